Background: an optimization exercise with open tools, aiming at small area. Do not read the settings as production practice. The RTL was checked by simulation tests, not by an equivalence proof against the original design. Runs are listed by start time; runs that overlapped did not see each other's results, and the first one shown may already differ from the original design. Some runs may be left out. An edit can pass the tests and still lose a function that they never use. Power is estimated from default activity; no workload was simulated. The flow treats the clock pin as an ideal source, which a real chip does not have.

==> run.sh <==
#!/bin/bash
# synth_recipe.tcl (not shown) runs the flow's synth.tcl, then flattens the netlist and writes it again
# the make line also repeats each setting of config.mk as NAME=value (left out here)
make -C /OpenROAD-flow-scripts/flow DESIGN_CONFIG=/design/flow/config.mk WORK_HOME=/design/flow/orfs CLKGATE_MAP_FILE= SYNTH_SCRIPT=/design/flow/synth_recipe.tcl finish
==> config.mk <==
export PLATFORM = sky130hd
export DESIGN_NAME = LedMatrix
export DESIGN_NICKNAME = LedMatrix
export VERILOG_FILES = /design/flow/design.v
export SDC_FILE = /design/flow/constraint.sdc
export NUM_CORES = 4
export LEC_CHECK = 0
export CAP_MARGIN = 20
export CORE_MARGIN = 2
export CORE_UTILIZATION = 40
export SLEW_MARGIN = 20
==> constraint.sdc <==
create_clock -name core_clock -period 10.0 [get_ports {clk}]
set_input_delay 2.0000 -clock core_clock [delete_from_list [all_inputs] [get_ports {clk}]]
set_output_delay 2.0000 -clock core_clock [all_outputs]
set_load 0.01 [all_outputs]
==> design.v <==
`timescale 1ns/1ps
module LedMatrix (
  output reg [34:0]   io_col,
  output     [5:0]    io_row,
  input               bus_write,
  input      [6:0]    bus_address,
  input      [31:0]   bus_writeData,
  input               clk,
  input               reset
);
  wire       [7:0]    _zz_pwm_pwmCnt_valueNext;
  wire       [0:0]    _zz_pwm_pwmCnt_valueNext_1;
  wire                _zz_ledSta;
  wire       [0:0]    _zz_ledSta_1;
  wire       [64:0]   _zz_ledSta_2;
  wire                _zz_ledSta_3;
  wire       [0:0]    _zz_ledSta_4;
  wire       [56:0]   _zz_ledSta_5;
  wire                _zz_ledSta_6;
  wire       [0:0]    _zz_ledSta_7;
  wire       [48:0]   _zz_ledSta_8;
  wire                _zz_ledSta_9;
  wire       [0:0]    _zz_ledSta_10;
  wire       [40:0]   _zz_ledSta_11;
  wire                _zz_ledSta_12;
  wire       [0:0]    _zz_ledSta_13;
  wire       [32:0]   _zz_ledSta_14;
  wire                _zz_ledSta_15;
  wire       [0:0]    _zz_ledSta_16;
  wire       [24:0]   _zz_ledSta_17;
  wire                _zz_ledSta_18;
  wire       [0:0]    _zz_ledSta_19;
  wire       [16:0]   _zz_ledSta_20;
  wire                _zz_ledSta_21;
  wire       [0:0]    _zz_ledSta_22;
  wire       [8:0]    _zz_ledSta_23;
  wire                _zz_ledSta_24;
  wire       [0:0]    _zz_ledSta_25;
  wire       [0:0]    _zz_ledSta_26;
  wire       [2:0]    _zz_scanner_rowCnt_valueNext;
  wire       [0:0]    _zz_scanner_rowCnt_valueNext_1;
  wire       [5:0]    _zz_io_row;
  wire       [7:0]    regs_ice_0;
  wire       [7:0]    regs_ice_1;
  wire       [7:0]    regs_ice_2;
  wire       [7:0]    regs_ice_3;
  wire       [7:0]    regs_ice_4;
  wire       [7:0]    regs_ice_5;
  wire       [7:0]    regs_ice_6;
  wire       [7:0]    regs_ice_7;
  wire       [7:0]    regs_ice_8;
  wire       [7:0]    regs_ice_9;
  wire       [7:0]    regs_ice_10;
  wire       [7:0]    regs_ice_11;
  wire       [7:0]    regs_ice_12;
  wire       [7:0]    regs_ice_13;
  wire       [7:0]    regs_ice_14;
  wire       [7:0]    regs_ice_15;
  wire       [7:0]    regs_ice_16;
  wire       [7:0]    regs_ice_17;
  wire       [7:0]    regs_ice_18;
  wire       [7:0]    regs_ice_19;
  wire       [7:0]    regs_ice_20;
  wire       [7:0]    regs_ice_21;
  wire       [7:0]    regs_ice_22;
  wire       [7:0]    regs_ice_23;
  wire       [7:0]    regs_ice_24;
  wire       [7:0]    regs_ice_25;
  wire       [7:0]    regs_ice_26;
  wire       [7:0]    regs_ice_27;
  wire       [7:0]    regs_ice_28;
  wire       [7:0]    regs_ice_29;
  wire       [7:0]    regs_ice_30;
  wire       [7:0]    regs_ice_31;
  wire       [7:0]    regs_ice_32;
  wire       [7:0]    regs_ice_33;
  wire       [7:0]    regs_ice_34;
  wire       [7:0]    regs_ice_35;
  wire       [7:0]    regs_ice_36;
  wire       [7:0]    regs_ice_37;
  wire       [7:0]    regs_ice_38;
  wire       [7:0]    regs_ice_39;
  wire       [7:0]    regs_ice_40;
  wire       [7:0]    regs_ice_41;
  wire       [7:0]    regs_ice_42;
  wire       [7:0]    regs_ice_43;
  wire       [7:0]    regs_ice_44;
  wire       [7:0]    regs_ice_45;
  wire       [7:0]    regs_ice_46;
  wire       [7:0]    regs_ice_47;
  wire       [7:0]    regs_ice_48;
  wire       [7:0]    regs_ice_49;
  wire       [7:0]    regs_ice_50;
  wire       [7:0]    regs_ice_51;
  wire       [7:0]    regs_ice_52;
  wire       [7:0]    regs_ice_53;
  wire       [7:0]    regs_ice_54;
  wire       [7:0]    regs_ice_55;
  wire       [7:0]    regs_ice_56;
  wire       [7:0]    regs_ice_57;
  wire       [7:0]    regs_ice_58;
  wire       [7:0]    regs_ice_59;
  wire       [7:0]    regs_ice_60;
  wire       [7:0]    regs_ice_61;
  wire       [7:0]    regs_ice_62;
  wire       [7:0]    regs_ice_63;
  wire       [7:0]    regs_ice_64;
  wire       [7:0]    regs_ice_65;
  wire       [7:0]    regs_ice_66;
  wire       [7:0]    regs_ice_67;
  wire       [7:0]    regs_ice_68;
  wire       [7:0]    regs_ice_69;
  wire       [7:0]    regs_ice_70;
  wire       [7:0]    regs_ice_71;
  wire       [7:0]    regs_ice_72;
  wire       [15:0]   regs_fn;
  wire       [7:0]    regs_locks_0;
  wire       [7:0]    regs_locks_1;
  wire       [7:0]    regs_locks_2;
  wire       [23:0]   regs_rgb_0;
  wire       [23:0]   regs_rgb_1;
  wire       [23:0]   regs_rgb_2;
  wire       [23:0]   regs_rgb_3;
  wire       [23:0]   regs_rgb_4;
  wire       [23:0]   regs_rgb_5;
  wire       [23:0]   regs_rgb_6;
  wire       [23:0]   regs_rgb_7;
  wire       [23:0]   regs_rgb_8;
  wire       [23:0]   regs_rgb_9;
  wire       [23:0]   regs_rgb_10;
  wire       [23:0]   regs_rgb_11;
  wire       [23:0]   regs_rgb_12;
  wire       [23:0]   regs_rgb_13;
  wire       [23:0]   regs_rgb_14;
  wire       [23:0]   regs_rgb_15;
  wire       [23:0]   regs_rgb_16;
  wire       [23:0]   regs_rgb_17;
  wire       [23:0]   regs_rgb_18;
  wire       [23:0]   regs_rgb_19;
  wire       [23:0]   regs_rgb_20;
  wire       [23:0]   regs_rgb_21;
  wire       [23:0]   regs_rgb_22;
  wire       [23:0]   regs_rgb_23;
  wire       [23:0]   regs_rgb_24;
  wire       [23:0]   regs_rgb_25;
  wire       [23:0]   regs_rgb_26;
  wire       [23:0]   regs_rgb_27;
  wire       [23:0]   regs_rgb_28;
  wire       [23:0]   regs_rgb_29;
  wire                when_LedMatrix_l21;
  reg        [7:0]   _zz_regs_ice_0;
  wire                when_LedMatrix_l21_1;
  reg        [7:0]   _zz_regs_ice_1;
  wire                when_LedMatrix_l21_2;
  reg        [7:0]   _zz_regs_ice_2;
  wire                when_LedMatrix_l21_3;
  reg        [7:0]   _zz_regs_ice_3;
  wire                when_LedMatrix_l21_4;
  reg        [7:0]   _zz_regs_ice_4;
  wire                when_LedMatrix_l21_5;
  reg        [7:0]   _zz_regs_ice_5;
  wire                when_LedMatrix_l21_6;
  reg        [7:0]   _zz_regs_ice_6;
  wire                when_LedMatrix_l21_7;
  reg        [7:0]   _zz_regs_ice_7;
  wire                when_LedMatrix_l21_8;
  reg        [7:0]   _zz_regs_ice_8;
  wire                when_LedMatrix_l21_9;
  reg        [7:0]   _zz_regs_ice_9;
  wire                when_LedMatrix_l21_10;
  reg        [7:0]   _zz_regs_ice_10;
  wire                when_LedMatrix_l21_11;
  reg        [7:0]   _zz_regs_ice_11;
  wire                when_LedMatrix_l21_12;
  reg        [7:0]   _zz_regs_ice_12;
  wire                when_LedMatrix_l21_13;
  reg        [7:0]   _zz_regs_ice_13;
  wire                when_LedMatrix_l21_14;
  reg        [7:0]   _zz_regs_ice_14;
  wire                when_LedMatrix_l21_15;
  reg        [7:0]   _zz_regs_ice_15;
  wire                when_LedMatrix_l21_16;
  reg        [7:0]   _zz_regs_ice_16;
  wire                when_LedMatrix_l21_17;
  reg        [7:0]   _zz_regs_ice_17;
  wire                when_LedMatrix_l21_18;
  reg        [7:0]   _zz_regs_ice_18;
  wire                when_LedMatrix_l21_19;
  reg        [7:0]   _zz_regs_ice_19;
  wire                when_LedMatrix_l21_20;
  reg        [7:0]   _zz_regs_ice_20;
  wire                when_LedMatrix_l21_21;
  reg        [7:0]   _zz_regs_ice_21;
  wire                when_LedMatrix_l21_22;
  reg        [7:0]   _zz_regs_ice_22;
  wire                when_LedMatrix_l21_23;
  reg        [7:0]   _zz_regs_ice_23;
  wire                when_LedMatrix_l21_24;
  reg        [7:0]   _zz_regs_ice_24;
  wire                when_LedMatrix_l21_25;
  reg        [7:0]   _zz_regs_ice_25;
  wire                when_LedMatrix_l21_26;
  reg        [7:0]   _zz_regs_ice_26;
  wire                when_LedMatrix_l21_27;
  reg        [7:0]   _zz_regs_ice_27;
  wire                when_LedMatrix_l21_28;
  reg        [7:0]   _zz_regs_ice_28;
  wire                when_LedMatrix_l21_29;
  reg        [7:0]   _zz_regs_ice_29;
  wire                when_LedMatrix_l21_30;
  reg        [7:0]   _zz_regs_ice_30;
  wire                when_LedMatrix_l21_31;
  reg        [7:0]   _zz_regs_ice_31;
  wire                when_LedMatrix_l21_32;
  reg        [7:0]   _zz_regs_ice_32;
  wire                when_LedMatrix_l21_33;
  reg        [7:0]   _zz_regs_ice_33;
  wire                when_LedMatrix_l21_34;
  reg        [7:0]   _zz_regs_ice_34;
  wire                when_LedMatrix_l21_35;
  reg        [7:0]   _zz_regs_ice_35;
  wire                when_LedMatrix_l21_36;
  reg        [7:0]   _zz_regs_ice_36;
  wire                when_LedMatrix_l21_37;
  reg        [7:0]   _zz_regs_ice_37;
  wire                when_LedMatrix_l21_38;
  reg        [7:0]   _zz_regs_ice_38;
  wire                when_LedMatrix_l21_39;
  reg        [7:0]   _zz_regs_ice_39;
  wire                when_LedMatrix_l21_40;
  reg        [7:0]   _zz_regs_ice_40;
  wire                when_LedMatrix_l21_41;
  reg        [7:0]   _zz_regs_ice_41;
  wire                when_LedMatrix_l21_42;
  reg        [7:0]   _zz_regs_ice_42;
  wire                when_LedMatrix_l21_43;
  reg        [7:0]   _zz_regs_ice_43;
  wire                when_LedMatrix_l21_44;
  reg        [7:0]   _zz_regs_ice_44;
  wire                when_LedMatrix_l21_45;
  reg        [7:0]   _zz_regs_ice_45;
  wire                when_LedMatrix_l21_46;
  reg        [7:0]   _zz_regs_ice_46;
  wire                when_LedMatrix_l21_47;
  reg        [7:0]   _zz_regs_ice_47;
  wire                when_LedMatrix_l21_48;
  reg        [7:0]   _zz_regs_ice_48;
  wire                when_LedMatrix_l21_49;
  reg        [7:0]   _zz_regs_ice_49;
  wire                when_LedMatrix_l21_50;
  reg        [7:0]   _zz_regs_ice_50;
  wire                when_LedMatrix_l21_51;
  reg        [7:0]   _zz_regs_ice_51;
  wire                when_LedMatrix_l21_52;
  reg        [7:0]   _zz_regs_ice_52;
  wire                when_LedMatrix_l21_53;
  reg        [7:0]   _zz_regs_ice_53;
  wire                when_LedMatrix_l21_54;
  reg        [7:0]   _zz_regs_ice_54;
  wire                when_LedMatrix_l21_55;
  reg        [7:0]   _zz_regs_ice_55;
  wire                when_LedMatrix_l21_56;
  reg        [7:0]   _zz_regs_ice_56;
  wire                when_LedMatrix_l21_57;
  reg        [7:0]   _zz_regs_ice_57;
  wire                when_LedMatrix_l21_58;
  reg        [7:0]   _zz_regs_ice_58;
  wire                when_LedMatrix_l21_59;
  reg        [7:0]   _zz_regs_ice_59;
  wire                when_LedMatrix_l21_60;
  reg        [7:0]   _zz_regs_ice_60;
  wire                when_LedMatrix_l21_61;
  reg        [7:0]   _zz_regs_ice_61;
  wire                when_LedMatrix_l21_62;
  reg        [7:0]   _zz_regs_ice_62;
  wire                when_LedMatrix_l21_63;
  reg        [7:0]   _zz_regs_ice_63;
  wire                when_LedMatrix_l21_64;
  reg        [7:0]   _zz_regs_ice_64;
  wire                when_LedMatrix_l21_65;
  reg        [7:0]   _zz_regs_ice_65;
  wire                when_LedMatrix_l21_66;
  reg        [7:0]   _zz_regs_ice_66;
  wire                when_LedMatrix_l21_67;
  reg        [7:0]   _zz_regs_ice_67;
  wire                when_LedMatrix_l21_68;
  reg        [7:0]   _zz_regs_ice_68;
  wire                when_LedMatrix_l21_69;
  reg        [7:0]   _zz_regs_ice_69;
  wire                when_LedMatrix_l21_70;
  reg        [7:0]   _zz_regs_ice_70;
  wire                when_LedMatrix_l21_71;
  reg        [7:0]   _zz_regs_ice_71;
  wire                when_LedMatrix_l21_72;
  reg        [7:0]   _zz_regs_ice_72;
  wire                when_LedMatrix_l21_73;
  reg        [15:0]  _zz_regs_fn;
  wire                when_LedMatrix_l21_74;
  reg        [23:0]  _zz_regs_rgb_0;
  wire                when_LedMatrix_l21_75;
  reg        [23:0]  _zz_regs_rgb_1;
  wire                when_LedMatrix_l21_76;
  reg        [23:0]  _zz_regs_rgb_2;
  wire                when_LedMatrix_l21_77;
  reg        [23:0]  _zz_regs_rgb_3;
  wire                when_LedMatrix_l21_78;
  reg        [23:0]  _zz_regs_rgb_4;
  wire                when_LedMatrix_l21_79;
  reg        [23:0]  _zz_regs_rgb_5;
  wire                when_LedMatrix_l21_80;
  reg        [23:0]  _zz_regs_rgb_6;
  wire                when_LedMatrix_l21_81;
  reg        [23:0]  _zz_regs_rgb_7;
  wire                when_LedMatrix_l21_82;
  reg        [23:0]  _zz_regs_rgb_8;
  wire                when_LedMatrix_l21_83;
  reg        [23:0]  _zz_regs_rgb_9;
  wire                when_LedMatrix_l21_84;
  reg        [23:0]  _zz_regs_rgb_10;
  wire                when_LedMatrix_l21_85;
  reg        [23:0]  _zz_regs_rgb_11;
  wire                when_LedMatrix_l21_86;
  reg        [23:0]  _zz_regs_rgb_12;
  wire                when_LedMatrix_l21_87;
  reg        [23:0]  _zz_regs_rgb_13;
  wire                when_LedMatrix_l21_88;
  reg        [23:0]  _zz_regs_rgb_14;
  wire                when_LedMatrix_l21_89;
  reg        [23:0]  _zz_regs_rgb_15;
  wire                when_LedMatrix_l21_90;
  reg        [23:0]  _zz_regs_rgb_16;
  wire                when_LedMatrix_l21_91;
  reg        [23:0]  _zz_regs_rgb_17;
  wire                when_LedMatrix_l21_92;
  reg        [23:0]  _zz_regs_rgb_18;
  wire                when_LedMatrix_l21_93;
  reg        [23:0]  _zz_regs_rgb_19;
  wire                when_LedMatrix_l21_94;
  reg        [23:0]  _zz_regs_rgb_20;
  wire                when_LedMatrix_l21_95;
  reg        [23:0]  _zz_regs_rgb_21;
  wire                when_LedMatrix_l21_96;
  reg        [23:0]  _zz_regs_rgb_22;
  wire                when_LedMatrix_l21_97;
  reg        [23:0]  _zz_regs_rgb_23;
  wire                when_LedMatrix_l21_98;
  reg        [23:0]  _zz_regs_rgb_24;
  wire                when_LedMatrix_l21_99;
  reg        [23:0]  _zz_regs_rgb_25;
  wire                when_LedMatrix_l21_100;
  reg        [23:0]  _zz_regs_rgb_26;
  wire                when_LedMatrix_l21_101;
  reg        [23:0]  _zz_regs_rgb_27;
  wire                when_LedMatrix_l21_102;
  reg        [23:0]  _zz_regs_rgb_28;
  wire                when_LedMatrix_l21_103;
  reg        [23:0]  _zz_regs_rgb_29;
  wire                when_LedMatrix_l21_104;
  reg        [7:0]   _zz_regs_locks_0;
  wire                when_LedMatrix_l21_105;
  reg        [7:0]   _zz_regs_locks_1;
  wire                when_LedMatrix_l21_106;
  reg        [7:0]   _zz_regs_locks_2;
  reg        [167:0]  ledSta;
  reg        [12:0]   _zz_when_ClockDomain_l369;
  wire                when_ClockDomain_l369;
  reg                 when_ClockDomain_l369_regNext;
  wire                pwm_pwmCnt_willIncrement;
  wire                pwm_pwmCnt_willClear;
  reg        [7:0]    pwm_pwmCnt_valueNext;
  reg        [7:0]    pwm_pwmCnt_value;
  wire                pwm_pwmCnt_willOverflowIfInc;
  wire                pwm_pwmCnt_willOverflow;
  reg        [9:0]    _zz_when_ClockDomain_l369_1;
  wire                when_ClockDomain_l369_1;
  reg                 when_ClockDomain_l369_1_regNext;
  wire                scanner_rowCnt_willIncrement;
  wire                scanner_rowCnt_willClear;
  reg        [2:0]    scanner_rowCnt_valueNext;
  reg        [2:0]    scanner_rowCnt_value;
  wire                scanner_rowCnt_willOverflowIfInc;
  wire                scanner_rowCnt_willOverflow;
  assign _zz_pwm_pwmCnt_valueNext_1 = pwm_pwmCnt_willIncrement;
  assign _zz_pwm_pwmCnt_valueNext = {7'd0, _zz_pwm_pwmCnt_valueNext_1};
  assign _zz_scanner_rowCnt_valueNext_1 = scanner_rowCnt_willIncrement;
  assign _zz_scanner_rowCnt_valueNext = {2'd0, _zz_scanner_rowCnt_valueNext_1};
  assign _zz_io_row = (6'h01 <<< scanner_rowCnt_value);
  assign _zz_ledSta = (regs_ice_66 < pwm_pwmCnt_value);
  assign _zz_ledSta_1 = (regs_ice_65 < pwm_pwmCnt_value);
  assign _zz_ledSta_2 = {(regs_ice_64 < pwm_pwmCnt_value),{(regs_ice_63 < pwm_pwmCnt_value),{(regs_ice_62 < pwm_pwmCnt_value),{(regs_ice_61 < pwm_pwmCnt_value),{(regs_ice_60 < pwm_pwmCnt_value),{(regs_ice_59 < pwm_pwmCnt_value),{_zz_ledSta_3,{_zz_ledSta_4,_zz_ledSta_5}}}}}}}};
  assign _zz_ledSta_3 = (regs_ice_58 < pwm_pwmCnt_value);
  assign _zz_ledSta_4 = (regs_ice_57 < pwm_pwmCnt_value);
  assign _zz_ledSta_5 = {(regs_ice_56 < pwm_pwmCnt_value),{(regs_ice_55 < pwm_pwmCnt_value),{(regs_ice_54 < pwm_pwmCnt_value),{(regs_ice_53 < pwm_pwmCnt_value),{(regs_ice_52 < pwm_pwmCnt_value),{(regs_ice_51 < pwm_pwmCnt_value),{_zz_ledSta_6,{_zz_ledSta_7,_zz_ledSta_8}}}}}}}};
  assign _zz_ledSta_6 = (regs_ice_50 < pwm_pwmCnt_value);
  assign _zz_ledSta_7 = (regs_ice_49 < pwm_pwmCnt_value);
  assign _zz_ledSta_8 = {(regs_ice_48 < pwm_pwmCnt_value),{(regs_ice_47 < pwm_pwmCnt_value),{(regs_ice_46 < pwm_pwmCnt_value),{(regs_ice_45 < pwm_pwmCnt_value),{(regs_ice_44 < pwm_pwmCnt_value),{(regs_ice_43 < pwm_pwmCnt_value),{_zz_ledSta_9,{_zz_ledSta_10,_zz_ledSta_11}}}}}}}};
  assign _zz_ledSta_9 = (regs_ice_42 < pwm_pwmCnt_value);
  assign _zz_ledSta_10 = (regs_ice_41 < pwm_pwmCnt_value);
  assign _zz_ledSta_11 = {(regs_ice_40 < pwm_pwmCnt_value),{(regs_ice_39 < pwm_pwmCnt_value),{(regs_ice_38 < pwm_pwmCnt_value),{(regs_ice_37 < pwm_pwmCnt_value),{(regs_ice_36 < pwm_pwmCnt_value),{(regs_ice_35 < pwm_pwmCnt_value),{_zz_ledSta_12,{_zz_ledSta_13,_zz_ledSta_14}}}}}}}};
  assign _zz_ledSta_12 = (regs_ice_34 < pwm_pwmCnt_value);
  assign _zz_ledSta_13 = (regs_ice_33 < pwm_pwmCnt_value);
  assign _zz_ledSta_14 = {(regs_ice_32 < pwm_pwmCnt_value),{(regs_ice_31 < pwm_pwmCnt_value),{(regs_ice_30 < pwm_pwmCnt_value),{(regs_ice_29 < pwm_pwmCnt_value),{(regs_ice_28 < pwm_pwmCnt_value),{(regs_ice_27 < pwm_pwmCnt_value),{_zz_ledSta_15,{_zz_ledSta_16,_zz_ledSta_17}}}}}}}};
  assign _zz_ledSta_15 = (regs_ice_26 < pwm_pwmCnt_value);
  assign _zz_ledSta_16 = (regs_ice_25 < pwm_pwmCnt_value);
  assign _zz_ledSta_17 = {(regs_ice_24 < pwm_pwmCnt_value),{(regs_ice_23 < pwm_pwmCnt_value),{(regs_ice_22 < pwm_pwmCnt_value),{(regs_ice_21 < pwm_pwmCnt_value),{(regs_ice_20 < pwm_pwmCnt_value),{(regs_ice_19 < pwm_pwmCnt_value),{_zz_ledSta_18,{_zz_ledSta_19,_zz_ledSta_20}}}}}}}};
  assign _zz_ledSta_18 = (regs_ice_18 < pwm_pwmCnt_value);
  assign _zz_ledSta_19 = (regs_ice_17 < pwm_pwmCnt_value);
  assign _zz_ledSta_20 = {(regs_ice_16 < pwm_pwmCnt_value),{(regs_ice_15 < pwm_pwmCnt_value),{(regs_ice_14 < pwm_pwmCnt_value),{(regs_ice_13 < pwm_pwmCnt_value),{(regs_ice_12 < pwm_pwmCnt_value),{(regs_ice_11 < pwm_pwmCnt_value),{_zz_ledSta_21,{_zz_ledSta_22,_zz_ledSta_23}}}}}}}};
  assign _zz_ledSta_21 = (regs_ice_10 < pwm_pwmCnt_value);
  assign _zz_ledSta_22 = (regs_ice_9 < pwm_pwmCnt_value);
  assign _zz_ledSta_23 = {(regs_ice_8 < pwm_pwmCnt_value),{(regs_ice_7 < pwm_pwmCnt_value),{(regs_ice_6 < pwm_pwmCnt_value),{(regs_ice_5 < pwm_pwmCnt_value),{(regs_ice_4 < pwm_pwmCnt_value),{(regs_ice_3 < pwm_pwmCnt_value),{_zz_ledSta_24,{_zz_ledSta_25,_zz_ledSta_26}}}}}}}};
  assign _zz_ledSta_24 = (regs_ice_2 < pwm_pwmCnt_value);
  assign _zz_ledSta_25 = (regs_ice_1 < pwm_pwmCnt_value);
  assign _zz_ledSta_26 = (regs_ice_0 < pwm_pwmCnt_value);
  assign when_LedMatrix_l21 = (bus_write && (bus_address == 7'h0));
  assign regs_ice_0 = _zz_regs_ice_0[7:0];
  assign when_LedMatrix_l21_1 = (bus_write && (bus_address == 7'h01));
  assign regs_ice_1 = _zz_regs_ice_1[7:0];
  assign when_LedMatrix_l21_2 = (bus_write && (bus_address == 7'h02));
  assign regs_ice_2 = _zz_regs_ice_2[7:0];
  assign when_LedMatrix_l21_3 = (bus_write && (bus_address == 7'h03));
  assign regs_ice_3 = _zz_regs_ice_3[7:0];
  assign when_LedMatrix_l21_4 = (bus_write && (bus_address == 7'h04));
  assign regs_ice_4 = _zz_regs_ice_4[7:0];
  assign when_LedMatrix_l21_5 = (bus_write && (bus_address == 7'h05));
  assign regs_ice_5 = _zz_regs_ice_5[7:0];
  assign when_LedMatrix_l21_6 = (bus_write && (bus_address == 7'h06));
  assign regs_ice_6 = _zz_regs_ice_6[7:0];
  assign when_LedMatrix_l21_7 = (bus_write && (bus_address == 7'h07));
  assign regs_ice_7 = _zz_regs_ice_7[7:0];
  assign when_LedMatrix_l21_8 = (bus_write && (bus_address == 7'h08));
  assign regs_ice_8 = _zz_regs_ice_8[7:0];
  assign when_LedMatrix_l21_9 = (bus_write && (bus_address == 7'h09));
  assign regs_ice_9 = _zz_regs_ice_9[7:0];
  assign when_LedMatrix_l21_10 = (bus_write && (bus_address == 7'h0a));
  assign regs_ice_10 = _zz_regs_ice_10[7:0];
  assign when_LedMatrix_l21_11 = (bus_write && (bus_address == 7'h0b));
  assign regs_ice_11 = _zz_regs_ice_11[7:0];
  assign when_LedMatrix_l21_12 = (bus_write && (bus_address == 7'h0c));
  assign regs_ice_12 = _zz_regs_ice_12[7:0];
  assign when_LedMatrix_l21_13 = (bus_write && (bus_address == 7'h0d));
  assign regs_ice_13 = _zz_regs_ice_13[7:0];
  assign when_LedMatrix_l21_14 = (bus_write && (bus_address == 7'h0e));
  assign regs_ice_14 = _zz_regs_ice_14[7:0];
  assign when_LedMatrix_l21_15 = (bus_write && (bus_address == 7'h0f));
  assign regs_ice_15 = _zz_regs_ice_15[7:0];
  assign when_LedMatrix_l21_16 = (bus_write && (bus_address == 7'h10));
  assign regs_ice_16 = _zz_regs_ice_16[7:0];
  assign when_LedMatrix_l21_17 = (bus_write && (bus_address == 7'h11));
  assign regs_ice_17 = _zz_regs_ice_17[7:0];
  assign when_LedMatrix_l21_18 = (bus_write && (bus_address == 7'h12));
  assign regs_ice_18 = _zz_regs_ice_18[7:0];
  assign when_LedMatrix_l21_19 = (bus_write && (bus_address == 7'h13));
  assign regs_ice_19 = _zz_regs_ice_19[7:0];
  assign when_LedMatrix_l21_20 = (bus_write && (bus_address == 7'h14));
  assign regs_ice_20 = _zz_regs_ice_20[7:0];
  assign when_LedMatrix_l21_21 = (bus_write && (bus_address == 7'h15));
  assign regs_ice_21 = _zz_regs_ice_21[7:0];
  assign when_LedMatrix_l21_22 = (bus_write && (bus_address == 7'h16));
  assign regs_ice_22 = _zz_regs_ice_22[7:0];
  assign when_LedMatrix_l21_23 = (bus_write && (bus_address == 7'h17));
  assign regs_ice_23 = _zz_regs_ice_23[7:0];
  assign when_LedMatrix_l21_24 = (bus_write && (bus_address == 7'h18));
  assign regs_ice_24 = _zz_regs_ice_24[7:0];
  assign when_LedMatrix_l21_25 = (bus_write && (bus_address == 7'h19));
  assign regs_ice_25 = _zz_regs_ice_25[7:0];
  assign when_LedMatrix_l21_26 = (bus_write && (bus_address == 7'h1a));
  assign regs_ice_26 = _zz_regs_ice_26[7:0];
  assign when_LedMatrix_l21_27 = (bus_write && (bus_address == 7'h1b));
  assign regs_ice_27 = _zz_regs_ice_27[7:0];
  assign when_LedMatrix_l21_28 = (bus_write && (bus_address == 7'h1c));
  assign regs_ice_28 = _zz_regs_ice_28[7:0];
  assign when_LedMatrix_l21_29 = (bus_write && (bus_address == 7'h1d));
  assign regs_ice_29 = _zz_regs_ice_29[7:0];
  assign when_LedMatrix_l21_30 = (bus_write && (bus_address == 7'h1e));
  assign regs_ice_30 = _zz_regs_ice_30[7:0];
  assign when_LedMatrix_l21_31 = (bus_write && (bus_address == 7'h1f));
  assign regs_ice_31 = _zz_regs_ice_31[7:0];
  assign when_LedMatrix_l21_32 = (bus_write && (bus_address == 7'h20));
  assign regs_ice_32 = _zz_regs_ice_32[7:0];
  assign when_LedMatrix_l21_33 = (bus_write && (bus_address == 7'h21));
  assign regs_ice_33 = _zz_regs_ice_33[7:0];
  assign when_LedMatrix_l21_34 = (bus_write && (bus_address == 7'h22));
  assign regs_ice_34 = _zz_regs_ice_34[7:0];
  assign when_LedMatrix_l21_35 = (bus_write && (bus_address == 7'h23));
  assign regs_ice_35 = _zz_regs_ice_35[7:0];
  assign when_LedMatrix_l21_36 = (bus_write && (bus_address == 7'h24));
  assign regs_ice_36 = _zz_regs_ice_36[7:0];
  assign when_LedMatrix_l21_37 = (bus_write && (bus_address == 7'h25));
  assign regs_ice_37 = _zz_regs_ice_37[7:0];
  assign when_LedMatrix_l21_38 = (bus_write && (bus_address == 7'h26));
  assign regs_ice_38 = _zz_regs_ice_38[7:0];
  assign when_LedMatrix_l21_39 = (bus_write && (bus_address == 7'h27));
  assign regs_ice_39 = _zz_regs_ice_39[7:0];
  assign when_LedMatrix_l21_40 = (bus_write && (bus_address == 7'h28));
  assign regs_ice_40 = _zz_regs_ice_40[7:0];
  assign when_LedMatrix_l21_41 = (bus_write && (bus_address == 7'h29));
  assign regs_ice_41 = _zz_regs_ice_41[7:0];
  assign when_LedMatrix_l21_42 = (bus_write && (bus_address == 7'h2a));
  assign regs_ice_42 = _zz_regs_ice_42[7:0];
  assign when_LedMatrix_l21_43 = (bus_write && (bus_address == 7'h2b));
  assign regs_ice_43 = _zz_regs_ice_43[7:0];
  assign when_LedMatrix_l21_44 = (bus_write && (bus_address == 7'h2c));
  assign regs_ice_44 = _zz_regs_ice_44[7:0];
  assign when_LedMatrix_l21_45 = (bus_write && (bus_address == 7'h2d));
  assign regs_ice_45 = _zz_regs_ice_45[7:0];
  assign when_LedMatrix_l21_46 = (bus_write && (bus_address == 7'h2e));
  assign regs_ice_46 = _zz_regs_ice_46[7:0];
  assign when_LedMatrix_l21_47 = (bus_write && (bus_address == 7'h2f));
  assign regs_ice_47 = _zz_regs_ice_47[7:0];
  assign when_LedMatrix_l21_48 = (bus_write && (bus_address == 7'h30));
  assign regs_ice_48 = _zz_regs_ice_48[7:0];
  assign when_LedMatrix_l21_49 = (bus_write && (bus_address == 7'h31));
  assign regs_ice_49 = _zz_regs_ice_49[7:0];
  assign when_LedMatrix_l21_50 = (bus_write && (bus_address == 7'h32));
  assign regs_ice_50 = _zz_regs_ice_50[7:0];
  assign when_LedMatrix_l21_51 = (bus_write && (bus_address == 7'h33));
  assign regs_ice_51 = _zz_regs_ice_51[7:0];
  assign when_LedMatrix_l21_52 = (bus_write && (bus_address == 7'h34));
  assign regs_ice_52 = _zz_regs_ice_52[7:0];
  assign when_LedMatrix_l21_53 = (bus_write && (bus_address == 7'h35));
  assign regs_ice_53 = _zz_regs_ice_53[7:0];
  assign when_LedMatrix_l21_54 = (bus_write && (bus_address == 7'h36));
  assign regs_ice_54 = _zz_regs_ice_54[7:0];
  assign when_LedMatrix_l21_55 = (bus_write && (bus_address == 7'h37));
  assign regs_ice_55 = _zz_regs_ice_55[7:0];
  assign when_LedMatrix_l21_56 = (bus_write && (bus_address == 7'h38));
  assign regs_ice_56 = _zz_regs_ice_56[7:0];
  assign when_LedMatrix_l21_57 = (bus_write && (bus_address == 7'h39));
  assign regs_ice_57 = _zz_regs_ice_57[7:0];
  assign when_LedMatrix_l21_58 = (bus_write && (bus_address == 7'h3a));
  assign regs_ice_58 = _zz_regs_ice_58[7:0];
  assign when_LedMatrix_l21_59 = (bus_write && (bus_address == 7'h3b));
  assign regs_ice_59 = _zz_regs_ice_59[7:0];
  assign when_LedMatrix_l21_60 = (bus_write && (bus_address == 7'h3c));
  assign regs_ice_60 = _zz_regs_ice_60[7:0];
  assign when_LedMatrix_l21_61 = (bus_write && (bus_address == 7'h3d));
  assign regs_ice_61 = _zz_regs_ice_61[7:0];
  assign when_LedMatrix_l21_62 = (bus_write && (bus_address == 7'h3e));
  assign regs_ice_62 = _zz_regs_ice_62[7:0];
  assign when_LedMatrix_l21_63 = (bus_write && (bus_address == 7'h3f));
  assign regs_ice_63 = _zz_regs_ice_63[7:0];
  assign when_LedMatrix_l21_64 = (bus_write && (bus_address == 7'h40));
  assign regs_ice_64 = _zz_regs_ice_64[7:0];
  assign when_LedMatrix_l21_65 = (bus_write && (bus_address == 7'h41));
  assign regs_ice_65 = _zz_regs_ice_65[7:0];
  assign when_LedMatrix_l21_66 = (bus_write && (bus_address == 7'h42));
  assign regs_ice_66 = _zz_regs_ice_66[7:0];
  assign when_LedMatrix_l21_67 = (bus_write && (bus_address == 7'h43));
  assign regs_ice_67 = _zz_regs_ice_67[7:0];
  assign when_LedMatrix_l21_68 = (bus_write && (bus_address == 7'h44));
  assign regs_ice_68 = _zz_regs_ice_68[7:0];
  assign when_LedMatrix_l21_69 = (bus_write && (bus_address == 7'h45));
  assign regs_ice_69 = _zz_regs_ice_69[7:0];
  assign when_LedMatrix_l21_70 = (bus_write && (bus_address == 7'h46));
  assign regs_ice_70 = _zz_regs_ice_70[7:0];
  assign when_LedMatrix_l21_71 = (bus_write && (bus_address == 7'h47));
  assign regs_ice_71 = _zz_regs_ice_71[7:0];
  assign when_LedMatrix_l21_72 = (bus_write && (bus_address == 7'h48));
  assign regs_ice_72 = _zz_regs_ice_72[7:0];
  assign when_LedMatrix_l21_73 = (bus_write && (bus_address == 7'h49));
  assign regs_fn = _zz_regs_fn[15:0];
  assign when_LedMatrix_l21_74 = (bus_write && (bus_address == 7'h4a));
  assign regs_rgb_0 = _zz_regs_rgb_0[23:0];
  assign when_LedMatrix_l21_75 = (bus_write && (bus_address == 7'h4b));
  assign regs_rgb_1 = _zz_regs_rgb_1[23:0];
  assign when_LedMatrix_l21_76 = (bus_write && (bus_address == 7'h4c));
  assign regs_rgb_2 = _zz_regs_rgb_2[23:0];
  assign when_LedMatrix_l21_77 = (bus_write && (bus_address == 7'h4d));
  assign regs_rgb_3 = _zz_regs_rgb_3[23:0];
  assign when_LedMatrix_l21_78 = (bus_write && (bus_address == 7'h4e));
  assign regs_rgb_4 = _zz_regs_rgb_4[23:0];
  assign when_LedMatrix_l21_79 = (bus_write && (bus_address == 7'h4f));
  assign regs_rgb_5 = _zz_regs_rgb_5[23:0];
  assign when_LedMatrix_l21_80 = (bus_write && (bus_address == 7'h50));
  assign regs_rgb_6 = _zz_regs_rgb_6[23:0];
  assign when_LedMatrix_l21_81 = (bus_write && (bus_address == 7'h51));
  assign regs_rgb_7 = _zz_regs_rgb_7[23:0];
  assign when_LedMatrix_l21_82 = (bus_write && (bus_address == 7'h52));
  assign regs_rgb_8 = _zz_regs_rgb_8[23:0];
  assign when_LedMatrix_l21_83 = (bus_write && (bus_address == 7'h53));
  assign regs_rgb_9 = _zz_regs_rgb_9[23:0];
  assign when_LedMatrix_l21_84 = (bus_write && (bus_address == 7'h54));
  assign regs_rgb_10 = _zz_regs_rgb_10[23:0];
  assign when_LedMatrix_l21_85 = (bus_write && (bus_address == 7'h55));
  assign regs_rgb_11 = _zz_regs_rgb_11[23:0];
  assign when_LedMatrix_l21_86 = (bus_write && (bus_address == 7'h56));
  assign regs_rgb_12 = _zz_regs_rgb_12[23:0];
  assign when_LedMatrix_l21_87 = (bus_write && (bus_address == 7'h57));
  assign regs_rgb_13 = _zz_regs_rgb_13[23:0];
  assign when_LedMatrix_l21_88 = (bus_write && (bus_address == 7'h58));
  assign regs_rgb_14 = _zz_regs_rgb_14[23:0];
  assign when_LedMatrix_l21_89 = (bus_write && (bus_address == 7'h59));
  assign regs_rgb_15 = _zz_regs_rgb_15[23:0];
  assign when_LedMatrix_l21_90 = (bus_write && (bus_address == 7'h5a));
  assign regs_rgb_16 = _zz_regs_rgb_16[23:0];
  assign when_LedMatrix_l21_91 = (bus_write && (bus_address == 7'h5b));
  assign regs_rgb_17 = _zz_regs_rgb_17[23:0];
  assign when_LedMatrix_l21_92 = (bus_write && (bus_address == 7'h5c));
  assign regs_rgb_18 = _zz_regs_rgb_18[23:0];
  assign when_LedMatrix_l21_93 = (bus_write && (bus_address == 7'h5d));
  assign regs_rgb_19 = _zz_regs_rgb_19[23:0];
  assign when_LedMatrix_l21_94 = (bus_write && (bus_address == 7'h5e));
  assign regs_rgb_20 = _zz_regs_rgb_20[23:0];
  assign when_LedMatrix_l21_95 = (bus_write && (bus_address == 7'h5f));
  assign regs_rgb_21 = _zz_regs_rgb_21[23:0];
  assign when_LedMatrix_l21_96 = (bus_write && (bus_address == 7'h60));
  assign regs_rgb_22 = _zz_regs_rgb_22[23:0];
  assign when_LedMatrix_l21_97 = (bus_write && (bus_address == 7'h61));
  assign regs_rgb_23 = _zz_regs_rgb_23[23:0];
  assign when_LedMatrix_l21_98 = (bus_write && (bus_address == 7'h62));
  assign regs_rgb_24 = _zz_regs_rgb_24[23:0];
  assign when_LedMatrix_l21_99 = (bus_write && (bus_address == 7'h63));
  assign regs_rgb_25 = _zz_regs_rgb_25[23:0];
  assign when_LedMatrix_l21_100 = (bus_write && (bus_address == 7'h64));
  assign regs_rgb_26 = _zz_regs_rgb_26[23:0];
  assign when_LedMatrix_l21_101 = (bus_write && (bus_address == 7'h65));
  assign regs_rgb_27 = _zz_regs_rgb_27[23:0];
  assign when_LedMatrix_l21_102 = (bus_write && (bus_address == 7'h66));
  assign regs_rgb_28 = _zz_regs_rgb_28[23:0];
  assign when_LedMatrix_l21_103 = (bus_write && (bus_address == 7'h67));
  assign regs_rgb_29 = _zz_regs_rgb_29[23:0];
  assign when_LedMatrix_l21_104 = (bus_write && (bus_address == 7'h68));
  assign when_LedMatrix_l21_105 = (bus_write && (bus_address == 7'h69));
  assign when_LedMatrix_l21_106 = (bus_write && (bus_address == 7'h6a));
  assign regs_locks_0 = _zz_regs_locks_0[7:0];
  assign regs_locks_1 = _zz_regs_locks_1[7:0];
  assign regs_locks_2 = _zz_regs_locks_2[7:0];
  assign when_ClockDomain_l369 = (_zz_when_ClockDomain_l369 == 13'h1387);
  assign pwm_pwmCnt_willClear = 1'b0;
  assign pwm_pwmCnt_willOverflowIfInc = (pwm_pwmCnt_value == 8'hff);
  assign pwm_pwmCnt_willOverflow = (pwm_pwmCnt_willOverflowIfInc && pwm_pwmCnt_willIncrement);
  always @(*) begin
    pwm_pwmCnt_valueNext = (pwm_pwmCnt_value + _zz_pwm_pwmCnt_valueNext);
    if(pwm_pwmCnt_willClear) begin
      pwm_pwmCnt_valueNext = 8'h0;
    end
  end
  assign pwm_pwmCnt_willIncrement = 1'b1;
  always @(*) begin
    ledSta[72 : 0] = {(regs_ice_72 < pwm_pwmCnt_value),{(regs_ice_71 < pwm_pwmCnt_value),{(regs_ice_70 < pwm_pwmCnt_value),{(regs_ice_69 < pwm_pwmCnt_value),{(regs_ice_68 < pwm_pwmCnt_value),{(regs_ice_67 < pwm_pwmCnt_value),{_zz_ledSta,{_zz_ledSta_1,_zz_ledSta_2}}}}}}}};
    ledSta[74 : 73] = {(regs_fn[7 : 0] < pwm_pwmCnt_value),(regs_fn[15 : 8] < pwm_pwmCnt_value)};
    ledSta[77 : 75] = {(regs_rgb_0[7 : 0] < pwm_pwmCnt_value),{(regs_rgb_0[15 : 8] < pwm_pwmCnt_value),(regs_rgb_0[23 : 16] < pwm_pwmCnt_value)}};
    ledSta[80 : 78] = {(regs_rgb_1[7 : 0] < pwm_pwmCnt_value),{(regs_rgb_1[15 : 8] < pwm_pwmCnt_value),(regs_rgb_1[23 : 16] < pwm_pwmCnt_value)}};
    ledSta[83 : 81] = {(regs_rgb_2[7 : 0] < pwm_pwmCnt_value),{(regs_rgb_2[15 : 8] < pwm_pwmCnt_value),(regs_rgb_2[23 : 16] < pwm_pwmCnt_value)}};
    ledSta[86 : 84] = {(regs_rgb_3[7 : 0] < pwm_pwmCnt_value),{(regs_rgb_3[15 : 8] < pwm_pwmCnt_value),(regs_rgb_3[23 : 16] < pwm_pwmCnt_value)}};
    ledSta[89 : 87] = {(regs_rgb_4[7 : 0] < pwm_pwmCnt_value),{(regs_rgb_4[15 : 8] < pwm_pwmCnt_value),(regs_rgb_4[23 : 16] < pwm_pwmCnt_value)}};
    ledSta[92 : 90] = {(regs_rgb_5[7 : 0] < pwm_pwmCnt_value),{(regs_rgb_5[15 : 8] < pwm_pwmCnt_value),(regs_rgb_5[23 : 16] < pwm_pwmCnt_value)}};
    ledSta[95 : 93] = {(regs_rgb_6[7 : 0] < pwm_pwmCnt_value),{(regs_rgb_6[15 : 8] < pwm_pwmCnt_value),(regs_rgb_6[23 : 16] < pwm_pwmCnt_value)}};
    ledSta[98 : 96] = {(regs_rgb_7[7 : 0] < pwm_pwmCnt_value),{(regs_rgb_7[15 : 8] < pwm_pwmCnt_value),(regs_rgb_7[23 : 16] < pwm_pwmCnt_value)}};
    ledSta[101 : 99] = {(regs_rgb_8[7 : 0] < pwm_pwmCnt_value),{(regs_rgb_8[15 : 8] < pwm_pwmCnt_value),(regs_rgb_8[23 : 16] < pwm_pwmCnt_value)}};
    ledSta[104 : 102] = {(regs_rgb_9[7 : 0] < pwm_pwmCnt_value),{(regs_rgb_9[15 : 8] < pwm_pwmCnt_value),(regs_rgb_9[23 : 16] < pwm_pwmCnt_value)}};
    ledSta[107 : 105] = {(regs_rgb_10[7 : 0] < pwm_pwmCnt_value),{(regs_rgb_10[15 : 8] < pwm_pwmCnt_value),(regs_rgb_10[23 : 16] < pwm_pwmCnt_value)}};
    ledSta[110 : 108] = {(regs_rgb_11[7 : 0] < pwm_pwmCnt_value),{(regs_rgb_11[15 : 8] < pwm_pwmCnt_value),(regs_rgb_11[23 : 16] < pwm_pwmCnt_value)}};
    ledSta[113 : 111] = {(regs_rgb_12[7 : 0] < pwm_pwmCnt_value),{(regs_rgb_12[15 : 8] < pwm_pwmCnt_value),(regs_rgb_12[23 : 16] < pwm_pwmCnt_value)}};
    ledSta[116 : 114] = {(regs_rgb_13[7 : 0] < pwm_pwmCnt_value),{(regs_rgb_13[15 : 8] < pwm_pwmCnt_value),(regs_rgb_13[23 : 16] < pwm_pwmCnt_value)}};
    ledSta[119 : 117] = {(regs_rgb_14[7 : 0] < pwm_pwmCnt_value),{(regs_rgb_14[15 : 8] < pwm_pwmCnt_value),(regs_rgb_14[23 : 16] < pwm_pwmCnt_value)}};
    ledSta[122 : 120] = {(regs_rgb_15[7 : 0] < pwm_pwmCnt_value),{(regs_rgb_15[15 : 8] < pwm_pwmCnt_value),(regs_rgb_15[23 : 16] < pwm_pwmCnt_value)}};
    ledSta[125 : 123] = {(regs_rgb_16[7 : 0] < pwm_pwmCnt_value),{(regs_rgb_16[15 : 8] < pwm_pwmCnt_value),(regs_rgb_16[23 : 16] < pwm_pwmCnt_value)}};
    ledSta[128 : 126] = {(regs_rgb_17[7 : 0] < pwm_pwmCnt_value),{(regs_rgb_17[15 : 8] < pwm_pwmCnt_value),(regs_rgb_17[23 : 16] < pwm_pwmCnt_value)}};
    ledSta[131 : 129] = {(regs_rgb_18[7 : 0] < pwm_pwmCnt_value),{(regs_rgb_18[15 : 8] < pwm_pwmCnt_value),(regs_rgb_18[23 : 16] < pwm_pwmCnt_value)}};
    ledSta[134 : 132] = {(regs_rgb_19[7 : 0] < pwm_pwmCnt_value),{(regs_rgb_19[15 : 8] < pwm_pwmCnt_value),(regs_rgb_19[23 : 16] < pwm_pwmCnt_value)}};
    ledSta[137 : 135] = {(regs_rgb_20[7 : 0] < pwm_pwmCnt_value),{(regs_rgb_20[15 : 8] < pwm_pwmCnt_value),(regs_rgb_20[23 : 16] < pwm_pwmCnt_value)}};
    ledSta[140 : 138] = {(regs_rgb_21[7 : 0] < pwm_pwmCnt_value),{(regs_rgb_21[15 : 8] < pwm_pwmCnt_value),(regs_rgb_21[23 : 16] < pwm_pwmCnt_value)}};
    ledSta[143 : 141] = {(regs_rgb_22[7 : 0] < pwm_pwmCnt_value),{(regs_rgb_22[15 : 8] < pwm_pwmCnt_value),(regs_rgb_22[23 : 16] < pwm_pwmCnt_value)}};
    ledSta[146 : 144] = {(regs_rgb_23[7 : 0] < pwm_pwmCnt_value),{(regs_rgb_23[15 : 8] < pwm_pwmCnt_value),(regs_rgb_23[23 : 16] < pwm_pwmCnt_value)}};
    ledSta[149 : 147] = {(regs_rgb_24[7 : 0] < pwm_pwmCnt_value),{(regs_rgb_24[15 : 8] < pwm_pwmCnt_value),(regs_rgb_24[23 : 16] < pwm_pwmCnt_value)}};
    ledSta[152 : 150] = {(regs_rgb_25[7 : 0] < pwm_pwmCnt_value),{(regs_rgb_25[15 : 8] < pwm_pwmCnt_value),(regs_rgb_25[23 : 16] < pwm_pwmCnt_value)}};
    ledSta[155 : 153] = {(regs_rgb_26[7 : 0] < pwm_pwmCnt_value),{(regs_rgb_26[15 : 8] < pwm_pwmCnt_value),(regs_rgb_26[23 : 16] < pwm_pwmCnt_value)}};
    ledSta[158 : 156] = {(regs_rgb_27[7 : 0] < pwm_pwmCnt_value),{(regs_rgb_27[15 : 8] < pwm_pwmCnt_value),(regs_rgb_27[23 : 16] < pwm_pwmCnt_value)}};
    ledSta[161 : 159] = {(regs_rgb_28[7 : 0] < pwm_pwmCnt_value),{(regs_rgb_28[15 : 8] < pwm_pwmCnt_value),(regs_rgb_28[23 : 16] < pwm_pwmCnt_value)}};
    ledSta[164 : 162] = {(regs_rgb_29[7 : 0] < pwm_pwmCnt_value),{(regs_rgb_29[15 : 8] < pwm_pwmCnt_value),(regs_rgb_29[23 : 16] < pwm_pwmCnt_value)}};
    ledSta[167 : 165] = {(regs_locks_2 < pwm_pwmCnt_value),{(regs_locks_1 < pwm_pwmCnt_value),(regs_locks_0 < pwm_pwmCnt_value)}};
  end
  assign when_ClockDomain_l369_1 = (_zz_when_ClockDomain_l369_1 == 10'h340);
  assign scanner_rowCnt_willClear = 1'b0;
  assign scanner_rowCnt_willOverflowIfInc = (scanner_rowCnt_value == 3'b101);
  assign scanner_rowCnt_willOverflow = (scanner_rowCnt_willOverflowIfInc && scanner_rowCnt_willIncrement);
  always @(*) begin
    if(scanner_rowCnt_willOverflow) begin
      scanner_rowCnt_valueNext = 3'b000;
    end else begin
      scanner_rowCnt_valueNext = (scanner_rowCnt_value + _zz_scanner_rowCnt_valueNext);
    end
    if(scanner_rowCnt_willClear) begin
      scanner_rowCnt_valueNext = 3'b000;
    end
  end
  assign scanner_rowCnt_willIncrement = 1'b1;
  assign io_row = (~ _zz_io_row);
  always @(*) begin
    io_col = (~ 35'h0);
    case(scanner_rowCnt_value)
      3'b000 : begin
        io_col[0] = ledSta[0];
        io_col[13 : 2] = ledSta[12 : 1];
        io_col[22 : 14] = ledSta[83 : 75];
        io_col[28] = ledSta[165];
        io_col[31] = ledSta[166];
        io_col[34] = ledSta[167];
      end
      3'b001 : begin
        io_col[13 : 0] = ledSta[26 : 13];
        io_col[34 : 14] = ledSta[104 : 84];
      end
      3'b010 : begin
        io_col[13 : 0] = ledSta[40 : 27];
        io_col[34 : 14] = ledSta[125 : 105];
      end
      3'b011 : begin
        io_col[11 : 0] = ledSta[52 : 41];
        io_col[13] = ledSta[53];
        io_col[31 : 23] = ledSta[134 : 126];
      end
      3'b100 : begin
        io_col[10 : 0] = ledSta[64 : 54];
        io_col[13] = ledSta[65];
        io_col[19 : 17] = ledSta[137 : 135];
        io_col[31 : 23] = ledSta[146 : 138];
      end
      3'b101 : begin
        io_col[2 : 0] = ledSta[68 : 66];
        io_col[5] = ledSta[69];
        io_col[10 : 9] = ledSta[71 : 70];
        io_col[12 : 11] = ledSta[74 : 73];
        io_col[25 : 13] = {ledSta[158 : 147],ledSta[72]};
        io_col[34 : 29] = ledSta[164 : 159];
      end
      default : begin
      end
    endcase
  end
  always @(posedge clk or posedge reset) begin
    if(reset) begin
      _zz_regs_ice_0 <= 8'h0;
      _zz_regs_ice_1 <= 8'h0;
      _zz_regs_ice_2 <= 8'h0;
      _zz_regs_ice_3 <= 8'h0;
      _zz_regs_ice_4 <= 8'h0;
      _zz_regs_ice_5 <= 8'h0;
      _zz_regs_ice_6 <= 8'h0;
      _zz_regs_ice_7 <= 8'h0;
      _zz_regs_ice_8 <= 8'h0;
      _zz_regs_ice_9 <= 8'h0;
      _zz_regs_ice_10 <= 8'h0;
      _zz_regs_ice_11 <= 8'h0;
      _zz_regs_ice_12 <= 8'h0;
      _zz_regs_ice_13 <= 8'h0;
      _zz_regs_ice_14 <= 8'h0;
      _zz_regs_ice_15 <= 8'h0;
      _zz_regs_ice_16 <= 8'h0;
      _zz_regs_ice_17 <= 8'h0;
      _zz_regs_ice_18 <= 8'h0;
      _zz_regs_ice_19 <= 8'h0;
      _zz_regs_ice_20 <= 8'h0;
      _zz_regs_ice_21 <= 8'h0;
      _zz_regs_ice_22 <= 8'h0;
      _zz_regs_ice_23 <= 8'h0;
      _zz_regs_ice_24 <= 8'h0;
      _zz_regs_ice_25 <= 8'h0;
      _zz_regs_ice_26 <= 8'h0;
      _zz_regs_ice_27 <= 8'h0;
      _zz_regs_ice_28 <= 8'h0;
      _zz_regs_ice_29 <= 8'h0;
      _zz_regs_ice_30 <= 8'h0;
      _zz_regs_ice_31 <= 8'h0;
      _zz_regs_ice_32 <= 8'h0;
      _zz_regs_ice_33 <= 8'h0;
      _zz_regs_ice_34 <= 8'h0;
      _zz_regs_ice_35 <= 8'h0;
      _zz_regs_ice_36 <= 8'h0;
      _zz_regs_ice_37 <= 8'h0;
      _zz_regs_ice_38 <= 8'h0;
      _zz_regs_ice_39 <= 8'h0;
      _zz_regs_ice_40 <= 8'h0;
      _zz_regs_ice_41 <= 8'h0;
      _zz_regs_ice_42 <= 8'h0;
      _zz_regs_ice_43 <= 8'h0;
      _zz_regs_ice_44 <= 8'h0;
      _zz_regs_ice_45 <= 8'h0;
      _zz_regs_ice_46 <= 8'h0;
      _zz_regs_ice_47 <= 8'h0;
      _zz_regs_ice_48 <= 8'h0;
      _zz_regs_ice_49 <= 8'h0;
      _zz_regs_ice_50 <= 8'h0;
      _zz_regs_ice_51 <= 8'h0;
      _zz_regs_ice_52 <= 8'h0;
      _zz_regs_ice_53 <= 8'h0;
      _zz_regs_ice_54 <= 8'h0;
      _zz_regs_ice_55 <= 8'h0;
      _zz_regs_ice_56 <= 8'h0;
      _zz_regs_ice_57 <= 8'h0;
      _zz_regs_ice_58 <= 8'h0;
      _zz_regs_ice_59 <= 8'h0;
      _zz_regs_ice_60 <= 8'h0;
      _zz_regs_ice_61 <= 8'h0;
      _zz_regs_ice_62 <= 8'h0;
      _zz_regs_ice_63 <= 8'h0;
      _zz_regs_ice_64 <= 8'h0;
      _zz_regs_ice_65 <= 8'h0;
      _zz_regs_ice_66 <= 8'h0;
      _zz_regs_ice_67 <= 8'h0;
      _zz_regs_ice_68 <= 8'h0;
      _zz_regs_ice_69 <= 8'h0;
      _zz_regs_ice_70 <= 8'h0;
      _zz_regs_ice_71 <= 8'h0;
      _zz_regs_ice_72 <= 8'h0;
      _zz_regs_fn <= 16'h0;
      _zz_regs_rgb_0 <= 24'h0;
      _zz_regs_rgb_1 <= 24'h0;
      _zz_regs_rgb_2 <= 24'h0;
      _zz_regs_rgb_3 <= 24'h0;
      _zz_regs_rgb_4 <= 24'h0;
      _zz_regs_rgb_5 <= 24'h0;
      _zz_regs_rgb_6 <= 24'h0;
      _zz_regs_rgb_7 <= 24'h0;
      _zz_regs_rgb_8 <= 24'h0;
      _zz_regs_rgb_9 <= 24'h0;
      _zz_regs_rgb_10 <= 24'h0;
      _zz_regs_rgb_11 <= 24'h0;
      _zz_regs_rgb_12 <= 24'h0;
      _zz_regs_rgb_13 <= 24'h0;
      _zz_regs_rgb_14 <= 24'h0;
      _zz_regs_rgb_15 <= 24'h0;
      _zz_regs_rgb_16 <= 24'h0;
      _zz_regs_rgb_17 <= 24'h0;
      _zz_regs_rgb_18 <= 24'h0;
      _zz_regs_rgb_19 <= 24'h0;
      _zz_regs_rgb_20 <= 24'h0;
      _zz_regs_rgb_21 <= 24'h0;
      _zz_regs_rgb_22 <= 24'h0;
      _zz_regs_rgb_23 <= 24'h0;
      _zz_regs_rgb_24 <= 24'h0;
      _zz_regs_rgb_25 <= 24'h0;
      _zz_regs_rgb_26 <= 24'h0;
      _zz_regs_rgb_27 <= 24'h0;
      _zz_regs_rgb_28 <= 24'h0;
      _zz_regs_rgb_29 <= 24'h0;
      _zz_regs_locks_0 <= 8'h0;
      _zz_regs_locks_1 <= 8'h0;
      _zz_regs_locks_2 <= 8'h0;
      _zz_when_ClockDomain_l369 <= 13'h0;
      when_ClockDomain_l369_regNext <= 1'b0;
      _zz_when_ClockDomain_l369_1 <= 10'h0;
      when_ClockDomain_l369_1_regNext <= 1'b0;
    end else begin
      if(when_LedMatrix_l21) begin
        _zz_regs_ice_0 <= bus_writeData[7:0];
      end
      if(when_LedMatrix_l21_1) begin
        _zz_regs_ice_1 <= bus_writeData[7:0];
      end
      if(when_LedMatrix_l21_2) begin
        _zz_regs_ice_2 <= bus_writeData[7:0];
      end
      if(when_LedMatrix_l21_3) begin
        _zz_regs_ice_3 <= bus_writeData[7:0];
      end
      if(when_LedMatrix_l21_4) begin
        _zz_regs_ice_4 <= bus_writeData[7:0];
      end
      if(when_LedMatrix_l21_5) begin
        _zz_regs_ice_5 <= bus_writeData[7:0];
      end
      if(when_LedMatrix_l21_6) begin
        _zz_regs_ice_6 <= bus_writeData[7:0];
      end
      if(when_LedMatrix_l21_7) begin
        _zz_regs_ice_7 <= bus_writeData[7:0];
      end
      if(when_LedMatrix_l21_8) begin
        _zz_regs_ice_8 <= bus_writeData[7:0];
      end
      if(when_LedMatrix_l21_9) begin
        _zz_regs_ice_9 <= bus_writeData[7:0];
      end
      if(when_LedMatrix_l21_10) begin
        _zz_regs_ice_10 <= bus_writeData[7:0];
      end
      if(when_LedMatrix_l21_11) begin
        _zz_regs_ice_11 <= bus_writeData[7:0];
      end
      if(when_LedMatrix_l21_12) begin
        _zz_regs_ice_12 <= bus_writeData[7:0];
      end
      if(when_LedMatrix_l21_13) begin
        _zz_regs_ice_13 <= bus_writeData[7:0];
      end
      if(when_LedMatrix_l21_14) begin
        _zz_regs_ice_14 <= bus_writeData[7:0];
      end
      if(when_LedMatrix_l21_15) begin
        _zz_regs_ice_15 <= bus_writeData[7:0];
      end
      if(when_LedMatrix_l21_16) begin
        _zz_regs_ice_16 <= bus_writeData[7:0];
      end
      if(when_LedMatrix_l21_17) begin
        _zz_regs_ice_17 <= bus_writeData[7:0];
      end
      if(when_LedMatrix_l21_18) begin
        _zz_regs_ice_18 <= bus_writeData[7:0];
      end
      if(when_LedMatrix_l21_19) begin
        _zz_regs_ice_19 <= bus_writeData[7:0];
      end
      if(when_LedMatrix_l21_20) begin
        _zz_regs_ice_20 <= bus_writeData[7:0];
      end
      if(when_LedMatrix_l21_21) begin
        _zz_regs_ice_21 <= bus_writeData[7:0];
      end
      if(when_LedMatrix_l21_22) begin
        _zz_regs_ice_22 <= bus_writeData[7:0];
      end
      if(when_LedMatrix_l21_23) begin
        _zz_regs_ice_23 <= bus_writeData[7:0];
      end
      if(when_LedMatrix_l21_24) begin
        _zz_regs_ice_24 <= bus_writeData[7:0];
      end
      if(when_LedMatrix_l21_25) begin
        _zz_regs_ice_25 <= bus_writeData[7:0];
      end
      if(when_LedMatrix_l21_26) begin
        _zz_regs_ice_26 <= bus_writeData[7:0];
      end
      if(when_LedMatrix_l21_27) begin
        _zz_regs_ice_27 <= bus_writeData[7:0];
      end
      if(when_LedMatrix_l21_28) begin
        _zz_regs_ice_28 <= bus_writeData[7:0];
      end
      if(when_LedMatrix_l21_29) begin
        _zz_regs_ice_29 <= bus_writeData[7:0];
      end
      if(when_LedMatrix_l21_30) begin
        _zz_regs_ice_30 <= bus_writeData[7:0];
      end
      if(when_LedMatrix_l21_31) begin
        _zz_regs_ice_31 <= bus_writeData[7:0];
      end
      if(when_LedMatrix_l21_32) begin
        _zz_regs_ice_32 <= bus_writeData[7:0];
      end
      if(when_LedMatrix_l21_33) begin
        _zz_regs_ice_33 <= bus_writeData[7:0];
      end
      if(when_LedMatrix_l21_34) begin
        _zz_regs_ice_34 <= bus_writeData[7:0];
      end
      if(when_LedMatrix_l21_35) begin
        _zz_regs_ice_35 <= bus_writeData[7:0];
      end
      if(when_LedMatrix_l21_36) begin
        _zz_regs_ice_36 <= bus_writeData[7:0];
      end
      if(when_LedMatrix_l21_37) begin
        _zz_regs_ice_37 <= bus_writeData[7:0];
      end
      if(when_LedMatrix_l21_38) begin
        _zz_regs_ice_38 <= bus_writeData[7:0];
      end
      if(when_LedMatrix_l21_39) begin
        _zz_regs_ice_39 <= bus_writeData[7:0];
      end
      if(when_LedMatrix_l21_40) begin
        _zz_regs_ice_40 <= bus_writeData[7:0];
      end
      if(when_LedMatrix_l21_41) begin
        _zz_regs_ice_41 <= bus_writeData[7:0];
      end
      if(when_LedMatrix_l21_42) begin
        _zz_regs_ice_42 <= bus_writeData[7:0];
      end
      if(when_LedMatrix_l21_43) begin
        _zz_regs_ice_43 <= bus_writeData[7:0];
      end
      if(when_LedMatrix_l21_44) begin
        _zz_regs_ice_44 <= bus_writeData[7:0];
      end
      if(when_LedMatrix_l21_45) begin
        _zz_regs_ice_45 <= bus_writeData[7:0];
      end
      if(when_LedMatrix_l21_46) begin
        _zz_regs_ice_46 <= bus_writeData[7:0];
      end
      if(when_LedMatrix_l21_47) begin
        _zz_regs_ice_47 <= bus_writeData[7:0];
      end
      if(when_LedMatrix_l21_48) begin
        _zz_regs_ice_48 <= bus_writeData[7:0];
      end
      if(when_LedMatrix_l21_49) begin
        _zz_regs_ice_49 <= bus_writeData[7:0];
      end
      if(when_LedMatrix_l21_50) begin
        _zz_regs_ice_50 <= bus_writeData[7:0];
      end
      if(when_LedMatrix_l21_51) begin
        _zz_regs_ice_51 <= bus_writeData[7:0];
      end
      if(when_LedMatrix_l21_52) begin
        _zz_regs_ice_52 <= bus_writeData[7:0];
      end
      if(when_LedMatrix_l21_53) begin
        _zz_regs_ice_53 <= bus_writeData[7:0];
      end
      if(when_LedMatrix_l21_54) begin
        _zz_regs_ice_54 <= bus_writeData[7:0];
      end
      if(when_LedMatrix_l21_55) begin
        _zz_regs_ice_55 <= bus_writeData[7:0];
      end
      if(when_LedMatrix_l21_56) begin
        _zz_regs_ice_56 <= bus_writeData[7:0];
      end
      if(when_LedMatrix_l21_57) begin
        _zz_regs_ice_57 <= bus_writeData[7:0];
      end
      if(when_LedMatrix_l21_58) begin
        _zz_regs_ice_58 <= bus_writeData[7:0];
      end
      if(when_LedMatrix_l21_59) begin
        _zz_regs_ice_59 <= bus_writeData[7:0];
      end
      if(when_LedMatrix_l21_60) begin
        _zz_regs_ice_60 <= bus_writeData[7:0];
      end
      if(when_LedMatrix_l21_61) begin
        _zz_regs_ice_61 <= bus_writeData[7:0];
      end
      if(when_LedMatrix_l21_62) begin
        _zz_regs_ice_62 <= bus_writeData[7:0];
      end
      if(when_LedMatrix_l21_63) begin
        _zz_regs_ice_63 <= bus_writeData[7:0];
      end
      if(when_LedMatrix_l21_64) begin
        _zz_regs_ice_64 <= bus_writeData[7:0];
      end
      if(when_LedMatrix_l21_65) begin
        _zz_regs_ice_65 <= bus_writeData[7:0];
      end
      if(when_LedMatrix_l21_66) begin
        _zz_regs_ice_66 <= bus_writeData[7:0];
      end
      if(when_LedMatrix_l21_67) begin
        _zz_regs_ice_67 <= bus_writeData[7:0];
      end
      if(when_LedMatrix_l21_68) begin
        _zz_regs_ice_68 <= bus_writeData[7:0];
      end
      if(when_LedMatrix_l21_69) begin
        _zz_regs_ice_69 <= bus_writeData[7:0];
      end
      if(when_LedMatrix_l21_70) begin
        _zz_regs_ice_70 <= bus_writeData[7:0];
      end
      if(when_LedMatrix_l21_71) begin
        _zz_regs_ice_71 <= bus_writeData[7:0];
      end
      if(when_LedMatrix_l21_72) begin
        _zz_regs_ice_72 <= bus_writeData[7:0];
      end
      if(when_LedMatrix_l21_73) begin
        _zz_regs_fn <= bus_writeData[15:0];
      end
      if(when_LedMatrix_l21_74) begin
        _zz_regs_rgb_0 <= bus_writeData[23:0];
      end
      if(when_LedMatrix_l21_75) begin
        _zz_regs_rgb_1 <= bus_writeData[23:0];
      end
      if(when_LedMatrix_l21_76) begin
        _zz_regs_rgb_2 <= bus_writeData[23:0];
      end
      if(when_LedMatrix_l21_77) begin
        _zz_regs_rgb_3 <= bus_writeData[23:0];
      end
      if(when_LedMatrix_l21_78) begin
        _zz_regs_rgb_4 <= bus_writeData[23:0];
      end
      if(when_LedMatrix_l21_79) begin
        _zz_regs_rgb_5 <= bus_writeData[23:0];
      end
      if(when_LedMatrix_l21_80) begin
        _zz_regs_rgb_6 <= bus_writeData[23:0];
      end
      if(when_LedMatrix_l21_81) begin
        _zz_regs_rgb_7 <= bus_writeData[23:0];
      end
      if(when_LedMatrix_l21_82) begin
        _zz_regs_rgb_8 <= bus_writeData[23:0];
      end
      if(when_LedMatrix_l21_83) begin
        _zz_regs_rgb_9 <= bus_writeData[23:0];
      end
      if(when_LedMatrix_l21_84) begin
        _zz_regs_rgb_10 <= bus_writeData[23:0];
      end
      if(when_LedMatrix_l21_85) begin
        _zz_regs_rgb_11 <= bus_writeData[23:0];
      end
      if(when_LedMatrix_l21_86) begin
        _zz_regs_rgb_12 <= bus_writeData[23:0];
      end
      if(when_LedMatrix_l21_87) begin
        _zz_regs_rgb_13 <= bus_writeData[23:0];
      end
      if(when_LedMatrix_l21_88) begin
        _zz_regs_rgb_14 <= bus_writeData[23:0];
      end
      if(when_LedMatrix_l21_89) begin
        _zz_regs_rgb_15 <= bus_writeData[23:0];
      end
      if(when_LedMatrix_l21_90) begin
        _zz_regs_rgb_16 <= bus_writeData[23:0];
      end
      if(when_LedMatrix_l21_91) begin
        _zz_regs_rgb_17 <= bus_writeData[23:0];
      end
      if(when_LedMatrix_l21_92) begin
        _zz_regs_rgb_18 <= bus_writeData[23:0];
      end
      if(when_LedMatrix_l21_93) begin
        _zz_regs_rgb_19 <= bus_writeData[23:0];
      end
      if(when_LedMatrix_l21_94) begin
        _zz_regs_rgb_20 <= bus_writeData[23:0];
      end
      if(when_LedMatrix_l21_95) begin
        _zz_regs_rgb_21 <= bus_writeData[23:0];
      end
      if(when_LedMatrix_l21_96) begin
        _zz_regs_rgb_22 <= bus_writeData[23:0];
      end
      if(when_LedMatrix_l21_97) begin
        _zz_regs_rgb_23 <= bus_writeData[23:0];
      end
      if(when_LedMatrix_l21_98) begin
        _zz_regs_rgb_24 <= bus_writeData[23:0];
      end
      if(when_LedMatrix_l21_99) begin
        _zz_regs_rgb_25 <= bus_writeData[23:0];
      end
      if(when_LedMatrix_l21_100) begin
        _zz_regs_rgb_26 <= bus_writeData[23:0];
      end
      if(when_LedMatrix_l21_101) begin
        _zz_regs_rgb_27 <= bus_writeData[23:0];
      end
      if(when_LedMatrix_l21_102) begin
        _zz_regs_rgb_28 <= bus_writeData[23:0];
      end
      if(when_LedMatrix_l21_103) begin
        _zz_regs_rgb_29 <= bus_writeData[23:0];
      end
      if(when_LedMatrix_l21_104) begin
        _zz_regs_locks_0 <= bus_writeData[7:0];
      end
      if(when_LedMatrix_l21_105) begin
        _zz_regs_locks_1 <= bus_writeData[7:0];
      end
      if(when_LedMatrix_l21_106) begin
        _zz_regs_locks_2 <= bus_writeData[7:0];
      end
      _zz_when_ClockDomain_l369 <= (_zz_when_ClockDomain_l369 + 13'h0001);
      if(when_ClockDomain_l369) begin
        _zz_when_ClockDomain_l369 <= 13'h0;
      end
      when_ClockDomain_l369_regNext <= when_ClockDomain_l369;
      _zz_when_ClockDomain_l369_1 <= (_zz_when_ClockDomain_l369_1 + 10'h001);
      if(when_ClockDomain_l369_1) begin
        _zz_when_ClockDomain_l369_1 <= 10'h0;
      end
      when_ClockDomain_l369_1_regNext <= when_ClockDomain_l369_1;
    end
  end
  always @(posedge clk or posedge reset) begin
    if(reset) begin
      pwm_pwmCnt_value <= 8'h0;
    end else begin
      if(when_ClockDomain_l369_regNext) begin
        pwm_pwmCnt_value <= pwm_pwmCnt_valueNext;
      end
    end
  end
  always @(posedge clk or posedge reset) begin
    if(reset) begin
      scanner_rowCnt_value <= 3'b000;
    end else begin
      if(when_ClockDomain_l369_1_regNext) begin
        scanner_rowCnt_value <= scanner_rowCnt_valueNext;
      end
    end
  end
endmodule
==> flow_summary.json, run 1 <==
{
  "status": "timing/DRC/antenna clean",
  "rsz0062_at_grt": "false",
  "yosysTopAreaCell": "dfrtp_1",
  "top_layer": "met4",
  "io_pins": 83,
  "clk_pin_slew_worst_paths_ns": 0.06,
  "firstDrtPassIters": 5,
  "slew_violations": 0,
  "ys_types": 80,
  "ir_worst_vdd_mv": 0.1093,
  "drt-initial-drc-count": 2977,
  "cpMaxStageDelayCell": "buf_4",
  "synthTopCellsByArea": "dfrtp_1 44%, ha_1 19%, mux2_2 19%",
  "cts_setup_buffers": 0,
  "gp_congestion": 0.7951,
  "worst_r2r_endpoint": "pwm_pwmCnt_value[7]",
  "p_per_area_mw_per_mm2": 164.6,
  "ys.flop_type": "dfrtp_1",
  "arrival_ns": 5.08,
  "ys_ff_latch": 1380,
  "die_h_um": 444.5,
  "total_power_w": 0.01421,
  "dr_total_vias": 50950,
  "yosys_warnings": 1,
  "required_ns": 8.00,
  "whs_ns": 0.4615,
  "place.port_buffers": 74,
  "crit_path_max_fanout": 73,
  "hp-start": "_zz_when_ClockDomain_l369[0]",
  "cp-end-kind": "output port",
  "critPathLaunchType": "register",
  "cts_sinks": 1380,
  "crit_top_cell": "o21ai_0",
  "placementRows": 161,
  "synth_top_cells_by_count": "1380 x dfrtp_1, 1287 x mux2_2, 1183 x ha_1",
  "slew_headroom_pct": 20.92,
  "drc_errors": 0,
  "coreArea_mm2": 0.1926,
  "ant_nets": 0,
  "ff_latch_area_mm2": 0.03454,
  "synth_nets": 7371,
  "fillers": 17580,
  "cts_tree": "done",
  "hold_viol_final": 0,
  "area_growth_pct": 11.21,
  "post_cts_resized": 0,
  "finalSetupViolCount": 0,
  "ys_seq_area_share_pct": 44.49,
  "wl_met3_um": 8081,
  "wl_um": 214200,
  "htree_levels": 4,
  "crit_family": "buffers and inverters",
  "reg2reg_depth": 6,
  "numCtsBuffers": 152,
  "hold_path_depth": 1,
  "nets": 7417,
  "wl_met2_um": 102700,
  "avgSynthCellArea_um2": 12.63,
  "synth_cells": 6146,
  "overflow": 0,
  "grt_use_total_pct": 21.89,
  "hold_class": "register to register",
  "fin_setup_tns_ns": 0,
  "path_buf_inv": 3,
  "max_stage_delay_ns": 0.72,
  "grt_pass1_wl_um": 330800,
  "die-width_um": 444.5,
  "yosysTopAreaCellShare_pct": 44.49,
  "drive_gt1_share_pct": 27.45,
  "wl_met1_um": 97560,
  "power_leakage_nw": 42.65,
  "antenna_found_initial": 17,
  "synth.most_common_cell": "dfrtp_1",
  "synth_edf_count": 0,
  "worst_pin_slew_ns": 1.186,
  "grt_pass1_vias": 53150,
  "final.min_clock_period_ns": 7.080,
  "timing.final.crit_share_pct": 70.80,
  "whs_endpoint": "_zz_when_ClockDomain_l369[0]",
  "multi_input_area_mm2": 0.04176,
  "async_reset_ff_share_pct": 100.0,
  "mappedNetlistArea_mm2": 0.07761,
  "max_freq_ghz": 0.1412,
  "start_util_pct": 40.30,
  "cap_violations": 0,
  "fp.dieArea_mm2": 0.1976,
  "vias_per_cell": 5.758,
  "worstSetupPathType": "register to output port",
  "ctsLongestPathBuffers": 3,
  "ff2ff_setup_slack_ns": 7.27,
  "clkLatencyLatePin_ns": 0.82,
  "wl_per_cell_um": 24.21,
  "dpl.hpwl_um": 122300,
  "cp_cell_sequence": "inv_8 -> buf_4 -> ha_1 -> nand2_1 -> o21ai_0 -> a21o_1 -> a21oi_1 -> o21ai_0 -> nand4_1 -> clkdlybuf4s50_1",
  "rr_startpoint": "pwm_pwmCnt_value[0]",
  "hold_buffers": 0,
  "root_buffer": "clkbuf_16",
  "clock_skew_ns": 0.01909,
  "grt_max_degree": 165
}
[logic make-up (layout without fill, tap and decap cells)]
| group | Yosys count | after routing | share of synthesized area, % |
|---|---|---|---|
| AOI/OAI and AO/OA | 1158 | 1158 | 9.542 |
| xor gates and xnor gates | 25 | 25 | 0.2821 |
| muxes | 1344 | 1344 | 19.60 |
| adders and majority gates | 1183 | 1183 | 19.07 |
| buffers and inverters | 296 | 466 | 1.756 |
| DFF | 1380 | 1380 | 44.49 |
| and+or+nand+nor | 760 | 760 | 5.260 |
| other | 0 | 7 | 0 |
[worst max-delay path by stage]
stage,start,end,cells past startpoint
global placement,pwm_pwmCnt_value[2],io_col[11],10
global route,pwm_pwmCnt_value[0],io_col[29],9
detailed placement,pwm_pwmCnt_value[2],io_col[11],10
CTS,pwm_pwmCnt_value[2],io_col[11],10
floorplan,reset,_zz_regs_fn[0],1
finish,pwm_pwmCnt_value[2],io_col[11],10
[through the flow]
step / area, µm² / setup slack [ns] / utilization [%] / std cells
after floorplan: 77620 / -11.09 / - / 6146
after global placement: 81030 / 3.747 / 42.08 / 8563
after detailed placement: 81050 / 3.763 / 42.09 / 8564
after CTS: 86290 / 2.839 / 44.81 / 8842
after global routing: 86310 / 2.807 / 44.82 / 8846
final: 86310 / 2.920 / 44.82 / 8849
[final cells by class]
type | instances | share of cell area (%)
multi-input cells | 4470 | 48.38
flip-flops and latches | 1380 | 40.01
clock buffers | 228 | 5.295
well taps | 2526 | 3.662
repair buffers | 159 | 1.655
clock inverters | 50 | 0.7755
inverters | 29 | 0.1971
diodes | 7 | 0.02029
[power breakdown]
| part | internal [W] | leakage, nW | switching [W] |
|---|---|---|---|
| logic | 0.00101 | 21.3 | 0.00103 |
| registers | 0.00603 | 18.8 | 0.000240 |
| clock network | 0.00346 | 2.60 | 0.00243 |
| total | 0.0105 | 42.6 | 0.00371 |
[routing by layer]
layer  global-route usage [%]  up-vias
li1                         -    23340
met1                    29.21    26500
met2                    36.86      805
met3                    2.872      312
met4                    6.770        0
met5                        0        -
[layout by cell type, fill, tap and decap left out, types with 11 or more instances in the layout]
cell	instances
buf_2	16
nand2_1	227
xor2_1	11
o21bai_1	15
nor2_1	107
and3_1	13
clkbuf_1	29
a31oi_1	33
mux2_4	20
nand3_1	77
xnor2_1	14
a21o_1	129
dfrtp_1	1379
a2111oi_0	33
clkdlybuf4s50_1	50
mux2_1	37
o211ai_1	60
bufinv_16	11
o21ai_0	317
a211o_1	41
ha_1	1183
nor2b_1	41
clkbuf_8	46
inv_1	17
o2111ai_1	13
nor4_1	37
nor2_4	15
mux2_2	1287
a21oi_1	258
a211oi_1	141
nand4_1	42
buf_4	75
nor3_1	37
clkbuf_16	153
nor3b_1	23
o21a_1	39
nand2b_1	61
clkinv_2	23
==> run 2: changes to the inputs <==
==> design.v (replaced) <==
`timescale 1ns/1ps
module LedMatrix (
  output     [34:0]   io_col,
  output     [5:0]    io_row,
  input               bus_write,
  input      [6:0]    bus_address,
  input      [31:0]   bus_writeData,
  input               clk,
  input               reset
);
  reg  [12:0] pwmDiv;
  reg         pwmTick;
  reg  [9:0]  rowDiv;
  reg         rowTick;
  reg  [7:0]  pwmCnt;
  reg  [2:0]  rowCnt;
  wire        pwmWrap = (pwmDiv == 13'd4999);
  wire        rowWrap = (rowDiv == 10'd832);
  always @(posedge clk or posedge reset) begin
    if (reset) begin
      pwmDiv  <= 13'd0;
      pwmTick <= 1'b0;
      rowDiv  <= 10'd0;
      rowTick <= 1'b0;
      pwmCnt  <= 8'd0;
      rowCnt  <= 3'd0;
    end else begin
      pwmDiv  <= pwmWrap ? 13'd0 : pwmDiv + 13'd1;
      pwmTick <= pwmWrap;
      rowDiv  <= rowWrap ? 10'd0 : rowDiv + 10'd1;
      rowTick <= rowWrap;
      if (pwmTick) pwmCnt <= pwmCnt + 8'd1;
      if (rowTick) rowCnt <= (rowCnt == 3'd5) ? 3'd0 : rowCnt + 3'd1;
    end
  end
  reg         ph;
  reg         done;
  always @(posedge clk or posedge reset) begin
    if (reset) begin
      ph   <= 1'b1;
      done <= 1'b0;
    end else begin
      ph   <= ~ph;
      done <= 1'b1;
    end
  end
  wire        clr = ~done;
  wire [23:0] wd = bus_writeData[23:0] ^ {24{ph}};
  reg  [7:0] r0;
  wire        ld0 = bus_write & (bus_address == 7'd0);
  wire        ha0 = ld0 | clr;
  wire        hb0 = ~ld0;
  always @(posedge clk) r0 <= ~((r0 | {8{ha0}}) & (wd[7:0] | {8{hb0}}));
  reg  [7:0] r1;
  wire        ld1 = bus_write & (bus_address == 7'd1);
  wire        ha1 = ld1 | clr;
  wire        hb1 = ~ld1;
  always @(posedge clk) r1 <= ~((r1 | {8{ha1}}) & (wd[7:0] | {8{hb1}}));
  reg  [7:0] r2;
  wire        ld2 = bus_write & (bus_address == 7'd2);
  wire        ha2 = ld2 | clr;
  wire        hb2 = ~ld2;
  always @(posedge clk) r2 <= ~((r2 | {8{ha2}}) & (wd[7:0] | {8{hb2}}));
  reg  [7:0] r3;
  wire        ld3 = bus_write & (bus_address == 7'd3);
  wire        ha3 = ld3 | clr;
  wire        hb3 = ~ld3;
  always @(posedge clk) r3 <= ~((r3 | {8{ha3}}) & (wd[7:0] | {8{hb3}}));
  reg  [7:0] r4;
  wire        ld4 = bus_write & (bus_address == 7'd4);
  wire        ha4 = ld4 | clr;
  wire        hb4 = ~ld4;
  always @(posedge clk) r4 <= ~((r4 | {8{ha4}}) & (wd[7:0] | {8{hb4}}));
  reg  [7:0] r5;
  wire        ld5 = bus_write & (bus_address == 7'd5);
  wire        ha5 = ld5 | clr;
  wire        hb5 = ~ld5;
  always @(posedge clk) r5 <= ~((r5 | {8{ha5}}) & (wd[7:0] | {8{hb5}}));
  reg  [7:0] r6;
  wire        ld6 = bus_write & (bus_address == 7'd6);
  wire        ha6 = ld6 | clr;
  wire        hb6 = ~ld6;
  always @(posedge clk) r6 <= ~((r6 | {8{ha6}}) & (wd[7:0] | {8{hb6}}));
  reg  [7:0] r7;
  wire        ld7 = bus_write & (bus_address == 7'd7);
  wire        ha7 = ld7 | clr;
  wire        hb7 = ~ld7;
  always @(posedge clk) r7 <= ~((r7 | {8{ha7}}) & (wd[7:0] | {8{hb7}}));
  reg  [7:0] r8;
  wire        ld8 = bus_write & (bus_address == 7'd8);
  wire        ha8 = ld8 | clr;
  wire        hb8 = ~ld8;
  always @(posedge clk) r8 <= ~((r8 | {8{ha8}}) & (wd[7:0] | {8{hb8}}));
  reg  [7:0] r9;
  wire        ld9 = bus_write & (bus_address == 7'd9);
  wire        ha9 = ld9 | clr;
  wire        hb9 = ~ld9;
  always @(posedge clk) r9 <= ~((r9 | {8{ha9}}) & (wd[7:0] | {8{hb9}}));
  reg  [7:0] r10;
  wire        ld10 = bus_write & (bus_address == 7'd10);
  wire        ha10 = ld10 | clr;
  wire        hb10 = ~ld10;
  always @(posedge clk) r10 <= ~((r10 | {8{ha10}}) & (wd[7:0] | {8{hb10}}));
  reg  [7:0] r11;
  wire        ld11 = bus_write & (bus_address == 7'd11);
  wire        ha11 = ld11 | clr;
  wire        hb11 = ~ld11;
  always @(posedge clk) r11 <= ~((r11 | {8{ha11}}) & (wd[7:0] | {8{hb11}}));
  reg  [7:0] r12;
  wire        ld12 = bus_write & (bus_address == 7'd12);
  wire        ha12 = ld12 | clr;
  wire        hb12 = ~ld12;
  always @(posedge clk) r12 <= ~((r12 | {8{ha12}}) & (wd[7:0] | {8{hb12}}));
  reg  [7:0] r13;
  wire        ld13 = bus_write & (bus_address == 7'd13);
  wire        ha13 = ld13 | clr;
  wire        hb13 = ~ld13;
  always @(posedge clk) r13 <= ~((r13 | {8{ha13}}) & (wd[7:0] | {8{hb13}}));
  reg  [7:0] r14;
  wire        ld14 = bus_write & (bus_address == 7'd14);
  wire        ha14 = ld14 | clr;
  wire        hb14 = ~ld14;
  always @(posedge clk) r14 <= ~((r14 | {8{ha14}}) & (wd[7:0] | {8{hb14}}));
  reg  [7:0] r15;
  wire        ld15 = bus_write & (bus_address == 7'd15);
  wire        ha15 = ld15 | clr;
  wire        hb15 = ~ld15;
  always @(posedge clk) r15 <= ~((r15 | {8{ha15}}) & (wd[7:0] | {8{hb15}}));
  reg  [7:0] r16;
  wire        ld16 = bus_write & (bus_address == 7'd16);
  wire        ha16 = ld16 | clr;
  wire        hb16 = ~ld16;
  always @(posedge clk) r16 <= ~((r16 | {8{ha16}}) & (wd[7:0] | {8{hb16}}));
  reg  [7:0] r17;
  wire        ld17 = bus_write & (bus_address == 7'd17);
  wire        ha17 = ld17 | clr;
  wire        hb17 = ~ld17;
  always @(posedge clk) r17 <= ~((r17 | {8{ha17}}) & (wd[7:0] | {8{hb17}}));
  reg  [7:0] r18;
  wire        ld18 = bus_write & (bus_address == 7'd18);
  wire        ha18 = ld18 | clr;
  wire        hb18 = ~ld18;
  always @(posedge clk) r18 <= ~((r18 | {8{ha18}}) & (wd[7:0] | {8{hb18}}));
  reg  [7:0] r19;
  wire        ld19 = bus_write & (bus_address == 7'd19);
  wire        ha19 = ld19 | clr;
  wire        hb19 = ~ld19;
  always @(posedge clk) r19 <= ~((r19 | {8{ha19}}) & (wd[7:0] | {8{hb19}}));
  reg  [7:0] r20;
  wire        ld20 = bus_write & (bus_address == 7'd20);
  wire        ha20 = ld20 | clr;
  wire        hb20 = ~ld20;
  always @(posedge clk) r20 <= ~((r20 | {8{ha20}}) & (wd[7:0] | {8{hb20}}));
  reg  [7:0] r21;
  wire        ld21 = bus_write & (bus_address == 7'd21);
  wire        ha21 = ld21 | clr;
  wire        hb21 = ~ld21;
  always @(posedge clk) r21 <= ~((r21 | {8{ha21}}) & (wd[7:0] | {8{hb21}}));
  reg  [7:0] r22;
  wire        ld22 = bus_write & (bus_address == 7'd22);
  wire        ha22 = ld22 | clr;
  wire        hb22 = ~ld22;
  always @(posedge clk) r22 <= ~((r22 | {8{ha22}}) & (wd[7:0] | {8{hb22}}));
  reg  [7:0] r23;
  wire        ld23 = bus_write & (bus_address == 7'd23);
  wire        ha23 = ld23 | clr;
  wire        hb23 = ~ld23;
  always @(posedge clk) r23 <= ~((r23 | {8{ha23}}) & (wd[7:0] | {8{hb23}}));
  reg  [7:0] r24;
  wire        ld24 = bus_write & (bus_address == 7'd24);
  wire        ha24 = ld24 | clr;
  wire        hb24 = ~ld24;
  always @(posedge clk) r24 <= ~((r24 | {8{ha24}}) & (wd[7:0] | {8{hb24}}));
  reg  [7:0] r25;
  wire        ld25 = bus_write & (bus_address == 7'd25);
  wire        ha25 = ld25 | clr;
  wire        hb25 = ~ld25;
  always @(posedge clk) r25 <= ~((r25 | {8{ha25}}) & (wd[7:0] | {8{hb25}}));
  reg  [7:0] r26;
  wire        ld26 = bus_write & (bus_address == 7'd26);
  wire        ha26 = ld26 | clr;
  wire        hb26 = ~ld26;
  always @(posedge clk) r26 <= ~((r26 | {8{ha26}}) & (wd[7:0] | {8{hb26}}));
  reg  [7:0] r27;
  wire        ld27 = bus_write & (bus_address == 7'd27);
  wire        ha27 = ld27 | clr;
  wire        hb27 = ~ld27;
  always @(posedge clk) r27 <= ~((r27 | {8{ha27}}) & (wd[7:0] | {8{hb27}}));
  reg  [7:0] r28;
  wire        ld28 = bus_write & (bus_address == 7'd28);
  wire        ha28 = ld28 | clr;
  wire        hb28 = ~ld28;
  always @(posedge clk) r28 <= ~((r28 | {8{ha28}}) & (wd[7:0] | {8{hb28}}));
  reg  [7:0] r29;
  wire        ld29 = bus_write & (bus_address == 7'd29);
  wire        ha29 = ld29 | clr;
  wire        hb29 = ~ld29;
  always @(posedge clk) r29 <= ~((r29 | {8{ha29}}) & (wd[7:0] | {8{hb29}}));
  reg  [7:0] r30;
  wire        ld30 = bus_write & (bus_address == 7'd30);
  wire        ha30 = ld30 | clr;
  wire        hb30 = ~ld30;
  always @(posedge clk) r30 <= ~((r30 | {8{ha30}}) & (wd[7:0] | {8{hb30}}));
  reg  [7:0] r31;
  wire        ld31 = bus_write & (bus_address == 7'd31);
  wire        ha31 = ld31 | clr;
  wire        hb31 = ~ld31;
  always @(posedge clk) r31 <= ~((r31 | {8{ha31}}) & (wd[7:0] | {8{hb31}}));
  reg  [7:0] r32;
  wire        ld32 = bus_write & (bus_address == 7'd32);
  wire        ha32 = ld32 | clr;
  wire        hb32 = ~ld32;
  always @(posedge clk) r32 <= ~((r32 | {8{ha32}}) & (wd[7:0] | {8{hb32}}));
  reg  [7:0] r33;
  wire        ld33 = bus_write & (bus_address == 7'd33);
  wire        ha33 = ld33 | clr;
  wire        hb33 = ~ld33;
  always @(posedge clk) r33 <= ~((r33 | {8{ha33}}) & (wd[7:0] | {8{hb33}}));
  reg  [7:0] r34;
  wire        ld34 = bus_write & (bus_address == 7'd34);
  wire        ha34 = ld34 | clr;
  wire        hb34 = ~ld34;
  always @(posedge clk) r34 <= ~((r34 | {8{ha34}}) & (wd[7:0] | {8{hb34}}));
  reg  [7:0] r35;
  wire        ld35 = bus_write & (bus_address == 7'd35);
  wire        ha35 = ld35 | clr;
  wire        hb35 = ~ld35;
  always @(posedge clk) r35 <= ~((r35 | {8{ha35}}) & (wd[7:0] | {8{hb35}}));
  reg  [7:0] r36;
  wire        ld36 = bus_write & (bus_address == 7'd36);
  wire        ha36 = ld36 | clr;
  wire        hb36 = ~ld36;
  always @(posedge clk) r36 <= ~((r36 | {8{ha36}}) & (wd[7:0] | {8{hb36}}));
  reg  [7:0] r37;
  wire        ld37 = bus_write & (bus_address == 7'd37);
  wire        ha37 = ld37 | clr;
  wire        hb37 = ~ld37;
  always @(posedge clk) r37 <= ~((r37 | {8{ha37}}) & (wd[7:0] | {8{hb37}}));
  reg  [7:0] r38;
  wire        ld38 = bus_write & (bus_address == 7'd38);
  wire        ha38 = ld38 | clr;
  wire        hb38 = ~ld38;
  always @(posedge clk) r38 <= ~((r38 | {8{ha38}}) & (wd[7:0] | {8{hb38}}));
  reg  [7:0] r39;
  wire        ld39 = bus_write & (bus_address == 7'd39);
  wire        ha39 = ld39 | clr;
  wire        hb39 = ~ld39;
  always @(posedge clk) r39 <= ~((r39 | {8{ha39}}) & (wd[7:0] | {8{hb39}}));
  reg  [7:0] r40;
  wire        ld40 = bus_write & (bus_address == 7'd40);
  wire        ha40 = ld40 | clr;
  wire        hb40 = ~ld40;
  always @(posedge clk) r40 <= ~((r40 | {8{ha40}}) & (wd[7:0] | {8{hb40}}));
  reg  [7:0] r41;
  wire        ld41 = bus_write & (bus_address == 7'd41);
  wire        ha41 = ld41 | clr;
  wire        hb41 = ~ld41;
  always @(posedge clk) r41 <= ~((r41 | {8{ha41}}) & (wd[7:0] | {8{hb41}}));
  reg  [7:0] r42;
  wire        ld42 = bus_write & (bus_address == 7'd42);
  wire        ha42 = ld42 | clr;
  wire        hb42 = ~ld42;
  always @(posedge clk) r42 <= ~((r42 | {8{ha42}}) & (wd[7:0] | {8{hb42}}));
  reg  [7:0] r43;
  wire        ld43 = bus_write & (bus_address == 7'd43);
  wire        ha43 = ld43 | clr;
  wire        hb43 = ~ld43;
  always @(posedge clk) r43 <= ~((r43 | {8{ha43}}) & (wd[7:0] | {8{hb43}}));
  reg  [7:0] r44;
  wire        ld44 = bus_write & (bus_address == 7'd44);
  wire        ha44 = ld44 | clr;
  wire        hb44 = ~ld44;
  always @(posedge clk) r44 <= ~((r44 | {8{ha44}}) & (wd[7:0] | {8{hb44}}));
  reg  [7:0] r45;
  wire        ld45 = bus_write & (bus_address == 7'd45);
  wire        ha45 = ld45 | clr;
  wire        hb45 = ~ld45;
  always @(posedge clk) r45 <= ~((r45 | {8{ha45}}) & (wd[7:0] | {8{hb45}}));
  reg  [7:0] r46;
  wire        ld46 = bus_write & (bus_address == 7'd46);
  wire        ha46 = ld46 | clr;
  wire        hb46 = ~ld46;
  always @(posedge clk) r46 <= ~((r46 | {8{ha46}}) & (wd[7:0] | {8{hb46}}));
  reg  [7:0] r47;
  wire        ld47 = bus_write & (bus_address == 7'd47);
  wire        ha47 = ld47 | clr;
  wire        hb47 = ~ld47;
  always @(posedge clk) r47 <= ~((r47 | {8{ha47}}) & (wd[7:0] | {8{hb47}}));
  reg  [7:0] r48;
  wire        ld48 = bus_write & (bus_address == 7'd48);
  wire        ha48 = ld48 | clr;
  wire        hb48 = ~ld48;
  always @(posedge clk) r48 <= ~((r48 | {8{ha48}}) & (wd[7:0] | {8{hb48}}));
  reg  [7:0] r49;
  wire        ld49 = bus_write & (bus_address == 7'd49);
  wire        ha49 = ld49 | clr;
  wire        hb49 = ~ld49;
  always @(posedge clk) r49 <= ~((r49 | {8{ha49}}) & (wd[7:0] | {8{hb49}}));
  reg  [7:0] r50;
  wire        ld50 = bus_write & (bus_address == 7'd50);
  wire        ha50 = ld50 | clr;
  wire        hb50 = ~ld50;
  always @(posedge clk) r50 <= ~((r50 | {8{ha50}}) & (wd[7:0] | {8{hb50}}));
  reg  [7:0] r51;
  wire        ld51 = bus_write & (bus_address == 7'd51);
  wire        ha51 = ld51 | clr;
  wire        hb51 = ~ld51;
  always @(posedge clk) r51 <= ~((r51 | {8{ha51}}) & (wd[7:0] | {8{hb51}}));
  reg  [7:0] r52;
  wire        ld52 = bus_write & (bus_address == 7'd52);
  wire        ha52 = ld52 | clr;
  wire        hb52 = ~ld52;
  always @(posedge clk) r52 <= ~((r52 | {8{ha52}}) & (wd[7:0] | {8{hb52}}));
  reg  [7:0] r53;
  wire        ld53 = bus_write & (bus_address == 7'd53);
  wire        ha53 = ld53 | clr;
  wire        hb53 = ~ld53;
  always @(posedge clk) r53 <= ~((r53 | {8{ha53}}) & (wd[7:0] | {8{hb53}}));
  reg  [7:0] r54;
  wire        ld54 = bus_write & (bus_address == 7'd54);
  wire        ha54 = ld54 | clr;
  wire        hb54 = ~ld54;
  always @(posedge clk) r54 <= ~((r54 | {8{ha54}}) & (wd[7:0] | {8{hb54}}));
  reg  [7:0] r55;
  wire        ld55 = bus_write & (bus_address == 7'd55);
  wire        ha55 = ld55 | clr;
  wire        hb55 = ~ld55;
  always @(posedge clk) r55 <= ~((r55 | {8{ha55}}) & (wd[7:0] | {8{hb55}}));
  reg  [7:0] r56;
  wire        ld56 = bus_write & (bus_address == 7'd56);
  wire        ha56 = ld56 | clr;
  wire        hb56 = ~ld56;
  always @(posedge clk) r56 <= ~((r56 | {8{ha56}}) & (wd[7:0] | {8{hb56}}));
  reg  [7:0] r57;
  wire        ld57 = bus_write & (bus_address == 7'd57);
  wire        ha57 = ld57 | clr;
  wire        hb57 = ~ld57;
  always @(posedge clk) r57 <= ~((r57 | {8{ha57}}) & (wd[7:0] | {8{hb57}}));
  reg  [7:0] r58;
  wire        ld58 = bus_write & (bus_address == 7'd58);
  wire        ha58 = ld58 | clr;
  wire        hb58 = ~ld58;
  always @(posedge clk) r58 <= ~((r58 | {8{ha58}}) & (wd[7:0] | {8{hb58}}));
  reg  [7:0] r59;
  wire        ld59 = bus_write & (bus_address == 7'd59);
  wire        ha59 = ld59 | clr;
  wire        hb59 = ~ld59;
  always @(posedge clk) r59 <= ~((r59 | {8{ha59}}) & (wd[7:0] | {8{hb59}}));
  reg  [7:0] r60;
  wire        ld60 = bus_write & (bus_address == 7'd60);
  wire        ha60 = ld60 | clr;
  wire        hb60 = ~ld60;
  always @(posedge clk) r60 <= ~((r60 | {8{ha60}}) & (wd[7:0] | {8{hb60}}));
  reg  [7:0] r61;
  wire        ld61 = bus_write & (bus_address == 7'd61);
  wire        ha61 = ld61 | clr;
  wire        hb61 = ~ld61;
  always @(posedge clk) r61 <= ~((r61 | {8{ha61}}) & (wd[7:0] | {8{hb61}}));
  reg  [7:0] r62;
  wire        ld62 = bus_write & (bus_address == 7'd62);
  wire        ha62 = ld62 | clr;
  wire        hb62 = ~ld62;
  always @(posedge clk) r62 <= ~((r62 | {8{ha62}}) & (wd[7:0] | {8{hb62}}));
  reg  [7:0] r63;
  wire        ld63 = bus_write & (bus_address == 7'd63);
  wire        ha63 = ld63 | clr;
  wire        hb63 = ~ld63;
  always @(posedge clk) r63 <= ~((r63 | {8{ha63}}) & (wd[7:0] | {8{hb63}}));
  reg  [7:0] r64;
  wire        ld64 = bus_write & (bus_address == 7'd64);
  wire        ha64 = ld64 | clr;
  wire        hb64 = ~ld64;
  always @(posedge clk) r64 <= ~((r64 | {8{ha64}}) & (wd[7:0] | {8{hb64}}));
  reg  [7:0] r65;
  wire        ld65 = bus_write & (bus_address == 7'd65);
  wire        ha65 = ld65 | clr;
  wire        hb65 = ~ld65;
  always @(posedge clk) r65 <= ~((r65 | {8{ha65}}) & (wd[7:0] | {8{hb65}}));
  reg  [7:0] r66;
  wire        ld66 = bus_write & (bus_address == 7'd66);
  wire        ha66 = ld66 | clr;
  wire        hb66 = ~ld66;
  always @(posedge clk) r66 <= ~((r66 | {8{ha66}}) & (wd[7:0] | {8{hb66}}));
  reg  [7:0] r67;
  wire        ld67 = bus_write & (bus_address == 7'd67);
  wire        ha67 = ld67 | clr;
  wire        hb67 = ~ld67;
  always @(posedge clk) r67 <= ~((r67 | {8{ha67}}) & (wd[7:0] | {8{hb67}}));
  reg  [7:0] r68;
  wire        ld68 = bus_write & (bus_address == 7'd68);
  wire        ha68 = ld68 | clr;
  wire        hb68 = ~ld68;
  always @(posedge clk) r68 <= ~((r68 | {8{ha68}}) & (wd[7:0] | {8{hb68}}));
  reg  [7:0] r69;
  wire        ld69 = bus_write & (bus_address == 7'd69);
  wire        ha69 = ld69 | clr;
  wire        hb69 = ~ld69;
  always @(posedge clk) r69 <= ~((r69 | {8{ha69}}) & (wd[7:0] | {8{hb69}}));
  reg  [7:0] r70;
  wire        ld70 = bus_write & (bus_address == 7'd70);
  wire        ha70 = ld70 | clr;
  wire        hb70 = ~ld70;
  always @(posedge clk) r70 <= ~((r70 | {8{ha70}}) & (wd[7:0] | {8{hb70}}));
  reg  [7:0] r71;
  wire        ld71 = bus_write & (bus_address == 7'd71);
  wire        ha71 = ld71 | clr;
  wire        hb71 = ~ld71;
  always @(posedge clk) r71 <= ~((r71 | {8{ha71}}) & (wd[7:0] | {8{hb71}}));
  reg  [7:0] r72;
  wire        ld72 = bus_write & (bus_address == 7'd72);
  wire        ha72 = ld72 | clr;
  wire        hb72 = ~ld72;
  always @(posedge clk) r72 <= ~((r72 | {8{ha72}}) & (wd[7:0] | {8{hb72}}));
  reg  [15:0] r73;
  wire        ld73 = bus_write & (bus_address == 7'd73);
  wire        ha73 = ld73 | clr;
  wire        hb73 = ~ld73;
  always @(posedge clk) r73 <= ~((r73 | {16{ha73}}) & (wd[15:0] | {16{hb73}}));
  reg  [23:0] r74;
  wire        ld74 = bus_write & (bus_address == 7'd74);
  wire        ha74 = ld74 | clr;
  wire        hb74 = ~ld74;
  always @(posedge clk) r74 <= ~((r74 | {24{ha74}}) & (wd[23:0] | {24{hb74}}));
  reg  [23:0] r75;
  wire        ld75 = bus_write & (bus_address == 7'd75);
  wire        ha75 = ld75 | clr;
  wire        hb75 = ~ld75;
  always @(posedge clk) r75 <= ~((r75 | {24{ha75}}) & (wd[23:0] | {24{hb75}}));
  reg  [23:0] r76;
  wire        ld76 = bus_write & (bus_address == 7'd76);
  wire        ha76 = ld76 | clr;
  wire        hb76 = ~ld76;
  always @(posedge clk) r76 <= ~((r76 | {24{ha76}}) & (wd[23:0] | {24{hb76}}));
  reg  [23:0] r77;
  wire        ld77 = bus_write & (bus_address == 7'd77);
  wire        ha77 = ld77 | clr;
  wire        hb77 = ~ld77;
  always @(posedge clk) r77 <= ~((r77 | {24{ha77}}) & (wd[23:0] | {24{hb77}}));
  reg  [23:0] r78;
  wire        ld78 = bus_write & (bus_address == 7'd78);
  wire        ha78 = ld78 | clr;
  wire        hb78 = ~ld78;
  always @(posedge clk) r78 <= ~((r78 | {24{ha78}}) & (wd[23:0] | {24{hb78}}));
  reg  [23:0] r79;
  wire        ld79 = bus_write & (bus_address == 7'd79);
  wire        ha79 = ld79 | clr;
  wire        hb79 = ~ld79;
  always @(posedge clk) r79 <= ~((r79 | {24{ha79}}) & (wd[23:0] | {24{hb79}}));
  reg  [23:0] r80;
  wire        ld80 = bus_write & (bus_address == 7'd80);
  wire        ha80 = ld80 | clr;
  wire        hb80 = ~ld80;
  always @(posedge clk) r80 <= ~((r80 | {24{ha80}}) & (wd[23:0] | {24{hb80}}));
  reg  [23:0] r81;
  wire        ld81 = bus_write & (bus_address == 7'd81);
  wire        ha81 = ld81 | clr;
  wire        hb81 = ~ld81;
  always @(posedge clk) r81 <= ~((r81 | {24{ha81}}) & (wd[23:0] | {24{hb81}}));
  reg  [23:0] r82;
  wire        ld82 = bus_write & (bus_address == 7'd82);
  wire        ha82 = ld82 | clr;
  wire        hb82 = ~ld82;
  always @(posedge clk) r82 <= ~((r82 | {24{ha82}}) & (wd[23:0] | {24{hb82}}));
  reg  [23:0] r83;
  wire        ld83 = bus_write & (bus_address == 7'd83);
  wire        ha83 = ld83 | clr;
  wire        hb83 = ~ld83;
  always @(posedge clk) r83 <= ~((r83 | {24{ha83}}) & (wd[23:0] | {24{hb83}}));
  reg  [23:0] r84;
  wire        ld84 = bus_write & (bus_address == 7'd84);
  wire        ha84 = ld84 | clr;
  wire        hb84 = ~ld84;
  always @(posedge clk) r84 <= ~((r84 | {24{ha84}}) & (wd[23:0] | {24{hb84}}));
  reg  [23:0] r85;
  wire        ld85 = bus_write & (bus_address == 7'd85);
  wire        ha85 = ld85 | clr;
  wire        hb85 = ~ld85;
  always @(posedge clk) r85 <= ~((r85 | {24{ha85}}) & (wd[23:0] | {24{hb85}}));
  reg  [23:0] r86;
  wire        ld86 = bus_write & (bus_address == 7'd86);
  wire        ha86 = ld86 | clr;
  wire        hb86 = ~ld86;
  always @(posedge clk) r86 <= ~((r86 | {24{ha86}}) & (wd[23:0] | {24{hb86}}));
  reg  [23:0] r87;
  wire        ld87 = bus_write & (bus_address == 7'd87);
  wire        ha87 = ld87 | clr;
  wire        hb87 = ~ld87;
  always @(posedge clk) r87 <= ~((r87 | {24{ha87}}) & (wd[23:0] | {24{hb87}}));
  reg  [23:0] r88;
  wire        ld88 = bus_write & (bus_address == 7'd88);
  wire        ha88 = ld88 | clr;
  wire        hb88 = ~ld88;
  always @(posedge clk) r88 <= ~((r88 | {24{ha88}}) & (wd[23:0] | {24{hb88}}));
  reg  [23:0] r89;
  wire        ld89 = bus_write & (bus_address == 7'd89);
  wire        ha89 = ld89 | clr;
  wire        hb89 = ~ld89;
  always @(posedge clk) r89 <= ~((r89 | {24{ha89}}) & (wd[23:0] | {24{hb89}}));
  reg  [23:0] r90;
  wire        ld90 = bus_write & (bus_address == 7'd90);
  wire        ha90 = ld90 | clr;
  wire        hb90 = ~ld90;
  always @(posedge clk) r90 <= ~((r90 | {24{ha90}}) & (wd[23:0] | {24{hb90}}));
  reg  [23:0] r91;
  wire        ld91 = bus_write & (bus_address == 7'd91);
  wire        ha91 = ld91 | clr;
  wire        hb91 = ~ld91;
  always @(posedge clk) r91 <= ~((r91 | {24{ha91}}) & (wd[23:0] | {24{hb91}}));
  reg  [23:0] r92;
  wire        ld92 = bus_write & (bus_address == 7'd92);
  wire        ha92 = ld92 | clr;
  wire        hb92 = ~ld92;
  always @(posedge clk) r92 <= ~((r92 | {24{ha92}}) & (wd[23:0] | {24{hb92}}));
  reg  [23:0] r93;
  wire        ld93 = bus_write & (bus_address == 7'd93);
  wire        ha93 = ld93 | clr;
  wire        hb93 = ~ld93;
  always @(posedge clk) r93 <= ~((r93 | {24{ha93}}) & (wd[23:0] | {24{hb93}}));
  reg  [23:0] r94;
  wire        ld94 = bus_write & (bus_address == 7'd94);
  wire        ha94 = ld94 | clr;
  wire        hb94 = ~ld94;
  always @(posedge clk) r94 <= ~((r94 | {24{ha94}}) & (wd[23:0] | {24{hb94}}));
  reg  [23:0] r95;
  wire        ld95 = bus_write & (bus_address == 7'd95);
  wire        ha95 = ld95 | clr;
  wire        hb95 = ~ld95;
  always @(posedge clk) r95 <= ~((r95 | {24{ha95}}) & (wd[23:0] | {24{hb95}}));
  reg  [23:0] r96;
  wire        ld96 = bus_write & (bus_address == 7'd96);
  wire        ha96 = ld96 | clr;
  wire        hb96 = ~ld96;
  always @(posedge clk) r96 <= ~((r96 | {24{ha96}}) & (wd[23:0] | {24{hb96}}));
  reg  [23:0] r97;
  wire        ld97 = bus_write & (bus_address == 7'd97);
  wire        ha97 = ld97 | clr;
  wire        hb97 = ~ld97;
  always @(posedge clk) r97 <= ~((r97 | {24{ha97}}) & (wd[23:0] | {24{hb97}}));
  reg  [23:0] r98;
  wire        ld98 = bus_write & (bus_address == 7'd98);
  wire        ha98 = ld98 | clr;
  wire        hb98 = ~ld98;
  always @(posedge clk) r98 <= ~((r98 | {24{ha98}}) & (wd[23:0] | {24{hb98}}));
  reg  [23:0] r99;
  wire        ld99 = bus_write & (bus_address == 7'd99);
  wire        ha99 = ld99 | clr;
  wire        hb99 = ~ld99;
  always @(posedge clk) r99 <= ~((r99 | {24{ha99}}) & (wd[23:0] | {24{hb99}}));
  reg  [23:0] r100;
  wire        ld100 = bus_write & (bus_address == 7'd100);
  wire        ha100 = ld100 | clr;
  wire        hb100 = ~ld100;
  always @(posedge clk) r100 <= ~((r100 | {24{ha100}}) & (wd[23:0] | {24{hb100}}));
  reg  [23:0] r101;
  wire        ld101 = bus_write & (bus_address == 7'd101);
  wire        ha101 = ld101 | clr;
  wire        hb101 = ~ld101;
  always @(posedge clk) r101 <= ~((r101 | {24{ha101}}) & (wd[23:0] | {24{hb101}}));
  reg  [23:0] r102;
  wire        ld102 = bus_write & (bus_address == 7'd102);
  wire        ha102 = ld102 | clr;
  wire        hb102 = ~ld102;
  always @(posedge clk) r102 <= ~((r102 | {24{ha102}}) & (wd[23:0] | {24{hb102}}));
  reg  [23:0] r103;
  wire        ld103 = bus_write & (bus_address == 7'd103);
  wire        ha103 = ld103 | clr;
  wire        hb103 = ~ld103;
  always @(posedge clk) r103 <= ~((r103 | {24{ha103}}) & (wd[23:0] | {24{hb103}}));
  reg  [7:0] r104;
  wire        ld104 = bus_write & (bus_address == 7'd104);
  wire        ha104 = ld104 | clr;
  wire        hb104 = ~ld104;
  always @(posedge clk) r104 <= ~((r104 | {8{ha104}}) & (wd[7:0] | {8{hb104}}));
  reg  [7:0] r105;
  wire        ld105 = bus_write & (bus_address == 7'd105);
  wire        ha105 = ld105 | clr;
  wire        hb105 = ~ld105;
  always @(posedge clk) r105 <= ~((r105 | {8{ha105}}) & (wd[7:0] | {8{hb105}}));
  reg  [7:0] r106;
  wire        ld106 = bus_write & (bus_address == 7'd106);
  wire        ha106 = ld106 | clr;
  wire        hb106 = ~ld106;
  always @(posedge clk) r106 <= ~((r106 | {8{ha106}}) & (wd[7:0] | {8{hb106}}));
  wire [5:0]  rs;
  assign rs[0] = (rowCnt == 3'd0);
  assign rs[1] = (rowCnt == 3'd1);
  assign rs[2] = (rowCnt == 3'd2);
  assign rs[3] = (rowCnt == 3'd3);
  assign rs[4] = (rowCnt == 3'd4);
  assign rs[5] = (rowCnt == 3'd5);
  assign io_row = ~rs;
  wire [7:0]  pm = pwmCnt ^ {8{~ph}};
  wire        cin = ~ph;
  wire [7:0]  x0 = ({8{rs[0]}} & r0[7:0]) | ({8{rs[1]}} & r13[7:0]) | ({8{rs[2]}} & r27[7:0]) | ({8{rs[3]}} & r41[7:0]) | ({8{rs[4]}} & r54[7:0]) | ({8{rs[5]}} & r66[7:0]);
  wire [8:0]  c0;
  assign c0[0] = cin;
  genvar g0;
  generate for (g0 = 0; g0 < 8; g0 = g0 + 1) begin : ch0
    assign c0[g0+1] = (pm[g0] & x0[g0]) | (pm[g0] & c0[g0]) | (x0[g0] & c0[g0]);
  end endgenerate
  assign io_col[0] = (c0[8] ^ cin);
  wire [7:0]  x1 = ({8{rs[1]}} & r14[7:0]) | ({8{rs[2]}} & r28[7:0]) | ({8{rs[3]}} & r42[7:0]) | ({8{rs[4]}} & r55[7:0]) | ({8{rs[5]}} & r67[7:0]);
  wire [8:0]  c1;
  assign c1[0] = cin;
  genvar g1;
  generate for (g1 = 0; g1 < 8; g1 = g1 + 1) begin : ch1
    assign c1[g1+1] = (pm[g1] & x1[g1]) | (pm[g1] & c1[g1]) | (x1[g1] & c1[g1]);
  end endgenerate
  assign io_col[1] = (c1[8] ^ cin) | rs[0];
  wire [7:0]  x2 = ({8{rs[0]}} & r1[7:0]) | ({8{rs[1]}} & r15[7:0]) | ({8{rs[2]}} & r29[7:0]) | ({8{rs[3]}} & r43[7:0]) | ({8{rs[4]}} & r56[7:0]) | ({8{rs[5]}} & r68[7:0]);
  wire [8:0]  c2;
  assign c2[0] = cin;
  genvar g2;
  generate for (g2 = 0; g2 < 8; g2 = g2 + 1) begin : ch2
    assign c2[g2+1] = (pm[g2] & x2[g2]) | (pm[g2] & c2[g2]) | (x2[g2] & c2[g2]);
  end endgenerate
  assign io_col[2] = (c2[8] ^ cin);
  wire [7:0]  x3 = ({8{rs[0]}} & r2[7:0]) | ({8{rs[1]}} & r16[7:0]) | ({8{rs[2]}} & r30[7:0]) | ({8{rs[3]}} & r44[7:0]) | ({8{rs[4]}} & r57[7:0]);
  wire [8:0]  c3;
  assign c3[0] = cin;
  genvar g3;
  generate for (g3 = 0; g3 < 8; g3 = g3 + 1) begin : ch3
    assign c3[g3+1] = (pm[g3] & x3[g3]) | (pm[g3] & c3[g3]) | (x3[g3] & c3[g3]);
  end endgenerate
  assign io_col[3] = (c3[8] ^ cin) | rs[5];
  wire [7:0]  x4 = ({8{rs[0]}} & r3[7:0]) | ({8{rs[1]}} & r17[7:0]) | ({8{rs[2]}} & r31[7:0]) | ({8{rs[3]}} & r45[7:0]) | ({8{rs[4]}} & r58[7:0]);
  wire [8:0]  c4;
  assign c4[0] = cin;
  genvar g4;
  generate for (g4 = 0; g4 < 8; g4 = g4 + 1) begin : ch4
    assign c4[g4+1] = (pm[g4] & x4[g4]) | (pm[g4] & c4[g4]) | (x4[g4] & c4[g4]);
  end endgenerate
  assign io_col[4] = (c4[8] ^ cin) | rs[5];
  wire [7:0]  x5 = ({8{rs[0]}} & r4[7:0]) | ({8{rs[1]}} & r18[7:0]) | ({8{rs[2]}} & r32[7:0]) | ({8{rs[3]}} & r46[7:0]) | ({8{rs[4]}} & r59[7:0]) | ({8{rs[5]}} & r69[7:0]);
  wire [8:0]  c5;
  assign c5[0] = cin;
  genvar g5;
  generate for (g5 = 0; g5 < 8; g5 = g5 + 1) begin : ch5
    assign c5[g5+1] = (pm[g5] & x5[g5]) | (pm[g5] & c5[g5]) | (x5[g5] & c5[g5]);
  end endgenerate
  assign io_col[5] = (c5[8] ^ cin);
  wire [7:0]  x6 = ({8{rs[0]}} & r5[7:0]) | ({8{rs[1]}} & r19[7:0]) | ({8{rs[2]}} & r33[7:0]) | ({8{rs[3]}} & r47[7:0]) | ({8{rs[4]}} & r60[7:0]);
  wire [8:0]  c6;
  assign c6[0] = cin;
  genvar g6;
  generate for (g6 = 0; g6 < 8; g6 = g6 + 1) begin : ch6
    assign c6[g6+1] = (pm[g6] & x6[g6]) | (pm[g6] & c6[g6]) | (x6[g6] & c6[g6]);
  end endgenerate
  assign io_col[6] = (c6[8] ^ cin) | rs[5];
  wire [7:0]  x7 = ({8{rs[0]}} & r6[7:0]) | ({8{rs[1]}} & r20[7:0]) | ({8{rs[2]}} & r34[7:0]) | ({8{rs[3]}} & r48[7:0]) | ({8{rs[4]}} & r61[7:0]);
  wire [8:0]  c7;
  assign c7[0] = cin;
  genvar g7;
  generate for (g7 = 0; g7 < 8; g7 = g7 + 1) begin : ch7
    assign c7[g7+1] = (pm[g7] & x7[g7]) | (pm[g7] & c7[g7]) | (x7[g7] & c7[g7]);
  end endgenerate
  assign io_col[7] = (c7[8] ^ cin) | rs[5];
  wire [7:0]  x8 = ({8{rs[0]}} & r7[7:0]) | ({8{rs[1]}} & r21[7:0]) | ({8{rs[2]}} & r35[7:0]) | ({8{rs[3]}} & r49[7:0]) | ({8{rs[4]}} & r62[7:0]);
  wire [8:0]  c8;
  assign c8[0] = cin;
  genvar g8;
  generate for (g8 = 0; g8 < 8; g8 = g8 + 1) begin : ch8
    assign c8[g8+1] = (pm[g8] & x8[g8]) | (pm[g8] & c8[g8]) | (x8[g8] & c8[g8]);
  end endgenerate
  assign io_col[8] = (c8[8] ^ cin) | rs[5];
  wire [7:0]  x9 = ({8{rs[0]}} & r8[7:0]) | ({8{rs[1]}} & r22[7:0]) | ({8{rs[2]}} & r36[7:0]) | ({8{rs[3]}} & r50[7:0]) | ({8{rs[4]}} & r63[7:0]) | ({8{rs[5]}} & r70[7:0]);
  wire [8:0]  c9;
  assign c9[0] = cin;
  genvar g9;
  generate for (g9 = 0; g9 < 8; g9 = g9 + 1) begin : ch9
    assign c9[g9+1] = (pm[g9] & x9[g9]) | (pm[g9] & c9[g9]) | (x9[g9] & c9[g9]);
  end endgenerate
  assign io_col[9] = (c9[8] ^ cin);
  wire [7:0]  x10 = ({8{rs[0]}} & r9[7:0]) | ({8{rs[1]}} & r23[7:0]) | ({8{rs[2]}} & r37[7:0]) | ({8{rs[3]}} & r51[7:0]) | ({8{rs[4]}} & r64[7:0]) | ({8{rs[5]}} & r71[7:0]);
  wire [8:0]  c10;
  assign c10[0] = cin;
  genvar g10;
  generate for (g10 = 0; g10 < 8; g10 = g10 + 1) begin : ch10
    assign c10[g10+1] = (pm[g10] & x10[g10]) | (pm[g10] & c10[g10]) | (x10[g10] & c10[g10]);
  end endgenerate
  assign io_col[10] = (c10[8] ^ cin);
  wire [7:0]  x11 = ({8{rs[0]}} & r10[7:0]) | ({8{rs[1]}} & r24[7:0]) | ({8{rs[2]}} & r38[7:0]) | ({8{rs[3]}} & r52[7:0]) | ({8{rs[5]}} & r73[15:8]);
  wire [8:0]  c11;
  assign c11[0] = cin;
  genvar g11;
  generate for (g11 = 0; g11 < 8; g11 = g11 + 1) begin : ch11
    assign c11[g11+1] = (pm[g11] & x11[g11]) | (pm[g11] & c11[g11]) | (x11[g11] & c11[g11]);
  end endgenerate
  assign io_col[11] = (c11[8] ^ cin) | rs[4];
  wire [7:0]  x12 = ({8{rs[0]}} & r11[7:0]) | ({8{rs[1]}} & r25[7:0]) | ({8{rs[2]}} & r39[7:0]) | ({8{rs[5]}} & r73[7:0]);
  wire [8:0]  c12;
  assign c12[0] = cin;
  genvar g12;
  generate for (g12 = 0; g12 < 8; g12 = g12 + 1) begin : ch12
    assign c12[g12+1] = (pm[g12] & x12[g12]) | (pm[g12] & c12[g12]) | (x12[g12] & c12[g12]);
  end endgenerate
  assign io_col[12] = (c12[8] ^ cin) | rs[3] | rs[4];
  wire [7:0]  x13 = ({8{rs[0]}} & r12[7:0]) | ({8{rs[1]}} & r26[7:0]) | ({8{rs[2]}} & r40[7:0]) | ({8{rs[3]}} & r53[7:0]) | ({8{rs[4]}} & r65[7:0]) | ({8{rs[5]}} & r72[7:0]);
  wire [8:0]  c13;
  assign c13[0] = cin;
  genvar g13;
  generate for (g13 = 0; g13 < 8; g13 = g13 + 1) begin : ch13
    assign c13[g13+1] = (pm[g13] & x13[g13]) | (pm[g13] & c13[g13]) | (x13[g13] & c13[g13]);
  end endgenerate
  assign io_col[13] = (c13[8] ^ cin);
  wire [7:0]  x14 = ({8{rs[0]}} & r74[23:16]) | ({8{rs[1]}} & r77[23:16]) | ({8{rs[2]}} & r84[23:16]) | ({8{rs[5]}} & r98[23:16]);
  wire [8:0]  c14;
  assign c14[0] = cin;
  genvar g14;
  generate for (g14 = 0; g14 < 8; g14 = g14 + 1) begin : ch14
    assign c14[g14+1] = (pm[g14] & x14[g14]) | (pm[g14] & c14[g14]) | (x14[g14] & c14[g14]);
  end endgenerate
  assign io_col[14] = (c14[8] ^ cin) | rs[3] | rs[4];
  wire [7:0]  x15 = ({8{rs[0]}} & r74[15:8]) | ({8{rs[1]}} & r77[15:8]) | ({8{rs[2]}} & r84[15:8]) | ({8{rs[5]}} & r98[15:8]);
  wire [8:0]  c15;
  assign c15[0] = cin;
  genvar g15;
  generate for (g15 = 0; g15 < 8; g15 = g15 + 1) begin : ch15
    assign c15[g15+1] = (pm[g15] & x15[g15]) | (pm[g15] & c15[g15]) | (x15[g15] & c15[g15]);
  end endgenerate
  assign io_col[15] = (c15[8] ^ cin) | rs[3] | rs[4];
  wire [7:0]  x16 = ({8{rs[0]}} & r74[7:0]) | ({8{rs[1]}} & r77[7:0]) | ({8{rs[2]}} & r84[7:0]) | ({8{rs[5]}} & r98[7:0]);
  wire [8:0]  c16;
  assign c16[0] = cin;
  genvar g16;
  generate for (g16 = 0; g16 < 8; g16 = g16 + 1) begin : ch16
    assign c16[g16+1] = (pm[g16] & x16[g16]) | (pm[g16] & c16[g16]) | (x16[g16] & c16[g16]);
  end endgenerate
  assign io_col[16] = (c16[8] ^ cin) | rs[3] | rs[4];
  wire [7:0]  x17 = ({8{rs[0]}} & r75[23:16]) | ({8{rs[1]}} & r78[23:16]) | ({8{rs[2]}} & r85[23:16]) | ({8{rs[4]}} & r94[23:16]) | ({8{rs[5]}} & r99[23:16]);
  wire [8:0]  c17;
  assign c17[0] = cin;
  genvar g17;
  generate for (g17 = 0; g17 < 8; g17 = g17 + 1) begin : ch17
    assign c17[g17+1] = (pm[g17] & x17[g17]) | (pm[g17] & c17[g17]) | (x17[g17] & c17[g17]);
  end endgenerate
  assign io_col[17] = (c17[8] ^ cin) | rs[3];
  wire [7:0]  x18 = ({8{rs[0]}} & r75[15:8]) | ({8{rs[1]}} & r78[15:8]) | ({8{rs[2]}} & r85[15:8]) | ({8{rs[4]}} & r94[15:8]) | ({8{rs[5]}} & r99[15:8]);
  wire [8:0]  c18;
  assign c18[0] = cin;
  genvar g18;
  generate for (g18 = 0; g18 < 8; g18 = g18 + 1) begin : ch18
    assign c18[g18+1] = (pm[g18] & x18[g18]) | (pm[g18] & c18[g18]) | (x18[g18] & c18[g18]);
  end endgenerate
  assign io_col[18] = (c18[8] ^ cin) | rs[3];
  wire [7:0]  x19 = ({8{rs[0]}} & r75[7:0]) | ({8{rs[1]}} & r78[7:0]) | ({8{rs[2]}} & r85[7:0]) | ({8{rs[4]}} & r94[7:0]) | ({8{rs[5]}} & r99[7:0]);
  wire [8:0]  c19;
  assign c19[0] = cin;
  genvar g19;
  generate for (g19 = 0; g19 < 8; g19 = g19 + 1) begin : ch19
    assign c19[g19+1] = (pm[g19] & x19[g19]) | (pm[g19] & c19[g19]) | (x19[g19] & c19[g19]);
  end endgenerate
  assign io_col[19] = (c19[8] ^ cin) | rs[3];
  wire [7:0]  x20 = ({8{rs[0]}} & r76[23:16]) | ({8{rs[1]}} & r79[23:16]) | ({8{rs[2]}} & r86[23:16]) | ({8{rs[5]}} & r100[23:16]);
  wire [8:0]  c20;
  assign c20[0] = cin;
  genvar g20;
  generate for (g20 = 0; g20 < 8; g20 = g20 + 1) begin : ch20
    assign c20[g20+1] = (pm[g20] & x20[g20]) | (pm[g20] & c20[g20]) | (x20[g20] & c20[g20]);
  end endgenerate
  assign io_col[20] = (c20[8] ^ cin) | rs[3] | rs[4];
  wire [7:0]  x21 = ({8{rs[0]}} & r76[15:8]) | ({8{rs[1]}} & r79[15:8]) | ({8{rs[2]}} & r86[15:8]) | ({8{rs[5]}} & r100[15:8]);
  wire [8:0]  c21;
  assign c21[0] = cin;
  genvar g21;
  generate for (g21 = 0; g21 < 8; g21 = g21 + 1) begin : ch21
    assign c21[g21+1] = (pm[g21] & x21[g21]) | (pm[g21] & c21[g21]) | (x21[g21] & c21[g21]);
  end endgenerate
  assign io_col[21] = (c21[8] ^ cin) | rs[3] | rs[4];
  wire [7:0]  x22 = ({8{rs[0]}} & r76[7:0]) | ({8{rs[1]}} & r79[7:0]) | ({8{rs[2]}} & r86[7:0]) | ({8{rs[5]}} & r100[7:0]);
  wire [8:0]  c22;
  assign c22[0] = cin;
  genvar g22;
  generate for (g22 = 0; g22 < 8; g22 = g22 + 1) begin : ch22
    assign c22[g22+1] = (pm[g22] & x22[g22]) | (pm[g22] & c22[g22]) | (x22[g22] & c22[g22]);
  end endgenerate
  assign io_col[22] = (c22[8] ^ cin) | rs[3] | rs[4];
  wire [7:0]  x23 = ({8{rs[1]}} & r80[23:16]) | ({8{rs[2]}} & r87[23:16]) | ({8{rs[3]}} & r91[23:16]) | ({8{rs[4]}} & r95[23:16]) | ({8{rs[5]}} & r101[23:16]);
  wire [8:0]  c23;
  assign c23[0] = cin;
  genvar g23;
  generate for (g23 = 0; g23 < 8; g23 = g23 + 1) begin : ch23
    assign c23[g23+1] = (pm[g23] & x23[g23]) | (pm[g23] & c23[g23]) | (x23[g23] & c23[g23]);
  end endgenerate
  assign io_col[23] = (c23[8] ^ cin) | rs[0];
  wire [7:0]  x24 = ({8{rs[1]}} & r80[15:8]) | ({8{rs[2]}} & r87[15:8]) | ({8{rs[3]}} & r91[15:8]) | ({8{rs[4]}} & r95[15:8]) | ({8{rs[5]}} & r101[15:8]);
  wire [8:0]  c24;
  assign c24[0] = cin;
  genvar g24;
  generate for (g24 = 0; g24 < 8; g24 = g24 + 1) begin : ch24
    assign c24[g24+1] = (pm[g24] & x24[g24]) | (pm[g24] & c24[g24]) | (x24[g24] & c24[g24]);
  end endgenerate
  assign io_col[24] = (c24[8] ^ cin) | rs[0];
  wire [7:0]  x25 = ({8{rs[1]}} & r80[7:0]) | ({8{rs[2]}} & r87[7:0]) | ({8{rs[3]}} & r91[7:0]) | ({8{rs[4]}} & r95[7:0]) | ({8{rs[5]}} & r101[7:0]);
  wire [8:0]  c25;
  assign c25[0] = cin;
  genvar g25;
  generate for (g25 = 0; g25 < 8; g25 = g25 + 1) begin : ch25
    assign c25[g25+1] = (pm[g25] & x25[g25]) | (pm[g25] & c25[g25]) | (x25[g25] & c25[g25]);
  end endgenerate
  assign io_col[25] = (c25[8] ^ cin) | rs[0];
  wire [7:0]  x26 = ({8{rs[1]}} & r81[23:16]) | ({8{rs[2]}} & r88[23:16]) | ({8{rs[3]}} & r92[23:16]) | ({8{rs[4]}} & r96[23:16]);
  wire [8:0]  c26;
  assign c26[0] = cin;
  genvar g26;
  generate for (g26 = 0; g26 < 8; g26 = g26 + 1) begin : ch26
    assign c26[g26+1] = (pm[g26] & x26[g26]) | (pm[g26] & c26[g26]) | (x26[g26] & c26[g26]);
  end endgenerate
  assign io_col[26] = (c26[8] ^ cin) | rs[0] | rs[5];
  wire [7:0]  x27 = ({8{rs[1]}} & r81[15:8]) | ({8{rs[2]}} & r88[15:8]) | ({8{rs[3]}} & r92[15:8]) | ({8{rs[4]}} & r96[15:8]);
  wire [8:0]  c27;
  assign c27[0] = cin;
  genvar g27;
  generate for (g27 = 0; g27 < 8; g27 = g27 + 1) begin : ch27
    assign c27[g27+1] = (pm[g27] & x27[g27]) | (pm[g27] & c27[g27]) | (x27[g27] & c27[g27]);
  end endgenerate
  assign io_col[27] = (c27[8] ^ cin) | rs[0] | rs[5];
  wire [7:0]  x28 = ({8{rs[0]}} & r104[7:0]) | ({8{rs[1]}} & r81[7:0]) | ({8{rs[2]}} & r88[7:0]) | ({8{rs[3]}} & r92[7:0]) | ({8{rs[4]}} & r96[7:0]);
  wire [8:0]  c28;
  assign c28[0] = cin;
  genvar g28;
  generate for (g28 = 0; g28 < 8; g28 = g28 + 1) begin : ch28
    assign c28[g28+1] = (pm[g28] & x28[g28]) | (pm[g28] & c28[g28]) | (x28[g28] & c28[g28]);
  end endgenerate
  assign io_col[28] = (c28[8] ^ cin) | rs[5];
  wire [7:0]  x29 = ({8{rs[1]}} & r82[23:16]) | ({8{rs[2]}} & r89[23:16]) | ({8{rs[3]}} & r93[23:16]) | ({8{rs[4]}} & r97[23:16]) | ({8{rs[5]}} & r102[23:16]);
  wire [8:0]  c29;
  assign c29[0] = cin;
  genvar g29;
  generate for (g29 = 0; g29 < 8; g29 = g29 + 1) begin : ch29
    assign c29[g29+1] = (pm[g29] & x29[g29]) | (pm[g29] & c29[g29]) | (x29[g29] & c29[g29]);
  end endgenerate
  assign io_col[29] = (c29[8] ^ cin) | rs[0];
  wire [7:0]  x30 = ({8{rs[1]}} & r82[15:8]) | ({8{rs[2]}} & r89[15:8]) | ({8{rs[3]}} & r93[15:8]) | ({8{rs[4]}} & r97[15:8]) | ({8{rs[5]}} & r102[15:8]);
  wire [8:0]  c30;
  assign c30[0] = cin;
  genvar g30;
  generate for (g30 = 0; g30 < 8; g30 = g30 + 1) begin : ch30
    assign c30[g30+1] = (pm[g30] & x30[g30]) | (pm[g30] & c30[g30]) | (x30[g30] & c30[g30]);
  end endgenerate
  assign io_col[30] = (c30[8] ^ cin) | rs[0];
  wire [7:0]  x31 = ({8{rs[0]}} & r105[7:0]) | ({8{rs[1]}} & r82[7:0]) | ({8{rs[2]}} & r89[7:0]) | ({8{rs[3]}} & r93[7:0]) | ({8{rs[4]}} & r97[7:0]) | ({8{rs[5]}} & r102[7:0]);
  wire [8:0]  c31;
  assign c31[0] = cin;
  genvar g31;
  generate for (g31 = 0; g31 < 8; g31 = g31 + 1) begin : ch31
    assign c31[g31+1] = (pm[g31] & x31[g31]) | (pm[g31] & c31[g31]) | (x31[g31] & c31[g31]);
  end endgenerate
  assign io_col[31] = (c31[8] ^ cin);
  wire [7:0]  x32 = ({8{rs[1]}} & r83[23:16]) | ({8{rs[2]}} & r90[23:16]) | ({8{rs[5]}} & r103[23:16]);
  wire [8:0]  c32;
  assign c32[0] = cin;
  genvar g32;
  generate for (g32 = 0; g32 < 8; g32 = g32 + 1) begin : ch32
    assign c32[g32+1] = (pm[g32] & x32[g32]) | (pm[g32] & c32[g32]) | (x32[g32] & c32[g32]);
  end endgenerate
  assign io_col[32] = (c32[8] ^ cin) | rs[0] | rs[3] | rs[4];
  wire [7:0]  x33 = ({8{rs[1]}} & r83[15:8]) | ({8{rs[2]}} & r90[15:8]) | ({8{rs[5]}} & r103[15:8]);
  wire [8:0]  c33;
  assign c33[0] = cin;
  genvar g33;
  generate for (g33 = 0; g33 < 8; g33 = g33 + 1) begin : ch33
    assign c33[g33+1] = (pm[g33] & x33[g33]) | (pm[g33] & c33[g33]) | (x33[g33] & c33[g33]);
  end endgenerate
  assign io_col[33] = (c33[8] ^ cin) | rs[0] | rs[3] | rs[4];
  wire [7:0]  x34 = ({8{rs[0]}} & r106[7:0]) | ({8{rs[1]}} & r83[7:0]) | ({8{rs[2]}} & r90[7:0]) | ({8{rs[5]}} & r103[7:0]);
  wire [8:0]  c34;
  assign c34[0] = cin;
  genvar g34;
  generate for (g34 = 0; g34 < 8; g34 = g34 + 1) begin : ch34
    assign c34[g34+1] = (pm[g34] & x34[g34]) | (pm[g34] & c34[g34]) | (x34[g34] & c34[g34]);
  end endgenerate
  assign io_col[34] = (c34[8] ^ cin) | rs[3] | rs[4];
endmodule
--- a/config.mk
+++ b/config.mk
@@ -5,6 +5,7 @@
 export SDC_FILE = /design/flow/constraint.sdc
 export NUM_CORES = 4
 export LEC_CHECK = 0
+export ABC_AREA = 1
 export CAP_MARGIN = 20
 export CORE_MARGIN = 2
 export CORE_UTILIZATION = 40
==> run 2 against run 1 <==
Compared with the run above: still clean; cell area fell by 29%; clock power decreased by 3.4%; setup slack lost 0.41 ns; sequential share of layout area is 5.7 points higher; fmax decreased by 5.5%.
==> flow_summary.json, run 2 <==
{
  "status": "timing/DRC/antenna clean",
  "layout_commonest_cell": "nand2_1",
  "gp_congestion": 0.8606,
  "fp.dieArea_mm2": 0.1364,
  "power_frac_comb_pct": 5.7,
  "post_cts_resized": 0,
  "ir_worst_vdd_mv": 0.1292,
  "root_buffer": "clkbuf_16",
  "antenna_found_initial": 4,
  "power_leakage_nw": 25.58,
  "total_power_w": 0.01254,
  "dpl.hpwl_um": 107800,
  "vias_per_cell": 6.001,
  "fillers": 12830,
  "finalSetupViolCount": 0,
  "ff_latch_area_mm2": 0.02787,
  "clock_skew_ns": 0.02083,
  "reg2reg_depth": 4,
  "clk_pin_slew_worst_paths_ns": 0.06,
  "dr_total_vias": 50140,
  "hold_buffers": 0,
  "async_reset_ff_share_pct": 2.750,
  "ff2ff_setup_slack_ns": 6.63,
  "die_h_um": 369.3,
  "cts_setup_buffers": 0,
  "synth_edf_count": 0,
  "clkLatencyLatePin_ns": 0.79,
  "start_util_pct": 40.15,
  "wl_um": 197900,
  "avgSynthCellArea_um2": 8.050,
  "io_pins": 83,
  "yosys_warnings": 1,
  "worst_r2r_endpoint": "r97[2]",
  "ant_nets": 0,
  "ctsLongestPathBuffers": 3,
  "worstSetupPathType": "register to output port",
  "cts_tree": "done",
  "whs_endpoint": "r1[5]",
  "ys_seq_area_share_pct": 52.19,
  "worst_pin_slew_ns": 1.227,
  "final_cell_mix": "1787 x nand2_1, 1373 x o22ai_1, 1344 x dfxtp_1",
  "grt_pass1_wl_um": 295600,
  "hold_viol_final": 0,
  "grt_use_total_pct": 28.06,
  "htree_levels": 4,
  "synth_nets": 6678,
  "max_freq_ghz": 0.1335,
  "arrival_ns": 5.49,
  "synthTopCellsByArea": "dfxtp_1 50%, o22ai_1 16%, nand2_1 13%",
  "wl_per_cell_um": 23.68,
  "ys.flop_type": "dfxtp_1",
  "grt_pass1_vias": 46760,
  "place.port_buffers": 74,
  "synth_top_cells_by_count": "1798 x nand2_1, 1373 x o22ai_1, 1344 x dfxtp_1",
  "drive_gt1_share_pct": 6.725,
  "hp-start": "r1[5]",
  "critPathLaunchType": "register",
  "drc_errors": 0,
  "slew_headroom_pct": 18.17,
  "grt_max_degree": 173,
  "p_sw_w": 0.003013,
  "final.min_clock_period_ns": 7.491,
  "die-width_um": 369.3,
  "nets": 6517,
  "rsz0062_at_grt": "false",
  "final_util_pct": 45.83,
  "cts_sinks": 1382,
  "firstDrtPassIters": 7,
  "pwr-share-clk_pct": 45.4,
  "p_int_w": 0.009532,
  "mappedNetlistArea_mm2": 0.05338,
  "multi_input_area_mm2": 0.02280,
  "synth_cells": 6631,
  "power_frac_seq_pct": 48.9,
  "swShare_pct": 24.02,
  "ys_types": 52,
  "synth.most_common_cell": "nand2_1",
  "slew_violations": 0,
  "hold_class": "register to register",
  "p_per_area_mw_per_mm2": 205.9,
  "rr_startpoint": "ph",
  "required_ns": 8.00,
  "yosysTopAreaCellShare_pct": 50.41,
  "placementRows": 134,
  "fin_setup_tns_ns": 0,
  "area_growth_pct": 14.16,
  "num_antenna_cells": 0,
  "overflow": 0,
  "yosysTopAreaCell": "dfxtp_1",
  "coreArea_mm2": 0.1330,
  "timing.final.crit_share_pct": 74.91,
  "numCtsBuffers": 145,
  "hold_path_depth": 1,
  "cp-end-kind": "output port",
  "ys_ff_latch": 1382,
  "crit_path_max_fanout": 32,
  "cap_violations": 0,
  "drt-initial-drc-count": 5640
}
==> run 2: cell types whose count changed after synthesis, moves of 1178 or more <==
| cell | delta |
|---|---|
| nand2_1 | +1568 |
| o22ai_1 | +1370 |
| ha_1 | -1178 |
| dfxtp_1 | +1344 |
| dfrtp_1 | -1343 |
| mux2_2 | -1287 |
==> run 2: worst max path at each step <==
| stage | slack (ns) | cells past startpoint | to | start |
|---|---|---|---|---|
| final | 2.51 | 20 | io_col[30] | rowCnt[2] |
| after global routing | 2.35 | 20 | io_col[16] | rowCnt[2] |
| after CTS | 2.51 | 13 | io_col[16] | ph |
| after detailed placement | 3.33 | 13 | io_col[16] | ph |
| after global placement | 3.35 | 13 | io_col[16] | ph |
| after floorplan | 5.40 | 14 | io_col[4] | rowCnt[2] |
==> run 2: through the flow <==
step                setup WS (ns)  instances  cell area (µm²)  hold WS (ns)
finish                      2.509       8355            60940        0.4452
global route                2.353       8355            60940        0.4551
CTS                         2.506       8350            60780        0.4486
detailed placement          3.333       8086            55800        0.4410
global placement            3.349       8086            55800        0.4328
floorplan                   5.403       6631            53380        0.4199
==> run 2: layout make-up <==
| type | instances | area share, % |
|---|---|---|
| Clock buffer | 201 | 6.813 |
| Clock inverter | 63 | 1.357 |
| Inverter | 346 | 2.152 |
| Multi-Input combinational cell | 4404 | 37.41 |
| Sequential cell | 1382 | 45.73 |
| Tap cell | 1768 | 3.630 |
| Timing Repair Buffer | 191 | 2.903 |
==> run 2: critical path, stage by stage, from the launching register on <==
cell and delay [ns]:
dfrtp_1 0.39, inv_2 0.56, buf_4 0.46, nand3_2 0.70, buf_4 0.58, nor2_1 0.15, nor2_1 0.07, nand2_1 0.06
nand2_1 0.05, nand2_1 0.08, nand3_1 0.08, nand2_1 0.07, nand2_1 0.05, nand2_1 0.06, nand2_1 0.05, nand2_1 0.07
nand2_1 0.07, nand2_1 0.07, nand2_1 0.05, nand3_1 0.27, clkdlybuf4s50_1 0.74
==> run 2: power groups by stage <==
stage               logic [W]  registers, W  clock network [W]
floorplan            0.000484       0.00619                  0
global placement     0.000669       0.00624                  0
detailed placement   0.000694       0.00624                  0
CTS                  0.000693       0.00613            0.00573
global route         0.000778       0.00618            0.00595
finish               0.000715       0.00614            0.00569
==> run 2: cell families after synthesis <==
family | after synthesis | share of synthesized area (%)
buf+inv | 845 | 6.362
xor+xnor | 50 | 0.8485
fa+ha+maj | 5 | 0.1172
flops | 1382 | 52.19
compound gates | 1766 | 20.96
simple gates | 2582 | 19.51
other cells | 1 | 0.007025
==> run 2: per-layer routing <==
metal	vias up	global-route usage, %	wire length, µm
met5	-	0	18
met1	24180	38.62	84830
met4	4	10.42	7026
li1	23000	-	-
met2	2557	43.96	87490
met3	395	4.780	18490
==> run 3: changes to the inputs <==
==> flow/run.sh (new file) <==
#!/bin/bash
# Own flow: the standard layout (standard.sh), with synthesis run by flow/synth.tcl,
# which maps the logic with ABC's &nf area mapper (flow/area.abc).
set -euo pipefail
W=$(pwd)
F=$W/flow
export MY_ABC_SCRIPT=$F/area.abc
sed "s#SYNTH_SCRIPT=[^ ]*#SYNTH_SCRIPT=$F/synth.tcl#" standard.sh > "$W/own_standard.sh"
grep -q "SYNTH_SCRIPT=$F/synth.tcl" "$W/own_standard.sh"
bash "$W/own_standard.sh" finish > "$W/flow_make.log" 2>&1
==> flow/area.abc (new file) <==
strash
&get -n
&st
&dch -f
&nf -p -a -R 1000
&put
==> flow/synth.tcl (new file) <==
# The standard synthesis (synth_recipe.tcl), except that the final technology mapping
# runs ABC with the script named by MY_ABC_SCRIPT instead of ORFS's. Registers are mapped
# before ABC runs, so their names and cells are the standard synthesis's.
proc synth {args} { yosys synth -nofsm -noshare {*}$args }
proc abc {args} {
  set i [lsearch -exact $args -script]
  if {$i >= 0} { set args [lreplace $args $i [expr {$i + 1}] -script $::env(MY_ABC_SCRIPT)] }
  yosys abc {*}$args
}
source $::env(SCRIPTS_DIR)/synth.tcl
# left out here: clear keep_hierarchy, flatten, clean up, hide names made inside functions, write 1_2_yosys.v
==> standard.sh (new file) <==
#!/bin/bash
# synth_recipe.tcl (not shown) runs the flow's synth.tcl, then flattens the netlist and writes it again
# the make line also repeats each setting of config.mk as NAME=value (left out here)
make -C /OpenROAD-flow-scripts/flow DESIGN_CONFIG=/design/flow/config.mk WORK_HOME=/design/flow/orfs CLKGATE_MAP_FILE= SYNTH_SCRIPT=/design/flow/synth_recipe.tcl "${@:-finish}"
--- a/config.mk
+++ b/config.mk
@@ -5,7 +5,6 @@
 export SDC_FILE = /design/flow/constraint.sdc
 export NUM_CORES = 4
 export LEC_CHECK = 0
-export ABC_AREA = 1
 export CAP_MARGIN = 20
 export CORE_MARGIN = 2
 export CORE_UTILIZATION = 40
removed: run.sh
==> run 3 against run 2 <==
Compared with the run above: still clean on timing, DRC and antenna; first-iteration DRC count increased by 15%; clock power down 0.7%; total power is 0.83% lower; combinational power shrank 9.2%; worst hold slack got worse by 0.013 ns; global-route usage shrank 0.96 points; sequential power hardly changed; clock-buffer cell count is 8 higher; synthesized cell count fell by 34%; final cell count down 24%; fmax down 4.7%; critical path type unchanged.
==> flow_summary.json, run 3 <==
{
  "ys_ff_latch": 1382,
  "rsz0062_at_grt": "false",
  "gp_congestion": 0.8098,
  "ys_types": 36,
  "slew_violations": 0,
  "timing.final.crit_share_pct": 78.61,
  "yosysTopAreaCellShare_pct": 57.35,
  "fp.dieArea_mm2": 0.1200,
  "synth.most_common_cell": "o22ai_1",
  "synth_top_family_by_area": "compound AO/OA/AOI/OAI gates",
  "synth_edf_count": 0,
  "whs_ns": 0.4323,
  "final.min_clock_period_ns": 7.861,
  "hold_buffers": 0,
  "grt_use_total_pct": 27.10,
  "placementRows": 125,
  "worst_pin_slew_ns": 1.156,
  "die_h_um": 346.5,
  "antenna_found_initial": 5,
  "ff_latch_area_mm2": 0.02787,
  "cts_tree": "done",
  "final_cell_mix": "1413 x o22ai_1, 1344 x dfxtp_1, 627 x nand2_1",
  "final_util_pct": 48.45,
  "start_util_pct": 40.37,
  "slew_headroom_pct": 22.83,
  "place.port_buffers": 74,
  "synth_fa_ha_area_share_pct": 1.798,
  "finalSetupViolCount": 0,
  "ir_worst_vdd_mv": 0.1705,
  "yosysTopAreaCell": "dfxtp_1",
  "fillers": 10620,
  "root_buffer": "clkbuf_16",
  "overflow": 0,
  "synth_xor_area_share_pct": 1.512,
  "grt_pass1_wl_um": 255700,
  "hold_viol_final": 0,
  "grt_pass1_vias": 41250,
  "layout_commonest_cell": "o22ai_1",
  "htree_levels": 4,
  "async_reset_ff_share_pct": 2.750,
  "nets": 4783,
  "status": "timing/DRC/antenna clean",
  "wl_per_cell_um": 26.73,
  "critPathLaunchType": "register",
  "dpl.hpwl_um": 91930,
  "multi_input_area_mm2": 0.01962,
  "max_freq_ghz": 0.1272,
  "coreArea_mm2": 0.1162,
  "cap_violations": 0,
  "power_leakage_nw": 20.97,
  "drc_errors": 0,
  "ys_seq_area_share_pct": 59.38,
  "post_cts_resized": 0,
  "die-width_um": 346.5,
  "worstSetupPathType": "register to output port",
  "yosys_warnings": 1,
  "cts_setup_buffers": 0,
  "clkLatencyLatePin_ns": 0.77,
  "drive_gt1_share_pct": 8.000,
  "firstDrtPassIters": 13,
  "ant_nets": 0,
  "yosys.area_share.simple_pct": 6.374,
  "vias_per_cell": 6.749,
  "cts_sinks": 1382,
  "grt_max_degree": 114,
  "avgSynthCellArea_um2": 10.64,
  "io_pins": 83,
  "dr_total_vias": 43030,
  "synthTopCellsByArea": "dfxtp_1 57%, o22ai_1 19%, a222oi_1 7.0%",
  "clock_skew_ns": 0.03074,
  "arrival_ns": 5.86,
  "ctsLongestPathBuffers": 3,
  "drt-initial-drc-count": 6504,
  "required_ns": 8.00,
  "synthMuxAreaShare_pct": 0.02400,
  "p_per_area_mw_per_mm2": 220.9,
  "hold_class": "register to register",
  "mappedNetlistArea_mm2": 0.04691,
  "synth_top_cells_by_count": "1413 x o22ai_1, 1344 x dfxtp_1, 628 x nand2_1",
  "wl_um": 170500,
  "clk_pin_slew_worst_paths_ns": 0.06,
  "ys.flop_type": "dfxtp_1",
  "cp-end-kind": "output port",
  "synth_nets": 4455,
  "synth-compound-area-share_pct": 30.81,
  "numCtsBuffers": 144,
  "area_growth_pct": 20.02,
  "synth_cells": 4408,
  "crit_path_max_fanout": 21
}
-- run 3: cell types whose count changed in the layout (fill, tap and decap cells not counted), sizes merged, moves of 25 or more --
cell / change
a222oi: +329
a22o: -32
a22oi: +72
inv: -346
maj3: +78
nand2: -1171
nand3: -313
nand4: -64
nor2: -273
nor3: -25
o21ai: -35
o22ai: +40
xnor2: +31
-- run 3: power breakdown --
group          total (W)  switching [W]  internal, W
clock network    0.00565        0.00226      0.00338
registers        0.00614       0.000222      0.00592
logic           0.000649       0.000404     0.000244
total             0.0124        0.00289      0.00955
-- run 3: layout make-up --
class | count | share of cell area, %
sequential | 1382 | 49.49
multi-input combinational | 3015 | 34.84
clock buffer | 209 | 7.571
tap | 1524 | 3.387
timing repair buffer | 182 | 3.289
clock inverter | 51 | 1.338
inverter | 11 | 0.07333
antenna | 2 | 0.008888
-- run 3: critical path: stages, from the launching register on --
cell,delay (ns)
dfstp_4,0.99
inv_2,0.11
nor2_4,0.46
buf_4,0.54
a21oi_1,0.08
a21oi_1,0.13
o21ai_0,0.12
maj3_1,0.35
maj3_1,0.36
maj3_1,0.37
maj3_1,0.37
maj3_1,0.43
xnor2_1,0.17
clkdlybuf4s50_1,0.56
-- run 3: stage by stage --
step	instances	power (W)	worst slack, ns	cell area (µm²)	setup TNS (ns)
4_1_cts	6367	0.01246	2.129	56130	0
5_1_grt	6374	0.01280	1.867	56300	0
6_report	6376	0.01244	2.139	56310	0
3_5_place_dp	6107	0.006878	2.975	51120	0
3_3_place_gp	6104	0.006842	2.955	51030	0
2_1_floorplan	4408	0.006611	-0.03224	46970	-0.03224
-- run 3: worst paths after layout --
path / startpoint / end / slack, ns / depth (start not counted)
min: r92[15] / r92[15] / 0.43 / 1
max reg2reg: ph / r35[4] / 6.17 / 5
max in group asynchronous: reset / done / 7.90 / 3
min in group asynchronous: reset / pwmCnt[5] / 1.68 / 3
max: ph / io_col[13] / 2.14 / 13
min reg2reg: r92[15] / r92[15] / 0.43 / 1
-- run 3: layer usage --
metal / wire, µm / global-route usage [%] / share of wire (%) / vias up
met5: 46 / 0 / 0.027 / -
met1: 72310 / 36.65 / 42 / 21350
li1: - / - / - / 19120
met2: 77450 / 43.15 / 45 / 2236
met4: 5584 / 10.48 / 3.3 / 8
met3: 15070 / 4.630 / 8.8 / 320
-- run 3: cell families after synthesis --
logic type / after synthesis
AO/OA/AOI/OAI: 2095
flip-flops: 1382
AND/OR/NAND/NOR: 754
adder cells (fa/ha/maj): 83
XOR/XNOR: 81
buffers and inverters: 11
other: 1
multiplexers: 1
==> run 4: changes to the inputs <==
--- a/design.v
+++ b/design.v
@@ -9,42 +9,30 @@
   input               reset
 );
   reg  [12:0] pwmDiv;
-  reg         pwmTick;
   reg  [9:0]  rowDiv;
-  reg         rowTick;
   reg  [7:0]  pwmCnt;
   reg  [2:0]  rowCnt;
-  wire        pwmWrap = (pwmDiv == 13'd4999);
-  wire        rowWrap = (rowDiv == 10'd832);
+  wire        pwmTick = (pwmDiv == 13'd5000);
+  wire        rowTick = (rowDiv == 10'd833);
   always @(posedge clk or posedge reset) begin
     if (reset) begin
       pwmDiv  <= 13'd0;
-      pwmTick <= 1'b0;
       rowDiv  <= 10'd0;
-      rowTick <= 1'b0;
       pwmCnt  <= 8'd0;
       rowCnt  <= 3'd0;
     end else begin
-      pwmDiv  <= pwmWrap ? 13'd0 : pwmDiv + 13'd1;
-      pwmTick <= pwmWrap;
-      rowDiv  <= rowWrap ? 10'd0 : rowDiv + 10'd1;
-      rowTick <= rowWrap;
+      pwmDiv  <= pwmTick ? 13'd1 : pwmDiv + 13'd1;
+      rowDiv  <= rowTick ? 10'd1 : rowDiv + 10'd1;
       if (pwmTick) pwmCnt <= pwmCnt + 8'd1;
       if (rowTick) rowCnt <= (rowCnt == 3'd5) ? 3'd0 : rowCnt + 3'd1;
     end
   end
   reg         ph;
-  reg         done;
   always @(posedge clk or posedge reset) begin
-    if (reset) begin
-      ph   <= 1'b1;
-      done <= 1'b0;
-    end else begin
-      ph   <= ~ph;
-      done <= 1'b1;
-    end
+    if (reset) ph <= 1'b1;
+    else       ph <= ~ph;
   end
-  wire        clr = ~done;
+  wire        clr = (rowDiv == 10'd0);
   wire [23:0] wd = bus_writeData[23:0] ^ {24{ph}};
   reg  [7:0] r0;
   wire        ld0 = bus_write & (bus_address == 7'd0);
--- a/config.mk
+++ b/config.mk
@@ -8,4 +8,7 @@
 export CAP_MARGIN = 20
 export CORE_MARGIN = 2
 export CORE_UTILIZATION = 40
+export CTS_BUF_LIST = sky130_fd_sc_hd__clkbuf_16
+export CTS_CLUSTER_DIAMETER = 80
+export CTS_CLUSTER_SIZE = 30
 export SLEW_MARGIN = 20
==> run 4 against run 3 <==
Compared with the run above: largest power group unchanged; register-to-register slack got worse by 0.05 ns; clock power fell by about 50%; largest cell class unchanged; sequential share of layout area rose by 3.1 points; synthesized cell count rose by 0.20%; area after synthesis barely moved; sequential cell count fell by 3; utilization fell by 3.0 points; die area barely moved; total power fell by 20%; via count fell by 0.99%.
==> flow_summary.json, run 4 <==
{
  "status": "timing/DRC/antenna clean",
  "worstSetupPathType": "register to output port",
  "gp_congestion": 0.8089,
  "ys_seq_area_share_pct": 59.24,
  "hold_path_depth": 1,
  "reg2reg_depth": 5,
  "ys.flop_type": "dfxtp_1",
  "stdcell_area_mm2": 0.05284,
  "p_per_area_mw_per_mm2": 187.7,
  "fin_setup_tns_ns": 0,
  "start_util_pct": 40.36,
  "max_stage_delay_ns": 1.18,
  "hold_buffers": 0,
  "ctsLongestPathBuffers": 3,
  "io_pins": 83,
  "grt_pass1_wl_um": 251700,
  "layout_commonest_cell": "o22ai_1",
  "slew_headroom_pct": 22.76,
  "drive_gt1_share_pct": 4.931,
  "clkLatencyLatePin_ns": 0.72,
  "ys_types": 38,
  "ff2ff_setup_slack_ns": 6.12,
  "dp_cells": 6124,
  "synth_nets": 4466,
  "grt_max_degree": 126,
  "placementRows": 125,
  "fp.dieArea_mm2": 0.1200,
  "arrival_ns": 6.71,
  "coreArea_mm2": 0.1162,
  "hp-start": "r82[15]",
  "crit_family": "buffers and inverters",
  "drc_errors": 0,
  "grt_pass1_vias": 40310,
  "mappedNetlistArea_mm2": 0.04689,
  "final.min_clock_period_ns": 8.706,
  "clk_pin_slew_worst_paths_ns": 0.12,
  "drt-initial-drc-count": 6613,
  "cts_tree": "done",
  "nets": 4712,
  "crit_top_cell": "maj3_1",
  "critPathLaunchType": "register",
  "timing.final.crit_share_pct": 87.06,
  "overflow": 0,
  "max_freq_ghz": 0.1149,
  "dr_total_vias": 42600,
  "cts_setup_buffers": 0,
  "dpl.hpwl_um": 92000,
  "power_leakage_nw": 19.50,
  "cpMaxStageDelayCell": "dfstp_4",
  "root_buffer": "clkbuf_16",
  "ys_ff_latch": 1379,
  "ant_nets": 0,
  "antenna_found_initial": 6,
  "vias_per_cell": 6.859,
  "cap_violations": 0,
  "synth_edf_count": 0,
  "rr_startpoint": "ph",
  "instances_no_fill": 6211,
  "yosysTopAreaCell": "dfxtp_1",
  "async_reset_ff_share_pct": 2.538,
  "synth_cells": 4417,
  "slew_violations": 0,
  "finalSetupViolCount": 0,
  "die_h_um": 346.4,
  "post_cts_resized": 0,
  "cts_sinks": 1379,
  "place.port_buffers": 74,
  "worst_r2r_endpoint": "r89[5]",
  "hold_viol_final": 0,
  "cp_cell_sequence": "clkinv_1 -> nor2_4 -> buf_4 -> a21oi_1 -> maj3_1 -> maj3_1 -> maj3_1 -> a21oi_1 -> o21ai_0 -> maj3_1 -> maj3_1 -> xnor2_1 -> clkdlybuf4s50_1",
  "die-width_um": 346.4,
  "crit_path_max_fanout": 34,
  "numCtsBuffers": 55,
  "whs_endpoint": "r82[15]",
  "clock_skew_ns": 0.04275,
  "worst_pin_slew_ns": 1.156,
  "cp-end-kind": "output port",
  "hold_class": "register to register",
  "grt_use_total_pct": 26.45,
  "rsz0062_at_grt": "false",
  "wl_um": 167100,
  "avgSynthCellArea_um2": 10.62,
  "final_cell_mix": "1419 x o22ai_1, 1344 x dfxtp_1, 611 x nand2_1",
  "path_buf_inv": 3,
  "htree_levels": 2,
  "placed_area_mm2": 0.05109,
  "ir_worst_vdd_mv": 0.1438,
  "yosysTopAreaCellShare_pct": 57.37,
  "yosys_warnings": 1,
  "required_ns": 8.00,
  "firstDrtPassIters": 11,
  "synthTopCellsByArea": "dfxtp_1 57%, o22ai_1 19%, a222oi_1 7.0%",
  "synth.most_common_cell": "o22ai_1",
  "synth_top_cells_by_count": "1419 x o22ai_1, 1344 x dfxtp_1, 613 x nand2_1",
  "area_growth_pct": 12.68,
  "wl_per_cell_um": 26.90
}
run 4: per-layer routing:
metal / GRT usage (%) / vias to the layer above / share of wire, %
met1: 36.95 / 21230 / 44
met5: 0 / - / 0.011
met2: 41.89 / 2110 / 45
met4: 9.447 / 4 / 3.4
met3: 3.465 / 284 / 8.2
li1: - / 18970 / -
run 4: through the flow:
stage          total power [W]  setup slack [ns]  util, %  hold WS, ns
2_1_floorplan         0.006899           0.09666        -       0.4106
3_3_place_gp          0.007115             2.068    43.91       0.4168
3_5_place_dp          0.007162             2.048    43.96       0.4261
4_1_cts               0.009929             1.267    45.34       0.4417
5_1_grt                0.01026             1.136    45.47       0.4511
6_report              0.009919             1.294    45.47       0.4386
run 4: worst reg2reg max path, delay by kind of cell (launching register included):
kind,cells,cell delay [ns]
xor+xnor,1,0.19
flops,1,1.18
buf+inv,3,2.05
compound gates,1,0.29
run 4: power by group:
| group | switching (W) | total [W] | leakage (nW) | internal, W |
|---|---|---|---|---|
| Combinational | 0.000366 | 0.000650 | 6.24 | 0.000284 |
| Clock | 0.00178 | 0.00285 | 0.813 | 0.00106 |
| Sequential | 0.000319 | 0.00642 | 12.4 | 0.00610 |
run 4: logic make-up (layout without fill, tap and decap cells):
group                      Yosys count  in the layout  synth area share [%]
and+or+nand+nor                    759            759                 6.500
AOI/OAI and AO/OA                 2122           2122                 31.25
other                                0              2                     0
xor gates and xnor gates            74             74                 1.382
adders and majority gates           69             69                 1.510
DFF                               1379           1379                 59.24
buffers and inverters               14            282                0.1121
run 4: worst max path at each step:
stage                    from          to  slack [ns]  depth (start not counted)
floorplan           rowCnt[0]   io_col[9]         0.1                         14
global placement           ph  io_col[13]        2.07                         13
detailed placement         ph   io_col[9]        2.05                         13
CTS                        ph   io_col[9]        1.27                         13
global route               ph   io_col[9]        1.14                         13
finish                     ph   io_col[9]        1.29                         13
run 4: cell type report:
type                            count  area [µm²]
Multi-Input combinational cell   3024       19670
Sequential cell                  1379       27790
Fill cell                       10950       63360
Antenna cell                        2       5.005
Timing Repair Buffer              189        1814
Clock inverter                     22       181.4
Inverter                           14       52.55
Tap cell                         1524        1907
Clock buffer                       57        1426
==> run 5: changes to the inputs <==
--- a/config.mk
+++ b/config.mk
@@ -8,7 +8,7 @@
 export CAP_MARGIN = 20
 export CORE_MARGIN = 2
 export CORE_UTILIZATION = 40
-export CTS_BUF_LIST = sky130_fd_sc_hd__clkbuf_16
-export CTS_CLUSTER_DIAMETER = 80
-export CTS_CLUSTER_SIZE = 30
+export CTS_BUF_LIST = sky130_fd_sc_hd__clkbuf_8
+export CTS_CLUSTER_DIAMETER = 60
+export CTS_CLUSTER_SIZE = 18
 export SLEW_MARGIN = 20
==> run 5 against run 4 <==
Compared with the run above: clock skew increased by 0.027 ns; die area unchanged; area after synthesis unchanged; clock-buffer cell count increased by 53; sequential share of layout area decreased by 0.75 points; routed wire length increased by 0.56%; combinational power about the same; global-route usage increased by 0.24 points; setup slack got worse by 0.11 ns; still clean on timing, DRC and antenna; largest power group unchanged; sequential cell count unchanged; cell area increased by 1.5%; largest cell class unchanged; non-clock buffer count increased by 1.
==> flow_summary.json, run 5 <==
{
  "status": "timing/DRC/antenna clean",
  "timing.final.crit_share_pct": 88.16,
  "die-width_um": 346.4,
  "reg2reg_depth": 4,
  "io_pins": 83,
  "root_buffer": "clkbuf_8",
  "whs_endpoint": "r86[22]",
  "grt_use_total_pct": 26.69,
  "synthTopCellsByArea": "dfxtp_1 57%, o22ai_1 19%, a222oi_1 7.0%",
  "drt-initial-drc-count": 6569,
  "critPathLaunchType": "register",
  "ys_ff_latch": 1379,
  "ctsLongestPathBuffers": 3,
  "synth_top_cells_by_count": "1419 x o22ai_1, 1344 x dfxtp_1, 613 x nand2_1",
  "mappedNetlistArea_mm2": 0.04689,
  "cts_sinks": 1379,
  "dr_total_vias": 43000,
  "grt_max_degree": 126,
  "fp.dieArea_mm2": 0.1200,
  "worst_pin_slew_ns": 1.146,
  "arrival_ns": 6.82,
  "die_h_um": 346.4,
  "rr_startpoint": "ph",
  "wl_um": 168000,
  "start_util_pct": 40.36,
  "hold_path_depth": 1,
  "coreArea_mm2": 0.1162,
  "max_freq_ghz": 0.1134,
  "drc_errors": 0,
  "clk_pin_slew_worst_paths_ns": 0.11,
  "whs_ns": 0.4387,
  "layout_commonest_cell": "o22ai_1",
  "place.port_buffers": 74,
  "fillers": 10910,
  "finalSetupViolCount": 0,
  "async_reset_ff_share_pct": 2.538,
  "htree_levels": 3,
  "synth_edf_count": 0,
  "yosysTopAreaCellShare_pct": 57.37,
  "final_cell_mix": "1419 x o22ai_1, 1344 x dfxtp_1, 611 x nand2_1",
  "power_leakage_nw": 19.89,
  "yosysTopAreaCell": "dfxtp_1",
  "vias_per_cell": 6.811,
  "cts_tree": "done",
  "overflow": 0,
  "ys_types": 38,
  "worstSetupPathType": "register to output port",
  "synth.most_common_cell": "o22ai_1",
  "ir_worst_vdd_mv": 0.1095,
  "ys_seq_area_share_pct": 59.24,
  "crit_path_max_fanout": 34,
  "synth_nets": 4466,
  "nets": 4763,
  "area_growth_pct": 14.32,
  "p_per_area_mw_per_mm2": 195.3,
  "yosys_warnings": 1,
  "clock_skew_ns": 0.06986,
  "avgSynthCellArea_um2": 10.62,
  "cp-end-kind": "output port",
  "grt_pass1_vias": 40830,
  "synth_cells": 4417,
  "gp_congestion": 0.8089,
  "hp-start": "r86[22]",
  "post_cts_resized": 0,
  "cap_violations": 0,
  "clkLatencyLatePin_ns": 0.86,
  "hold_buffers": 0,
  "placementRows": 125,
  "firstDrtPassIters": 8,
  "grt_pass1_wl_um": 253800,
  "wl_per_cell_um": 26.61,
  "antenna_found_initial": 8,
  "worst_r2r_endpoint": "r92[2]",
  "cts_setup_buffers": 0,
  "rsz0062_at_grt": "false",
  "total_power_w": 0.01047,
  "ant_nets": 0,
  "final.min_clock_period_ns": 8.816,
  "required_ns": 8.00,
  "ff2ff_setup_slack_ns": 6.12,
  "numCtsBuffers": 105,
  "dpl.hpwl_um": 92000,
  "fin_setup_tns_ns": 0,
  "slew_violations": 0,
  "hold_viol_final": 0,
  "slew_headroom_pct": 23.39,
  "hold_class": "register to register",
  "ys.flop_type": "dfxtp_1",
  "drive_gt1_share_pct": 7.061
}
[run 5: kinds of logic (layout without fill, tap and decap cells)]
kind of cell / after synthesis / in the layout / share of synthesized area [%]
AND/OR/NAND/NOR: 759 / 759 / 6.500
buffers and inverters: 14 / 384 / 0.1121
adder cells (fa/ha/maj): 69 / 69 / 1.510
XOR/XNOR: 74 / 74 / 1.382
AO/OA/AOI/OAI: 2122 / 2122 / 31.25
flip-flops: 1379 / 1379 / 59.24
other: 0 / 3 / 0
[run 5: per-stage QoR]
step / utilization, % / area, µm² / worst slack [ns] / cells
final: 46.13 / 53610 / 1.184 / 6314
after floorplan: - / 46940 / 0.09666 / 4417
after CTS: 45.99 / 53450 / 1.155 / 6304
after detailed placement: 43.96 / 51090 / 2.048 / 6124
after global routing: 46.13 / 53610 / 1.023 / 6312
after global placement: 43.91 / 51030 / 2.068 / 6122
[run 5: worst max-delay path by stage]
stage	cells past startpoint	start	slack, ns	endpoint
floorplan	14	rowCnt[0]	0.1	io_col[9]
global placement	13	ph	2.07	io_col[13]
detailed placement	13	ph	2.05	io_col[9]
CTS	13	ph	1.15	io_col[9]
global route	13	ph	1.02	io_col[9]
finish	13	ph	1.18	io_col[9]
[run 5: per-layer routing]
layer,up-vias,GRT usage (%),part of all wire (%)
met5,-,0,0.021
met4,6,9.750,3.4
met3,315,3.959,8.6
met2,2251,42.05,45
met1,21330,37.09,43
li1,19110,-,-
[run 5: worst max-delay path, cell delays in order, from the launching register on]
cell	delay [ns]
dfstp_4	1.18
clkinv_1	0.80
nor2_4	0.67
buf_4	0.48
a21oi_1	0.09
maj3_1	0.38
maj3_1	0.37
maj3_1	0.36
a21oi_1	0.13
o21ai_0	0.10
maj3_1	0.33
maj3_1	0.38
xnor2_1	0.14
clkdlybuf4s50_1	0.55
[run 5: final cells by class]
class / count / area (µm²) / area share, %
inverter: 14 / 52.55 / 0.09802
sequential: 1379 / 27790 / 51.83
multi-input combinational: 3024 / 19670 / 36.69
clock inverter: 70 / 847.1 / 1.580
tap: 1524 / 1907 / 3.557
clock buffer: 110 / 1514 / 2.824
antenna: 3 / 7.507 / 0.01400
timing repair buffer: 190 / 1826 / 3.405
[run 5: report_power, final]
part	internal [W]	switching [W]
Combinational	0.000284	0.000366
Sequential	0.00610	0.000319
Clock	0.00140	0.00200
==> run 6: changes to the inputs <==
--- a/config.mk
+++ b/config.mk
@@ -7,8 +7,8 @@
 export LEC_CHECK = 0
 export CAP_MARGIN = 20
 export CORE_MARGIN = 2
-export CORE_UTILIZATION = 40
-export CTS_BUF_LIST = sky130_fd_sc_hd__clkbuf_8
-export CTS_CLUSTER_DIAMETER = 60
-export CTS_CLUSTER_SIZE = 18
+export CORE_UTILIZATION = 60
+export CTS_BUF_LIST = sky130_fd_sc_hd__clkbuf_16
+export CTS_CLUSTER_DIAMETER = 80
+export CTS_CLUSTER_SIZE = 30
 export SLEW_MARGIN = 20
==> run 6 against run 5 <==
Compared with the run above: non-clock buffer count is 7 lower; routed wire length is 5.4% lower; total power is 5.6% lower; clock-buffer cell count is 52 lower; sequential share of layout area is 1.5 points higher; sequential cell count stayed put; critical path depth stayed put; cell area is 2.7% lower; critical endpoint is now io_col[13].
==> flow_summary.json, run 6 <==
{
  "status": "timing/DRC/antenna clean",
  "root_buffer": "clkbuf_16",
  "crit_top_cell": "maj3_1",
  "max_freq_ghz": 0.1129,
  "area_growth_pct": 11.21,
  "gp_congestion": 0.8195,
  "cpMaxStageDelayCell": "dfstp_4",
  "ir_worst_vdd_mv": 0.1780,
  "ys_seq_area_share_pct": 59.24,
  "drive_gt1_share_pct": 4.787,
  "clkLatencyLatePin_ns": 0.70,
  "arrival_ns": 6.86,
  "hold_viol_final": 0,
  "cts_sinks": 1379,
  "final_util_pct": 67.32,
  "grt_use_total_pct": 37.63,
  "wl_per_cell_um": 27.77,
  "finalSetupViolCount": 0,
  "nets": 4705,
  "synth_nets": 4466,
  "overflow": 0,
  "clk_pin_slew_worst_paths_ns": 0.10,
  "dpl.hpwl_um": 87960,
  "clock_skew_ns": 0.02354,
  "synth_cells": 4417,
  "p_per_area_mw_per_mm2": 189.5,
  "wl_um": 158900,
  "ys.flop_type": "dfxtp_1",
  "die_h_um": 283.6,
  "synth_top_cells_by_count": "1419 x o22ai_1, 1344 x dfxtp_1, 613 x nand2_1",
  "worst_pin_slew_ns": 1.197,
  "post_cts_resized": 0,
  "start_util_pct": 60.54,
  "cp_cell_sequence": "clkinv_1 -> nor2_4 -> buf_4 -> a21oi_1 -> a21oi_1 -> o21ai_0 -> maj3_1 -> maj3_1 -> maj3_1 -> maj3_1 -> maj3_1 -> xnor2_1 -> clkdlybuf4s50_1",
  "dr_total_vias": 43160,
  "grt_max_degree": 133,
  "crit_cells": 13,
  "firstDrtPassIters": 10,
  "path_buf_inv": 3,
  "whs_ns": 0.4386,
  "layout_commonest_cell": "o22ai_1",
  "ctsLongestPathBuffers": 3,
  "yosysTopAreaCellShare_pct": 57.37,
  "timing.final.crit_share_pct": 88.57,
  "async_reset_ff_share_pct": 2.538,
  "crit_path_max_fanout": 25,
  "final.min_clock_period_ns": 8.857,
  "worstSetupPathType": "register to output port",
  "yosys_warnings": 1,
  "hold_class": "register to register",
  "cap_violations": 0,
  "cp-end-kind": "output port",
  "fin_setup_tns_ns": 0,
  "drt-initial-drc-count": 7337,
  "drc_errors": 0,
  "final_cell_mix": "1419 x o22ai_1, 1344 x dfxtp_1, 611 x nand2_1",
  "power_leakage_nw": 19.46,
  "critPathLaunchType": "register",
  "hold_path_depth": 1,
  "io_pins": 83,
  "coreArea_mm2": 0.07747,
  "synthTopCellsByArea": "dfxtp_1 57%, o22ai_1 19%, a222oi_1 7.0%",
  "yosysTopAreaCell": "dfxtp_1",
  "ant_nets": 0,
  "place.port_buffers": 74,
  "htree_levels": 2,
  "placementRows": 102,
  "cts_tree": "done",
  "reg2reg_depth": 5,
  "fp.dieArea_mm2": 0.08041,
  "total_power_w": 0.009882,
  "ys_ff_latch": 1379,
  "cts_setup_buffers": 0,
  "ys_types": 38,
  "avgSynthCellArea_um2": 10.62,
  "max_stage_delay_ns": 1.09,
  "crit_family": "adder cells",
  "hold_buffers": 0,
  "synth_edf_count": 0,
  "antenna_found_initial": 5,
  "vias_per_cell": 7.539,
  "mappedNetlistArea_mm2": 0.04689,
  "rsz0062_at_grt": "false",
  "synth.most_common_cell": "o22ai_1",
  "slew_violations": 0,
  "numCtsBuffers": 54,
  "grt_pass1_wl_um": 241700,
  "die-width_um": 283.6,
  "slew_headroom_pct": 20.03,
  "grt_pass1_vias": 40480,
  "required_ns": 8.00
}
-- run 6: layer usage --
layer,GRT usage (%),routed length [µm],up-vias
met1,53.53,66190,21120
met3,6.270,17420,367
met4,14.55,6222,4
met2,57.49,69070,2706
met5,0,23,-
li1,-,-,18960
-- run 6: final timing paths --
check	slack, ns	startpoint	end
setup reg to reg	6.03	ph	r96[1]
hold / removal	0.44	r20[7]	r20[7]
max in group asynchronous	7.87	reset	pwmCnt[0]
setup / recovery	1.14	ph	io_col[13]
min in group asynchronous	1.75	reset	rowCnt[1]
hold reg to reg	0.44	r20[7]	r20[7]
-- run 6: power breakdown --
group          switching (W)  total (W)  internal, W
Clock                0.00174    0.00281      0.00107
Sequential          0.000324    0.00643      0.00610
Combinational       0.000366   0.000647     0.000281
Total                0.00243    0.00988      0.00745
-- run 6: layout make-up --
class	count	area, µm²
diodes	5	12.51
clock buffers	58	1451
clock inverters	21	141.4
fillers	6106	25320
inverters	14	52.55
multi-input cells	3024	19670
flip-flops and latches	1379	27790
well taps	1040	1301
repair buffers	183	1732
-- run 6: through the flow --
stage                     std cells  setup slack, ns  instance area [µm²]
after global routing           5719            1.009                52140
final                          5724            1.143                52150
after floorplan                4417          0.09666                46940
after global placement         5637            1.983                50450
after detailed placement       5637            1.946                50460
after CTS                      5716            1.198                52050
-- run 6: kinds of logic after synthesis --
group / share of synthesized area [%]
AO/OA/AOI/OAI: 31.25
buffers and inverters: 0.1121
AND/OR/NAND/NOR: 6.500
XOR/XNOR: 1.382
adder cells (fa/ha/maj): 1.510
flip-flops: 59.24
==> run 7: changes to the inputs <==
==> flow/run.sh (replaced) <==
#!/bin/bash
# Own flow: the standard layout (standard.sh) with three changes:
#  - synthesis runs flow/synth.tcl, which maps the logic with ABC's &nf area mapper
#    (flow/area.abc); registers are mapped before ABC, exactly as in the standard synthesis;
#  - ports are buffered with sky130_fd_sc_hd__buf_1;
#  - clock tree synthesis runs without dummy loads.
set -euo pipefail
W=$(pwd)
F=$W/flow
export MY_ABC_SCRIPT=$F/area.abc
sed "s#SYNTH_SCRIPT=[^ ]*#SYNTH_SCRIPT=$F/synth.tcl#" standard.sh > "$W/own_standard.sh"
grep -q "SYNTH_SCRIPT=$F/synth.tcl" "$W/own_standard.sh"
CTS="-sink_clustering_enable -repair_clock_nets -sink_clustering_size 30 -sink_clustering_max_diameter 80 -buf_list sky130_fd_sc_hd__clkbuf_16 -dont_use_dummy_load"
bash "$W/own_standard.sh" "CTS_ARGS=$CTS" "BUFFER_PORTS_ARGS=-buffer_cell sky130_fd_sc_hd__buf_1" finish > "$W/flow_make.log" 2>&1
==> run 7 against run 6 <==
Compared with the run above: still clean on timing, DRC and antenna; non-clock buffer count fell by 2; sequential cell count did not move; area after synthesis did not move; setup slack improved by 0.68 ns; clock power fell by 7.1%; cell area fell by 1.5%; global-route usage rose by 0.47 points; routed wire length rose by 1.4%; critical path depth rose by 1; worst hold slack got worse by 0.0060 ns; fmax rose by 8.4%; clock skew rose by 0.031 ns.
==> flow_summary.json, run 7 <==
{
  "whs_ns": 0.4326,
  "htree_levels": 2,
  "rsz0062_at_grt": "false",
  "drt-initial-drc-count": 7365,
  "ant_nets": 0,
  "mappedNetlistArea_mm2": 0.04689,
  "arrival_ns": 6.17,
  "drc_errors": 0,
  "io_pins": 83,
  "timing.final.crit_share_pct": 81.73,
  "ff2ff_setup_slack_ns": 5.63,
  "ys_ff_latch": 1379,
  "reg2reg_depth": 4,
  "cts_sinks": 1379,
  "worstSetupPathType": "register to output port",
  "p_per_area_mw_per_mm2": 188.3,
  "dr_total_vias": 43270,
  "grt_use_total_pct": 38.10,
  "worst_r2r_endpoint": "r106[6]",
  "cts_setup_buffers": 0,
  "die-width_um": 283.6,
  "ir_worst_vdd_mv": 0.1764,
  "clock_skew_ns": 0.05497,
  "slew_violations": 0,
  "area_growth_pct": 9.554,
  "synthTopCellsByArea": "dfxtp_1 57%, o22ai_1 19%, a222oi_1 7.0%",
  "ys_seq_area_share_pct": 59.24,
  "placementRows": 102,
  "dpl.hpwl_um": 88830,
  "ys_types": 38,
  "die_h_um": 283.6,
  "async_reset_ff_share_pct": 2.538,
  "clk_pin_slew_worst_paths_ns": 0.11,
  "drive_gt1_share_pct": 4.386,
  "cap_violations": 0,
  "final_cell_mix": "1419 x o22ai_1, 1344 x dfxtp_1, 612 x nand2_1",
  "nets": 4702,
  "worstSetupStartpoint": "ph",
  "crit_family": "adder cells",
  "worst_pin_slew_ns": 1.231,
  "place.port_buffers": 74,
  "synth_top_cells_by_count": "1419 x o22ai_1, 1344 x dfxtp_1, 613 x nand2_1",
  "coreArea_mm2": 0.07747,
  "synth_cells": 4417,
  "yosysTopAreaCellShare_pct": 57.37,
  "clkLatencyLatePin_ns": 0.70,
  "finalSetupViolCount": 0,
  "wl_per_cell_um": 28.30,
  "grt_pass1_vias": 40070,
  "rr_startpoint": "ph",
  "path_buf_inv": 3,
  "yosys_warnings": 1,
  "max_stage_delay_ns": 1.15,
  "yosysTopAreaCell": "dfxtp_1",
  "synth_edf_count": 0,
  "max_freq_ghz": 0.1224,
  "crit_path_max_fanout": 35,
  "overflow": 0,
  "crit_cells": 14,
  "gp_congestion": 0.8475,
  "grt_max_degree": 123,
  "cts_tree": "done",
  "layout_commonest_cell": "o22ai_1",
  "firstDrtPassIters": 10,
  "hold_viol_final": 0,
  "ctsLongestPathBuffers": 3,
  "cp-end-kind": "output port",
  "hold_class": "register to register",
  "required_ns": 8.00,
  "critPathLaunchType": "register",
  "hold_buffers": 0,
  "wl_um": 161100,
  "grt_pass1_wl_um": 243000,
  "cp_cell_sequence": "clkinv_1 -> nor2_4 -> buf_4 -> a31oi_1 -> a21oi_1 -> o21ai_0 -> maj3_1 -> maj3_1 -> maj3_1 -> maj3_1 -> maj3_1 -> a211oi_1 -> o21ai_0 -> buf_1",
  "slew_headroom_pct": 17.92,
  "numCtsBuffers": 53,
  "antenna_found_initial": 5,
  "power_leakage_nw": 19.08,
  "fp.dieArea_mm2": 0.08041,
  "root_buffer": "clkbuf_16",
  "start_util_pct": 60.54,
  "fin_setup_tns_ns": 0,
  "vias_per_cell": 7.601,
  "ys.flop_type": "dfxtp_1",
  "avgSynthCellArea_um2": 10.62,
  "synth.most_common_cell": "o22ai_1",
  "status": "timing/DRC/antenna clean",
  "crit_top_cell": "maj3_1",
  "final.min_clock_period_ns": 8.173,
  "synth_nets": 4466,
  "post_cts_resized": 0,
  "cp-endpoint": "io_col[27]",
  "cpMaxStageDelayCell": "dfstp_4"
}
-- run 7: cell counts after synthesis --
Identical to the previous run, type by type.
-- run 7: routing by layer --
metal	vias up	global-route usage, %	wire length (µm)
met2	2727	57.91	69930
met4	6	13.96	5982
met5	-	0	27
met1	21310	54.78	67160
met3	328	6.342	17990
li1	18910	-	-
-- run 7: metrics by stage --
| step | utilization (%) | power (W) | cells | cell area, µm² | worst slack [ns] |
|---|---|---|---|---|---|
| floorplan | - | 0.006899 | 4417 | 46940 | 0.09666 |
| global placement | 64.42 | 0.007099 | 5632 | 49900 | 2.689 |
| detailed placement | 64.49 | 0.007151 | 5634 | 49960 | 2.664 |
| CTS | 66.20 | 0.009643 | 5687 | 51280 | 1.928 |
| global route | 66.32 | 0.009987 | 5692 | 51370 | 1.687 |
| finish | 66.32 | 0.009676 | 5693 | 51380 | 1.827 |
-- run 7: worst register-to-register path, delay by kind of cell (launching register included) --
kind / cells / cell delay [ns]
buffers and inverters: 2 / 1.78
DFF: 1 / 1.15
xor gates and xnor gates: 1 / 0.99
AOI/OAI and AO/OA: 1 / 0.29
-- run 7: how the worst min path moves through the flow --
stage / end / slack, ns / cells after the start / from
after global placement: r24[7] / 0.42 / 1 / r24[7]
after floorplan: r100[21] / 0.41 / 1 / r100[21]
after detailed placement: r100[12] / 0.43 / 1 / r100[12]
after global routing: r34[6] / 0.44 / 1 / r34[6]
after CTS: r34[6] / 0.44 / 1 / r34[6]
final: r61[2] / 0.43 / 1 / r61[2]
-- run 7: layout make-up --
cell class | count | area (µm²)
sequential | 1379 | 27790
fill | 6391 | 26090
multi-input combinational | 3024 | 19660
clock buffer | 53 | 1326
tap | 1040 | 1301
timing repair buffer | 181 | 1239
inverter | 14 | 52.55
antenna | 2 | 5.005
-- run 7: kinds of logic (layout without fill, tap and decap cells) --
| logic type | count (synthesis) | count (layout) | synth area share (%) |
|---|---|---|---|
| compound gates | 2122 | 2122 | 31.25 |
| flops | 1379 | 1379 | 59.24 |
| fa+ha+maj | 69 | 69 | 1.510 |
| xor+xnor | 74 | 74 | 1.382 |
| simple gates | 759 | 759 | 6.500 |
| other cells | 0 | 2 | 0 |
| buf+inv | 14 | 248 | 0.1121 |
-- run 7: where the power goes --
group	total (W)	internal, W	switching, W
clock	0.00261	0.000956	0.00165
combinational	0.000639	0.000273	0.000366
sequential	0.00643	0.00610	0.000323
total	0.00968	0.00733	0.00234
==> run 8: changes to the inputs <==
--- a/config.mk
+++ b/config.mk
@@ -7,7 +7,7 @@
 export LEC_CHECK = 0
 export CAP_MARGIN = 20
 export CORE_MARGIN = 2
-export CORE_UTILIZATION = 60
+export CORE_UTILIZATION = 75
 export CTS_BUF_LIST = sky130_fd_sc_hd__clkbuf_16
 export CTS_CLUSTER_DIAMETER = 80
 export CTS_CLUSTER_SIZE = 30
==> run 8 against run 7 <==
Compared with the run above: clock skew shrank 0.013 ns; global-route usage rose by 8.0 points; still clean; clock-buffer cell count down 1; largest cell class unchanged; area after synthesis stayed put; via count up 4.2%; sequential power about the same; combinational power is 3% higher; register-to-register slack improved by 0.54 ns; synthesized cell count unchanged; routed wire length is 3.6% lower; utilization rose by 17 points.
==> flow_summary.json, run 8 <==
{
  "status": "timing/DRC/antenna clean",
  "fillers": 3754,
  "cpMaxStageDelayCell": "buf_4",
  "fin_setup_tns_ns": 0,
  "final.min_clock_period_ns": 8.009,
  "area_growth_pct": 9.109,
  "dpl.hpwl_um": 86180,
  "wl_um": 155300,
  "hold_viol_final": 0,
  "yosysTopAreaCell": "dfxtp_1",
  "ant_nets": 0,
  "post_cts_resized": 0,
  "slew_violations": 0,
  "synth_cells": 4417,
  "worstSetupPathType": "register to output port",
  "vias_per_cell": 8.217,
  "synth_nets": 4466,
  "cp_cell_sequence": "buf_4 -> buf_4 -> xnor2_2 -> buf_4 -> maj3_1 -> maj3_1 -> maj3_1 -> maj3_1 -> maj3_1 -> xnor2_1 -> nand2_1 -> buf_1",
  "overflow": 0,
  "placementRows": 91,
  "ys_seq_area_share_pct": 59.24,
  "wl_per_cell_um": 28.31,
  "io_pins": 83,
  "grt_max_degree": 134,
  "grt_pass1_vias": 42480,
  "coreArea_mm2": 0.06171,
  "firstDrtPassIters": 11,
  "die_h_um": 254.1,
  "whs_ns": 0.4374,
  "hold_buffers": 0,
  "cts_tree": "done",
  "power_leakage_nw": 19.10,
  "ff_latch_area_mm2": 0.02779,
  "required_ns": 8.00,
  "grt_pass1_wl_um": 235700,
  "path_buf_inv": 4,
  "yosys_warnings": 1,
  "die-width_um": 254.1,
  "htree_levels": 2,
  "final_cell_mix": "1419 x o22ai_1, 1344 x dfxtp_1, 613 x nand2_1",
  "max_stage_delay_ns": 0.88,
  "postLayoutSetupSlackWorst_ns": 1.991,
  "fp.dieArea_mm2": 0.06454,
  "synthTopCellsByArea": "dfxtp_1 57%, o22ai_1 19%, a222oi_1 7.0%",
  "cts_sinks": 1379,
  "crit_family": "buffers and inverters",
  "p_per_area_mw_per_mm2": 188.9,
  "grt_use_total_pct": 46.12,
  "numCtsBuffers": 52,
  "timing.final.crit_share_pct": 80.09,
  "max_freq_ghz": 0.1249,
  "crit_top_cell": "maj3_1",
  "synth_edf_count": 0,
  "ys_types": 38,
  "gp_congestion": 0.8737,
  "ctsLongestPathBuffers": 3,
  "avgSynthCellArea_um2": 10.62,
  "rsz0062_at_grt": "false",
  "ys.flop_type": "dfxtp_1",
  "clkLatencyLatePin_ns": 0.68,
  "slew_headroom_pct": 15.64,
  "cp-end-kind": "output port",
  "root_buffer": "clkbuf_16",
  "place.port_buffers": 74,
  "clk_pin_slew_worst_paths_ns": 0.11,
  "nets": 4698,
  "dr_total_vias": 45080,
  "clock_skew_ns": 0.04167,
  "synth_top_cells_by_count": "1419 x o22ai_1, 1344 x dfxtp_1, 613 x nand2_1",
  "ir_worst_vdd_mv": 0.1872,
  "async_reset_ff_share_pct": 2.538,
  "multi_input_area_mm2": 0.01967,
  "drc_errors": 0,
  "arrival_ns": 6.01,
  "hold_class": "register to register",
  "start_util_pct": 75.99,
  "ys_ff_latch": 1379,
  "synth.most_common_cell": "o22ai_1",
  "drive_gt1_share_pct": 4.304,
  "antenna_found_initial": 3,
  "mappedNetlistArea_mm2": 0.04689,
  "worst_pin_slew_ns": 1.265,
  "crit_path_max_fanout": 30,
  "cts_setup_buffers": 0,
  "finalSetupViolCount": 0,
  "drt-initial-drc-count": 9853,
  "layout_commonest_cell": "o22ai_1",
  "pre_cts_slack_ns": 2.853,
  "critPathLaunchType": "register",
  "cap_violations": 0,
  "yosysTopAreaCellShare_pct": 57.37
}
[run 8: metrics by stage]
| stage | instances | cell area, µm² | util, % | total power, W |
|---|---|---|---|---|
| 2_1_floorplan | 4417 | 46940 | - | 0.006899 |
| 3_3_place_gp | 5424 | 49640 | 80.43 | 0.007083 |
| 3_5_place_dp | 5427 | 49720 | 80.56 | 0.007164 |
| 4_1_cts | 5479 | 51020 | 82.67 | 0.009569 |
| 5_1_grt | 5484 | 51160 | 82.90 | 0.009898 |
| 6_report | 5486 | 51170 | 82.91 | 0.009664 |
[run 8: area by class of cell]
| cell class | instances | area share (%) |
|---|---|---|
| Inverter | 14 | 0.1027 |
| Sequential cell | 1379 | 54.31 |
| Timing Repair Buffer | 178 | 2.553 |
| Multi-Input combinational cell | 3024 | 38.44 |
| Clock buffer | 52 | 2.543 |
| Antenna cell | 2 | 0.009781 |
| Tap cell | 837 | 2.047 |
[run 8: cell families (layout without fill, tap and decap cells)]
group	count (synthesis)	count (layout)	synth area share (%)
AND/OR/NAND/NOR	759	759	6.500
buffers and inverters	14	244	0.1121
AO/OA/AOI/OAI	2122	2122	31.25
other	0	2	0
adder cells (fa/ha/maj)	69	69	1.510
XOR/XNOR	74	74	1.382
flip-flops	1379	1379	59.24
[run 8: worst paths after layout]
check | start | end | slack (ns) | depth (start not counted)
max in group asynchronous | reset | pwmCnt[0] | 8.18 | 3
max reg2reg | rowDiv[0] | r101[23] | 6.17 | 7
max | ph | io_col[34] | 1.99 | 12
min reg2reg | r48[6] | r48[6] | 0.44 | 1
min in group asynchronous | reset | pwmDiv[7] | 1.42 | 3
min | r48[6] | r48[6] | 0.44 | 1
[run 8: routing by layer]
metal / vias to the layer above / routed length [µm] / global-route usage [%]
li1: 18920 / - / -
met1: 21460 / 56010 / 60.59
met2: 3957 / 66760 / 70.02
met3: 728 / 23420 / 11.82
met4: 8 / 9031 / 24.89
met5: - / 114 / 0.9266
[run 8: worst register-to-register path, stage by stage (launching register included)]
cell	delay, ns
dfrtp_1	0.45
clkinv_1	0.12
ha_1	0.23
nand4_1	0.08
buf_4	0.55
buf_4	0.87
nand2_1	1.00
o22ai_1	0.46
[run 8: power breakdown]
part           switching, W  total, W  internal, W  leakage (nW)
Clock               0.00162   0.00255     0.000939         0.641
Combinational      0.000383  0.000658     0.000276          6.01
Sequential         0.000347   0.00645      0.00610          12.4
Total               0.00235   0.00966      0.00732          19.1
==> run 9: changes to the inputs <==
--- a/config.mk
+++ b/config.mk
@@ -5,10 +5,10 @@
 export SDC_FILE = /design/flow/constraint.sdc
 export NUM_CORES = 4
 export LEC_CHECK = 0
-export CAP_MARGIN = 20
+export CAP_MARGIN = 5
 export CORE_MARGIN = 2
 export CORE_UTILIZATION = 75
 export CTS_BUF_LIST = sky130_fd_sc_hd__clkbuf_16
 export CTS_CLUSTER_DIAMETER = 80
 export CTS_CLUSTER_SIZE = 30
-export SLEW_MARGIN = 20
+export SLEW_MARGIN = 5
==> run 9 against run 8 <==
Compared with the run above: still clean; area after synthesis is the same; global-route usage shrank 0.11 points; clock-buffer cell count stayed put; combinational power fell by 2%; sequential share of layout area increased by 0.24 points; via count shrank 0.80%; non-clock buffer count shrank 8; largest cell class unchanged.
==> flow_summary.json, run 9 <==
{
  "placementRows": 91,
  "synth_cells": 4417,
  "fin_setup_tns_ns": 0,
  "grt_use_total_pct": 46.01,
  "vias_per_cell": 8.162,
  "ys_ff_latch": 1379,
  "max_freq_ghz": 0.1255,
  "worst_pin_slew_ns": 1.413,
  "worstSetupPathType": "register to output port",
  "cap_violations": 0,
  "hold_viol_final": 0,
  "hold_class": "register to register",
  "cts_sinks": 1379,
  "crit_family": "buffers and inverters",
  "avgSynthCellArea_um2": 10.62,
  "worstSetupStartpoint": "ph",
  "area_growth_pct": 8.634,
  "multi_input_area_mm2": 0.01966,
  "ys_seq_area_share_pct": 59.24,
  "mappedNetlistArea_mm2": 0.04689,
  "yosysTopAreaCell": "dfxtp_1",
  "timing.final.crit_share_pct": 79.69,
  "ctsLongestPathBuffers": 3,
  "firstDrtPassIters": 11,
  "rr_startpoint": "ph",
  "place.port_buffers": 74,
  "ys.flop_type": "dfxtp_1",
  "drc_errors": 0,
  "root_buffer": "clkbuf_16",
  "die-width_um": 254.1,
  "gp_congestion": 0.8737,
  "grt_max_degree": 134,
  "io_pins": 83,
  "finalSetupViolCount": 0,
  "slew_headroom_pct": 5.639,
  "htree_levels": 2,
  "cts_tree": "done",
  "nets": 4690,
  "final.min_clock_period_ns": 7.969,
  "synth_top_cells_by_count": "1419 x o22ai_1, 1344 x dfxtp_1, 613 x nand2_1",
  "clkLatencyLatePin_ns": 0.67,
  "numCtsBuffers": 52,
  "final_cell_mix": "1419 x o22ai_1, 1344 x dfxtp_1, 613 x nand2_1",
  "dp_cells": 5424,
  "start_util_pct": 75.99,
  "drt-initial-drc-count": 9094,
  "grt_pass1_wl_um": 234600,
  "dpl.hpwl_um": 85410,
  "cts_setup_buffers": 0,
  "crit_top_cell": "maj3_1",
  "die_h_um": 254.1,
  "synthTopCellsByArea": "dfxtp_1 57%, o22ai_1 19%, a222oi_1 7.0%",
  "wl_per_cell_um": 28.13,
  "p_per_area_mw_per_mm2": 189.4,
  "required_ns": 8.00,
  "layout_commonest_cell": "o22ai_1",
  "antenna_found_initial": 7,
  "max_stage_delay_ns": 0.88,
  "post_cts_resized": 0,
  "ff_latch_area_mm2": 0.02779,
  "yosys_warnings": 1,
  "critPathLaunchType": "register",
  "fp.dieArea_mm2": 0.06454,
  "wl_um": 154100,
  "fillers": 3816,
  "cpMaxStageDelayCell": "buf_4",
  "instances_no_fill": 5479,
  "ys_types": 38,
  "path_buf_inv": 4,
  "whs_ns": 0.4395,
  "power_leakage_nw": 19.00,
  "rsz0062_at_grt": "false",
  "synth_edf_count": 0,
  "hold_buffers": 0,
  "hp-start": "r53[4]",
  "synth_nets": 4466,
  "arrival_ns": 5.97,
  "ff2ff_setup_slack_ns": 6.13,
  "dr_total_vias": 44720,
  "synth.most_common_cell": "o22ai_1",
  "slew_violations": 0,
  "overflow": 0,
  "ant_nets": 0,
  "coreArea_mm2": 0.06171,
  "async_reset_ff_share_pct": 2.538,
  "cp_cell_sequence": "buf_4 -> buf_4 -> xnor2_2 -> buf_4 -> maj3_1 -> maj3_1 -> maj3_1 -> maj3_1 -> maj3_1 -> xnor2_1 -> nand2_1 -> buf_1",
  "status": "timing/DRC/antenna clean",
  "clock_skew_ns": 0.02949,
  "cp-end-kind": "output port",
  "clk_pin_slew_worst_paths_ns": 0.11,
  "crit_path_max_fanout": 30,
  "yosysTopAreaCellShare_pct": 57.37,
  "ir_worst_vdd_mv": 0.2310,
  "drive_gt1_share_pct": 4.117,
  "grt_pass1_vias": 42380
}
-- run 9: cell counts after synthesis --
Identical to the previous run, type by type.
-- run 9: final timing paths --
path                                   end  cells after the start
min in group asynchronous        pwmDiv[7]                      3
worst max register to register     r91[11]                      4
worst max-delay path            io_col[34]                     12
max in group asynchronous        pwmCnt[0]                      3
worst min-delay path                r53[4]                      1
worst min register to register      r53[4]                      1
-- run 9: per-layer routing --
| metal | routed length, µm | vias up | share of wire, % | global-route usage (%) |
|---|---|---|---|---|
| met5 | 43 | - | 0.028 | 0 |
| met4 | 9300 | 6 | 6.0 | 25.46 |
| met3 | 23900 | 751 | 16 | 13.05 |
| met2 | 65820 | 3883 | 43 | 69.40 |
| met1 | 55070 | 21180 | 36 | 59.84 |
| li1 | - | 18900 | - | - |
-- run 9: layout make-up --
cell class,count,area share [%]
flip-flops and latches,1379,54.55
multi-input cells,3024,38.59
clock buffers,52,2.554
repair buffers,170,2.132
well taps,837,2.056
inverters,14,0.1032
diodes,3,0.01474
-- run 9: logic make-up (layout without fill, tap and decap cells) --
kind of cell	count (synthesis)	after routing	synth area share, %
adders and majority gates	69	69	1.510
and+or+nand+nor	759	759	6.500
buffers and inverters	14	236	0.1121
other	0	3	0
AOI/OAI and AO/OA	2122	2122	31.25
xor gates and xnor gates	74	74	1.382
DFF	1379	1379	59.24
-- run 9: worst register-to-register path, cell delays in order (launching register included) --
cell and delay (ns):
dfstp_4 0.67, buf_4 0.71, buf_4 0.89, xor2_4 1.18, o22ai_1 0.26
-- run 9: power by group --
| part | switching, W | leakage, nW | internal [W] |
|---|---|---|---|
| registers | 0.000343 | 12.4 | 0.00610 |
| clock network | 0.00162 | 0.641 | 0.000939 |
| logic | 0.000377 | 5.91 | 0.000267 |
| total | 0.00234 | 19.0 | 0.00731 |
-- run 9: stage by stage --
stage	power [W]	util, %	instance area (µm²)	setup slack, ns
floorplan	0.006899	-	46940	0.09666
global placement	0.007083	80.43	49640	2.898
detailed placement	0.007159	80.43	49640	2.857
CTS	0.009569	82.54	50940	2.160
global route	0.009900	82.54	50940	1.952
finish	0.009650	82.55	50940	2.031
==> run 10: changes to the inputs <==
--- a/design.v
+++ b/design.v
@@ -12,8 +12,10 @@
   reg  [9:0]  rowDiv;
   reg  [7:0]  pwmCnt;
   reg  [2:0]  rowCnt;
-  wire        pwmTick = (pwmDiv == 13'd5000);
-  wire        rowTick = (rowDiv == 10'd833);
+  wire        pwmTick = (pwmDiv == 13'd3458);
+  wire        rowTick = (rowDiv == 10'd473);
+  wire        pwmFb = ~(pwmDiv[12] ^ pwmDiv[3] ^ pwmDiv[2] ^ pwmDiv[0]);
+  wire        rowFb = ~(rowDiv[9] ^ rowDiv[6]);
   always @(posedge clk or posedge reset) begin
     if (reset) begin
       pwmDiv  <= 13'd0;
@@ -21,8 +23,8 @@
       pwmCnt  <= 8'd0;
       rowCnt  <= 3'd0;
     end else begin
-      pwmDiv  <= pwmTick ? 13'd1 : pwmDiv + 13'd1;
-      rowDiv  <= rowTick ? 10'd1 : rowDiv + 10'd1;
+      pwmDiv  <= pwmTick ? 13'd1 : {pwmDiv[11:0], pwmFb};
+      rowDiv  <= rowTick ? 10'd1 : {rowDiv[8:0], rowFb};
       if (pwmTick) pwmCnt <= pwmCnt + 8'd1;
       if (rowTick) rowCnt <= (rowCnt == 3'd5) ? 3'd0 : rowCnt + 3'd1;
     end
==> run 10 against run 9 <==
Compared with the run above: still clean; utilization is 0.26 points lower; sequential share of layout area grew 0.28 points; via count shrank 0.81%; critical endpoint is now io_col[21]; largest power group unchanged.
==> flow_summary.json, run 10 <==
{
  "status": "timing/DRC/antenna clean",
  "firstDrtPassIters": 11,
  "antenna_found_initial": 2,
  "ys_seq_area_share_pct": 59.55,
  "multi_input_area_mm2": 0.01940,
  "synth.most_common_cell": "o22ai_1",
  "crit_top_cell": "maj3_1",
  "ys_ff_latch": 1379,
  "max_freq_ghz": 0.1267,
  "clock_skew_ns": 0.03862,
  "cp-end-kind": "output port",
  "crit_path_max_fanout": 37,
  "yosysTopAreaCellShare_pct": 57.67,
  "finalSetupViolCount": 0,
  "cts_tree": "done",
  "p_per_area_mw_per_mm2": 190.4,
  "arrival_ns": 5.89,
  "io_pins": 83,
  "cpMaxStageDelayCell": "dfstp_4",
  "ff_latch_area_mm2": 0.02779,
  "slew_violations": 0,
  "nets": 4633,
  "required_ns": 8.00,
  "ir_worst_vdd_mv": 0.1948,
  "placed_area_mm2": 0.04938,
  "coreArea_mm2": 0.06160,
  "wl_um": 156100,
  "dr_total_vias": 44360,
  "fin_setup_tns_ns": 0,
  "synth_edf_count": 0,
  "start_util_pct": 75.74,
  "grt_pass1_wl_um": 235600,
  "grt_pass1_vias": 41440,
  "cp_cell_sequence": "clkinv_1 -> nor2_4 -> buf_4 -> a31oi_1 -> a21oi_1 -> o21ai_0 -> maj3_1 -> maj3_1 -> maj3_1 -> maj3_1 -> maj3_1 -> xnor2_1 -> nand2_1 -> buf_1",
  "final.min_clock_period_ns": 7.893,
  "power_leakage_nw": 18.89,
  "worstSetupPathType": "register to output port",
  "rsz0062_at_grt": "false",
  "async_reset_ff_share_pct": 2.538,
  "yosys_warnings": 1,
  "gp_congestion": 0.9092,
  "grt_use_total_pct": 46.76,
  "layout_commonest_cell": "o22ai_1",
  "post_cts_resized": 0,
  "vias_per_cell": 8.173,
  "synthTopCellsByArea": "dfxtp_1 58%, o22ai_1 19%, a222oi_1 7.1%",
  "fillers": 3840,
  "yosysTopAreaCell": "dfxtp_1",
  "cts_setup_buffers": 0,
  "cap_violations": 0,
  "avgSynthCellArea_um2": 10.67,
  "dpl.hpwl_um": 84780,
  "clkLatencyLatePin_ns": 0.68,
  "die_h_um": 253.4,
  "numCtsBuffers": 52,
  "place.port_buffers": 74,
  "drive_gt1_share_pct": 4.338,
  "ant_nets": 0,
  "placementRows": 91,
  "drt-initial-drc-count": 9724,
  "synth_cells": 4373,
  "timing.final.crit_share_pct": 78.93,
  "cts_sinks": 1379,
  "root_buffer": "clkbuf_16",
  "stdcell_area_mm2": 0.05069,
  "critPathLaunchType": "register",
  "fp.dieArea_mm2": 0.06422,
  "grt_max_degree": 131,
  "hold_buffers": 0,
  "clk_pin_slew_worst_paths_ns": 0.11,
  "ys.flop_type": "dfxtp_1",
  "synth_nets": 4417,
  "synth_top_cells_by_count": "1411 x o22ai_1, 1344 x dfxtp_1, 602 x nand2_1",
  "area_growth_pct": 8.647,
  "final_cell_mix": "1411 x o22ai_1, 1344 x dfxtp_1, 602 x nand2_1",
  "max_stage_delay_ns": 1.05,
  "ctsLongestPathBuffers": 3,
  "ys_types": 37,
  "drc_errors": 0,
  "worst_pin_slew_ns": 1.320,
  "slew_headroom_pct": 11.99,
  "mappedNetlistArea_mm2": 0.04665,
  "htree_levels": 2,
  "die-width_um": 253.4,
  "hold_class": "register to register",
  "hold_viol_final": 0,
  "overflow": 0,
  "wl_per_cell_um": 28.76
}
[run 10: final timing paths]
check,startpoint,to,slack (ns),depth (start not counted)
max,ph,io_col[21],2.11,14
min,rowDiv[1],rowDiv[2],0.40,0
max reg2reg,ph,r91[2],5.60,5
min reg2reg,rowDiv[1],rowDiv[2],0.40,0
max in group asynchronous,reset,rowCnt[1],8.23,3
min in group asynchronous,reset,pwmDiv[2],1.43,3
[run 10: kinds of logic (layout without fill, tap and decap cells)]
logic type,Yosys count,after routing,synth area share [%]
AOI/OAI and AO/OA,2103,2103,31.13
xor gates and xnor gates,68,68,1.277
adders and majority gates,74,74,1.598
buffers and inverters,19,233,0.1529
DFF,1379,1379,59.55
muxes,1,1,0.02414
other,0,3,0
and+or+nand+nor,729,729,6.265
[run 10: layout make-up]
cell class / count / share of cell area, %
multi-input cells: 2975 / 38.28
well taps: 837 / 2.066
repair buffers: 172 / 2.172
diodes: 3 / 0.01481
clock buffers: 52 / 2.567
inverters: 9 / 0.06665
flip-flops and latches: 1379 / 54.83
[run 10: per-layer routing]
metal  vias to the layer above  track usage, %  wire (µm)
met3                       683           10.74      22520
met1                     21080           62.10      56940
met5                         -               0         14
li1                      18690               -          -
met4                         2           26.76       9795
met2                      3900           70.57      66810
[run 10: critical path: cells and delay by family, from the launching register on]
kind / cells / cell delay, ns
flip-flops: 1 / 1.05
AND/OR/NAND/NOR: 2 / 0.79
buffers and inverters: 3 / 1.02
AO/OA/AOI/OAI: 3 / 0.33
adder cells (fa/ha/maj): 5 / 1.86
XOR/XNOR: 1 / 0.15
[run 10: through the flow]
| step | hold WS, ns | total power (W) | util, % | setup WS (ns) | instances |
|---|---|---|---|---|---|
| floorplan | 0.4106 | 0.006898 | - | -0.1829 | 4373 |
| global placement | 0.3589 | 0.007084 | 80.16 | 3.018 | 5372 |
| detailed placement | 0.3772 | 0.007158 | 80.16 | 3.000 | 5372 |
| CTS | 0.4034 | 0.009573 | 82.28 | 2.293 | 5424 |
| global route | 0.4124 | 0.009896 | 82.28 | 1.994 | 5424 |
| finish | 0.4047 | 0.009650 | 82.29 | 2.107 | 5427 |
[run 10: where the power goes]
group / total (W) / internal [W] / switching (W)
logic: 0.000646 / 0.000267 / 0.000379
registers: 0.00645 / 0.00610 / 0.000342
clock network: 0.00256 / 0.000938 / 0.00162
total: 0.00965 / 0.00731 / 0.00234
==> run 11: changes to the inputs <==
--- a/config.mk
+++ b/config.mk
@@ -5,10 +5,11 @@
 export SDC_FILE = /design/flow/constraint.sdc
 export NUM_CORES = 4
 export LEC_CHECK = 0
-export CAP_MARGIN = 5
+export CAP_MARGIN = 0
 export CORE_MARGIN = 2
 export CORE_UTILIZATION = 75
 export CTS_BUF_LIST = sky130_fd_sc_hd__clkbuf_16
 export CTS_CLUSTER_DIAMETER = 80
 export CTS_CLUSTER_SIZE = 30
-export SLEW_MARGIN = 5
+export GPL_TIMING_DRIVEN = 0
+export SLEW_MARGIN = 0
==> run 11 against run 10 <==
Compared with the run above: the layout now fails its checks (max-slew violations); sequential power hardly changed; die area unchanged; cell area grew 4.8%; utilization up 4.0 points; critical path type unchanged; highest routed layer unchanged; clock power barely moved; global-route usage is 3.9 points higher; final cell count is 1.3% higher; via count grew 4.7%.
==> flow_summary.json, run 11 <==
{
  "mappedNetlistArea_mm2": 0.04665,
  "grt_pass1_wl_um": 253700,
  "rr_startpoint": "rowDiv[1]",
  "drc_errors": 0,
  "dr_total_vias": 46450,
  "crit_path_max_fanout": 37,
  "total_power_w": 0.009771,
  "ys_types": 37,
  "gp_congestion": 0.8544,
  "max_stage_delay_ns": 1.01,
  "max_freq_ghz": 0.1092,
  "overflow": 0,
  "hold_class": "register to register",
  "timing.final.crit_share_pct": 91.55,
  "ir_worst_vdd_mv": 0.2078,
  "fp.dieArea_mm2": 0.06422,
  "worst_r2r_endpoint": "r79[15]",
  "cts_tree": "done",
  "firstDrtPassIters": 15,
  "yosysTopAreaCellShare_pct": 57.67,
  "power_leakage_nw": 19.90,
  "hold_path_depth": 1,
  "place.port_buffers": 74,
  "antenna_found_initial": 11,
  "whs_endpoint": "r34[6]",
  "yosys_warnings": 1,
  "dp_cells": 5440,
  "cts_setup_buffers": 0,
  "wl_um": 168600,
  "nets": 4702,
  "htree_levels": 2,
  "status": "finished with violations",
  "ys_ff_latch": 1379,
  "slew_headroom_pct": -8.098,
  "arrival_ns": 7.16,
  "synth_nets": 4417,
  "ctsLongestPathBuffers": 3,
  "p_per_area_mw_per_mm2": 183.9,
  "hold_viol_final": 0,
  "ant_nets": 0,
  "clock_skew_ns": 0.04341,
  "area_growth_pct": 13.90,
  "coreArea_mm2": 0.06160,
  "cp_cell_sequence": "buf_16 -> buf_16 -> inv_2 -> nor2_4 -> buf_12 -> a41oi_1 -> a21oi_1 -> o21ai_0 -> maj3_1 -> maj3_1 -> maj3_1 -> maj3_1 -> maj3_1 -> o21ai_0 -> buf_1",
  "die-width_um": 253.4,
  "failed_checks": "max-slew violations",
  "cap_violations": 0,
  "critPathLaunchType": "register",
  "grt_use_total_pct": 50.67,
  "instances_no_fill": 5498,
  "placed_area_mm2": 0.05181,
  "async_reset_ff_share_pct": 2.538,
  "path_buf_inv": 5,
  "start_util_pct": 75.74,
  "cpMaxStageDelayCell": "dfstp_4",
  "ys.flop_type": "dfxtp_1",
  "slew_violations": 1,
  "die_h_um": 253.4,
  "dpl.hpwl_um": 103000,
  "numCtsBuffers": 52,
  "wl_per_cell_um": 30.67,
  "synthTopCellsByArea": "dfxtp_1 58%, o22ai_1 19%, a222oi_1 7.1%",
  "hold_buffers": 0,
  "synth_top_cells_by_count": "1411 x o22ai_1, 1344 x dfxtp_1, 602 x nand2_1",
  "placementRows": 91,
  "required_ns": 8.00,
  "yosysTopAreaCell": "dfxtp_1",
  "drt-initial-drc-count": 11150,
  "post_cts_resized": 0,
  "grt_pass1_vias": 44010,
  "finalSetupViolCount": 0,
  "crit_top_cell": "maj3_1",
  "ff2ff_setup_slack_ns": 6.69,
  "ys_seq_area_share_pct": 59.55,
  "stdcell_area_mm2": 0.05314,
  "grt_max_degree": 75,
  "reg2reg_depth": 5,
  "cp-end-kind": "output port",
  "crit_family": "adder cells",
  "synth_edf_count": 0,
  "vias_per_cell": 8.449,
  "final_cell_mix": "1411 x o22ai_1, 1344 x dfxtp_1, 602 x nand2_1",
  "clk_pin_slew_worst_paths_ns": 0.11,
  "drive_gt1_share_pct": 5.692,
  "clkLatencyLatePin_ns": 0.68,
  "final.min_clock_period_ns": 9.155,
  "synth.most_common_cell": "o22ai_1",
  "rsz0062_at_grt": "false",
  "avgSynthCellArea_um2": 10.67,
  "cts_sinks": 1379,
  "root_buffer": "clkbuf_16",
  "worst_pin_slew_ns": 1.621,
  "io_pins": 83,
  "worstSetupPathType": "register to output port",
  "layout_commonest_cell": "o22ai_1",
  "synth_cells": 4373,
  "hp-start": "r34[6]"
}
[run 11: cell counts after synthesis]
Identical to the previous run, type by type.
[run 11: worst max-delay path by stage]
stage / depth (start not counted) / from / to / slack [ns]
floorplan: 12 / rowCnt[1] / io_col[8] / -0.18
global placement: 12 / rowCnt[2] / io_col[3] / -6.70
detailed placement: 15 / ph / io_col[19] / 0.81
CTS: 15 / ph / io_col[19] / 0.03
global route: 15 / ph / io_col[19] / 0.89
finish: 15 / ph / io_col[19] / 0.84
[run 11: where the power goes]
part / total (W) / leakage, nW / switching [W] / internal (W)
Combinational: 0.000715 / 6.83 / 0.000412 / 0.000303
Clock: 0.00258 / 0.641 / 0.00164 / 0.000939
Sequential: 0.00647 / 12.4 / 0.000368 / 0.00611
[run 11: cell type report]
| type | count | area, µm² |
|---|---|---|
| Timing Repair Buffer | 231 | 3470 |
| Buffer | 10 | 37.54 |
| Fill cell | 3182 | 8459 |
| Sequential cell | 1379 | 27790 |
| Inverter | 9 | 33.78 |
| Multi-Input combinational cell | 2975 | 19440 |
| Clock buffer | 52 | 1301 |
| Tap cell | 837 | 1047 |
| Antenna cell | 5 | 12.51 |
[run 11: metal layers]
layer / track usage [%] / wire length, µm
met5: 0 / 110
met4: 35.27 / 13970
met3: 17.23 / 26770
met2: 72.59 / 70620
met1: 64.43 / 57160
[run 11: cells by family (layout without fill, tap and decap cells)]
| kind of cell | Yosys count | count (layout) | share of synthesized area, % |
|---|---|---|---|
| AOI/OAI and AO/OA | 2103 | 2103 | 31.13 |
| DFF | 1379 | 1379 | 59.55 |
| and+or+nand+nor | 729 | 729 | 6.265 |
| adders and majority gates | 74 | 74 | 1.598 |
| xor gates and xnor gates | 68 | 68 | 1.277 |
| buffers and inverters | 19 | 302 | 0.1529 |
| muxes | 1 | 1 | 0.02414 |
| other | 0 | 5 | 0 |
[run 11: through the flow]
| step | setup WS (ns) | util (%) | hold slack, ns | TNS, ns |
|---|---|---|---|---|
| 3_3_place_gp | -6.695 | 77.99 | 0.4168 | -361.08 |
| 6_report | 0.8446 | 86.27 | 0.4372 | 0 |
| 2_1_floorplan | -0.1829 | - | 0.4106 | -0.1829 |
| 5_1_grt | 0.8921 | 86.25 | 0.4483 | 0 |
| 4_1_cts | 0.03135 | 86.22 | 0.4378 | 0 |
| 3_5_place_dp | 0.8060 | 84.11 | 0.4260 | 0 |
==> run 12: changes to the inputs <==
--- a/config.mk
+++ b/config.mk
@@ -11,5 +11,4 @@
 export CTS_BUF_LIST = sky130_fd_sc_hd__clkbuf_16
 export CTS_CLUSTER_DIAMETER = 80
 export CTS_CLUSTER_SIZE = 30
-export GPL_TIMING_DRIVEN = 0
 export SLEW_MARGIN = 0
==> run 12 against run 11 <==
Compared with the run above: clock skew is 0.0048 ns lower; largest cell class unchanged; global-route usage is 3.9 points lower; the run now finishes clean; routed wire length is 7.4% lower; cell area is 4.6% lower; clock-buffer cell count stayed put.
==> flow_summary.json, run 12 <==
{
  "status": "timing/DRC/antenna clean",
  "crit_top_cell": "maj3_1",
  "ys_seq_area_share_pct": 59.55,
  "crit_path_max_fanout": 37,
  "coreArea_mm2": 0.06160,
  "synth_top_cells_by_count": "1411 x o22ai_1, 1344 x dfxtp_1, 602 x nand2_1",
  "instances_no_fill": 5427,
  "nets": 4633,
  "numCtsBuffers": 52,
  "synth_edf_count": 0,
  "ys.flop_type": "dfxtp_1",
  "clock_skew_ns": 0.03862,
  "cpMaxStageDelayCell": "dfstp_4",
  "slew_headroom_pct": 11.99,
  "synth_fa_ha_area_share_pct": 1.598,
  "required_ns": 8.00,
  "final_cell_mix": "1411 x o22ai_1, 1344 x dfxtp_1, 602 x nand2_1",
  "cts_tree": "done",
  "total_power_w": 0.009650,
  "place.port_buffers": 74,
  "htree_levels": 2,
  "io_pins": 83,
  "vias_per_cell": 8.173,
  "drive_gt1_share_pct": 4.338,
  "ant_nets": 0,
  "layout_commonest_cell": "o22ai_1",
  "grt_max_degree": 131,
  "hold_viol_final": 0,
  "cts_sinks": 1379,
  "max_stage_delay_ns": 1.05,
  "synthMuxAreaShare_pct": 0.02414,
  "finalSetupViolCount": 0,
  "critPathLaunchType": "register",
  "placementRows": 91,
  "arrival_ns": 5.89,
  "final_util_pct": 82.29,
  "synth_nets": 4417,
  "worstSetupPathType": "register to output port",
  "slew_violations": 0,
  "grt_use_total_pct": 46.76,
  "dr_total_vias": 44360,
  "power_leakage_nw": 18.89,
  "crit_family": "adder cells",
  "yosys_warnings": 1,
  "overflow": 0,
  "synth_cells": 4373,
  "final.min_clock_period_ns": 7.893,
  "yosys.area_share.simple_pct": 6.265,
  "cp_cell_sequence": "clkinv_1 -> nor2_4 -> buf_4 -> a31oi_1 -> a21oi_1 -> o21ai_0 -> maj3_1 -> maj3_1 -> maj3_1 -> maj3_1 -> maj3_1 -> xnor2_1 -> nand2_1 -> buf_1",
  "hold_class": "register to register",
  "whs_ns": 0.4047,
  "avgSynthCellArea_um2": 10.67,
  "post_cts_resized": 0,
  "rsz0062_at_grt": "false",
  "p_per_area_mw_per_mm2": 190.4,
  "synth.most_common_cell": "o22ai_1",
  "synth-compound-area-share_pct": 31.13,
  "clk_pin_slew_worst_paths_ns": 0.11,
  "placed_area_mm2": 0.04938,
  "die_h_um": 253.4,
  "clkLatencyLatePin_ns": 0.68,
  "gp_congestion": 0.9092,
  "synth_top_family_by_area": "compound AO/OA/AOI/OAI gates",
  "start_util_pct": 75.74,
  "fp.dieArea_mm2": 0.06422,
  "ys_types": 37,
  "cts_setup_buffers": 0,
  "wl_um": 156100,
  "cp-end-kind": "output port",
  "root_buffer": "clkbuf_16",
  "dpl.hpwl_um": 84780,
  "timing.final.crit_share_pct": 78.93,
  "firstDrtPassIters": 11,
  "stdcell_area_mm2": 0.05069,
  "drc_errors": 0,
  "dp_cells": 5372,
  "drt-initial-drc-count": 9724,
  "ir_worst_vdd_mv": 0.1948,
  "yosysTopAreaCell": "dfxtp_1",
  "hold_buffers": 0,
  "wl_per_cell_um": 28.76,
  "worst_pin_slew_ns": 1.320,
  "ff2ff_setup_slack_ns": 5.60,
  "ys_ff_latch": 1379,
  "mappedNetlistArea_mm2": 0.04665,
  "fillers": 3840,
  "max_freq_ghz": 0.1267,
  "async_reset_ff_share_pct": 2.538,
  "synthTopCellsByArea": "dfxtp_1 58%, o22ai_1 19%, a222oi_1 7.1%",
  "area_growth_pct": 8.647,
  "grt_pass1_vias": 41440,
  "synth_xor_area_share_pct": 1.277,
  "cap_violations": 0,
  "yosysTopAreaCellShare_pct": 57.67,
  "antenna_found_initial": 2,
  "die-width_um": 253.4,
  "grt_pass1_wl_um": 235600,
  "path_buf_inv": 3,
  "ctsLongestPathBuffers": 3
}
==> run 12: cell counts after synthesis <==
No cell type changed its count.
==> run 12: routing by layer <==
metal / part of all wire (%) / up-vias / track usage, % / wire length (µm)
li1: - / 18690 / - / -
met1: 36 / 21080 / 62.10 / 56940
met2: 43 / 3900 / 70.57 / 66810
met3: 14 / 683 / 10.74 / 22520
met4: 6.3 / 2 / 26.76 / 9795
met5: 0.0090 / - / 0 / 14
==> run 12: cell families (layout without fill, tap and decap cells) <==
logic type | after synthesis | in the layout
XOR/XNOR | 68 | 68
flip-flops | 1379 | 1379
other | 0 | 3
AND/OR/NAND/NOR | 729 | 729
buffers and inverters | 19 | 233
adder cells (fa/ha/maj) | 74 | 74
AO/OA/AOI/OAI | 2103 | 2103
multiplexers | 1 | 1
==> run 12: per-stage QoR <==
stage               worst slack [ns]  setup TNS, ns
finish                         2.107              0
global route                   1.994              0
CTS                            2.293              0
detailed placement             3.000              0
global placement               3.018              0
floorplan                    -0.1829        -0.1829
==> run 12: path summary, 6_finish.rpt <==
kind / start / end / cells after the start
setup / recovery: ph / io_col[21] / 14
hold / removal: rowDiv[1] / rowDiv[2] / 0
setup reg to reg: ph / r91[2] / 5
hold reg to reg: rowDiv[1] / rowDiv[2] / 0
max in group asynchronous: reset / rowCnt[1] / 3
min in group asynchronous: reset / pwmDiv[2] / 3
==> run 12: area by class of cell <==
class                      count  area, µm²  share of cell area, %
clock buffer                  52       1301                  2.567
tap                          837       1047                  2.066
timing repair buffer         172       1101                  2.172
sequential                  1379      27790                  54.83
inverter                       9      33.78                0.06665
antenna                        3      7.507                0.01481
multi-input combinational   2975      19400                  38.28
==> run 12: power by group <==
group | total [W] | switching (W) | internal (W)
combinational | 0.000646 | 0.000379 | 0.000267
sequential | 0.00645 | 0.000342 | 0.00610
clock | 0.00256 | 0.00162 | 0.000938
total | 0.00965 | 0.00234 | 0.00731

-- afterwards: timing with drivers on the ports --
No port has a modelled driver above. Below, the same layouts with a new extraction and two added sets of constraints.
Step 1 assumes that a clkbuf_16 drives the clock port and a buf_2 every other input.
Step 2 times the ports against the registers' clock, not the clock port: input delays grow and output delays shrink by t, the midpoint of the rising clock arrivals with the driver on.
Three values: no drivers, after step 1, after step 2; two values: the first two.
run | t (ns) | setup slack, ns | worst setup path after step 2 | latest minus earliest clock arrival (ns)
run 1 | 0.882 | 2.920 / 2.839 / 3.721 | register to output | 0.035 / 0.036
run 2 | 0.849 | 2.509 / 2.435 / 3.285 | register to output | 0.030 / 0.029
run 3 | 0.824 | 2.139 / 2.067 / 2.891 | register to output | 0.032 / 0.033
run 4 | 0.770 | 1.294 / 1.227 / 1.997 | register to output | 0.047 / 0.046
run 5 | 0.891 | 1.184 / 1.117 / 2.009 | register to output | 0.071 / 0.071
run 6 | 0.754 | 1.143 / 1.071 / 1.825 | register to output | 0.027 / 0.027
run 7 | 0.738 | 1.827 / 1.758 / 2.496 | register to output | 0.057 / 0.058
run 8 | 0.724 | 1.991 / 1.926 / 2.650 | register to output | 0.044 / 0.044
run 9 | 0.728 | 2.031 / 1.961 / 2.689 | register to output | 0.031 / 0.031
run 10 | 0.716 | 2.107 / 2.039 / 2.755 | register to output | 0.069 / 0.069
run 11 | 0.738 | 0.845 / 0.774 / 1.512 | register to output | 0.055 / 0.055
run 12 | 0.716 | 2.107 / 2.039 / 2.755 | register to output | 0.069 / 0.069
